Background: an optimization exercise with open tools, aiming at small area. Do not read the settings as production practice.
RTL that was checked went through simulation tests only; none was proved equivalent to the original.
Order is by start time. A run may have started before the one above it ended, and the first run may already hold edits.
Not every run is shown, and edits may drop behaviour that the tests do not exercise.
For run 7, only the layout was checked, not whether the RTL still works.

$ cat flow/design.v
module ds18b20_ctrl(
   input                       sys_clk     ,  
   input                       sys_rst_n   ,  
   output     [13:0]           temp_data_r , 
   output reg                  temp_sign   , 
   output reg                  temp_over   ,
   input                       dq_in       ,
   output                      dq_out_o    ,
   output                      dq_oe_o
);
parameter TIME_1US               = 5'd24          ;
parameter TIME_750MS             = 20'd749_999    ;
parameter IDLE                   = 4'd0           ;
parameter RESET_PULSES           = 4'd1           ;
parameter PRESENCE_PULSES        = 4'd2           ;
parameter WR_RCC_CMD             = 4'd3           ;
parameter WAIT_750MS             = 4'd4           ;
parameter RESET_PULSES_2         = 4'd5           ;
parameter PRESENCE_PULSES_2      = 4'd6           ;
parameter WR_RCC_CMD_2           = 4'd7           ;
parameter RD_TEMP                = 4'd8           ;
parameter CC44              = 16'b0100010011001100;
parameter CCBE              = 16'b1011111011001100;
reg    [4:0 ]   cnt_1us                           ;
reg    [19:0]   cnt_us                            ;
reg            dq_out,dq_en                       ;
wire            end_cnt_us                        ;
assign          dq_out_o=dq_out                   ;
assign          dq_oe_o=dq_en                     ;
reg             clk_us                            ;
wire            us_tick                           ;
assign          us_tick=(cnt_1us==TIME_1US)&&(clk_us==1'b0);
reg    [3:0 ]   state_c                           ;
reg    [3:0 ]   state_n                           ;
reg    [3:0 ]   bit_num                           ; 
reg             start_flag                        ;
reg    [15:0]   data                              ;
reg    [15:0]   data_r                            ;
reg    [20:0]   temp_data                         ; 
assign temp_data_r=temp_data/100;
always @(posedge sys_clk or negedge sys_rst_n)begin 
    if(!sys_rst_n)begin
        cnt_1us <= 5'd0;
    end 
    else if(cnt_1us==TIME_1US)begin 
        cnt_1us <= 5'd0;
    end 
    else begin 
        cnt_1us <= cnt_1us + 1'd1;
    end 
end
always @(posedge sys_clk or negedge sys_rst_n)begin 
    if(!sys_rst_n)begin
        clk_us <= 1'd0;
    end 
    else if(cnt_1us==TIME_1US)begin 
        clk_us <= ~clk_us;
    end 
    else begin 
        clk_us <= clk_us;
    end 
end
always @(posedge sys_clk or negedge sys_rst_n)begin 
    if(!sys_rst_n)begin
        cnt_us <= 20'd0;
    end 
    else if(!us_tick)begin
    end
    else if(end_cnt_us)begin 
        cnt_us <= 20'd0;
    end 
    else begin 
        cnt_us <= cnt_us + 1'd1;
    end 
end
always @(posedge sys_clk or negedge sys_rst_n) begin
    if(!sys_rst_n)begin
        temp_over <= 1'b0;
    end
    else if(state_c==RD_TEMP&&cnt_us==64&&bit_num==15)begin
        temp_over <= 1'b1;
    end
    else begin
        temp_over <= 1'b0;
    end
end
assign end_cnt_us=(cnt_us==499&&(state_c==RESET_PULSES||state_c==RESET_PULSES_2||state_c==PRESENCE_PULSES||state_c==PRESENCE_PULSES_2))||(state_c==RD_TEMP&&cnt_us==64)||(cnt_us==74&&(state_c==WR_RCC_CMD||state_c==WR_RCC_CMD_2))||state_c==IDLE||(state_c==WAIT_750MS&&cnt_us==TIME_750MS);
always @(posedge sys_clk or negedge sys_rst_n)begin 
    if(!sys_rst_n)begin
        state_c <= IDLE;
    end 
    else if(!us_tick)begin
    end
    else begin 
        state_c <= state_n;
    end 
end
always @(posedge sys_clk or negedge sys_rst_n) begin
    if(!sys_rst_n)begin
        start_flag <= 1'b0;
    end
    else if(!us_tick)begin
    end
    else if(state_c==PRESENCE_PULSES||state_c==PRESENCE_PULSES_2)begin
        if(cnt_us==70&&dq_in==0)begin
            start_flag <= 1'b1;
        end
        else begin
            start_flag <= start_flag;
        end
    end
    else begin
        start_flag <= 1'b0;
    end
end
always @(posedge sys_clk or negedge sys_rst_n) begin
    if(!sys_rst_n)begin
        bit_num <= 4'd0;
    end
    else if(!us_tick)begin
    end
    else if(state_c==WR_RCC_CMD||WR_RCC_CMD_2||RD_TEMP)begin
        if((state_c==WR_RCC_CMD&&cnt_us==74)||(state_c==WR_RCC_CMD_2&&cnt_us==74)||(state_c==RD_TEMP&&cnt_us==64))begin
            bit_num <= bit_num + 1'd1;
        end
        else begin
            bit_num <= bit_num;
        end
    end
    else begin
        bit_num <= 4'd0;
    end
end
always @(*)begin 
    case (state_c)
        IDLE             :begin
            state_n = RESET_PULSES;
        end
        RESET_PULSES     :begin
            if(cnt_us==499)begin
                state_n = PRESENCE_PULSES;
            end
            else begin
                state_n = RESET_PULSES;
            end
        end
        PRESENCE_PULSES  :begin
            if(start_flag==1 &&cnt_us==499)begin
                state_n = WR_RCC_CMD;
            end
            else if(start_flag==0&&cnt_us==499)begin
                state_n = IDLE;
            end
            else begin
                state_n = PRESENCE_PULSES;
            end
        end
        WR_RCC_CMD       :begin
            if(cnt_us==74&&bit_num==15)begin
                state_n = WAIT_750MS;
            end
            else begin
                state_n = WR_RCC_CMD;
            end
        end
        WAIT_750MS       :begin
            if(cnt_us==TIME_750MS)begin
                state_n = RESET_PULSES_2;
            end
            else begin
                state_n = WAIT_750MS;
            end
        end
        RESET_PULSES_2   :begin
            if(cnt_us==499)begin
                state_n = PRESENCE_PULSES_2;
            end
            else begin
                state_n = RESET_PULSES_2;
            end
        end
        PRESENCE_PULSES_2:begin
            if(start_flag==1&&cnt_us==499)begin
                state_n = WR_RCC_CMD_2;
            end
            else if(start_flag==0&&cnt_us==499)begin
                state_n = IDLE;
            end
            else begin
                state_n = PRESENCE_PULSES_2;
            end
        end
        WR_RCC_CMD_2     :begin
            if(cnt_us==74&&bit_num==15)begin
                state_n = RD_TEMP;
            end
            else begin
                state_n = WR_RCC_CMD_2;
            end
        end
        RD_TEMP          :begin
            if(cnt_us==64&&bit_num==15)begin
                state_n = IDLE;
            end
            else begin
                state_n = RD_TEMP;
            end
        end
        default: state_n = IDLE;
    endcase
end
always @(*) begin
    dq_out=1'b0;
    dq_en =1'b0;
    case (state_c)
        IDLE             :begin
            dq_out=1'b0;
            dq_en =1'b0;
        end
        RESET_PULSES     :begin
            dq_out=1'b0;
            dq_en =1'b1;
        end
        PRESENCE_PULSES  :begin
            dq_out=1'b0;
            dq_en =1'b0;
        end
        WR_RCC_CMD       :begin
            if(cnt_us>62)begin
               dq_out=1'b0;
               dq_en =1'b0; 
            end
            else if(cnt_us<=1)begin
                dq_out=1'b0;
                dq_en =1'b1; 
            end
            else if(CC44[bit_num]==0)begin
                dq_out=1'b0;
                dq_en =1'b1; 
            end
            else if(CC44[bit_num]==1)begin
                dq_out=1'b0;
                dq_en =1'b0; 
            end
        end
        WAIT_750MS       :begin
            dq_out=1'b1;
            dq_en =1'b1;
        end
        RESET_PULSES_2   :begin
            dq_out=1'b0;
            dq_en =1'b1;
        end
        PRESENCE_PULSES_2:begin
            dq_out=1'b0;
            dq_en =1'b0;
        end
        WR_RCC_CMD_2     :begin
            if(cnt_us>62)begin
               dq_out=1'b0;
               dq_en =1'b0; 
            end
            else if(cnt_us<=1)begin
                dq_out=1'b0;
                dq_en =1'b1; 
            end
            else if(CCBE[bit_num]==0)begin
                dq_out=1'b0;
                dq_en =1'b1; 
            end
            else if(CCBE[bit_num]==1)begin
                dq_out=1'b0;
                dq_en =1'b0; 
            end
        end
        RD_TEMP          :begin
            if(cnt_us<=2)begin
                    dq_out=1'b0;
                    dq_en =1'b1;
                end
            else begin
                dq_out=1'b0;
                dq_en =1'b0;
            end
        end
        default: begin
            dq_out=1'b0;
            dq_en =1'b0;
        end
    endcase
end
always @(posedge sys_clk or negedge sys_rst_n) begin
    if(!sys_rst_n)begin
        data <= 16'd0;
    end
    else if(!us_tick)begin
    end
    else if(state_c==RD_TEMP)begin
        if(cnt_us==14)begin
            data[bit_num] <= dq_in;
        end
        else begin
            data <= data;
        end
    end
    else begin
        data <= 16'd0;
    end
end
always @(posedge sys_clk or negedge sys_rst_n)begin 
    if(!sys_rst_n)begin
        data_r <= 16'd0;
    end 
    else if(!us_tick)begin
    end
    else if(state_c==IDLE)begin
        data_r <= 16'd0;
    end
    else if((data[15]==1)&&state_c==RD_TEMP&&cnt_us==20&&bit_num==15)begin 
        data_r <= ~data + 1;
    end 
    else if((data[15]==0)&&state_c==RD_TEMP&&cnt_us==20&&bit_num==15)begin
        data_r <= data;
    end
    else begin
        data_r <= data_r;
    end
end
always @(posedge sys_clk or negedge sys_rst_n) begin
    if(!sys_rst_n)begin
        temp_data <= 21'd0; 
    end
    else if(!us_tick)begin
    end
    else if(state_c==RD_TEMP&&cnt_us==63&&bit_num==15)begin
        temp_data <= data_r[0]*625+data_r[1]*1250+data_r[2]*2500+data_r[3]*5000+data_r[4]*10000+data_r[5]*20000+data_r[6]*40000+data_r[7]*80000+data_r[8]*160000+data_r[9]*320000+data_r[10]*640000;
    end
    else begin
        temp_data <= temp_data ;
    end
end
always @(posedge sys_clk or negedge sys_rst_n)begin 
    if(!sys_rst_n)begin
        temp_sign <= 1'b0;
    end 
    else if(state_c==RD_TEMP&&cnt_us==63&&bit_num==15)begin 
        temp_sign <= data[15];
    end 
    else begin 
        temp_sign <= temp_sign ;
    end 
end
endmodule
module seg_driver(
	input                       Clk     ,  
	input                       Rst_n   ,  
	input              [05:00]	point  	,  
	input              [23:00]	data_in ,  
	input                       sign    ,
	output    reg      [05:00]	dig_sel , 
	output    reg      [07:00]	dig_seg   
);
	parameter MAX_1MS = 50_000;
	localparam  
		SYB_0 = 8'b1100_0000,
		SYB_1 = 8'b1111_1001,
		SYB_2 = 8'b1010_0100,
		SYB_3 = 8'b1011_0000,
		SYB_4 = 8'b1001_1001,
		SYB_5 = 8'b1001_0010,
		SYB_6 = 8'b1000_0010,
		SYB_7 = 8'b1111_1000,
		SYB_8 = 8'b1000_0000,
		SYB_9 = 8'b1001_0000,
		SYB_A = 8'b1000_1000,
		SYB_B = 8'b1000_0011,
		SYB_C = 8'b1100_0110,
		SYB_D = 8'b1010_0001,
		SYB_E = 8'b1000_0110,
		SYB_F = 8'b1000_1110;
	reg          [15:00]    cnt_1ms     ;  
	wire                    add_cnt_1ms ;  
	wire                    end_cnt_1ms ;  
	reg      	[03:00]		data_tmp 	; 
	reg 					dot 		;  
	always @(posedge Clk or negedge Rst_n)begin
		if(!Rst_n)begin  
			cnt_1ms <= 'd0; 
		end  
		else if(add_cnt_1ms)begin  
			if(end_cnt_1ms)begin  
				cnt_1ms <= 'd0; 
			end  
			else begin  
				cnt_1ms <= cnt_1ms + 1'b1; 
			end  
		end  
		else begin  
			cnt_1ms <= 'd0;  
		end  
	end 
	assign add_cnt_1ms = 1'b1; 
	assign end_cnt_1ms = add_cnt_1ms && cnt_1ms >= MAX_1MS - 1; 
	always @(posedge Clk or negedge Rst_n)begin 
		if(!Rst_n)begin
			dig_sel <= 6'b011_111;
		end  
		else if(end_cnt_1ms)begin
			dig_sel <= {dig_sel[0],dig_sel[5:1]};  
		end  
		else begin
			dig_sel <= dig_sel;
		end
	end  
	always @(posedge Clk or negedge Rst_n)begin 
		if(!Rst_n)begin
			data_tmp <= 4'd0;
			dot      <= 1'b1;
		end  
		else begin
			case(dig_sel)
				6'b011_111:begin data_tmp <= data_in % 10 		  ;dot <= point[0] ;end  
				6'b101_111:begin data_tmp <= data_in / 10 % 10 	  ;dot <= point[1] ;end  
				6'b110_111:begin data_tmp <= data_in / 100 % 10   ;dot <= point[2] ;end  
				6'b111_011:begin data_tmp <= data_in / 1000 % 10  ;dot <= point[3] ;end  
				6'b111_101:begin data_tmp <= data_in / 10000 % 10 ;dot <= point[4] ;end  
				6'b111_110:begin 
					if(sign==1)begin
					dot <= point[5] ; 
					data_tmp <= 10;
				    end 
				    else begin
					    dot <= point[5] ;  
					    data_tmp <= 11;
				    end
	                end
				default: ;
			endcase
		end
	end  
	always @(posedge Clk or negedge Rst_n)begin 
		if(!Rst_n)begin
			dig_seg <= SYB_0;
		end   
		else begin
			case(data_tmp)
				0:dig_seg <= {dot,SYB_0[6:0]};
				1:dig_seg <= {dot,SYB_1[6:0]};
				2:dig_seg <= {dot,SYB_2[6:0]};
				3:dig_seg <= {dot,SYB_3[6:0]};
				4:dig_seg <= {dot,SYB_4[6:0]};
				5:dig_seg <= {dot,SYB_5[6:0]};
				6:dig_seg <= {dot,SYB_6[6:0]};
				7:dig_seg <= {dot,SYB_7[6:0]};
				8:dig_seg <= {dot,SYB_8[6:0]};
				9:dig_seg <= {dot,SYB_9[6:0]};
				10:dig_seg <= {dot,7'b0111111};
				11:dig_seg <= {dot,7'b1111111};
				default: ;
			endcase
		end
	end  
endmodule 
module uart_tx(
   input    wire               sys_clk     ,  
   input    wire               sys_rst_n   ,  
   input    wire               start_flag_x  ,  
   input    wire   [16:0]      baud_rate   , 
   input    wire   [7 :0]      data        ,  
   output                      over_flag   ,
   output   reg                tx    
);
parameter TIME_1S = 26'd5000_0000;
parameter START   = 2'b01        ,
          SEND    = 2'b10        ;
wire [12:0] bit_time  ; 
wire [10:0] rx_data;
reg  [1:0]  state_c   ;
reg  [1:0]  state_n   ;
reg  [12:0] cnt_bit   ;
reg  [3:0]  bit_num   ;
reg         parity_bit;
assign bit_time=(TIME_1S/baud_rate)-1;  
assign rx_data = {1'b1,parity_bit,data, 1'b0};  
always @(posedge sys_clk or negedge sys_rst_n) begin
   if(!sys_rst_n)begin
      state_c <= START;  
   end
   else begin
      state_c <= state_n;  
   end
end
always @(*) begin
   case (state_c)
      START:begin
         if(start_flag_x==1)begin
            state_n = SEND;  
         end
         else begin
            state_n = START;  
         end
      end
      SEND :begin
         if(cnt_bit==bit_time&&bit_num==10)begin
            state_n = START;  
         end
         else begin
            state_n = SEND;  
         end
      end
      default: state_n = START;  
   endcase
end
always @(posedge sys_clk or negedge sys_rst_n) begin
   if (!sys_rst_n) begin
      parity_bit <= 1'b0;  
   end
   else begin
      case (state_c)
         START: parity_bit <= 1'b0;  
         SEND: begin
            if (cnt_bit == bit_time && bit_num == 8) begin
               if (data[0] ^ data[1] ^ data[2] ^ data[3] ^ data[4] ^ data[5] ^ data[6] ^ data[7]) begin
                  parity_bit <= 1'b0;  
               end
               else begin
                  parity_bit <= 1'b1;  
               end
            end
            else begin
               parity_bit <= parity_bit;
            end
         end
         default: parity_bit <= 1'b0;  
      endcase
   end
end
always @(posedge sys_clk or negedge sys_rst_n) begin
   if(!sys_rst_n)begin
      cnt_bit <= 13'b0;  
   end
   else if(cnt_bit == bit_time&&state_c==SEND)begin
      cnt_bit <= 13'b0;  
   end
   else if(state_c==SEND)begin
      cnt_bit <= cnt_bit + 1'b1;  
   end
   else begin
      cnt_bit <= 13'b0;  
   end
end
always @(posedge sys_clk or negedge sys_rst_n) begin
   if(!sys_rst_n)begin
      bit_num <= 1'b0;  
   end
   else if(state_c==SEND)begin
      if(cnt_bit==bit_time)begin
         if(bit_num==10)begin
            bit_num <= 1'b0;  
         end
         else begin
            bit_num <= bit_num + 1'b1;  
         end
      end
      else begin
         bit_num <= bit_num;  
      end
   end
   else begin
      bit_num <= 1'b0;  
   end
end
always @(*) begin
   if(!sys_rst_n)begin
      tx = 1'b1;  
   end
   else begin
      case (state_c)
         START:tx = 1'b1;  
         SEND :tx = rx_data[bit_num];  
         default:tx = 1'b1;  
      endcase
   end
end
reg flag_send_data;
always @(posedge sys_clk or negedge sys_rst_n) begin
      if(!sys_rst_n) begin
         flag_send_data <= 0;
      end
      else if(start_flag_x) begin
         flag_send_data <= 1;
      end
      else if(cnt_bit==bit_time&&bit_num==10) begin
         flag_send_data <= 0;
      end
      else begin
         flag_send_data <= flag_send_data;
      end
   end
assign over_flag = ~flag_send_data  ;
endmodule
module tx_fifo(
	input              aclr_n ,
	input              clock  ,
	input      [7:0]   data   ,
	input              rdreq  ,
	input              wrreq  ,
	output             empty  ,
	output             full   ,
	output reg [7:0]   q
);
reg [7:0] mem [0:15];
reg [3:0] wptr;
reg [3:0] rptr;
reg [4:0] count;
wire do_wr = wrreq && !full;
wire do_rd = rdreq && !empty;
assign empty = (count == 5'd0);
assign full  = (count == 5'd16);
always @(posedge clock) begin
	if (do_wr)
		mem[wptr] <= data;
end
always @(posedge clock or negedge aclr_n) begin
	if (!aclr_n) begin
		wptr  <= 4'd0;
		rptr  <= 4'd0;
		count <= 5'd0;
		q     <= 8'd0;
	end
	else begin
		if (do_wr)
			wptr <= wptr + 4'd1;
		if (do_rd) begin
			rptr <= rptr + 4'd1;
			q    <= mem[rptr];
		end
		case ({do_wr, do_rd})
			2'b10: count <= count + 5'd1;
			2'b01: count <= count - 5'd1;
			default: count <= count;
		endcase
	end
end
endmodule
module ds18b20_top(
   input                       sys_clk     ,  
   input                       sys_rst_n   ,  
   output             [05:00]  dig_sel     , 
   output             [07:00]  dig_seg     , 
   output                      tx          ,
   input                       dq_in       ,  
   output                      dq_out      ,  
   output                      dq_oe          
);
wire                            over_flag       ;
wire        [13:0]              temp_data_r     ;
wire                            temp_sign       ;
reg         [ 7:0 ]             data            ;
wire							rdreq			;
wire							wrreq			;
wire							empty			;
wire							full			;
wire		[ 7:0 ]			    data_in			;
reg								send_flag		;
reg								flag			;
reg			[ 3:0 ]				cnt_byte		;
wire                            temp_over       ;
wire        [19:0]              temp            ;
reg		    [25:00]			    cnt             ;	
wire						    add_cnt         ;
wire						    end_cnt         ;
assign temp[3:0]   =temp_data_r%10;
assign temp[7:4]   =temp_data_r/10%10;
assign temp[11:8]  =temp_data_r/100%10;
assign temp[15:12] =temp_data_r/1000%10;
assign temp[19:16] =temp_data_r/10000%10;
parameter TIME_1S = 26'd99999;
ds18b20_ctrl #(.TIME_750MS(20'd999)) u_ds18b20_ctrl(
    .sys_clk     (sys_clk     ),
    .sys_rst_n   (sys_rst_n   ),
    .temp_data_r (temp_data_r ),
    .temp_sign   (temp_sign   ),
    .temp_over   (temp_over   ),
    .dq_in       (dq_in       ),
    .dq_out_o    (dq_out      ),
    .dq_oe_o     (dq_oe       )
);
seg_driver #(.MAX_1MS(1000)) u_seg_driver(
.Clk    (sys_clk    ),
.Rst_n  (sys_rst_n  ),
.point  (6'b111011  ),
.data_in({10'd0,temp_data_r}),
.sign   (temp_sign  ),
.dig_sel(dig_sel),
.dig_seg(dig_seg)
);
uart_tx u_uart_tx(
.sys_clk     (sys_clk     ),
.sys_rst_n   (sys_rst_n   ),
.start_flag_x(rdreq       ),
.baud_rate   (115200      ),
.data        (data_in     ),
.over_flag   (over_flag   ),
.tx          (tx          )
);
tx_fifo	tx_fifo_inst (
	.aclr_n ( sys_rst_n ),
	.clock ( sys_clk),
	.data ( data ),
	.rdreq ( rdreq ),
	.wrreq ( wrreq ),
	.empty ( empty ),
	.full ( full ),
	.q ( data_in )
	);
assign rdreq = over_flag && ~empty;
assign wrreq = ~full && send_flag && flag;
always @(posedge sys_clk or negedge sys_rst_n) begin
    if(!sys_rst_n) begin
        send_flag <= 0;
    end
    else if(cnt_byte==11)begin
        send_flag <= 0;
    end
    else if(cnt_byte==0&&end_cnt)begin
        send_flag <= ~send_flag;
    end
    else begin
        send_flag <= send_flag;
    end
end
always @(posedge sys_clk or negedge sys_rst_n)begin 
    if(!sys_rst_n)begin
        cnt <= 0;
    end 
    else if(add_cnt)begin 
        if(end_cnt)begin 
            cnt <= 0;
        end
        else begin 
            cnt <= cnt + 1;
        end 
    end
end 
assign add_cnt = 1;
assign end_cnt = add_cnt && cnt == TIME_1S ;
always @(posedge sys_clk or negedge sys_rst_n) begin
    if(!sys_rst_n) begin
        cnt_byte <= 0;
    end
    else if(cnt_byte == 11) begin
        cnt_byte <= 0;
    end
    else if(send_flag==0)begin
        cnt_byte <= 0;
    end
    else if(send_flag) begin
        cnt_byte <= cnt_byte + 1;
    end
end
always @(*) begin
    if(!sys_rst_n) begin
        flag = 0;
    end
    else if(!send_flag) begin
        flag = 0;
    end
    else if(cnt_byte<5) begin
        flag = 1;
    end
    else if(cnt_byte==5&&temp_sign==1)begin
        flag = 1;
    end
    else if(cnt_byte==6&&data>48)begin
        flag = 1;
    end
    else if(cnt_byte>6)begin
        flag = 1;
    end
    else begin
        flag = 0;
    end
end
always @(*) begin
    data = 0;
    if(!sys_rst_n) begin
        data =0;
    end
    else if(send_flag) begin
        case (cnt_byte)
            0 : data = 116; 
            1 : data = 101; 
            2 : data = 109; 
            3 : data = 112; 
            4 : data = 58 ; 
            5 : data = 45 ; 
            6 : data = temp[19:16] +  48 ;
            7 : data = temp[15:12] +  48 ;
            8 : data = temp[11:8]  +  48 ;
            9 : data = 46 ; 
            10: data = temp[7:4]   +  48 ;
            11: data = temp[3:0]   +  48 ;
            default: data =0;
        endcase
    end
end
endmodule
$ cat flow/run.sh
#!/bin/bash
# synth_recipe.tcl (not shown) runs the flow's synth.tcl, then flattens the netlist and writes it again
# the make line also repeats each setting of config.mk as NAME=value (left out here)
make -C /OpenROAD-flow-scripts/flow DESIGN_CONFIG=/design/flow/config.mk WORK_HOME=/design/flow/orfs CLKGATE_MAP_FILE= SYNTH_SCRIPT=/design/flow/synth_recipe.tcl finish
$ cat flow/config.mk
export PLATFORM = sky130hd
export DESIGN_NAME = ds18b20_top
export DESIGN_NICKNAME = ds18b20_top
export VERILOG_FILES = /design/flow/design.v
export SDC_FILE = /design/flow/constraint.sdc
export NUM_CORES = 4
export LEC_CHECK = 0
export CAP_MARGIN = 20
export CORE_MARGIN = 2
export CORE_UTILIZATION = 40
export SLEW_MARGIN = 20
$ cat flow/constraint.sdc
create_clock -name core_clock -period 130.0 [get_ports {sys_clk}]
set_input_delay 26.0000 -clock core_clock [delete_from_list [all_inputs] [get_ports {sys_clk}]]
set_output_delay 26.0000 -clock core_clock [all_outputs]
set_load 0.01 [all_outputs]
==> results of run 1 <==
[per-layer routing]
layer,track usage,share of wire
met5,0,0
met4,0.0516,0.019
met3,0.0351,0.070
met2,0.323,0.45
met1,0.293,0.46
[state kept, by name (all words and copies together), names as in the netlist, 5 cells and up]
name / flops
tx_fifo_inst.count: 5
u_seg_driver.dig_seg: 8
cnt: 26
u_ds18b20_ctrl.data_r: 11
u_ds18b20_ctrl.cnt_us: 20
u_ds18b20_ctrl.cnt_1us: 5
u_uart_tx.cnt_bit: 13
tx_fifo_inst.mem: 112
tx_fifo_inst.q: 7
u_ds18b20_ctrl.temp_data: 19
u_seg_driver.dig_sel: 6
u_seg_driver.cnt_1ms: 16
u_ds18b20_ctrl.data: 12
[area by class of cell]
| type | instances | area share |
|---|---|---|
| clock inverters | 13 | 0.00592 |
| flip-flops and latches | 297 | 0.276 |
| inverters | 139 | 0.0180 |
| multi-input cells | 2531 | 0.618 |
| repair buffers | 52 | 0.0152 |
| clock buffers | 43 | 0.0286 |
| well taps | 873 | 0.0377 |
[Yosys cell counts (40+ instances only)]
cell,number,share of area
inv_1,129,0.018
nand4_1,43,0.0099
edfxtp_1,112,0.12
dfrtp_1,176,0.16
nand2_1,275,0.038
a21oi_1,162,0.030
o21ai_0,175,0.032
a31oi_1,42,0.0097
and3_1,40,0.0092
xnor2_1,137,0.044
nand3_1,119,0.022
xor2_1,53,0.017
ha_1,112,0.052
nor2_1,301,0.042
clkbuf_1,117,0.016
mux2_2,43,0.018
buf_2,40,0.0074
nor3_1,85,0.016
[worst max-delay path, stage by stage]
cell and delay (ns):
clkbuf_8 0.16, o2111ai_1 0.16, clkdlybuf4s50_1 0.63
[placed cells by master, fill, tap and decap left out, types with 18 or more instances in the layout]
master	Yosys	layout
or3_1	35	35
xnor2_1	137	137
nor4_1	39	38
a21o_1	36	36
nand2b_1	36	36
and2_1	24	24
clkbuf_16	0	30
nor2_1	301	301
mux4_2	36	36
fa_1	23	23
or2_2	23	23
a211o_1	18	18
nand3_1	119	119
and3_1	40	40
mux2i_1	39	39
o211ai_1	37	37
nand2_1	275	275
a21oi_1	162	162
nand4_1	43	43
xor2_1	53	53
nor3_1	85	84
o221ai_1	20	20
o21ai_1	23	25
buf_4	8	33
o21a_1	27	27
edfxtp_1	112	112
inv_1	129	129
nor2b_1	29	29
o21ai_0	175	173
dfrtp_1	176	175
a31oi_1	42	41
mux2_2	43	43
a211oi_1	30	30
ha_1	112	112
o22ai_1	32	32
clkdlybuf4s50_1	0	18
o31ai_1	28	27
[through the flow]
| step | util | worst slack [ns] |
|---|---|---|
| global placement | 0.416 | 76.99 |
| global route | 0.431 | 76.97 |
| detailed placement | 0.416 | 76.99 |
| CTS | 0.431 | 76.99 |
| floorplan | - | 77.86 |
| finish | 0.431 | 77.04 |
[logic make-up (layout without fill, tap and decap cells)]
kind of cell    after synthesis  after routing
mux                         123            123
fa+ha+maj                   152            152
buf+inv                     320            247
simple gates               1136           1136
other cells                   1              6
compound gates              922            922
xor+xnor                    192            192
flops                       297            297
[worst paths after layout]
kind,start,endpoint,cells after the start
min reg2reg,u_seg_driver.cnt_1ms[0],u_seg_driver.cnt_1ms[0],1
max,sys_rst_n,tx,3
min,u_seg_driver.cnt_1ms[0],u_seg_driver.cnt_1ms[0],1
max reg2reg,u_ds18b20_ctrl.temp_data[19],tx_fifo_inst.count[4],53
min in group asynchronous,sys_rst_n,u_ds18b20_ctrl.data[2],1
max in group asynchronous,sys_rst_n,tx_fifo_inst.rptr[0],3
==> key figures, run 1 <==
Status
  • Status: timing/DRC/antenna clean

Placed design
  • Cells after DPL: 3,892
  • HPWL Detailed: 53,100 um
  • Cell area after placement: 0.0279 mm2
  • RePlAce Congestion: 0.926
  • PortBufs: 19

Route
  • WL/cell: 18.5 um
  • DRT Pass-1 Iters: 8
  • Final wirelength: 73,200 um
  • DRC viols: 0
  • Via count: 24,200
  • First DRT Iteration DRCs: 1,986
  • Vias/cell: 6.13
  • ANT nets after route: 0

Critical path
  • Crit Path Max Fanout: 6
  • Crit path DAT: 26.96 ns
  • Startpoint Class: primary input
  • WP data required: 104.00 ns
  • Kind of critical path: primary input to primary output
  • CP endpoint kind: primary output
  • Reg2Reg Setup Slack: 109.62 ns

Synthesis
  • Async set-reset flop share out of synthesis: 0.623
  • Mapped Avg Cell Area: 8.64 um2
  • Synth Flop Type: dfrtp_1
  • Simple-Gate Fraction of Synth Area: 0.207
  • Largest family of logic cells by synthesized area: compound AO/OA/AOI/OAI gates
  • Post-Synth XOR/XNOR Area: 0.0625
  • Mux contribution to synthesized area: 0.0646
  • EDFF count, synth: 112
  • Post-synthesis sequential area ratio: 0.295
  • Adder-cell share of the synthesized area: 0.0749
  • Mapped Area: 0.0271 mm2
  • Syn Inst Count: 3,143
  • YS warnings: 6
  • Netlist cell types: 137
  • Compound-gate portion of the synthesized area: 0.248
  • Synth Register Bits: 297

Timing
  • Max Fclk: 18.9 MHz
  • RSZ-0062 raised after global routing: no
  • Min Tclk post-route: 52.96 ns
  • Clock Skews: 0.0136 ns
  • Max-slew violation count: 0
  • Total negative slack: 0 ns
  • Finish-stage setup viols: 0
  • Period utilisation layout: 0.407
  • Hold slack final: 0.458 ns
  • Worst-Margin Slew: 1.13 ns
  • Fin. Hold Viols: 0
  • Relative slew slack: 0.241

Clocking
  • CTS root buf: clkbuf_16
  • CTS tree: built
  • H-tree Lvls: 1
  • CTS buffer count: 30
  • Post-cts sizing count: 0
  • Hold-fix buffers, CTS: 0
  • Buffer levels on the longest clock path: 3
  • Post-CTS setup buffer count: 0
  • Clk slew on worst S/H paths: 0.06 ns
  • Clock Sinks: 297
  • Clk Latency, worst-skew pair: 0.60 ns

Layout
  • Final Non-Filler Cells: 3,948
  • Multi-input gate area: 0.0179 mm2
  • FF/Latch Area: 0.00801 mm2
  • Antenna diodes: 0
  • Layout cells sized above 1: 0.0972
  • Final std cell area, no fill: 0.0290 mm2
  • Final net count: 3,189
  • Fill count: 6,493
  • Synth-to-Final Area Change: 6.73%

Global route
  • Number of global-route vias before repair: 23,300
  • Antenna violations before repair: 0
  • Overall routing resource usage: 0.206
  • First-pass GRT wire length: 122,000 um
  • Remaining global-route overflow: 0
  • Largest net degree at the start of global routing: 76

Floorplanning
  • Initial Util: 0.404
  • Core Region: 0.0672 mm2
  • DIE AREA: 0.0700 mm2
  • Num rows: 95
  • Die width: 265 um
  • Chip height: 265 um
  • I/O Pins: 20

Worst hold path
  • Worst min-delay path category: flop to flop

Run
  • Max Cap Viol: 0
Power of run 1 is not shown: the default activity estimate is doubtful for this run.
==> run 2: changes to the inputs <==
==> flow/design.v (replaced) <==
module ds18b20_top(
   input              sys_clk  ,
   input              sys_rst_n,
   output     [5:0]   dig_sel  ,
   output     [7:0]   dig_seg  ,
   output             tx       ,
   input              dq_in    ,
   output             dq_out   ,
   output             dq_oe
);
reg [5:0] P;
reg [4:0] K;
reg [6:0] H;
wire p_end = (P == 6'd49);
wire k_end = (K == 5'd19);
wire rot   = p_end && k_end;             
always @(posedge sys_clk or negedge sys_rst_n) begin
    if (!sys_rst_n) begin
        P <= 6'd0; K <= 5'd0; H <= 7'd127;
    end else begin
        P <= p_end ? 6'd0 : P + 6'd1;
        if (p_end) K <= k_end ? 5'd0 : K + 5'd1;
        if (rot)   H <= (H == 7'd99) ? 7'd0 : H + 7'd1;
    end
end
wire tick    = (P == 6'd24);             
wire started = (H != 7'd127);            
wire trig    = (H == 7'd99) && (K == 5'd0) && (P == 6'd1);    
wire recent  = started && (K == 5'd0) && (P[5:1] == 5'd0);    
localparam S_IDLE=4'd0, S_RST=4'd1, S_PRES=4'd2, S_WR=4'd3, S_WAIT=4'd4,
           S_RST2=4'd5, S_PRES2=4'd6, S_WR2=4'd7, S_RD=4'd8;
localparam [15:0] CC44 = 16'b0100010011001100;
localparam [15:0] CCBE = 16'b1011111011001100;
reg [3:0] st;
reg [9:0] cu;
reg [3:0] bn;
reg       sf;
reg [11:0] D;            
reg [18:0] acc;          
reg [16:0] L;            
reg        SG;           
wire is_rp  = (st == S_RST) || (st == S_PRES) || (st == S_RST2) || (st == S_PRES2);
wire is_wr  = (st == S_WR) || (st == S_WR2);
wire is_rd  = (st == S_RD);
wire end_cu = (st == S_IDLE) || (is_rp && cu == 10'd499) || (is_wr && cu == 10'd74) ||
              (is_rd && cu == 10'd64) || (st == S_WAIT && cu == 10'd999);
reg [3:0] st_n;
always @(*) begin
    st_n = st;
    case (st)
        S_IDLE : st_n = S_RST;
        S_RST  : if (cu == 10'd499) st_n = S_PRES;
        S_PRES : if (cu == 10'd499) st_n = sf ? S_WR : S_IDLE;
        S_WR   : if (cu == 10'd74 && bn == 4'd15) st_n = S_WAIT;
        S_WAIT : if (cu == 10'd999) st_n = S_RST2;
        S_RST2 : if (cu == 10'd499) st_n = S_PRES2;
        S_PRES2: if (cu == 10'd499) st_n = sf ? S_WR2 : S_IDLE;
        S_WR2  : if (cu == 10'd74 && bn == 4'd15) st_n = S_RD;
        S_RD   : if (cu == 10'd64 && bn == 4'd15) st_n = S_IDLE;
        default: st_n = S_IDLE;
    endcase
end
always @(posedge sys_clk or negedge sys_rst_n) begin
    if (!sys_rst_n) begin
        st <= S_IDLE; cu <= 10'd0; bn <= 4'd0;
    end else if (tick) begin
        st <= st_n;
        cu <= end_cu ? 10'd0 : cu + 10'd1;
        if ((is_wr && cu == 10'd74) || (is_rd && cu == 10'd64)) bn <= bn + 4'd1;
    end
end
always @(posedge sys_clk)
    if (tick && cu == 10'd70) sf <= ~dq_in;
reg oe;
always @(*) begin
    oe = 1'b0;
    case (st)
        S_RST, S_RST2, S_WAIT: oe = 1'b1;
        S_WR : oe = (cu <= 10'd62) && ((cu <= 10'd1) || !CC44[bn]);
        S_WR2: oe = (cu <= 10'd62) && ((cu <= 10'd1) || !CCBE[bn]);
        S_RD : oe = (cu <= 10'd2);
        default: oe = 1'b0;
    endcase
end
assign dq_oe  = oe;
assign dq_out = (st == S_WAIT);
wire last = is_rd && (bn == 4'd15);
wire cen  = last && (cu >= 10'd16) && (D[10:0] != 11'd0);
always @(posedge sys_clk) begin
    if (tick && is_rd && cu == 10'd14 && !(bn >= 4'd11 && bn <= 4'd14))
        D <= {dq_in, D[11:1]};
    else if (cen)
        D[10:0] <= D[11] ? D[10:0] + 11'd1 : D[10:0] - 11'd1;
end
wire [1:0] fr = acc[1:0] + 2'd1;
wire       fc = (acc[1:0] == 2'd3);
wire [4:0] a0 = {1'b0, acc[5:2]} + (fc ? 5'd7 : 5'd6);
wire       c0 = (a0 >= 5'd10);
wire [3:0] n0 = c0 ? a0[3:0] - 4'd10 : a0[3:0];
wire [3:0] n1 = c0 ? ((acc[9:6]   == 4'd9) ? 4'd0 : acc[9:6]   + 4'd1) : acc[9:6];
wire       c1 = c0 && (acc[9:6] == 4'd9);
wire [3:0] n2 = c1 ? ((acc[13:10] == 4'd9) ? 4'd0 : acc[13:10] + 4'd1) : acc[13:10];
wire       c2 = c1 && (acc[13:10] == 4'd9);
wire [3:0] n3 = c2 ? ((acc[17:14] == 4'd9) ? 4'd0 : acc[17:14] + 4'd1) : acc[17:14];
wire       c3 = c2 && (acc[17:14] == 4'd9);
wire       n4 = acc[18] ^ c3;
always @(posedge sys_clk) begin
    if (cu < 10'd16) acc <= 19'd0;
    else if (cen)    acc <= {n4, n3, n2, n1, n0, fr};
end
always @(posedge sys_clk or negedge sys_rst_n) begin
    if (!sys_rst_n) begin
        L <= 17'd0; SG <= 1'b0;
    end else begin
        if (last && cu == 10'd64 && P == 6'd26) L  <= acc[18:2];
        if (last && cu == 10'd63 && P == 6'd27) SG <= D[11];
    end
end
reg [5:0] sel;
always @(posedge sys_clk or negedge sys_rst_n) begin
    if (!sys_rst_n) sel <= 6'b011111;
    else if (rot)   sel <= {sel[0], sel[5:1]};
end
assign dig_sel = sel;
wire [5:0] sel2 = recent ? {sel[4:0], sel[5]} : sel;    
reg [3:0] code;
always @(*) begin
    case (1'b0)
        sel2[5]: code = L[3:0];
        sel2[4]: code = L[7:4];
        sel2[3]: code = L[11:8];
        sel2[2]: code = L[15:12];
        sel2[1]: code = {3'b000, L[16]};
        default: code = SG ? 4'd10 : 4'd11;
    endcase
end
reg [6:0] seg;
always @(*) begin
    case (code)
        4'd0: seg = 7'b1000000;
        4'd1: seg = 7'b1111001;
        4'd2: seg = 7'b0100100;
        4'd3: seg = 7'b0110000;
        4'd4: seg = 7'b0011001;
        4'd5: seg = 7'b0010010;
        4'd6: seg = 7'b0000010;
        4'd7: seg = 7'b1111000;
        4'd8: seg = 7'b0000000;
        4'd9: seg = 7'b0010000;
        4'd10: seg = 7'b0111111;
        default: seg = 7'b1111111;
    endcase
end
assign dig_seg = {sel2[3], seg};
reg [3:0] slot;           
reg [3:0] ub;
reg [8:0] cb;
reg       ssg, s4;
reg [15:0] sd;
always @(posedge sys_clk)
    if (trig) begin ssg <= SG; s4 <= L[16]; sd <= L[15:0]; end
wire cb_end = (ub == 4'd10) ? (cb == 9'd434) : (cb == 9'd433);
reg [3:0] nslot;
always @(*) begin
    case (slot)
        4'd4:  nslot = ssg ? 4'd5 : (s4 ? 4'd6 : 4'd7);
        4'd5:  nslot = s4 ? 4'd6 : 4'd7;
        4'd11: nslot = 4'd15;
        default: nslot = slot + 4'd1;
    endcase
end
always @(posedge sys_clk or negedge sys_rst_n) begin
    if (!sys_rst_n) begin
        slot <= 4'd15; ub <= 4'd0; cb <= 9'd0;
    end else if (trig) begin
        slot <= 4'd0; ub <= 4'd0; cb <= 9'd0;
    end else if (slot != 4'd15) begin
        if (cb_end) begin
            cb <= 9'd0;
            if (ub == 4'd10) begin ub <= 4'd0; slot <= nslot; end
            else ub <= ub + 4'd1;
        end else cb <= cb + 9'd1;
    end
end
reg [7:0] byte_;
always @(*) begin
    case (slot)
        4'd0: byte_ = 8'h74;
        4'd1: byte_ = 8'h65;
        4'd2: byte_ = 8'h6D;
        4'd3: byte_ = 8'h70;
        4'd4: byte_ = 8'h3A;
        4'd5: byte_ = 8'h2D;
        4'd6: byte_ = 8'h31;
        4'd7: byte_ = {4'h3, sd[15:12]};
        4'd8: byte_ = {4'h3, sd[11:8]};
        4'd9: byte_ = 8'h2E;
        4'd10: byte_ = {4'h3, sd[7:4]};
        default: byte_ = {4'h3, sd[3:0]};
    endcase
end
wire [10:0] frame = {1'b1, ~^byte_, byte_, 1'b0};
assign tx = (slot == 4'd15) || (ub > 4'd10) || frame[ub];
endmodule
==> run 2 against run 1 <==
  * Sequential cell count down 170
  * Synthesized cell count fell by 74%
  * Cell count shrank 72%
  * Still clean on timing, DRC and antenna
==> key figures, run 2 <==
Placed design
  • Pre-CTS WS: 100.54 ns
  • RePlAce Congestion: 0.923
  • PortBufs: 19
  • HPWL Detailed: 11,400 um

Timing
  • Fin worst setup slack: 100.11 ns
  • RSZ-0062 raised after global routing: no
  • Worst-Margin Slew: 0.935 ns
  • Fin. Hold Viols: 0
  • Period utilisation layout: 0.230
  • Max-slew violation count: 0
  • Finish-stage setup viols: 0
  • Relative slew slack: 0.375
  • Min Tclk post-route: 29.89 ns
  • Max Fclk: 33.5 MHz
  • Total negative slack: 0 ns
  • Hold slack final: 0.478 ns
  • Clock Skews: 0.00831 ns

Synthesis
  • Top-count cell post-synth: nand2_1
  • Commonest cells in the synthesized netlist: nand2_1, o21ai_0, nor2_1
  • Synth Flop Type: dfrtp_1
  • Netlist cell types: 82
  • Synth area leader: dfrtp_1
  • YS warnings: 1
  • Syn Inst Count: 832
  • Async set-reset flop share out of synthesis: 0.606
  • Mapped Avg Cell Area: 9.19 um2
  • Synth Register Bits: 127
  • Synth top area share: 0.200
  • Largest cells by area after synthesis: dfrtp_1, edfxtp_1, ha_1
  • Mapped Area: 0.00765 mm2
  • EDFF count, synth: 31
  • Post-synthesis sequential area ratio: 0.426

Route
  • Vias/cell: 5.45
  • First DRT Iteration DRCs: 416
  • Final wirelength: 16,100 um
  • DRT Pass-1 Iters: 5
  • Via count: 5,931
  • ANT nets after route: 0
  • DRC viols: 0
  • WL/cell: 14.8 um

Global route
  • Antenna violations before repair: 0
  • Most Crowded Layer GR: met2
  • Remaining global-route overflow: 0
  • Number of global-route vias before repair: 5,839
  • Met1 usage: 0.228
  • First-pass GRT wire length: 27,900 um
  • Global routing usage on met3: 0.0421
  • Overall routing resource usage: 0.170
  • Largest net degree at the start of global routing: 78
  • GRT met2 Usage: 0.273

Clocking
  • Hold-fix buffers, CTS: 0
  • Post-cts sizing count: 0
  • Buffer levels on the longest clock path: 2
  • Clk Latency, worst-skew pair: 0.42 ns
  • Clk slew on worst S/H paths: 0.06 ns
  • CTS tree: built
  • Clock Sinks: 127
  • Post-CTS setup buffer count: 0
  • CTS buffer count: 17
  • CTS root buf: clkbuf_16
  • H-tree Lvls: 4

Critical path
  • Crit path to: dig_seg[4]
  • Worst r2r dst: acc[13]
  • Crit path DAT: 3.89 ns
  • Crit Path Max Fanout: 11
  • Crit path cell chain: ha_1 > nand3_1 > o21ai_2 > o21ai_0 > o2bb2a_1 > o2111ai_1 > o221a_2 > mux2_2 > a22oi_1 > clkdlybuf4s50_1
  • CP endpoint kind: primary output
  • Reg2Reg Setup Slack: 126.73 ns
  • WP data required: 104.00 ns
  • RR Startpoint: acc[0]
  • Startpoint Class: flop
  • Slowest CP cell: clkdlybuf4s50_1
  • CP startpoint: H[0]
  • Kind of critical path: flop to primary output
  • R2R cell count: 13
  • Slowest Stage Delay on Critical Path: 0.57 ns

Layout
  • Layout cells sized above 1: 0.108
  • Antenna diodes: 0
  • Final net count: 887
  • Commonest non-fill, non-tap cell in the layout: nand2_1
  • Synth-to-Final Area Change: 12.5%
  • Max FFs per register: 19
  • Fill count: 1,750
  • Highest-count cells in the layout ignoring fill and taps: nand2_1, o21ai_0, nor2_1, dfrtp_1, ha_1
  • Top reg by flops: acc
  • Largest regs: acc x19, L x17, sd x16

Floorplanning
  • Initial Util: 0.409
  • Core Region: 0.0187 mm2
  • DIE AREA: 0.0202 mm2
  • I/O Pins: 20
  • Chip height: 142 um
  • Num rows: 50
  • Die width: 142 um

Worst hold path
  • Worst min-delay path category: flop to flop

Status
  • Status: timing/DRC/antenna clean

Run
  • Max Cap Viol: 0
## run 2: critical path, delay by kind of cell, from the launching register on
family / cells / cell delay (ns)
and+or+nand+nor: 1 / 0.14
buffers and inverters: 1 / 0.57
muxes: 1 / 0.37
AOI/OAI and AO/OA: 6 / 1.62
adders and majority gates: 1 / 0.23
DFF: 1 / 0.55
## run 2: cells by family (layout without fill, tap and decap cells)
kind of cell	count (synthesis)	in the layout	share of synthesized area
simple gates	316	316	0.208
compound gates	213	213	0.173
flops	127	127	0.426
buf+inv	66	89	0.0370
fa+ha+maj	42	42	0.0697
xor+xnor	34	34	0.0389
mux	34	34	0.0479
## run 2: final cells by class
type / instances / area (um2) / area share
clock buffers: 24 / 483 / 0.0561
clock inverters: 8 / 103 / 0.0119
inverters: 34 / 128 / 0.0148
repair buffers: 23 / 221 / 0.0257
multi-input cells: 639 / 4120 / 0.479
well taps: 234 / 293 / 0.0340
flip-flops and latches: 127 / 3260 / 0.379
## run 2: per-layer routing
metal  vias to the layer above  share of wire
met1                      2789           0.50
met4                         0          0.014
met5                         -              0
met2                        95           0.46
met3                        22          0.034
li1                       3025              -
## run 2: worst min-delay path by stage
stage / startpoint / end / slack [ns] / cells past startpoint
floorplan: L[4] / sd[4] / 0.43 / 0
global placement: cb[8] / cb[8] / 0.47 / 1
detailed placement: L[9] / sd[9] / 0.47 / 0
CTS: cb[8] / cb[8] / 0.48 / 1
global route: cb[8] / cb[8] / 0.51 / 1
finish: cb[8] / cb[8] / 0.48 / 1
## run 2: stage by stage
stage / cells / util / instance area [um2]
2_1_floorplan: 832 / - / 7650
3_3_place_gp: 1057 / 0.428 / 8010
3_5_place_dp: 1057 / 0.428 / 8010
4_1_cts: 1089 / 0.460 / 8600
5_1_grt: 1089 / 0.460 / 8600
6_report: 1089 / 0.460 / 8600
Power of run 2 is not shown: the default activity estimate is doubtful for this run.
==> run 3: changes to the inputs <==
==> flow/design.v (replaced) <==
module ds18b20_ctrl(input clk, input rst_n, input [5:0] P, input trig, input dq_in,
                    output dq_out, output dq_oe, output [16:0] L, output SG,
                    output [16:0] A, output chg);
localparam S_IDLE=4'd0, S_RST=4'd1, S_PRES=4'd2, S_WR=4'd3, S_WAIT=4'd4,
           S_RST2=4'd5, S_PRES2=4'd6, S_WR2=4'd7, S_RD=4'd8;
localparam [15:0] CC44 = 16'b0100010011001100;
localparam [15:0] CCBE = 16'b1011111011001100;
reg [3:0] st;
reg [9:0] cu;            
reg [3:0] bn;            
reg       sf;            
wire tick   = P[5] & P[4] & ~P[3] & ~P[1] & ~P[0];               
wire is_rd  = st[3];
wire is_wr  = st[1] & st[0];
wire is_rp  = st[1] ^ st[0];
wire is_pr  = st[1] & ~st[0];
wire is_wt  = st[2] & ~st[1] & ~st[0];
wire is_id  = ~st[3] & ~st[2] & ~st[1] & ~st[0];
wire c499 = &cu[8:4] & cu[1] & cu[0];                
wire c74  = cu[6] & cu[3] & cu[1];                   
wire c64  = cu[6];                                   
wire c999 = &cu[9:5] & cu[2] & cu[1] & cu[0];        
wire end_slot = (is_wr & c74) | (is_rd & c64);
wire end_cu = is_id | (is_rp & c499) | end_slot | (is_wt & c999);
wire adv = end_cu & (~(is_wr | is_rd) | (bn == 4'd15));
always @(posedge clk or negedge rst_n) begin
    if (!rst_n) begin
        st <= S_IDLE; bn <= 4'd0;
    end else if (tick) begin
        if (is_pr & c499 & ~sf)   st <= S_IDLE;
        else if (is_rd & adv)     st <= S_IDLE;
        else if (adv)             st <= st + 4'd1;
        if (end_slot) bn <= bn + 4'd1;
    end
end
always @(posedge clk)
    if (tick) cu <= end_cu ? 10'd0 : cu + 10'd1;
always @(posedge clk)
    if (tick && cu[8:0] == 9'd70) sf <= ~dq_in;
wire lo1 = (cu[6:1] == 6'd0);                        
wire hi  = cu[6] | (&cu[5:0]);                       
wire cbit = st[2] ? CCBE[bn] : CC44[bn];
assign dq_oe  = (is_rp & ~st[1]) | is_wt |
                (is_wr & ~hi & (lo1 | ~cbit)) |
                (is_rd & (cu[6:2] == 5'd0) & ~(cu[1] & cu[0]));
assign dq_out = is_wt;
wire last = is_rd & (bn == 4'd15);
temp_conv u_conv (.clk(clk), .rst_n(rst_n), .dq_in(dq_in), .trig(trig),
  .shift(tick & is_rd & (cu[5:0] == 6'd14) & ~(bn[3] & (bn[2] | (bn[1] & bn[0])) & ~(&bn))),
  .clr(last & ~(cu[6] | cu[5] | cu[4])), .cnt(last & (cu[6] | cu[5] | cu[4])),
  .up_l(last & cu[6] & ~P[5] & ~P[3] & ~P[2] & ~P[0]),       
  .up_s(last & (&cu[5:0]) & ~P[4] & ~P[3] & ~P[1] & ~P[0]),    
  .L(L), .SG(SG), .A(A), .chg(chg));
endmodule
module temp_conv(input clk, input rst_n, input dq_in, input trig, input shift, input clr,
                 input cnt, input up_l, input up_s,
                 output reg [16:0] L, output reg SG, output [16:0] A, output reg chg);
reg [11:0] D;            
reg [18:0] acc;          
assign A = acc[18:2];
wire cen = cnt & (D[10:0] != 11'd0);
always @(posedge clk) begin
    if (shift)
        D <= {dq_in, D[11:1]};
    else if (cen)
        D[10:0] <= D[11] ? D[10:0] + 11'd1 : D[10:0] - 11'd1;
end
wire [1:0] fr = acc[1:0] + 2'd1;
wire       fc = &acc[1:0];
wire [4:0] a0 = {1'b0, acc[5:2]} + (fc ? 5'd7 : 5'd6);
wire       c0 = (a0 >= 5'd10);
wire [3:0] n0 = c0 ? a0[3:0] - 4'd10 : a0[3:0];
wire       c1 = c0 && (acc[9:6] == 4'd9);
wire [3:0] n1 = c0 ? (c1 ? 4'd0 : acc[9:6]   + 4'd1) : acc[9:6];
wire       c2 = c1 && (acc[13:10] == 4'd9);
wire [3:0] n2 = c1 ? (c2 ? 4'd0 : acc[13:10] + 4'd1) : acc[13:10];
wire       c3 = c2 && (acc[17:14] == 4'd9);
wire [3:0] n3 = c2 ? (c3 ? 4'd0 : acc[17:14] + 4'd1) : acc[17:14];
wire       n4 = acc[18] ^ c3;
always @(posedge clk) begin
    if (clr)       acc <= 19'd0;
    else if (cen)  acc <= {n4, n3, n2, n1, n0, fr};
    else if (up_l) acc[18:2] <= L;
end
always @(posedge clk or negedge rst_n) begin
    if (!rst_n) begin
        L <= 17'd0; SG <= 1'b0;
    end else begin
        if (up_l) L  <= acc[18:2];
        if (up_s) SG <= D[11];
    end
end
always @(posedge clk)
    if (up_l) chg <= 1'b1;
    else if (trig) chg <= 1'b0;
endmodule
module seg_driver(input clk, input rst_n, input rot, input recent, input [16:0] L, input SG,
                  output [5:0] dig_sel, output [7:0] dig_seg);
reg [2:0] J;             
always @(posedge clk or negedge rst_n) begin
    if (!rst_n)   J <= 3'b000;
    else if (rot) J <= {J[1:0], ~J[2]};
end
assign dig_sel = {~(~J[2] & ~J[0]), ~(~J[1] & J[0]), ~(~J[2] & J[1]),
                  ~(J[2] & J[0]), ~(J[1] & ~J[0]), ~(J[2] & ~J[1])};
wire [2:0] Q = recent ? {~J[0], J[2:1]} : J;    
reg [3:0] code;
always @(*) begin
    casez (Q)
        3'b0?0: code = L[3:0];
        3'b?01: code = L[7:4];
        3'b01?: code = L[11:8];
        3'b1?1: code = L[15:12];
        3'b?10: code = {3'b000, L[16]};
        default: code = SG ? 4'd10 : 4'd11;
    endcase
end
reg [6:0] seg;
always @(*) begin
    case (code)
        4'd0: seg = 7'b1000000;
        4'd1: seg = 7'b1111001;
        4'd2: seg = 7'b0100100;
        4'd3: seg = 7'b0110000;
        4'd4: seg = 7'b0011001;
        4'd5: seg = 7'b0010010;
        4'd6: seg = 7'b0000010;
        4'd7: seg = 7'b1111000;
        4'd8: seg = 7'b0000000;
        4'd9: seg = 7'b0010000;
        4'd10: seg = 7'b0111111;
        default: seg = 7'b1111111;
    endcase
end
assign dig_seg = {~(~Q[2] & Q[1]), seg};
endmodule
module uart_tx(input clk, input rst_n, input trig, input [16:0] L, input SG, input [16:0] A,
               input chg, output tx);
reg [3:0] slot;           
reg [3:0] ub;             
reg [8:0] cb;             
reg       ssg;            
always @(posedge clk)
    if (trig) ssg <= SG;
wire [16:0] V = chg ? A : L;      
wire cb_end = (ub == 4'd10) ? (~cb[8] & ~cb[7] & cb[5] & cb[4] & ~cb[3] & ~cb[1] & cb[0])    
                            : (~cb[8] & ~cb[7] & ~cb[6] & cb[4] & cb[3] & ~cb[2] & ~cb[0]);   
reg [3:0] nslot;
always @(*) begin
    case (slot)
        4'd4:  nslot = ssg ? 4'd5 : (V[16] ? 4'd6 : 4'd7);
        4'd5:  nslot = V[16] ? 4'd6 : 4'd7;
        4'd11: nslot = 4'd15;
        default: nslot = slot + 4'd1;
    endcase
end
always @(posedge clk or negedge rst_n) begin
    if (!rst_n)                                slot <= 4'd15;
    else if (trig)                             slot <= 4'd0;
    else if (slot != 4'd15 && cb_end && ub == 4'd10) slot <= nslot;
end
always @(posedge clk) begin
    if (trig) begin
        ub <= 4'd0; cb <= 9'd37;
    end else if (cb_end) begin
        cb <= 9'd37;
        ub <= (ub == 4'd10) ? 4'd0 : ub + 4'd1;
    end else cb <= {cb[7:0], cb[8] ^ cb[3]};
end
reg [7:0] byte_;
always @(*) begin
    case (slot)
        4'd0: byte_ = 8'h74;
        4'd1: byte_ = 8'h65;
        4'd2: byte_ = 8'h6D;
        4'd3: byte_ = 8'h70;
        4'd4: byte_ = 8'h3A;
        4'd5: byte_ = 8'h2D;
        4'd6: byte_ = 8'h31;
        4'd7: byte_ = {4'h3, V[15:12]};
        4'd8: byte_ = {4'h3, V[11:8]};
        4'd9: byte_ = 8'h2E;
        4'd10: byte_ = {4'h3, V[7:4]};
        default: byte_ = {4'h3, V[3:0]};
    endcase
end
wire [10:0] frame = {1'b1, ~^byte_, byte_, 1'b0};
assign tx = (slot == 4'd15) | frame[ub];
endmodule
module ds18b20_top(
   input              sys_clk  ,
   input              sys_rst_n,
   output     [5:0]   dig_sel  ,
   output     [7:0]   dig_seg  ,
   output             tx       ,
   input              dq_in    ,
   output             dq_out   ,
   output             dq_oe
);
wire [5:0]  P;
wire        k0, rot, started, trig;
wire [16:0] L;
wire        SG;
wire [16:0] A;
wire        chg;
timebase u_tb (.clk(sys_clk), .rst_n(sys_rst_n), .P(P), .k0(k0), .rot(rot),
               .started(started), .trig(trig));
ds18b20_ctrl u_ctrl (.clk(sys_clk), .rst_n(sys_rst_n), .P(P), .trig(trig), .dq_in(dq_in),
                     .dq_out(dq_out), .dq_oe(dq_oe), .L(L), .SG(SG), .A(A), .chg(chg));
seg_driver u_seg (.clk(sys_clk), .rst_n(sys_rst_n), .rot(rot),
                  .recent(started & k0 & ~P[5] & P[3] & P[2] & P[1] & P[0]), .L(L), .SG(SG),
                  .dig_sel(dig_sel), .dig_seg(dig_seg));
uart_tx u_uart (.clk(sys_clk), .rst_n(sys_rst_n), .trig(trig), .L(L), .SG(SG), .A(A),
                .chg(chg), .tx(tx));
endmodule
module timebase(input clk, input rst_n, output reg [5:0] P, output k0, output rot,
                output started, output trig);
reg [4:0] K;
reg [6:0] H;
wire p_end = ~P[4] & ~P[3] & ~P[2] & P[0];               
wire k_end = ~K[4] & ~K[3] & ~K[0];                      
wire h_end = H[6] & H[5] & ~H[4] & H[3] & H[0];          
assign rot     = p_end & k_end;                          
assign k0      = ~K[2] & K[1] & ~K[0];                   
assign started = ~(H[6] & ~H[5] & H[4] & H[3] & ~H[2]);  
assign trig    = h_end & k0 & ~P[5] & P[4] & P[3] & P[2] & P[1] & P[0];   
always @(posedge clk or negedge rst_n) begin
    if (!rst_n) begin
        P <= 6'd15; K <= 5'd10; H <= 7'd89;
    end else begin
        P <= p_end ? 6'd15 : {P[4:0], P[5] ^ P[0]};
        if (p_end) K <= k_end ? 5'd10 : {K[3:0], K[4] ^ K[1]};
        if (rot)   H <= h_end ? 7'd50 : {H[5:0], H[6] ^ H[0]};
    end
end
endmodule
--- a/flow/config.mk
+++ b/flow/config.mk
@@ -9,3 +9,4 @@
 export CORE_MARGIN = 2
-export CORE_UTILIZATION = 40
+export CORE_UTILIZATION = 70
+export CTS_BUF_LIST = sky130_fd_sc_hd__clkbuf_8
 export SLEW_MARGIN = 20
==> run 3 against run 2 <==
  * Highest routed layer unchanged
  * Clock skew increased by 0.0098 ns
  * Global-route usage increased by 12 points
  * Sequential cell count decreased by 19
  * Critical path type unchanged
  * Final area decreased by 15%
  * Non-clock buffer count increased by 3
  * Die area decreased by 47%
  * First-iteration DRC count decreased by 12%
  * Sequential share of layout area decreased by 1.3 points
==> key figures, run 3 <==
Clocking
  • Hold-fix buffers, CTS: 0
  • CTS buffer count: 9
  • Post-cts sizing count: 0
  • Clk Latency, worst-skew pair: 0.39 ns
  • Post-CTS setup buffer count: 0
  • Clock Sinks: 108
  • CTS tree: built
  • H-tree Lvls: 3
  • Clk slew on worst S/H paths: 0.09 ns
  • CTS root buf: clkbuf_8
  • Buffer levels on the longest clock path: 2

Critical path
  • RR Startpoint: u_tb.P[0]
  • CP endpoint kind: primary output
  • CP dominant cell by count: and2_1
  • Slowest CP cell: o211ai_2
  • Slowest Stage Delay on Critical Path: 0.80 ns
  • Startpoint Class: flop
  • Crit path DAT: 4.32 ns
  • Crit path cell chain: nand4b_1 > o211ai_2 > and2_1 > a22oi_1 > o31ai_1 > inv_1 > ha_1 > and2_1 > o21ai_1 > o21a_1 > clkdlybuf4s50_1
  • CP delay by family, top: compound AO/OA/AOI/OAI gates
  • Crit Path Max Fanout: 22
  • Kind of critical path: flop to primary output
  • Buf/Inv on CP: 2
  • CP startpoint: u_tb.H[6]
  • WP data required: 104.00 ns

Layout
  • Highest-count cells in the layout ignoring fill and taps: nor2_1, nand2_1, a21oi_1, o21ai_0, inv_1
  • Top reg by flops: u_ctrl.u_conv.acc
  • Fill count: 721
  • Final net count: 809
  • Synth-to-Final Area Change: 6.23%
  • Max FFs per register: 19
  • Largest regs: u_ctrl.u_conv.acc x19, u_ctrl.u_conv.L x17, u_ctrl.u_conv.D x12
  • Layout cells sized above 1: 0.0954
  • Antenna diodes: 0
  • Commonest non-fill, non-tap cell in the layout: nor2_1

Route
  • DRC viols: 0
  • Via count: 5,661
  • DRT Pass-1 Iters: 5
  • WL/cell: 16.6 um
  • Final wirelength: 15,100 um
  • First DRT Iteration DRCs: 367
  • ANT nets after route: 0
  • Vias/cell: 6.23

Placed design
  • HPWL Detailed: 11,000 um
  • Pre-CTS WS: 100.15 ns
  • RePlAce Congestion: 0.922
  • PortBufs: 19

Status
  • Status: timing/DRC/antenna clean

Synthesis
  • Mapped Area: 0.00688 mm2
  • YS warnings: 5
  • Synth top area share: 0.134
  • Commonest cells in the synthesized netlist: nor2_1, nand2_1, a21oi_1
  • Mapped Avg Cell Area: 8.88 um2
  • Syn Inst Count: 775
  • Netlist cell types: 82
  • EDFF count, synth: 24
  • Synth area leader: dfrtp_1
  • Async set-reset flop share out of synthesis: 0.472
  • Largest cells by area after synthesis: dfrtp_1, edfxtp_1, dfxtp_1
  • Synth Register Bits: 108
  • Top-count cell post-synth: nor2_1
  • Post-synthesis sequential area ratio: 0.389
  • Synth Flop Type: dfrtp_1

Timing
  • RSZ-0062 raised after global routing: no
  • Relative slew slack: 0.325
  • Worst-Margin Slew: 1.01 ns
  • Fin worst setup slack: 99.68 ns
  • Max-slew violation count: 0
  • Max Fclk: 33.0 MHz
  • Total negative slack: 0 ns
  • Fin. Hold Viols: 0
  • Finish-stage setup viols: 0
  • Clock Skews: 0.0181 ns
  • Min Tclk post-route: 30.32 ns
  • Period utilisation layout: 0.233

Global route
  • First-pass GRT wire length: 24,400 um
  • Overall routing resource usage: 0.291
  • Antenna violations before repair: 0
  • Remaining global-route overflow: 0
  • Number of global-route vias before repair: 5,238
  • Largest net degree at the start of global routing: 52

Floorplanning
  • DIE AREA: 0.0106 mm2
  • I/O Pins: 20
  • Core Region: 0.00964 mm2
  • Initial Util: 0.714
  • Num rows: 36
  • Die width: 103 um
  • Chip height: 103 um

Worst hold path
  • Worst min-delay path category: flop to flop
  • Min-delay src: u_tb.P[0]

Run
  • Max Cap Viol: 0
[run 3: changes by cell type in the layout (fill, tap and decap cells not counted), sizes merged, moves of 8 or more]
cell	previous run	this run
o21ai	91	48
nand2	96	68
dfrtp	61	37
a211oi	2	18
clkbuf	24	9
dfxtp	19	33
a21oi	38	50
o31ai	14	2
mux2	18	29
inv	36	44
nand2b	14	6
nand4	12	4
[run 3: layer usage]
layer,up-vias,global-route usage,share of wire
li1,2790,-,-
met1,2709,0.371,0.43
met2,135,0.490,0.49
met3,27,0.0551,0.048
met4,0,0.122,0.027
met5,-,0,0
[run 3: through the flow]
step                      instances  utilization  hold slack (ns)  area (um2)
after floorplan                 775            -            0.408        6880
after global placement          893        0.738            0.386        7110
after detailed placement        893        0.738            0.398        7110
after CTS                       909        0.759            0.413        7310
after global routing            909        0.759            0.424        7310
final                           909        0.759            0.411        7310
[run 3: final timing paths]
path / endpoint / slack (ns) / cells after the start
max: dig_seg[5] / 99.68 / 11
min: u_tb.P[1] / 0.41 / 0
max reg2reg: u_ctrl.u_conv.D[10] / 126.83 / 8
min reg2reg: u_tb.P[1] / 0.41 / 0
max in group asynchronous: u_ctrl.u_conv.SG / 103.83 / 2
min in group asynchronous: u_tb.H[2] / 25.73 / 2
[run 3: kinds of logic after synthesis]
group,after synthesis,synth area share
AND/OR/NAND/NOR,277,0.200
AO/OA/AOI/OAI,196,0.183
flip-flops,108,0.389
buffers and inverters,83,0.0485
multiplexers,47,0.0736
adder cells (fa/ha/maj),35,0.0647
XOR/XNOR,29,0.0411
[run 3: final cells by class]
class	count	area (um2)	share of cell area
Timing Repair Buffer	26	238	0.0325
Multi-Input combinational cell	584	3880	0.530
Clock inverter	7	75.1	0.0103
Sequential cell	108	2680	0.366
Clock buffer	9	124	0.0169
Tap cell	133	166	0.0228
Inverter	42	158	0.0216
Power of run 3 is not shown: the default activity estimate is doubtful for this run.
==> run 4: changes to the inputs <==
==> flow/flow/run.sh (new file) <==
#!/bin/bash
# Layout flow: the standard flow (standard.sh) with three changes that only make
# the layout smaller:
#  - synthesis maps the logic with an area-oriented ABC script (my_synth.tcl, area.abc);
#  - ports are buffered with the smallest buffer, sky130_fd_sc_hd__buf_1;
#  - clock tree synthesis inserts no dummy loads.
set -euo pipefail
W=$PWD
export MY_WORK=$W
export MY_ABC_SCRIPT=$W/flow/area.abc
export CTS_ARGS="-sink_clustering_enable -repair_clock_nets -buf_list sky130_fd_sc_hd__clkbuf_8 -dont_use_dummy_load"
export BUFFER_PORTS_ARGS="-buffer_cell sky130_fd_sc_hd__buf_1"
sed "s#SYNTH_SCRIPT=[^ ]*#SYNTH_SCRIPT=$W/flow/my_synth.tcl#" standard.sh > my_standard.sh
bash my_standard.sh > flow.log 2>&1
==> flow/flow/area.abc (new file) <==
strash
&get -n
&fraig -x
&put
scorr
dc2
strash
&get -n
&deepsyn -T 20
&put
dch -f
amap
==> flow/flow/my_synth.tcl (new file) <==
# The standard flow's synthesis script, unchanged, with its final technology mapping done by an
# area-oriented ABC script (flow/area.abc) instead of ORFS's speed script. ABC only
# remaps the combinational logic, so the registers are those of the standard synthesis.
proc abc {args} {
  set i [lsearch -exact $args -script]
  if {$i >= 0} { lset args [expr {$i + 1}] $::env(MY_ABC_SCRIPT) }
  yosys abc {*}$args
}
source $::env(MY_WORK)/synth_recipe.tcl
==> flow/standard.sh (new file) <==
#!/bin/bash
# synth_recipe.tcl (not shown) runs the flow's synth.tcl, then flattens the netlist and writes it again
# the make line also repeats each setting of config.mk as NAME=value (left out here)
make -C /OpenROAD-flow-scripts/flow DESIGN_CONFIG=/design/flow/config.mk WORK_HOME=/design/flow/orfs CLKGATE_MAP_FILE= SYNTH_SCRIPT=/design/flow/synth_recipe.tcl "${@:-finish}"
removed: flow/run.sh
==> run 4 against run 3 <==
  * Sequential cell count is the same
  * Critical path depth is 4 higher
  * Non-clock buffer count is 1 lower
  * Final area shrank 12%
  * Die area shrank 12%
  * Register-to-register slack got worse by 1.6 ns
  * Largest cell class unchanged
==> key figures, run 4 <==
Critical path
  • WP data required: 104.00 ns
  • Startpoint Class: flop
  • Slowest CP cell: dfstp_2
  • CP delay by family, top: simple AND/OR/NAND/NOR gates
  • Crit path DAT: 4.11 ns
  • Buf/Inv on CP: 5
  • R2R cell count: 15
  • Worst r2r dst: u_ctrl.u_conv.acc[11]
  • Crit Path Max Fanout: 6
  • RR Startpoint: u_ctrl.cu[6]
  • Slowest Stage Delay on Critical Path: 0.58 ns
  • Reg2Reg Setup Slack: 125.23 ns
  • Crit path cell chain: nand4_1 > nand4b_1 > a31oi_1 > clkinv_1 > o22ai_1 > clkinv_1 > nand2_1 > o22ai_1 > nor3_1 > clkinv_1 > nor2_1 > clkinv_1 > o21ai_0 > a31oi_1 > buf_1
  • CP dominant cell by count: clkinv_1
  • CP endpoint kind: primary output
  • Kind of critical path: flop to primary output

Synthesis
  • Largest cells by area after synthesis: dfrtp_1, edfxtp_1, dfxtp_1
  • Synth Flop Type: dfrtp_1
  • EDFF count, synth: 24
  • Syn Inst Count: 726
  • YS warnings: 5
  • Netlist cell types: 46
  • Post-synthesis sequential area ratio: 0.444
  • Synth area leader: dfrtp_1
  • Synth top area share: 0.154
  • Synth Register Bits: 108
  • Mapped Area: 0.00603 mm2
  • Top-count cell post-synth: nor2_1
  • Mapped Avg Cell Area: 8.30 um2
  • Commonest cells in the synthesized netlist: nor2_1, clkinv_1, nand2_1
  • Async set-reset flop share out of synthesis: 0.472

Floorplanning
  • DIE AREA: 0.00937 mm2
  • Die width: 96.8 um
  • Core Region: 0.00830 mm2
  • I/O Pins: 20
  • Chip height: 96.8 um
  • Num rows: 33
  • Initial Util: 0.726

Timing
  • Relative slew slack: 0.405
  • Fin. Hold Viols: 0
  • Min Tclk post-route: 30.11 ns
  • Clock Skews: 0.0248 ns
  • Total negative slack: 0 ns
  • Period utilisation layout: 0.232
  • Max-slew violation count: 0
  • Max Fclk: 33.2 MHz
  • Fin worst setup slack: 99.89 ns
  • RSZ-0062 raised after global routing: no
  • Worst-Margin Slew: 0.883 ns
  • Finish-stage setup viols: 0

Layout
  • Commonest non-fill, non-tap cell in the layout: nor2_1
  • Layout cells sized above 1: 0.0436
  • Highest-count cells in the layout ignoring fill and taps: nor2_1, clkinv_1, nand2_1, o21ai_0, dfrtp_1
  • Multi-input gate area: 0.00289 mm2
  • Top reg by flops: u_ctrl.u_conv.acc
  • Final Non-Filler Cells: 862
  • Max FFs per register: 19
  • Antenna diodes: 0
  • Final net count: 797
  • Fill count: 579
  • Synth-to-Final Area Change: 6.31%
  • FF/Latch Area: 0.00268 mm2
  • Largest regs: u_ctrl.u_conv.acc x19, u_ctrl.u_conv.L x17, u_ctrl.u_conv.D x12

Placed design
  • RePlAce Congestion: 0.971
  • Cells after DPL: 853
  • HPWL Detailed: 10,300 um
  • Pre-CTS WS: 100.45 ns
  • PortBufs: 19

Worst hold path
  • Worst min-delay path category: flop to flop
  • Min-delay src: u_tb.P[0]
  • Worst hold stages: 0
  • Hold EP: u_tb.P[1]

Route
  • DRC viols: 0
  • Final wirelength: 13,700 um
  • DRT Pass-1 Iters: 6
  • WL/cell: 15.9 um
  • Vias/cell: 6.29
  • Via count: 5,424
  • ANT nets after route: 0
  • First DRT Iteration DRCs: 430

Global route
  • Remaining global-route overflow: 0
  • Number of global-route vias before repair: 5,188
  • Overall routing resource usage: 0.296
  • Largest net degree at the start of global routing: 52
  • First-pass GRT wire length: 23,200 um
  • Antenna violations before repair: 0

Clocking
  • Buffer levels on the longest clock path: 2
  • CTS tree: built
  • Hold-fix buffers, CTS: 0
  • Post-cts sizing count: 0
  • CTS root buf: clkbuf_8
  • CTS buffer count: 9
  • Post-CTS setup buffer count: 0
  • Clk Latency, worst-skew pair: 0.36 ns
  • Clk slew on worst S/H paths: 0.10 ns
  • Clock Sinks: 108
  • H-tree Lvls: 3

Run
  • Max Cap Viol: 0

Status
  • Status: timing/DRC/antenna clean
run 4: changes by cell type in the layout (fill, tap and decap cells not counted), sizes merged, moves of 11 or more:
| cell | before | now |
|---|---|---|
| xnor2 | 18 | 0 |
| o22ai | 7 | 34 |
| inv | 44 | 0 |
| nand2 | 68 | 52 |
| and2 | 11 | 0 |
| a21oi | 50 | 31 |
| clkinv | 4 | 126 |
| nor2 | 81 | 130 |
| mux2 | 29 | 0 |
| nand3 | 23 | 7 |
| clkdlybuf4s50 | 18 | 0 |
| buf | 8 | 24 |
| mux2i | 18 | 0 |
| o221ai | 1 | 18 |
run 4: worst max path at each step:
| stage | depth (start not counted) | from | slack (ns) | to |
|---|---|---|---|---|
| finish | 15 | u_tb.P[3] | 99.89 | dig_seg[5] |
| floorplan | 13 | u_tb.P[3] | 101.10 | dig_seg[4] |
| CTS | 15 | u_tb.P[3] | 100.02 | dig_seg[5] |
| detailed placement | 15 | u_tb.P[3] | 100.45 | dig_seg[5] |
| global route | 15 | u_tb.P[3] | 99.64 | dig_seg[5] |
| global placement | 15 | u_tb.P[3] | 100.70 | dig_seg[5] |
run 4: cell families after synthesis:
kind of cell / share of synthesized area
simple gates: 0.180
compound gates: 0.222
buf+inv: 0.0803
flops: 0.444
fa+ha+maj: 0.0739
run 4: final cells by class:
class,count,area share
multi-input combinational,489,0.450
sequential,108,0.417
inverter,126,0.0738
tap,105,0.0205
clock buffer,9,0.0193
timing repair buffer,25,0.0184
run 4: metrics by stage:
step           area [um2]   util  hold WS (ns)
6_report             6410  0.772         0.401
5_1_grt              6410  0.772         0.400
4_1_cts              6410  0.772         0.396
3_5_place_dp         6280  0.757         0.383
3_3_place_gp         6280  0.757         0.378
2_1_floorplan        6030      -         0.398
run 4: per-layer routing:
layer	routed length, um	track usage
met2	6920	0.511
met1	5800	0.370
met4	326	0.114
met3	682	0.0549
met5	0	0
run 4: worst register-to-register path, stage by stage, from the launching register on:
cell and delay (ns):
edfxtp_1 0.50, nand4_1 0.22, nand4b_1 0.25, o21ai_0 0.17, a31oi_1 0.13, nor4b_2 0.31, buf_4 0.30, clkinv_1 0.56
nor2_1 0.46, clkinv_1 0.50, o21ai_0 0.45, nor2_1 0.20, nor2_1 0.22, clkinv_1 0.14, a21oi_1 0.17, o21ai_0 0.09
Power of run 4 is not shown: the default activity estimate is doubtful for this run.
==> run 5: changes to the inputs <==
--- a/flow/design.v
+++ b/flow/design.v
@@ -38,3 +38,3 @@
 always @(posedge clk)
-    if (tick && cu[8:0] == 9'd70) sf <= ~dq_in;
+    if (tick & ~cu[8] & ~cu[7] & ~cu[5] & ~cu[4] & ~cu[3] & ~cu[0]) sf <= ~dq_in;    
 wire lo1 = (cu[6:1] == 6'd0);                        
@@ -60,3 +60,9 @@
 assign A = acc[18:2];
-wire cen = cnt & (D[10:0] != 11'd0);
+wire cen = cnt & (|D[10:0]);
+wire [10:0] tg;                        
+assign tg[0] = 1'b1;
+genvar gi;
+generate for (gi = 1; gi < 11; gi = gi + 1) begin : g_tg
+    assign tg[gi] = tg[gi-1] & (D[gi-1] ^ ~D[11]);
+end endgenerate
 always @(posedge clk) begin
@@ -65,5 +71,9 @@
     else if (cen)
-        D[10:0] <= D[11] ? D[10:0] + 11'd1 : D[10:0] - 11'd1;
-end
-wire [1:0] fr = acc[1:0] + 2'd1;
+        D[10:0] <= D[10:0] ^ tg;
+end
+function [4:0] inc10;                  
+    input [3:0] d;
+    inc10 = {d[3] & d[0], d[3] ? ~d[0] : &d[2:0], d[2] ^ (d[1] & d[0]), (d[1] ^ d[0]) & ~d[3], ~d[0]};
+endfunction
+wire [1:0] fr = {acc[1] ^ acc[0], ~acc[0]};
 wire       fc = &acc[1:0];
@@ -72,8 +82,11 @@
 wire [3:0] n0 = c0 ? a0[3:0] - 4'd10 : a0[3:0];
-wire       c1 = c0 && (acc[9:6] == 4'd9);
-wire [3:0] n1 = c0 ? (c1 ? 4'd0 : acc[9:6]   + 4'd1) : acc[9:6];
-wire       c2 = c1 && (acc[13:10] == 4'd9);
-wire [3:0] n2 = c1 ? (c2 ? 4'd0 : acc[13:10] + 4'd1) : acc[13:10];
-wire       c3 = c2 && (acc[17:14] == 4'd9);
-wire [3:0] n3 = c2 ? (c3 ? 4'd0 : acc[17:14] + 4'd1) : acc[17:14];
+wire [4:0] s1 = inc10(acc[9:6]);
+wire [4:0] s2 = inc10(acc[13:10]);
+wire [4:0] s3 = inc10(acc[17:14]);
+wire       c1 = c0 & s1[4];
+wire       c2 = c1 & s2[4];
+wire       c3 = c2 & s3[4];
+wire [3:0] n1 = c0 ? s1[3:0] : acc[9:6];
+wire [3:0] n2 = c1 ? s2[3:0] : acc[13:10];
+wire [3:0] n3 = c2 ? s3[3:0] : acc[17:14];
 wire       n4 = acc[18] ^ c3;
--- a/flow/flow/run.sh
+++ b/flow/flow/run.sh
@@ -10,3 +10,3 @@
 export MY_ABC_SCRIPT=$W/flow/area.abc
-export CTS_ARGS="-sink_clustering_enable -repair_clock_nets -buf_list sky130_fd_sc_hd__clkbuf_8 -dont_use_dummy_load"
+export CTS_ARGS="-sink_clustering_enable -repair_clock_nets -buf_list sky130_fd_sc_hd__clkbuf_16 -sink_clustering_size 30 -dont_use_dummy_load"
 export BUFFER_PORTS_ARGS="-buffer_cell sky130_fd_sc_hd__buf_1"
==> flow/flow/area.abc (replaced) <==
strash
&get -n
&fraig -x
&put
scorr
dc2
strash
&get -n
&deepsyn -T 60
&put
dch -f
amap -m -F 4 -A 8
==> run 5 against run 4 <==
  * Hold slack improved by 0.0023 ns
  * Final area fell by 1.3%
  * Fmax shrank 3.0%
  * Register-to-register slack gained 0.88 ns
  * Clock skew decreased by 0.0064 ns
  * Worst setup slack worse by 0.93 ns
  * Die area shrank 2.8%
  * Synthesized cell count decreased by 5.0%
  * Global-route usage is 2.8 points higher
  * Via count down 2.0%
  * First-iteration DRC count increased by 9.3%
  * Sequential cell count stayed put
  * Critical endpoint is now dig_seg[3]
  * Largest cell class unchanged
==> key figures, run 5 <==
Global route
  • Largest net degree at the start of global routing: 52
  • Antenna violations before repair: 0
  • First-pass GRT wire length: 22,900 um
  • Remaining global-route overflow: 0
  • Number of global-route vias before repair: 4,902
  • Overall routing resource usage: 0.325

Clocking
  • Post-CTS setup buffer count: 0
  • Clock Sinks: 108
  • Buffer levels on the longest clock path: 2
  • CTS buffer count: 9
  • CTS tree: built
  • Clk Latency, worst-skew pair: 0.35 ns
  • Hold-fix buffers, CTS: 0
  • Clk slew on worst S/H paths: 0.07 ns
  • Post-cts sizing count: 0
  • H-tree Lvls: 3
  • CTS root buf: clkbuf_16

Critical path
  • Slowest Stage Delay on Critical Path: 0.58 ns
  • Startpoint Class: flop
  • Crit path cell chain: nand4_1 > or4_1 > a31oi_1 > clkinv_1 > o21ai_0 > nand2_1 > nor2_1 > nand3_1 > nand2_1 > nor2_1 > a222oi_1 > nor2_1 > a21oi_1 > clkinv_1 > o21ai_0 > a21boi_0 > o21ai_0 > buf_1
  • Crit path DAT: 5.04 ns
  • Crit Path Max Fanout: 6
  • WP data required: 104.00 ns
  • CP endpoint kind: primary output
  • Reg2Reg Setup Slack: 126.11 ns
  • Kind of critical path: flop to primary output
  • Slowest CP cell: dfstp_2

Floorplanning
  • Die width: 95.4 um
  • Core Region: 0.00818 mm2
  • Chip height: 95.4 um
  • Num rows: 33
  • DIE AREA: 0.00911 mm2
  • Initial Util: 0.716
  • I/O Pins: 20

Synthesis
  • YS warnings: 5
  • Mapped Avg Cell Area: 8.48 um2
  • Async set-reset flop share out of synthesis: 0.472
  • Netlist cell types: 46
  • Top-count cell post-synth: clkinv_1
  • Compound-gate portion of the synthesized area: 0.245
  • Post-Synth XOR/XNOR Area: 0.00299
  • Largest family of logic cells by synthesized area: compound AO/OA/AOI/OAI gates
  • Mapped Area: 0.00585 mm2
  • Simple-Gate Fraction of Synth Area: 0.154
  • Synth Register Bits: 108
  • Synth area leader: dfrtp_1
  • Commonest cells in the synthesized netlist: clkinv_1, nor2_1, o21ai_0
  • Mux contribution to synthesized area: 0
  • Adder-cell share of the synthesized area: 0.0535
  • Synth top area share: 0.158
  • EDFF count, synth: 24
  • Syn Inst Count: 690
  • Synth Flop Type: dfrtp_1
  • Post-synthesis sequential area ratio: 0.457
  • Largest cells by area after synthesis: dfrtp_1, edfxtp_1, dfxtp_1

Timing
  • Total negative slack: 0 ns
  • Worst-Margin Slew: 0.996 ns
  • Min Tclk post-route: 31.04 ns
  • Relative slew slack: 0.334
  • Fin. Hold Viols: 0
  • RSZ-0062 raised after global routing: no
  • Period utilisation layout: 0.239
  • Finish-stage setup viols: 0
  • Max Fclk: 32.2 MHz
  • Max-slew violation count: 0
  • Clock Skews: 0.0184 ns

Placed design
  • PortBufs: 19
  • RePlAce Congestion: 1.04
  • HPWL Detailed: 10,500 um

Layout
  • Top reg by flops: u_ctrl.u_conv.acc
  • Largest regs: u_ctrl.u_conv.acc x19, u_ctrl.u_conv.L x17, u_ctrl.u_conv.D x12
  • Commonest non-fill, non-tap cell in the layout: clkinv_1
  • Max FFs per register: 19
  • Layout cells sized above 1: 0.0444
  • Synth-to-Final Area Change: 8.10%
  • Antenna diodes: 0
  • Final net count: 751
  • FF/Latch Area: 0.00268 mm2
  • Fill count: 579
  • Multi-input gate area: 0.00268 mm2
  • Highest-count cells in the layout ignoring fill and taps: clkinv_1, nor2_1, o21ai_0, nand2_1, a21oi_1

Route
  • Vias/cell: 6.43
  • DRC viols: 0
  • First DRT Iteration DRCs: 470
  • Via count: 5,313
  • WL/cell: 17.1 um
  • Final wirelength: 14,100 um
  • ANT nets after route: 0
  • DRT Pass-1 Iters: 6

Run
  • Max Cap Viol: 0

Worst hold path
  • Worst min-delay path category: flop to flop

Status
  • Status: timing/DRC/antenna clean
[run 5: cell count changes after synthesis, sizes merged, moves of 5 or more]
cell / delta
nor2: -44
nand3: +11
o21ai: +11
a222oi: +9
ha: -9
nor3: -9
nand2: -8
a21oi: +7
and3: +7
clkinv: +6
a31oi: -5
a32oi: +5
o221ai: -5
[run 5: final cells by class]
| class | count | area share |
|---|---|---|
| Tap cell | 105 | 0.0208 |
| Clock buffer | 9 | 0.0356 |
| Inverter | 132 | 0.0783 |
| Timing Repair Buffer | 25 | 0.0186 |
| Sequential cell | 108 | 0.423 |
| Multi-Input combinational cell | 447 | 0.424 |
[run 5: logic make-up after synthesis]
family,count (synthesis)
xor gates and xnor gates,2
DFF,108
and+or+nand+nor,203
AOI/OAI and AO/OA,217
buffers and inverters,135
adders and majority gates,25
[run 5: worst paths after layout]
check / startpoint / to / cells after the start
worst min register to register: u_tb.P[0] / u_tb.P[1] / 0
max in group asynchronous: sys_rst_n / u_ctrl.u_conv.L[10] / 2
worst max register to register: u_ctrl.bn[1] / u_ctrl.u_conv.acc[3] / 9
worst min-delay path: u_tb.P[0] / u_tb.P[1] / 0
min in group asynchronous: sys_rst_n / u_ctrl.u_conv.L[14] / 2
worst max-delay path: u_tb.P[0] / dig_seg[3] / 18
[run 5: metal layers]
layer | global-route usage | wire length, um
met1 | 0.427 | 6040
met2 | 0.537 | 6730
met3 | 0.0593 | 955
met4 | 0.125 | 362
met5 | 0 | 0
[run 5: stage by stage]
stage | utilization | hold slack [ns] | setup WS [ns] | cells | cell area (um2)
6_report | 0.774 | 0.403 | 98.96 | 826 | 6330
5_1_grt | 0.774 | 0.412 | 98.69 | 826 | 6330
4_1_cts | 0.774 | 0.403 | 99.21 | 826 | 6330
3_5_place_dp | 0.746 | 0.390 | 99.62 | 817 | 6100
3_3_place_gp | 0.746 | 0.383 | 100.07 | 817 | 6100
2_1_floorplan | - | 0.398 | 100.36 | 690 | 5850
[run 5: critical path, delay by kind of cell (launching register included)]
| kind | cells | cell delay, ns |
|---|---|---|
| simple gates | 8 | 1.39 |
| flops | 1 | 0.58 |
| compound gates | 7 | 2.20 |
| buf+inv | 3 | 0.52 |
Power of run 5 is not shown: the default activity estimate is doubtful for this run.
==> run 6: changes to the inputs <==
--- a/flow/flow/run.sh
+++ b/flow/flow/run.sh
@@ -10,3 +10,3 @@
 export MY_ABC_SCRIPT=$W/flow/area.abc
-export CTS_ARGS="-sink_clustering_enable -repair_clock_nets -buf_list sky130_fd_sc_hd__clkbuf_16 -sink_clustering_size 30 -dont_use_dummy_load"
+export CTS_ARGS="-sink_clustering_enable -repair_clock_nets -buf_list sky130_fd_sc_hd__clkbuf_8 -dont_use_dummy_load"
 export BUFFER_PORTS_ARGS="-buffer_cell sky130_fd_sc_hd__buf_1"
==> run 6 against run 5 <==
  * Critical path type unchanged
  * Synthesized cell count unchanged
  * Area after synthesis unchanged
  * Largest cell class unchanged
  * Routed wire length down 0.82%
  * Via count up 0.21%
  * Still clean on timing, DRC and antenna
  * Sequential cell count unchanged
  * Clock skew up 0.011 ns
  * Critical path depth unchanged
==> key figures, run 6 <==
Synthesis
  • Post-Synth XOR/XNOR Area: 0.00299
  • Synth Register Bits: 108
  • Commonest cells in the synthesized netlist: clkinv_1, nor2_1, o21ai_0
  • Syn Inst Count: 690
  • Top-count cell post-synth: clkinv_1
  • YS warnings: 5
  • Synth top area share: 0.158
  • Adder-cell share of the synthesized area: 0.0535
  • Synth Flop Type: dfrtp_1
  • Async set-reset flop share out of synthesis: 0.472
  • EDFF count, synth: 24
  • Synth area leader: dfrtp_1
  • Largest family of logic cells by synthesized area: compound AO/OA/AOI/OAI gates
  • Largest cells by area after synthesis: dfrtp_1, edfxtp_1, dfxtp_1
  • Mapped Avg Cell Area: 8.48 um2
  • Mux contribution to synthesized area: 0
  • Netlist cell types: 46
  • Post-synthesis sequential area ratio: 0.457
  • Mapped Area: 0.00585 mm2
  • Compound-gate portion of the synthesized area: 0.245
  • Simple-Gate Fraction of Synth Area: 0.154

Global route
  • Met1 usage: 0.418
  • Antenna violations before repair: 0
  • Most Crowded Layer GR: met2
  • GRT met2 Usage: 0.531
  • First-pass GRT wire length: 22,500 um
  • Overall routing resource usage: 0.319
  • Largest net degree at the start of global routing: 52
  • Remaining global-route overflow: 0
  • Number of global-route vias before repair: 4,820
  • Global routing usage on met3: 0.0569

Clocking
  • Clock Sinks: 108
  • Clk Latency, worst-skew pair: 0.38 ns
  • CTS tree: built
  • CTS root buf: clkbuf_8
  • Buffer levels on the longest clock path: 2
  • Post-CTS setup buffer count: 0
  • H-tree Lvls: 3
  • CTS buffer count: 9
  • Hold-fix buffers, CTS: 0
  • Post-cts sizing count: 0
  • Clk slew on worst S/H paths: 0.10 ns

Route
  • Via count: 5,324
  • Vias/cell: 6.45
  • WL/cell: 16.9 um
  • First DRT Iteration DRCs: 420
  • DRT Pass-1 Iters: 7
  • DRC viols: 0
  • ANT nets after route: 0
  • Final wirelength: 14,000 um

Timing
  • Clock Skews: 0.0289 ns
  • Fin. Hold Viols: 0
  • Fin worst setup slack: 99.02 ns
  • RSZ-0062 raised after global routing: no
  • Max-slew violation count: 0
  • Period utilisation layout: 0.238
  • Relative slew slack: 0.352
  • Worst-Margin Slew: 0.970 ns
  • Total negative slack: 0 ns
  • Max Fclk: 32.3 MHz
  • Hold slack final: 0.412 ns
  • Min Tclk post-route: 30.98 ns
  • Finish-stage setup viols: 0

Critical path
  • Startpoint Class: flop
  • WP data required: 104.00 ns
  • Slowest Stage Delay on Critical Path: 0.57 ns
  • CP endpoint kind: primary output
  • Crit path cell chain: nand2_1 > or4_1 > a31oi_1 > clkinv_1 > o21ai_0 > nand2_1 > nor2_1 > nand3_1 > nand2_1 > nor2_1 > a222oi_1 > nor2_1 > a21oi_1 > clkinv_1 > o21ai_0 > a21boi_0 > o21ai_0 > buf_1
  • Crit path DAT: 4.98 ns
  • Kind of critical path: flop to primary output
  • Crit Path Max Fanout: 6
  • Slowest CP cell: dfstp_2

Layout
  • Final std cell area, no fill: 0.00622 mm2
  • Top reg by flops: u_ctrl.u_conv.acc
  • Layout cells sized above 1: 0.0444
  • Antenna diodes: 0
  • Largest regs: u_ctrl.u_conv.acc x19, u_ctrl.u_conv.L x17, u_ctrl.u_conv.D x12
  • Final net count: 751
  • Max FFs per register: 19
  • Synth-to-Final Area Change: 6.37%
  • Highest-count cells in the layout ignoring fill and taps: clkinv_1, nor2_1, o21ai_0, nand2_1, a21oi_1
  • Commonest non-fill, non-tap cell in the layout: clkinv_1
  • Fill count: 586

Placed design
  • Cell area after placement: 0.00610 mm2
  • HPWL Detailed: 10,500 um
  • Pre-CTS WS: 99.62 ns
  • RePlAce Congestion: 1.04
  • PortBufs: 19

Floorplanning
  • I/O Pins: 20
  • Die width: 95.4 um
  • DIE AREA: 0.00911 mm2
  • Chip height: 95.4 um
  • Initial Util: 0.716
  • Core Region: 0.00818 mm2
  • Num rows: 33

Status
  • Status: timing/DRC/antenna clean

Run
  • Max Cap Viol: 0

Worst hold path
  • Worst min-delay path category: flop to flop
run 6: final timing paths:
check	start	to	slack (ns)	depth (start not counted)
setup / recovery	u_tb.K[1]	dig_seg[3]	99.02	18
hold / removal	u_tb.P[0]	u_tb.P[1]	0.41	0
setup reg to reg	u_ctrl.bn[1]	u_ctrl.u_conv.acc[3]	126.10	9
hold reg to reg	u_tb.P[0]	u_tb.P[1]	0.41	0
max in group asynchronous	sys_rst_n	u_ctrl.u_conv.L[12]	103.83	2
min in group asynchronous	sys_rst_n	u_ctrl.u_conv.L[14]	25.72	2
run 6: routing by layer:
metal / wire, um / share of wire
met1: 5990 / 0.43
met2: 6760 / 0.48
met3: 909 / 0.065
met4: 328 / 0.023
met5: 0 / 0
run 6: area by class of cell:
class / count / area [um2] / share of cell area
well taps: 105 / 131 / 0.0211
repair buffers: 25 / 118 / 0.0189
clock buffers: 9 / 124 / 0.0199
flip-flops and latches: 108 / 2680 / 0.430
multi-input cells: 447 / 2680 / 0.431
inverters: 132 / 495 / 0.0796
run 6: kinds of logic (layout without fill, tap and decap cells):
kind of cell	count (synthesis)	count (layout)
compound gates	217	217
flops	108	108
xor+xnor	2	2
fa+ha+maj	25	25
buf+inv	135	166
simple gates	203	203
run 6: stage by stage:
step           std cells   util
2_1_floorplan        690      -
3_3_place_gp         817  0.746
3_5_place_dp         817  0.746
4_1_cts              826  0.761
5_1_grt              826  0.761
6_report             826  0.761
run 6: critical path, delay by kind of cell (launching register included):
| family | cells | cell delay [ns] |
|---|---|---|
| compound gates | 7 | 2.16 |
| buf+inv | 3 | 0.53 |
| simple gates | 8 | 1.32 |
| flops | 1 | 0.57 |
Power of run 6 is not shown: the default activity estimate is doubtful for this run.
==> run 7: changes to the inputs <==
--- a/flow/design.v
+++ b/flow/design.v
@@ -3,3 +3,3 @@
                     output [16:0] A, output chg);
-localparam S_IDLE=4'd0, S_RST=4'd1, S_PRES=4'd2, S_WR=4'd3, S_WAIT=4'd4,
+localparam S_IDLE=4'd0, S_RST=4'd1, S_PRES=4'd2, S_WR=4'd3, S_WAIT=4'd4, S_WAIT_B=4'd12,
            S_RST2=4'd5, S_PRES2=4'd6, S_WR2=4'd7, S_RD=4'd8;
@@ -8,3 +8,3 @@
 reg [3:0] st;
-reg [9:0] cu;            
+reg [8:0] cu;            
 reg [3:0] bn;            
@@ -12,3 +12,3 @@
 wire tick   = P[5] & P[4] & ~P[3] & ~P[1] & ~P[0];               
-wire is_rd  = st[3];
+wire is_rd  = st[3] & ~st[2];
 wire is_wr  = st[1] & st[0];
@@ -16,3 +16,3 @@
 wire is_pr  = st[1] & ~st[0];
-wire is_wt  = st[2] & ~st[1] & ~st[0];
+wire is_wt  = st[2] & ~st[1] & ~st[0];                  
 wire is_id  = ~st[3] & ~st[2] & ~st[1] & ~st[0];
@@ -21,5 +21,4 @@
 wire c64  = cu[6];                                   
-wire c999 = &cu[9:5] & cu[2] & cu[1] & cu[0];        
 wire end_slot = (is_wr & c74) | (is_rd & c64);
-wire end_cu = is_id | (is_rp & c499) | end_slot | (is_wt & c999);
+wire end_cu = is_id | ((is_rp | is_wt) & c499) | end_slot;
 wire adv = end_cu & (~(is_wr | is_rd) | (bn == 4'd15));
@@ -31,2 +30,3 @@
         else if (is_rd & adv)     st <= S_IDLE;
+        else if (adv & is_wt)     st <= st[3] ? S_RST2 : S_WAIT_B;
         else if (adv)             st <= st + 4'd1;
@@ -36,3 +36,3 @@
 always @(posedge clk)
-    if (tick) cu <= end_cu ? 10'd0 : cu + 10'd1;
+    if (tick) cu <= end_cu ? 9'd0 : cu + 9'd1;
 always @(posedge clk)
--- a/flow/flow/area.abc
+++ b/flow/flow/area.abc
@@ -8,2 +8,3 @@
 &get -n
+&syn4
 &deepsyn -T 60
==> run 7 against run 6 <==
  * Final area fell by 1.5%
  * Non-clock buffer count fell by 1
  * Register-to-register slack improved by 0.39 ns
  * Core utilization fell by 0.35 points
  * Clock-buffer cell count did not move
  * Sequential share of layout area rose by 0.15 points
  * Critical endpoint is now dig_seg[1]
==> key figures, run 7 <==
Status
  • Status: timing/DRC/antenna clean

Layout
  • FF/Latch Area: 0.00265 mm2
  • Multi-input gate area: 0.00265 mm2
  • Commonest non-fill, non-tap cell in the layout: clkinv_1
  • Antenna diodes: 0
  • Highest-count cells in the layout ignoring fill and taps: clkinv_1, nor2_1, o21ai_0, a21oi_1, nand2_1
  • Final net count: 740
  • Largest regs: u_ctrl.u_conv.acc x19, u_ctrl.u_conv.L x17, u_ctrl.u_conv.D x12
  • Top reg by flops: u_ctrl.u_conv.acc
  • Fill count: 576
  • Max FFs per register: 19
  • Fin util: 0.758
  • Layout cells sized above 1: 0.0423
  • Synth-to-Final Area Change: 6.24%

Synthesis
  • Synth top area share: 0.160
  • Largest cells by area after synthesis: dfrtp_1, edfxtp_1, dfxtp_1
  • EDFF count, synth: 23
  • Synth Flop Type: dfrtp_1
  • Async set-reset flop share out of synthesis: 0.477
  • Synth area leader: dfrtp_1
  • Top-count cell post-synth: clkinv_1
  • Syn Inst Count: 680
  • Mapped Avg Cell Area: 8.49 um2
  • Netlist cell types: 51
  • Synth Register Bits: 107
  • Commonest cells in the synthesized netlist: clkinv_1, nor2_1, o21ai_0
  • YS warnings: 5
  • Mapped Area: 0.00577 mm2
  • Post-synthesis sequential area ratio: 0.458

Critical path
  • WP data required: 104.00 ns
  • Crit path DAT: 3.88 ns
  • Kind of critical path: flop to primary output
  • CP endpoint kind: primary output
  • Crit Path Max Fanout: 5
  • Startpoint Class: flop

Placed design
  • PortBufs: 19
  • HPWL Detailed: 10,200 um
  • RePlAce Congestion: 1.04

Route
  • Vias/cell: 6.49
  • Final wirelength: 13,700 um
  • DR WL met2: 6750 um
  • Met1 Wirelength: 5540 um
  • Via count: 5,290
  • WL/cell: 16.8 um
  • ANT nets after route: 0
  • Uppermost layer routed: met4
  • DRC viols: 0
  • First DRT Iteration DRCs: 506
  • DRT Pass-1 Iters: 7
  • WL met3: 888 um

Clocking
  • Hold-fix buffers, CTS: 0
  • CTS root buf: clkbuf_8
  • Post-CTS setup buffer count: 0
  • CTS buffer count: 9
  • Post-cts sizing count: 0
  • Buffer levels on the longest clock path: 2
  • Clk Latency, worst-skew pair: 0.38 ns
  • CTS tree: built
  • Clock Sinks: 107
  • H-tree Lvls: 3
  • Clk slew on worst S/H paths: 0.09 ns

Floorplanning
  • I/O Pins: 20
  • Initial Util: 0.713
  • Die width: 94.8 um
  • DIE AREA: 0.00899 mm2
  • Num rows: 33
  • Core Region: 0.00809 mm2
  • Chip height: 94.8 um

Global route
  • Antenna violations before repair: 0
  • Overall routing resource usage: 0.322
  • Number of global-route vias before repair: 4,897
  • Remaining global-route overflow: 0
  • First-pass GRT wire length: 22,700 um
  • Largest net degree at the start of global routing: 52

Timing
  • Fin. Hold Viols: 0
  • Relative slew slack: 0.342
  • Worst-Margin Slew: 0.984 ns
  • Max Fclk: 33.5 MHz
  • Clock Skews: 0.0311 ns
  • Min Tclk post-route: 29.88 ns
  • RSZ-0062 raised after global routing: no
  • Period utilisation layout: 0.230
  • Finish-stage setup viols: 0
  • Total negative slack: 0 ns
  • Max-slew violation count: 0

Run
  • Max Cap Viol: 0

Worst hold path
  • Worst min-delay path category: flop to flop
## run 7: metal layers
| layer | up-vias | track usage |
|---|---|---|
| li1 | 2533 | - |
| met1 | 2473 | 0.406 |
| met2 | 237 | 0.547 |
| met3 | 47 | 0.0519 |
| met4 | 0 | 0.138 |
| met5 | - | 0 |
## run 7: critical path: stages (launching register included)
cell and delay, ns:
dfstp_2 0.58, nand4_1 0.08, nand4b_1 0.22, a31oi_1 0.35, clkinv_1 0.24, o22ai_1 0.39
nor2_1 0.15, a222oi_1 0.32, o311ai_0 0.38, clkinv_1 0.20, ha_1 0.27, o22ai_1 0.17
buf_1 0.16
## run 7: logic make-up after synthesis
logic type | Yosys count | share of synthesized area
fa+ha+maj | 25 | 0.0542
mux | 2 | 0.00368
flops | 107 | 0.458
buf+inv | 130 | 0.0845
simple gates | 206 | 0.155
compound gates | 210 | 0.244
## run 7: path summary, 6_finish.rpt
kind	startpoint	to	slack (ns)	cells after the start
worst max-delay path	u_tb.P[0]	dig_seg[1]	100.12	12
worst min-delay path	u_tb.P[0]	u_tb.P[1]	0.40	0
worst max register to register	u_ctrl.u_conv.acc[0]	u_ctrl.u_conv.acc[15]	126.49	17
worst min register to register	u_tb.P[0]	u_tb.P[1]	0.40	0
max in group asynchronous	sys_rst_n	u_tb.P[5]	103.79	2
min in group asynchronous	sys_rst_n	u_ctrl.u_conv.L[13]	25.74	2
## run 7: cell type report
class / instances / area share
flip-flops and latches: 107 / 0.431
repair buffers: 24 / 0.0180
clock buffers: 9 / 0.0202
inverters: 127 / 0.0777
multi-input cells: 443 / 0.431
well taps: 105 / 0.0214
## run 7: per-stage QoR
| stage | setup slack, ns | cells | hold WS [ns] | cell area, um2 |
|---|---|---|---|---|
| floorplan | 101.16 | 680 | 0.403 | 5770 |
| global route | 99.92 | 815 | 0.411 | 6130 |
| finish | 100.12 | 815 | 0.402 | 6130 |
| detailed placement | 100.59 | 806 | 0.386 | 6010 |
| global placement | 100.80 | 806 | 0.379 | 6010 |
| CTS | 100.19 | 815 | 0.401 | 6130 |
Power of run 7 is not shown: the default activity estimate is doubtful for this run.
==> run 8: changes to the inputs <==
--- a/flow/design.v
+++ b/flow/design.v
@@ -149,5 +149,5 @@
 endmodule
-module uart_tx(input clk, input rst_n, input trig, input [16:0] L, input SG, input [16:0] A,
-               input chg, output tx);
-reg [3:0] slot;           
+module uart_tx(input clk, input rst_n, input [16:0] L, input SG, input [16:0] A, input chg,
+               output trig, output tx);
+reg [5:0] slot;           
 reg [3:0] ub;             
@@ -155,27 +155,27 @@
 reg       ssg;            
+wire [16:0] V = chg ? A : L;      
+wire ub10     = (ub == 4'd10);
+wire lastslot = &slot;
+wire cb_end   = ub10 ? (lastslot ? (&cb[6:0])                                              
+                                 : (cb[7] & cb[6] & cb[5] & cb[4] & cb[2] & cb[1] & cb[0]))   
+                     : (~cb[8] & cb[6] & cb[5] & cb[4] & cb[3] & cb[1] & cb[0]);             
+assign trig = cb_end & ub10 & lastslot;     
 always @(posedge clk)
     if (trig) ssg <= SG;
-wire [16:0] V = chg ? A : L;      
-wire cb_end = (ub == 4'd10) ? (~cb[8] & ~cb[7] & cb[5] & cb[4] & ~cb[3] & ~cb[1] & cb[0])    
-                            : (~cb[8] & ~cb[7] & ~cb[6] & cb[4] & cb[3] & ~cb[2] & ~cb[0]);   
-reg [3:0] nslot;
+reg [5:0] nslot;
 always @(*) begin
     case (slot)
-        4'd4:  nslot = ssg ? 4'd5 : (V[16] ? 4'd6 : 4'd7);
-        4'd5:  nslot = V[16] ? 4'd6 : 4'd7;
-        4'd11: nslot = 4'd15;
-        default: nslot = slot + 4'd1;
-    endcase
-end
-always @(posedge clk or negedge rst_n) begin
-    if (!rst_n)                                slot <= 4'd15;
-    else if (trig)                             slot <= 4'd0;
-    else if (slot != 4'd15 && cb_end && ub == 4'd10) slot <= nslot;
-end
-always @(posedge clk) begin
-    if (trig) begin
-        ub <= 4'd0; cb <= 9'd37;
+        6'd4:  nslot = ssg ? 6'd5 : (V[16] ? 6'd6 : 6'd7);
+        6'd5:  nslot = V[16] ? 6'd6 : 6'd7;
+        6'd11: nslot = 6'd53 + ssg + V[16];
+        default: nslot = slot + 6'd1;
+    endcase
+end
+always @(posedge clk or negedge rst_n) begin
+    if (!rst_n) begin
+        slot <= 6'd42; ub <= 4'd10; cb <= 9'd251;         
     end else if (cb_end) begin
-        cb <= 9'd37;
-        ub <= (ub == 4'd10) ? 4'd0 : ub + 4'd1;
+        cb <= 9'd43;
+        if (ub10) begin ub <= 4'd0; slot <= nslot; end
+        else ub <= ub + 4'd1;
     end else cb <= {cb[7:0], cb[8] ^ cb[3]};
@@ -184,3 +184,3 @@
 always @(*) begin
-    case (slot)
+    case (slot[3:0])
         4'd0: byte_ = 8'h74;
@@ -200,3 +200,3 @@
 wire [10:0] frame = {1'b1, ~^byte_, byte_, 1'b0};
-assign tx = (slot == 4'd15) | frame[ub];
+assign tx = slot[5] | slot[4] | (slot[3] & slot[2]) | frame[ub];
 endmodule
@@ -213,3 +213,3 @@
 wire [5:0]  P;
-wire        k0, rot, started, trig;
+wire        rot, recent, trig;
 wire [16:0] L;
@@ -218,30 +218,23 @@
 wire        chg;
-timebase u_tb (.clk(sys_clk), .rst_n(sys_rst_n), .P(P), .k0(k0), .rot(rot),
-               .started(started), .trig(trig));
+timebase u_tb (.clk(sys_clk), .rst_n(sys_rst_n), .P(P), .rot(rot), .recent(recent));
 ds18b20_ctrl u_ctrl (.clk(sys_clk), .rst_n(sys_rst_n), .P(P), .trig(trig), .dq_in(dq_in),
                      .dq_out(dq_out), .dq_oe(dq_oe), .L(L), .SG(SG), .A(A), .chg(chg));
-seg_driver u_seg (.clk(sys_clk), .rst_n(sys_rst_n), .rot(rot),
-                  .recent(started & k0 & ~P[5] & P[3] & P[2] & P[1] & P[0]), .L(L), .SG(SG),
+seg_driver u_seg (.clk(sys_clk), .rst_n(sys_rst_n), .rot(rot), .recent(recent), .L(L), .SG(SG),
                   .dig_sel(dig_sel), .dig_seg(dig_seg));
-uart_tx u_uart (.clk(sys_clk), .rst_n(sys_rst_n), .trig(trig), .L(L), .SG(SG), .A(A),
-                .chg(chg), .tx(tx));
-endmodule
-module timebase(input clk, input rst_n, output reg [5:0] P, output k0, output rot,
-                output started, output trig);
+uart_tx u_uart (.clk(sys_clk), .rst_n(sys_rst_n), .L(L), .SG(SG), .A(A), .chg(chg),
+                .trig(trig), .tx(tx));
+endmodule
+module timebase(input clk, input rst_n, output reg [5:0] P, output rot, output recent);
 reg [4:0] K;
-reg [6:0] H;
 wire p_end = ~P[4] & ~P[3] & ~P[2] & P[0];               
-wire k_end = ~K[4] & ~K[3] & ~K[0];                      
-wire h_end = H[6] & H[5] & ~H[4] & H[3] & H[0];          
-assign rot     = p_end & k_end;                          
-assign k0      = ~K[2] & K[1] & ~K[0];                   
-assign started = ~(H[6] & ~H[5] & H[4] & H[3] & ~H[2]);  
-assign trig    = h_end & k0 & ~P[5] & P[4] & P[3] & P[2] & P[1] & P[0];   
-always @(posedge clk or negedge rst_n) begin
-    if (!rst_n) begin
-        P <= 6'd15; K <= 5'd10; H <= 7'd89;
+wire k18   = ~K[4] & ~K[1] & K[0];                       
+wire k19   = ~K[2] & K[1] & ~K[0];                       
+assign rot    = p_end & k18;                             
+assign recent = k19 & ~P[5] & P[3] & P[2] & P[1] & P[0];    
+always @(posedge clk or negedge rst_n) begin
+    if (!rst_n) begin
+        P <= 6'd15; K <= 5'd21;
     end else begin
         P <= p_end ? 6'd15 : {P[4:0], P[5] ^ P[0]};
-        if (p_end) K <= k_end ? 5'd10 : {K[3:0], K[4] ^ K[1]};
-        if (rot)   H <= h_end ? 7'd50 : {H[5:0], H[6] ^ H[0]};
+        if (p_end) K <= k19 ? 5'd11 : {K[3:0], K[4] ^ K[1]};
     end
==> run 8 against run 7 <==
  * Still clean
  * Clock skew grew 0.0018 ns
  * Critical path depth up 4
  * Core utilization fell by 0.62 points
  * Worst setup slack worse by 0.072 ns
==> key figures, run 8 <==
Status
  • Status: timing/DRC/antenna clean

Layout
  • Final net count: 742
  • Final std cell area, no fill: 0.00608 mm2
  • Max FFs per register: 19
  • Top reg by flops: u_ctrl.u_conv.acc
  • Multi-input gate area: 0.00267 mm2
  • FF/Latch Area: 0.00259 mm2
  • Largest regs: u_ctrl.u_conv.acc x19, u_ctrl.u_conv.L x17, u_ctrl.u_conv.D x12
  • Highest-count cells in the layout ignoring fill and taps: clkinv_1, nor2_1, o21ai_0, nand2_1, dfrtp_1
  • Commonest non-fill, non-tap cell in the layout: clkinv_1
  • Layout cells sized above 1: 0.0494
  • Synth-to-Final Area Change: 6.11%
  • Fill count: 568
  • Antenna diodes: 0

Floorplanning
  • I/O Pins: 20
  • DIE AREA: 0.00893 mm2
  • Initial Util: 0.708
  • Num rows: 33
  • Die width: 94.5 um
  • Core Region: 0.00809 mm2
  • Chip height: 94.5 um

Route
  • Vias/cell: 6.37
  • ANT nets after route: 0
  • WL/cell: 16.5 um
  • First DRT Iteration DRCs: 327
  • Via count: 5,176
  • DRC viols: 0
  • Final wirelength: 13,400 um
  • DRT Pass-1 Iters: 5

Critical path
  • Crit path DAT: 3.95 ns
  • Crit Path Max Fanout: 5
  • Kind of critical path: flop to primary output
  • WP data required: 104.00 ns
  • CP endpoint kind: primary output
  • Startpoint Class: flop

Clocking
  • Clk Latency, worst-skew pair: 0.37 ns
  • CTS root buf: clkbuf_8
  • Hold-fix buffers, CTS: 0
  • Clk slew on worst S/H paths: 0.09 ns
  • Clock Sinks: 102
  • H-tree Lvls: 3
  • Post-cts sizing count: 0
  • CTS buffer count: 9
  • Post-CTS setup buffer count: 0
  • CTS tree: built
  • Buffer levels on the longest clock path: 2

Synthesis
  • Commonest cells in the synthesized netlist: clkinv_1, nor2_1, o21ai_0
  • Synth Register Bits: 102
  • Simple-Gate Fraction of Synth Area: 0.162
  • Mux contribution to synthesized area: 0
  • Synth area leader: dfrtp_1
  • Synth top area share: 0.175
  • Async set-reset flop share out of synthesis: 0.578
  • Mapped Area: 0.00573 mm2
  • Mapped Avg Cell Area: 8.42 um2
  • Syn Inst Count: 681
  • Post-synthesis sequential area ratio: 0.452
  • YS warnings: 5
  • Post-Synth XOR/XNOR Area: 0.00153
  • Largest family of logic cells by synthesized area: compound AO/OA/AOI/OAI gates
  • Compound-gate portion of the synthesized area: 0.236
  • EDFF count, synth: 23
  • Largest cells by area after synthesis: dfrtp_1, edfxtp_1, dfstp_2
  • Top-count cell post-synth: clkinv_1
  • Synth Flop Type: dfrtp_1
  • Adder-cell share of the synthesized area: 0.0633
  • Netlist cell types: 44

Placed design
  • Cell area after placement: 0.00596 mm2
  • HPWL Detailed: 10,100 um
  • PortBufs: 19
  • RePlAce Congestion: 0.948

Timing
  • Min Tclk post-route: 29.95 ns
  • Relative slew slack: 0.311
  • Worst-Margin Slew: 1.02 ns
  • Total negative slack: 0 ns
  • Period utilisation layout: 0.230
  • Max-slew violation count: 0
  • Finish-stage setup viols: 0
  • Hold slack final: 0.373 ns
  • Fin. Hold Viols: 0
  • Max Fclk: 33.4 MHz
  • RSZ-0062 raised after global routing: no
  • Clock Skews: 0.0329 ns

Worst hold path
  • Worst min-delay path category: flop to flop

Global route
  • Number of global-route vias before repair: 4,826
  • Antenna violations before repair: 0
  • Overall routing resource usage: 0.320
  • Remaining global-route overflow: 0
  • First-pass GRT wire length: 22,500 um
  • Largest net degree at the start of global routing: 60

Run
  • Max Cap Viol: 0
[run 8: cell count changes after synthesis, moves of 6 or more]
cell / previous run / this run
nor4_1: 14 / 8
nand3_1: 5 / 14
dfxtp_1: 33 / 20
a21oi_1: 46 / 34
o22ai_1: 25 / 34
a22oi_1: 5 / 16
a31oi_1: 12 / 6
[run 8: critical path, stage by stage, from the launching register on]
cell,delay (ns)
dfstp_2,0.56
ha_1,0.22
clkinv_1,0.15
o21ai_0,0.45
nor2_1,0.07
a2111oi_0,0.33
nor2_1,0.08
a2111oi_0,0.68
nor2_1,0.08
nor2_1,0.12
o221ai_1,0.11
o22ai_1,0.17
nor2_1,0.06
nor3_1,0.17
clkinv_1,0.09
nand2b_1,0.14
buf_1,0.12
[run 8: per-layer routing]
metal | track usage | routed length (um) | vias to the layer above
li1 | - | - | 2491
met1 | 0.403 | 5550 | 2453
met2 | 0.551 | 6830 | 202
met3 | 0.0678 | 784 | 30
met4 | 0.109 | 276 | 0
met5 | 0 | 0 | -
[run 8: logic make-up after synthesis]
group | after synthesis
AO/OA/AOI/OAI | 206
XOR/XNOR | 1
adder cells (fa/ha/maj) | 29
buffers and inverters | 130
flip-flops | 102
AND/OR/NAND/NOR | 213
[run 8: area by class of cell]
class                      instances  share of cell area
timing repair buffer              23              0.0169
multi-input combinational        449               0.438
tap                              105              0.0216
sequential                       102               0.426
inverter                         125              0.0771
clock buffer                       9              0.0204
[run 8: metrics by stage]
| step | cells | util | worst slack (ns) |
|---|---|---|---|
| floorplan | 681 | - | 101.12 |
| global route | 813 | 0.752 | 99.36 |
| global placement | 804 | 0.736 | 100.66 |
| finish | 813 | 0.752 | 100.05 |
| detailed placement | 804 | 0.736 | 100.56 |
| CTS | 813 | 0.752 | 100.15 |
[run 8: path summary, 6_finish.rpt]
| check | start | to | slack [ns] | cells after the start |
|---|---|---|---|---|
| worst max-delay path | u_uart.slot[1] | tx | 100.05 | 16 |
| worst min-delay path | u_uart.cb[0] | u_uart.cb[1] | 0.37 | 0 |
| worst max register to register | u_ctrl.st[3] | u_ctrl.u_conv.acc[10] | 125.79 | 14 |
| worst min register to register | u_uart.cb[0] | u_uart.cb[1] | 0.37 | 0 |
| max in group asynchronous | sys_rst_n | u_seg.J[2] | 103.69 | 2 |
| min in group asynchronous | sys_rst_n | u_ctrl.u_conv.L[5] | 25.75 | 2 |
Power of run 8 is not shown: the default activity estimate is doubtful for this run.
==> run 9: changes to the inputs <==
--- a/flow/design.v
+++ b/flow/design.v
@@ -166,7 +166,7 @@
 always @(*) begin
-    case (slot)
-        6'd4:  nslot = ssg ? 6'd5 : (V[16] ? 6'd6 : 6'd7);
-        6'd5:  nslot = V[16] ? 6'd6 : 6'd7;
-        6'd11: nslot = 6'd53 + ssg + V[16];
-        default: nslot = slot + 6'd1;
+    casez (slot)
+        6'b0?0100: nslot = ssg ? 6'd5 : (V[16] ? 6'd6 : 6'd7);
+        6'b0?0101: nslot = V[16] ? 6'd6 : 6'd7;
+        6'b0?1011: nslot = 6'd53 + ssg + V[16];
+        default:   nslot = slot + 6'd1;
     endcase
@@ -200,3 +200,3 @@
 wire [10:0] frame = {1'b1, ~^byte_, byte_, 1'b0};
-assign tx = slot[5] | slot[4] | (slot[3] & slot[2]) | frame[ub];
+assign tx = slot[5] | frame[ub];
 endmodule
==> run 9 against run 8 <==
  * Non-clock buffer count down 1
  * Core utilization down 0.19 points
  * Routed wire length up 3.5%
  * Sequential share of layout area up 0.11 points
  * Largest cell class unchanged
==> key figures, run 9 <==
Layout
  • FF/Latch Area: 0.00259 mm2
  • Highest-count cells in the layout ignoring fill and taps: clkinv_1, nor2_1, o21ai_0, nand2_1, dfrtp_1
  • Commonest non-fill, non-tap cell in the layout: clkinv_1
  • Final net count: 734
  • Top reg by flops: u_ctrl.u_conv.acc
  • Fill count: 600
  • Synth-to-Final Area Change: 5.78%
  • Largest regs: u_ctrl.u_conv.acc x19, u_ctrl.u_conv.L x17, u_ctrl.u_conv.D x12
  • Layout cells sized above 1: 0.0457
  • Antenna diodes: 0
  • Multi-input gate area: 0.00263 mm2
  • Max FFs per register: 19

Synthesis
  • Post-synthesis sequential area ratio: 0.452
  • Mapped Area: 0.00574 mm2
  • Mapped Avg Cell Area: 8.51 um2
  • Synth area leader: dfrtp_1
  • Synth Register Bits: 102
  • Largest cells by area after synthesis: dfrtp_1, edfxtp_1, dfstp_2
  • YS warnings: 5
  • Commonest cells in the synthesized netlist: clkinv_1, nor2_1, o21ai_0
  • Async set-reset flop share out of synthesis: 0.578
  • Netlist cell types: 45
  • Top-count cell post-synth: clkinv_1
  • Synth top area share: 0.174
  • EDFF count, synth: 23
  • Syn Inst Count: 674
  • Synth Flop Type: dfrtp_1

Timing
  • Fin. Hold Viols: 0
  • Period utilisation layout: 0.231
  • Relative slew slack: 0.393
  • Max Fclk: 33.3 MHz
  • Total negative slack: 0 ns
  • Hold slack final: 0.372 ns
  • RSZ-0062 raised after global routing: no
  • Min Tclk post-route: 30.03 ns
  • Max-slew violation count: 0
  • Worst-Margin Slew: 0.902 ns
  • Clock Skews: 0.0267 ns
  • Finish-stage setup viols: 0

Route
  • WL/cell: 17.3 um
  • DRT Pass-1 Iters: 5
  • Via count: 5,178
  • Final wirelength: 13,900 um
  • Vias/cell: 6.43
  • ANT nets after route: 0
  • First DRT Iteration DRCs: 439
  • DRC viols: 0

Clocking
  • Clk slew on worst S/H paths: 0.09 ns
  • CTS tree: built
  • Clock Sinks: 102
  • Post-CTS setup buffer count: 0
  • Hold-fix buffers, CTS: 0
  • Post-cts sizing count: 0
  • Clk Latency, worst-skew pair: 0.36 ns
  • Buffer levels on the longest clock path: 2
  • CTS buffer count: 9
  • H-tree Lvls: 3
  • CTS root buf: clkbuf_8

Status
  • Status: timing/DRC/antenna clean

Floorplanning
  • I/O Pins: 20
  • Die width: 94.5 um
  • Chip height: 94.5 um
  • DIE AREA: 0.00894 mm2
  • Num rows: 33
  • Initial Util: 0.709
  • Core Region: 0.00809 mm2

Global route
  • Remaining global-route overflow: 0
  • Antenna violations before repair: 0
  • Overall routing resource usage: 0.327
  • First-pass GRT wire length: 23,000 um
  • Largest net degree at the start of global routing: 60
  • Number of global-route vias before repair: 4,925

Placed design
  • PortBufs: 19
  • HPWL Detailed: 10,500 um
  • RePlAce Congestion: 1.03

Critical path
  • Kind of critical path: flop to primary output
  • Crit Path Max Fanout: 10
  • Crit path DAT: 4.03 ns
  • WP data required: 104.00 ns
  • CP endpoint kind: primary output
  • Startpoint Class: flop

Run
  • Max Cap Viol: 0

Worst hold path
  • Worst min-delay path category: flop to flop
run 9: changes by cell type in the layout (fill, tap and decap cells not counted), moves of 4 or more:
cell	before	now
o22ai_1	34	39
a21oi_1	34	30
nor2b_1	7	3
nor2_1	99	83
o22a_1	6	1
a221oi_1	4	9
o21ai_0	53	57
clkinv_1	125	132
nor3_1	25	19
a22oi_1	16	11
run 9: path summary, 6_finish.rpt:
check / start / endpoint / slack [ns] / cells past startpoint
max in group asynchronous: sys_rst_n / u_seg.J[0] / 103.69 / 2
max: u_uart.slot[3] / tx / 99.97 / 16
max reg2reg: u_ctrl.u_conv.acc[0] / u_ctrl.u_conv.acc[18] / 125.98 / 17
min: u_uart.cb[0] / u_uart.cb[1] / 0.37 / 0
min in group asynchronous: sys_rst_n / u_ctrl.u_conv.L[16] / 25.79 / 2
min reg2reg: u_uart.cb[0] / u_uart.cb[1] / 0.37 / 0
run 9: cell families after synthesis:
kind of cell    after synthesis  share of synthesized area
simple gates                191                      0.148
fa+ha+maj                    29                     0.0633
xor+xnor                      2                    0.00305
buf+inv                     137                     0.0896
compound gates              213                      0.244
flops                       102                      0.452
run 9: layer usage:
layer	GRT usage	part of all wire	wire length (um)	vias up
met1	0.411	0.40	5620	2447
met4	0.130	0.028	395	0
met5	0	0	0	-
li1	-	-	-	2487
met3	0.0471	0.057	791	34
met2	0.570	0.51	7110	210
run 9: stage by stage:
step / instance area [um2] / worst slack [ns] / instances / utilization
detailed placement: 5940 / 100.41 / 796 / 0.735
global placement: 5940 / 100.52 / 796 / 0.735
finish: 6070 / 99.97 / 805 / 0.750
floorplan: 5740 / 100.90 / 674 / -
global route: 6070 / 99.57 / 805 / 0.750
CTS: 6070 / 100.02 / 805 / 0.750
run 9: worst max-delay path: stages, from the launching register on:
cell and delay [ns]:
dfstp_2 0.63, clkinv_1 0.24, nor2_1 0.26, nand2_1 0.13, o21ai_0 0.13, or2_0 0.21, nor2_1 0.10, a221o_1 0.34
a21oi_1 0.23, nor2_1 0.07, a21oi_1 0.17, clkinv_1 0.08, o221ai_1 0.20, xor2_1 0.18, nor4_1 0.06, or4b_1 0.52
buf_1 0.14
run 9: final cells by class:
| type | count | area share |
|---|---|---|
| clock buffers | 9 | 0.0204 |
| inverters | 132 | 0.0816 |
| repair buffers | 22 | 0.0157 |
| multi-input cells | 435 | 0.434 |
| flip-flops and latches | 102 | 0.427 |
| well taps | 105 | 0.0216 |
Power of run 9 is not shown: the default activity estimate is doubtful for this run.
==> run 10: changes to the inputs <==
--- a/flow/design.v
+++ b/flow/design.v
@@ -8,3 +8,3 @@
 reg [3:0] st;
-reg [8:0] cu;            
+reg [6:0] cu;            
 reg [3:0] bn;            
@@ -18,7 +18,10 @@
 wire is_id  = ~st[3] & ~st[2] & ~st[1] & ~st[0];
-wire c499 = &cu[8:4] & cu[1] & cu[0];                
+wire c124 = &cu[6:2];                                
 wire c74  = cu[6] & cu[3] & cu[1];                   
 wire c64  = cu[6];                                   
+wire is_lg  = is_rp | is_wt;                         
+wire end_q  = is_lg & c124;                          
+wire end_lg = end_q & bn[3] & bn[2];                 
 wire end_slot = (is_wr & c74) | (is_rd & c64);
-wire end_cu = is_id | ((is_rp | is_wt) & c499) | end_slot;
+wire end_cu = is_id | end_lg | end_slot;
 wire adv = end_cu & (~(is_wr | is_rd) | (bn == 4'd15));
@@ -28,3 +31,3 @@
     end else if (tick) begin
-        if (is_pr & c499 & ~sf)   st <= S_IDLE;
+        if (is_pr & end_lg & ~sf) st <= S_IDLE;
         else if (is_rd & adv)     st <= S_IDLE;
@@ -32,3 +35,3 @@
         else if (adv)             st <= st + 4'd1;
-        if (end_slot) bn <= bn + 4'd1;
+        if (end_slot | end_q) bn <= bn + {1'b0, end_q, 1'b0, end_slot};
     end
@@ -36,5 +39,5 @@
 always @(posedge clk)
-    if (tick) cu <= end_cu ? 9'd0 : cu + 9'd1;
-always @(posedge clk)
-    if (tick & ~cu[8] & ~cu[7] & ~cu[5] & ~cu[4] & ~cu[3] & ~cu[0]) sf <= ~dq_in;    
+    if (tick) cu <= (end_cu | end_q) ? 7'd0 : cu + 7'd1;
+always @(posedge clk)
+    if (tick & ~bn[3] & ~bn[2] & ~cu[5] & ~cu[4] & ~cu[3] & ~cu[0]) sf <= ~dq_in;    
 wire lo1 = (cu[6:1] == 6'd0);                        
==> run 10 against run 9 <==
  * Core utilization increased by 2.4 points
  * Area after synthesis decreased by 1.2%
  * Final area decreased by 0.89%
  * Largest cell class unchanged
  * Synthesized cell count decreased by 1.5%
  * Worst setup slack got worse by 0.17 ns
  * Global-route usage decreased by 0.63 points
  * Critical path type unchanged
  * Clock-buffer cell count unchanged
  * Critical path depth decreased by 1
  * Still clean on timing, DRC and antenna
  * Sequential share of layout area decreased by 0.62 points
  * First-iteration DRC count increased by 16%
==> key figures, run 10 <==
Layout
  • Max FFs per register: 19
  • Commonest non-fill, non-tap cell in the layout: clkinv_1
  • Layout cells sized above 1: 0.0507
  • Multi-input gate area: 0.00264 mm2
  • Antenna diodes: 0
  • Fill count: 561
  • Final net count: 726
  • Synth-to-Final Area Change: 6.11%
  • Largest regs: u_ctrl.u_conv.acc x19, u_ctrl.u_conv.L x17, u_ctrl.u_conv.D x12
  • FF/Latch Area: 0.00253 mm2
  • Top reg by flops: u_ctrl.u_conv.acc
  • Highest-count cells in the layout ignoring fill and taps: clkinv_1, nor2_1, o21ai_0, dfrtp_1, o22ai_1

Synthesis
  • Commonest cells in the synthesized netlist: clkinv_1, nor2_1, o21ai_0
  • Synth Flop Type: dfrtp_1
  • Top-count cell post-synth: clkinv_1
  • Largest cells by area after synthesis: dfrtp_1, edfxtp_1, dfstp_2
  • Synth area leader: dfrtp_1
  • Mux contribution to synthesized area: 0
  • Post-synthesis sequential area ratio: 0.447
  • Largest family of logic cells by synthesized area: compound AO/OA/AOI/OAI gates
  • Simple-Gate Fraction of Synth Area: 0.149
  • EDFF count, synth: 21
  • Mapped Area: 0.00567 mm2
  • Async set-reset flop share out of synthesis: 0.590
  • Syn Inst Count: 664
  • Synth Register Bits: 100
  • YS warnings: 5
  • Mapped Avg Cell Area: 8.54 um2
  • Post-Synth XOR/XNOR Area: 0.00309
  • Synth top area share: 0.177
  • Adder-cell share of the synthesized area: 0.0662
  • Netlist cell types: 47
  • Compound-gate portion of the synthesized area: 0.245

Route
  • ANT nets after route: 0
  • WL/cell: 17.1 um
  • DRT Pass-1 Iters: 5
  • DRC viols: 0
  • First DRT Iteration DRCs: 508
  • Via count: 5,190
  • Final wirelength: 13,600 um
  • Vias/cell: 6.54

Timing
  • Max Fclk: 33.1 MHz
  • Period utilisation layout: 0.232
  • Relative slew slack: 0.288
  • Min Tclk post-route: 30.20 ns
  • Finish-stage setup viols: 0
  • Worst-Margin Slew: 1.04 ns
  • Total negative slack: 0 ns
  • Max-slew violation count: 0
  • Clock Skews: 0.0298 ns
  • Fin. Hold Viols: 0
  • RSZ-0062 raised after global routing: no

Global route
  • Overall routing resource usage: 0.321
  • Antenna violations before repair: 0
  • Number of global-route vias before repair: 4,799
  • First-pass GRT wire length: 22,300 um
  • Remaining global-route overflow: 0
  • Largest net degree at the start of global routing: 60

Clocking
  • CTS tree: built
  • Post-cts sizing count: 0
  • Clk Latency, worst-skew pair: 0.38 ns
  • Hold-fix buffers, CTS: 0
  • Post-CTS setup buffer count: 0
  • Buffer levels on the longest clock path: 2
  • Clk slew on worst S/H paths: 0.09 ns
  • Clock Sinks: 100
  • H-tree Lvls: 3
  • CTS root buf: clkbuf_8
  • CTS buffer count: 9

Floorplanning
  • Chip height: 94.0 um
  • Die width: 94.0 um
  • Num rows: 32
  • I/O Pins: 20
  • DIE AREA: 0.00883 mm2
  • Initial Util: 0.730
  • Core Region: 0.00777 mm2

Critical path
  • CP startpoint: u_uart.slot[0]
  • Startpoint Class: flop
  • Slowest CP cell: a2111oi_0
  • Buf/Inv on CP: 2
  • RR Startpoint: u_ctrl.st[1]
  • Kind of critical path: flop to primary output
  • Crit Path Max Fanout: 6
  • CP delay by family, top: compound AO/OA/AOI/OAI gates
  • WP data required: 104.00 ns
  • Crit path cell chain: clkinv_1 > ha_1 > o21ai_0 > o21ai_0 > nand2b_1 > or2_0 > nor2_1 > a2111oi_0 > a21oi_1 > a31oi_1 > xnor2_1 > xor2_1 > or4_1 > nand2b_1 > buf_1
  • CP endpoint kind: primary output
  • Slowest Stage Delay on Critical Path: 0.91 ns
  • Crit path DAT: 4.20 ns

Placed design
  • HPWL Detailed: 10,100 um
  • PortBufs: 19
  • RePlAce Congestion: 0.986

Run
  • Max Cap Viol: 0

Status
  • Status: timing/DRC/antenna clean

Worst hold path
  • Min-delay src: u_uart.cb[4]
  • Worst min-delay path category: flop to flop
==> run 10: metal layers <==
layer | up-vias | global-route usage | share of wire
met5 | - | 0 | 0
met3 | 45 | 0.0642 | 0.071
met2 | 249 | 0.561 | 0.50
met1 | 2428 | 0.395 | 0.40
met4 | 0 | 0.111 | 0.029
li1 | 2468 | - | -
==> run 10: worst paths after layout <==
| kind | endpoint | slack [ns] | cells after the start |
|---|---|---|---|
| max | tx | 99.80 | 15 |
| min | u_uart.cb[5] | 0.35 | 0 |
| max reg2reg | u_ctrl.u_conv.acc[8] | 125.34 | 12 |
| min reg2reg | u_uart.cb[5] | 0.35 | 0 |
| max in group asynchronous | u_ctrl.u_conv.L[5] | 103.71 | 2 |
| min in group asynchronous | u_ctrl.u_conv.L[11] | 25.78 | 2 |
==> run 10: through the flow <==
stage          hold WS (ns)  cells  utilization  instance area (um2)  setup WS [ns]
3_3_place_gp          0.358    784        0.758                 5880         100.32
4_1_cts               0.346    793        0.774                 6010          99.84
5_1_grt               0.341    793        0.774                 6010          99.56
6_report              0.352    793        0.774                 6010          99.80
2_1_floorplan         0.423    664            -                 5670         100.87
3_5_place_dp          0.361    784        0.758                 5880         100.24
==> run 10: kinds of logic after synthesis <==
family,after synthesis
XOR/XNOR,2
AND/OR/NAND/NOR,191
flip-flops,100
AO/OA/AOI/OAI,205
adder cells (fa/ha/maj),30
buffers and inverters,136
==> run 10: area by class of cell <==
type / instances / area share
clock buffer: 9 / 0.0206
multi-input combinational: 428 / 0.439
timing repair buffer: 23 / 0.0171
sequential: 100 / 0.421
inverter: 131 / 0.0818
tap: 102 / 0.0212
==> run 10: worst reg2reg max path: stages, from the launching register on <==
cell      delay, ns
dfrtp_1        0.49
nor3_1         0.56
o21ai_0        0.18
nor4_1         0.72
a31oi_1        0.26
nor3_2         0.16
buf_4          0.28
clkinv_1       0.55
nor2_1         0.30
or2_0          0.42
nor2_1         0.14
a222oi_1       0.31
clkinv_1       0.15
Power of run 10 is not shown: the default activity estimate is doubtful for this run.
==> run 11: changes to the inputs <==
--- a/flow/design.v
+++ b/flow/design.v
@@ -3,3 +3,3 @@
                     output [16:0] A, output chg);
-localparam S_IDLE=4'd0, S_RST=4'd1, S_PRES=4'd2, S_WR=4'd3, S_WAIT=4'd4, S_WAIT_B=4'd12,
+localparam S_IDLE=4'd0, S_RST=4'd1, S_PRES=4'd2, S_WR=4'd3, S_WAIT=4'd4,
            S_RST2=4'd5, S_PRES2=4'd6, S_WR2=4'd7, S_RD=4'd8;
@@ -12,3 +12,3 @@
 wire tick   = P[5] & P[4] & ~P[3] & ~P[1] & ~P[0];               
-wire is_rd  = st[3] & ~st[2];
+wire is_rd  = st[3];
 wire is_wr  = st[1] & st[0];
@@ -16,3 +16,3 @@
 wire is_pr  = st[1] & ~st[0];
-wire is_wt  = st[2] & ~st[1] & ~st[0];                  
+wire is_wt  = st[2] & ~st[1] & ~st[0];
 wire is_id  = ~st[3] & ~st[2] & ~st[1] & ~st[0];
@@ -23,3 +23,3 @@
 wire end_q  = is_lg & c124;                          
-wire end_lg = end_q & bn[3] & bn[2];                 
+wire end_lg = end_q & bn[3] & bn[2] & (bn[1] | ~is_wt);    
 wire end_slot = (is_wr & c74) | (is_rd & c64);
@@ -33,5 +33,4 @@
         else if (is_rd & adv)     st <= S_IDLE;
-        else if (adv & is_wt)     st <= st[3] ? S_RST2 : S_WAIT_B;
         else if (adv)             st <= st + 4'd1;
-        if (end_slot | end_q) bn <= bn + {1'b0, end_q, 1'b0, end_slot};
+        if (end_slot | end_q) bn <= bn + {1'b0, end_q & ~is_wt, end_q & is_wt, end_slot};
     end
==> run 11 against run 10 <==
  * Still clean on timing, DRC and antenna
  * Area after synthesis shrank 0.29%
  * Cell count shrank 1.1%
  * Critical path depth grew 2
==> key figures, run 11 <==
Synthesis
  • Post-synthesis sequential area ratio: 0.448
  • Syn Inst Count: 658
  • Synth area leader: dfrtp_1
  • Async set-reset flop share out of synthesis: 0.590
  • Commonest cells in the synthesized netlist: clkinv_1, nor2_1, nand2_1
  • Mapped Avg Cell Area: 8.59 um2
  • Synth top area share: 0.177
  • YS warnings: 5
  • Top-count cell post-synth: clkinv_1
  • Synth Register Bits: 100
  • Netlist cell types: 42
  • Synth Flop Type: dfrtp_1
  • Largest cells by area after synthesis: dfrtp_1, edfxtp_1, dfstp_2
  • EDFF count, synth: 21
  • Mapped Area: 0.00565 mm2

Placed design
  • HPWL Detailed: 9580 um
  • RePlAce Congestion: 1.11
  • PortBufs: 19

Route
  • Vias/cell: 6.51
  • First DRT Iteration DRCs: 450
  • DRC viols: 0
  • WL/cell: 16.5 um
  • ANT nets after route: 0
  • DRT Pass-1 Iters: 5
  • Via count: 5,107
  • Final wirelength: 12,900 um

Timing
  • RSZ-0062 raised after global routing: no
  • Worst-Margin Slew: 1.02 ns
  • Relative slew slack: 0.319
  • Max-slew violation count: 0
  • Clock Skews: 0.0294 ns
  • Max Fclk: 33.1 MHz
  • Fin. Hold Viols: 0
  • Min Tclk post-route: 30.17 ns
  • Total negative slack: 0 ns
  • Finish-stage setup viols: 0
  • Hold slack final: 0.368 ns
  • Period utilisation layout: 0.232

Clocking
  • CTS tree: built
  • Hold-fix buffers, CTS: 0
  • Post-CTS setup buffer count: 0
  • Post-cts sizing count: 0
  • H-tree Lvls: 3
  • Clock Sinks: 100
  • Buffer levels on the longest clock path: 2
  • Clk Latency, worst-skew pair: 0.36 ns
  • CTS root buf: clkbuf_8
  • CTS buffer count: 9
  • Clk slew on worst S/H paths: 0.10 ns

Floorplanning
  • Core Region: 0.00777 mm2
  • Num rows: 32
  • I/O Pins: 20
  • Initial Util: 0.728
  • DIE AREA: 0.00881 mm2
  • Chip height: 93.9 um
  • Die width: 93.9 um

Global route
  • Remaining global-route overflow: 0
  • First-pass GRT wire length: 21,900 um
  • Antenna violations before repair: 0
  • Number of global-route vias before repair: 4,822
  • Largest net degree at the start of global routing: 60
  • Overall routing resource usage: 0.312

Critical path
  • CP endpoint kind: primary output
  • Buf/Inv on CP: 4
  • WP data required: 104.00 ns
  • Crit Path Max Fanout: 6
  • CP delay by family, top: compound AO/OA/AOI/OAI gates
  • Kind of critical path: flop to primary output
  • Reg2Reg Setup Slack: 125.97 ns
  • Startpoint Class: flop
  • Crit path DAT: 4.17 ns
  • Slowest Stage Delay on Critical Path: 0.60 ns
  • CP dominant cell by count: o21ai_0
  • Slowest CP cell: a222oi_1
  • Crit path cell chain: clkinv_1 > ha_1 > clkinv_1 > nand2_1 > nor2_1 > o21ai_0 > o21ai_0 > clkinv_1 > nor2_1 > a222oi_1 > nand2_1 > a222oi_1 > o21ai_0 > a2111oi_0 > o21ai_0 > or4b_1 > buf_1

Layout
  • Synth-to-Final Area Change: 5.53%
  • Antenna diodes: 0
  • Fin util: 0.768
  • Commonest non-fill, non-tap cell in the layout: clkinv_1
  • Largest regs: u_ctrl.u_conv.acc x19, u_ctrl.u_conv.L x17, u_ctrl.u_conv.D x12
  • Final net count: 719
  • Top reg by flops: u_ctrl.u_conv.acc
  • Fill count: 580
  • Layout cells sized above 1: 0.0440
  • Max FFs per register: 19
  • Highest-count cells in the layout ignoring fill and taps: clkinv_1, nor2_1, nand2_1, o21ai_0, a21oi_1

Worst hold path
  • Worst min-delay path category: flop to flop

Run
  • Max Cap Viol: 0

Status
  • Status: timing/DRC/antenna clean
[run 11: worst paths after layout]
kind                           startpoint                    end  cells after the start
max in group asynchronous       sys_rst_n         u_uart.slot[2]                      2
min                          u_uart.cb[0]           u_uart.cb[1]                      0
max                        u_uart.slot[0]                     tx                     17
max reg2reg                  u_ctrl.bn[1]  u_ctrl.u_conv.acc[11]                     10
min in group asynchronous       sys_rst_n     u_ctrl.u_conv.L[3]                      2
min reg2reg                  u_uart.cb[0]           u_uart.cb[1]                      0
[run 11: cells by family (layout without fill, tap and decap cells)]
group,Yosys count,in the layout,synth area share
AND/OR/NAND/NOR,195,195,0.151
buffers and inverters,124,148,0.0824
AO/OA/AOI/OAI,207,207,0.247
adder cells (fa/ha/maj),32,32,0.0722
flip-flops,100,100,0.448
[run 11: routing by layer]
layer	vias up	track usage	share of wire
met5	-	0	0
met4	0	0.101	0.032
met3	45	0.0666	0.072
met2	229	0.522	0.48
met1	2393	0.404	0.42
li1	2440	-	-
[run 11: final cells by class]
| cell class | count | area (um2) | area share |
|---|---|---|---|
| timing repair buffer | 20 | 80.1 | 0.0134 |
| clock buffer | 9 | 124 | 0.0208 |
| multi-input combinational | 434 | 2660 | 0.445 |
| inverter | 119 | 447 | 0.0749 |
| sequential | 100 | 2530 | 0.424 |
| tap | 102 | 128 | 0.0214 |
[run 11: through the flow]
| step | setup slack, ns | cell area [um2] | instances |
|---|---|---|---|
| floorplan | 101.04 | 5650 | 658 |
| global placement | 100.69 | 5840 | 775 |
| detailed placement | 100.44 | 5840 | 775 |
| CTS | 100.02 | 5960 | 784 |
| global route | 99.59 | 5960 | 784 |
| finish | 99.83 | 5960 | 784 |
Power of run 11 is not shown: the default activity estimate is doubtful for this run.
==> run 12: changes to the inputs <==
--- a/flow/design.v
+++ b/flow/design.v
@@ -156,3 +156,2 @@
 reg [8:0] cb;             
-reg       ssg;            
 wire [16:0] V = chg ? A : L;      
@@ -164,4 +163,2 @@
 assign trig = cb_end & ub10 & lastslot;     
-always @(posedge clk)
-    if (trig) ssg <= SG;
 reg [5:0] nslot;
@@ -169,5 +166,6 @@
     casez (slot)
-        6'b0?0100: nslot = ssg ? 6'd5 : (V[16] ? 6'd6 : 6'd7);
-        6'b0?0101: nslot = V[16] ? 6'd6 : 6'd7;
-        6'b0?1011: nslot = 6'd53 + ssg + V[16];
+        6'b0?0100: nslot = slot[4] ? 6'd21 : (V[16] ? 6'd6 : 6'd7);
+        6'b0?0101: nslot = V[16] ? 6'd22 : 6'd23;
+        6'b0?1011: nslot = 6'd53 + slot[4] + V[16];
+        6'b111111: nslot = {1'b0, SG, 4'd0};         
         default:   nslot = slot + 6'd1;
==> run 12 against run 11 <==
  * Via count grew 3.8%
  * Register-to-register slack worse by 0.38 ns
  * First-iteration DRC count up 14%
  * Largest cell class unchanged
==> key figures, run 12 <==
Critical path
  • Slowest CP cell: o311ai_0
  • WP data required: 104.00 ns
  • CP endpoint kind: primary output
  • Crit Path Max Fanout: 6
  • Buf/Inv on CP: 6
  • CP dominant cell by count: clkinv_1
  • Kind of critical path: flop to primary output
  • CP delay by family, top: compound AO/OA/AOI/OAI gates
  • Crit path DAT: 4.15 ns
  • Slowest Stage Delay on Critical Path: 0.79 ns
  • Crit path cell chain: clkinv_1 > nor3_1 > nand2_1 > o21ai_0 > clkinv_1 > nand2_1 > nor3_1 > clkinv_1 > nand2_1 > o311ai_0 > clkinv_1 > ha_1 > clkinv_1 > a221oi_1 > a31oi_1 > buf_1
  • Startpoint Class: flop

Clocking
  • Post-cts sizing count: 0
  • Clk slew on worst S/H paths: 0.10 ns
  • Buffer levels on the longest clock path: 2
  • Post-CTS setup buffer count: 0
  • H-tree Lvls: 3
  • CTS root buf: clkbuf_8
  • Clock Sinks: 99
  • Clk Latency, worst-skew pair: 0.37 ns
  • Hold-fix buffers, CTS: 0
  • CTS tree: built
  • CTS buffer count: 9

Route
  • First DRT Iteration DRCs: 513
  • DRC viols: 0
  • Via count: 5,300
  • ANT nets after route: 0
  • Final wirelength: 14,300 um
  • WL/cell: 17.6 um
  • Vias/cell: 6.54
  • DRT Pass-1 Iters: 7

Global route
  • Most Crowded Layer GR: met2
  • GRT met2 Usage: 0.565
  • Overall routing resource usage: 0.338
  • Largest net degree at the start of global routing: 60
  • Number of global-route vias before repair: 4,930
  • Antenna violations before repair: 0
  • Global routing usage on met3: 0.0490
  • Met1 usage: 0.468
  • Remaining global-route overflow: 0
  • First-pass GRT wire length: 23,500 um

Worst hold path
  • Worst min-delay path category: flop to flop

Timing
  • Relative slew slack: 0.360
  • Total negative slack: 0 ns
  • Finish-stage setup viols: 0
  • Worst-Margin Slew: 0.948 ns
  • Period utilisation layout: 0.232
  • Fin. Hold Viols: 0
  • Clock Skews: 0.0252 ns
  • RSZ-0062 raised after global routing: no
  • Max Fclk: 33.2 MHz
  • Min Tclk post-route: 30.15 ns
  • Max-slew violation count: 0

Layout
  • Largest regs: u_ctrl.u_conv.acc x19, u_ctrl.u_conv.L x17, u_ctrl.u_conv.D x12
  • Highest-count cells in the layout ignoring fill and taps: clkinv_1, nor2_1, o21ai_0, nand2_1, dfrtp_1
  • Final net count: 745
  • Top reg by flops: u_ctrl.u_conv.acc
  • Max FFs per register: 19
  • Commonest non-fill, non-tap cell in the layout: clkinv_1
  • Layout cells sized above 1: 0.0437
  • Antenna diodes: 0
  • Synth-to-Final Area Change: 5.61%

Floorplanning
  • DIE AREA: 0.00889 mm2
  • I/O Pins: 20
  • Chip height: 94.3 um
  • Initial Util: 0.731
  • Num rows: 32
  • Core Region: 0.00781 mm2
  • Die width: 94.3 um

Synthesis
  • Mux contribution to synthesized area: 0
  • Largest cells by area after synthesis: dfrtp_1, edfxtp_1, dfstp_2
  • Synth Flop Type: dfrtp_1
  • Synth Register Bits: 99
  • Async set-reset flop share out of synthesis: 0.596
  • Compound-gate portion of the synthesized area: 0.246
  • Post-Synth XOR/XNOR Area: 0
  • YS warnings: 5
  • Netlist cell types: 47
  • Syn Inst Count: 684
  • Simple-Gate Fraction of Synth Area: 0.159
  • Largest family of logic cells by synthesized area: compound AO/OA/AOI/OAI gates
  • Commonest cells in the synthesized netlist: clkinv_1, nor2_1, o21ai_0
  • Synth top area share: 0.175
  • Post-synthesis sequential area ratio: 0.438
  • Top-count cell post-synth: clkinv_1
  • EDFF count, synth: 20
  • Mapped Avg Cell Area: 8.34 um2
  • Mapped Area: 0.00571 mm2
  • Adder-cell share of the synthesized area: 0.0693
  • Synth area leader: dfrtp_1

Placed design
  • HPWL Detailed: 10,600 um
  • PortBufs: 19
  • RePlAce Congestion: 0.960

Run
  • Max Cap Viol: 0

Status
  • Status: timing/DRC/antenna clean
run 12: layout make-up:
cell class,instances,area [um2]
tap,102,128
timing repair buffer,21,87.6
sequential,99,2500
multi-input combinational,451,2700
clock buffer,9,124
fill,548,1780
inverter,129,484
run 12: kinds of logic (layout without fill, tap and decap cells):
kind of cell	count (synthesis)	count (layout)
fa+ha+maj	31	31
compound gates	213	213
flops	99	99
buf+inv	134	159
simple gates	207	207
run 12: metrics by stage:
stage | setup WS [ns] | hold slack [ns] | std cells | cell area [um2] | util
floorplan | 100.91 | 0.423 | 684 | 5710 | -
global placement | 100.62 | 0.361 | 802 | 5900 | 0.756
detailed placement | 100.35 | 0.359 | 802 | 5900 | 0.756
CTS | 99.95 | 0.375 | 811 | 6030 | 0.772
global route | 99.47 | 0.381 | 811 | 6030 | 0.772
finish | 99.85 | 0.377 | 811 | 6030 | 0.772
run 12: final timing paths:
check / start / cells past startpoint / slack, ns / end
min in group asynchronous: sys_rst_n / 2 / 25.77 / u_uart.cb[2]
worst min register to register: u_uart.cb[0] / 0 / 0.38 / u_uart.cb[1]
worst max-delay path: u_tb.K[1] / 16 / 99.85 / dig_seg[4]
max in group asynchronous: sys_rst_n / 2 / 103.72 / u_ctrl.u_conv.L[1]
worst max register to register: u_ctrl.u_conv.acc[0] / 19 / 125.59 / u_ctrl.u_conv.acc[16]
worst min-delay path: u_uart.cb[0] / 0 / 0.38 / u_uart.cb[1]
run 12: layer usage:
layer / up-vias / part of all wire / wire length, um
met5: - / 0 / 0
met4: 0 / 0.012 / 173
met3: 21 / 0.084 / 1200
met2: 270 / 0.48 / 6800
met1: 2491 / 0.43 / 6140
li1: 2518 / - / -
Power of run 12 is not shown: the default activity estimate is doubtful for this run.

## re-timing with driven ports
No port has a modelled driver above. Below, the same layouts with a new extraction and two added sets of constraints. Step 1, drivers: a clkbuf_16 drives sys_clk and a buf_2 each remaining input, both assumed. Step 2 moves the port delays by t, midway between the first and last clock arrival at a register: inputs arrive t later, outputs are due t later. That takes back most of the time a late clock gives input paths. a / b / c = ideal / step 1 / step 2; a / b = the first two.
| run | t, ns | slack for setup (ns) | latest minus earliest clock arrival (ns) | cell pins on the clock port's net |
|---|---|---|---|---|
| run 1 | 0.647 | 77.037 / 77.006 / 77.006 | 0.013 / 0.014 | 1 |
| run 2 | 0.458 | 100.105 / 100.063 / 100.521 | 0.009 / 0.010 | 1 |
| run 3 | 0.415 | 99.682 / 99.645 / 100.060 | 0.018 / 0.018 | 1 |
| run 4 | 0.384 | 99.892 / 99.860 / 100.244 | 0.027 / 0.027 | 1 |
| run 5 | 0.376 | 98.961 / 98.922 / 99.298 | 0.019 / 0.019 | 1 |
| run 6 | 0.402 | 99.020 / 98.984 / 99.387 | 0.029 / 0.029 | 1 |
| run 7 | 0.394 | 100.118 / 100.084 / 100.478 | 0.038 / 0.038 | 1 |
| run 8 | 0.388 | 100.046 / 100.015 / 100.402 | 0.033 / 0.033 | 1 |
| run 9 | 0.383 | 99.972 / 99.939 / 100.321 | 0.028 / 0.027 | 1 |
| run 10 | 0.392 | 99.801 / 99.772 / 100.164 | 0.030 / 0.030 | 1 |
| run 11 | 0.382 | 99.829 / 99.797 / 100.179 | 0.030 / 0.030 | 1 |
| run 12 | 0.394 | 99.851 / 99.814 / 100.207 | 0.025 / 0.025 | 1 |
After both steps every run listed still meets setup and hold. For run 1, which loses most, drivers alone change the setup slack by -0.031 ns; drivers and shift together by -0.031 ns.
